What follows belongs to an exercise in optimizing a design on an open flow for small area; a production flow would make more cautious choices.
RTL that was checked went through simulation tests only; none was proved equivalent to the original.
The runs stand in the order in which they began. Some may have run side by side, so a run need not build on the results above it, and the first need not be the original design.
Some runs may be left out. An edit can pass the tests and still lose a function that they never use.
Only the layout flow was run in runs 3 and 6 to 8; the RTL was not checked for function there.

--- run.sh ---
#!/bin/bash
# synth_recipe.tcl (not shown) runs the flow's synth.tcl, then flattens the netlist and writes it again
# the make line also repeats each setting of config.mk as NAME=value (left out here)
make -C /OpenROAD-flow-scripts/flow DESIGN_CONFIG=/design/flow/config.mk WORK_HOME=/design/flow/orfs CLKGATE_MAP_FILE= SYNTH_SCRIPT=/design/flow/synth_recipe.tcl finish
--- config.mk ---
export PLATFORM = sky130hd
export DESIGN_NAME = butterfly_unit
export DESIGN_NICKNAME = butterfly_unit
export VERILOG_FILES = /design/flow/design.v
export SDC_FILE = /design/flow/constraint.sdc
export NUM_CORES = 4
export LEC_CHECK = 0
export CAP_MARGIN = 20
export CORE_MARGIN = 2
export CORE_UTILIZATION = 40
export PLACE_DENSITY = 0.6
export SLEW_MARGIN = 20
--- constraint.sdc ---
create_clock -name core_clock -period 20.0 [get_ports {clk}]
set_input_delay 4.0000 -clock core_clock [delete_from_list [all_inputs] [get_ports {clk}]]
set_output_delay 4.0000 -clock core_clock [all_outputs]
set_load 0.01 [all_outputs]
--- design.v ---
module butterfly_unit #(
    parameter Q_IN    = 15,
    parameter Q_DATA = 15,
    parameter Q_OUT   = 15
)(
    input  wire clk,
    input  wire reset,
    input  wire valid_in,
    input  wire signed [Q_IN:0]    a_real, a_imag,
    input  wire signed [Q_IN:0]    b_real, b_imag,
    input  wire signed [Q_DATA:0] W_real, W_imag,
    output reg valid_out,
    output reg signed [Q_OUT:0]   y0_real, y0_imag,
    output reg signed [Q_OUT:0]   y1_real, y1_imag
);
    localparam IDLE = 2'b0;
    wire signed [Q_DATA+Q_IN+1:0] mult_real = b_real * W_real - b_imag * W_imag;
    wire signed [Q_DATA+Q_IN+1:0] mult_imag = b_real * W_imag + b_imag * W_real;
    wire signed [Q_OUT:0] bw_real = mult_real >>> (Q_DATA);
    wire signed [Q_OUT:0] bw_imag = mult_imag >>> (Q_DATA);
    always @(posedge clk or posedge reset) begin
        if (reset) begin
            y0_real <= 0;
            y0_imag <= 0;
            y1_real <= 0;
            y1_imag <= 0;
        end else if (valid_in) begin
            y0_real <= a_real + bw_real;
            y0_imag <= a_imag + bw_imag;
            y1_real <= a_real - bw_real;
            y1_imag <= a_imag - bw_imag;
            valid_out <= 1;
        end
        else begin
            valid_out <= 0;
        end
    end
endmodule
==> PnR_summary.wiki, run 1 <==
{| class="wikitable"
! Metric !! Value
|-
| Run status || no timing/DRC/antenna violations
|-
| Net total in the final layout || 6257
|-
| Routed vias/inst || 4.87
|-
| Data required time at the worst endpoint || 20180 ps
|-
| Fraction of layout cells with a size suffix above 1 || 0.0270
|-
| Number of cells upsized or downsized after cts || 0
|-
| Starting utilization of the core area || 0.404
|-
| Maximum net fanout on the critical path || 32
|-
| Synthesized area || 0.0433 mm^2
|-
| Cell types occupying the most area after synthesis || fa_1 52%, inv_1 11%, ha_1 11%, and2_1 7.8%, nand2_1 3.9%
|-
| Critical path class || in2reg
|-
| Maximum frequency from static timing analysis || 0.0719 GHz
|-
| Number of global-route vias before repair || 32209
|-
| Post-synthesis cell type with the largest combined area || fa_1
|-
| Signal arrival time at the worst endpoint || 14090 ps
|-
| Synth-to-Final Area Change || 7.90%
|-
| Routed vias || 29608
|-
| Wire length of the first global-routing pass || 182000 um
|-
| Final count of pins violating max slew || 0
|-
| Capturing element type of the critical path || register
|-
| Number of clock sinks seen by CTS || 63
|-
| Skew-Pair Late Insertion Delay || 330 ps
|-
| I/O pins || 164
|-
| Row cnt || 120
|-
| Total wirelength of the detailed-routed design || 111000 um
|-
| Sequential cell area fraction in the yosys report || 0.0365
|-
| Most Frequent Cell on Critical Path || fa_1
|-
| Slew HR || 0.344
|-
| Final hold violations || 0
|-
| Detailed Routing Iterations Pass 1 || 5
|-
| Wire per inst || 18.3 um
|-
| Overall routing resource usage || 0.210
|-
| Distinct cells, synth || 56
|-
| Final setup violation count || 0
|-
| Critical Path Slowest Stage Cell || xnor2_1
|-
| TritonCTS Buffers || 9
|-
| Number of enable-type register cells in the synthesized netlist || 1
|-
| Average cell area after synthesis || 9.33 um^2
|-
| Clock-pin slew of the registers on the worst-case setup and hold paths || 60 ps
|-
| Initial antenna violation count || 2
|-
| GRT Residual Overflow || 0
|-
| Pin slew with the least headroom to its limit || 983 ps
|-
| Antenna Violating Nets Remaining || 0
|-
| Die span in y || 333 um
|-
| Clock tree from TritonCTS || yes
|-
| Unrepaired setup endpoints after global routing || no
|-
| Worst stage delay on the critical path || 670 ps
|-
| Buffer count from post-CTS setup fixing || 0
|-
| Setup TNS || 0 ps
|-
| Share of flip-flops with an asynchronous set or reset after synthesis || 0.984
|-
| Setup crit start kind || primary input
|-
| Core region area || 0.107 mm^2
|-
| Ys flop type || dfrtp_1
|-
| Violation count after the first detailed-route iteration || 1465
|-
| Number of max-cap violations || 0
|-
| Hold_buf cts || 0
|-
| Clock Tree Buf Depth || 2
|-
| Final min period || 13910 ps
|-
| Yosys top cell area share || 0.519
|-
| Chip Width || 333 um
|-
| Hold WC Path Type || reg2reg
|-
| Weighted congestion at the end of routability-driven global placement || 0.863
|-
| Synthesis Warnings || 1
|-
| Root buffer cell || clkbuf_16
|-
| Pin count of the biggest net entering global routing || 93
|-
| Count of H-tree levels built during CTS || 3
|-
| Quantity of I/O buffers inserted on ports || 163
|-
| Finished Core Util || 0.436
|-
| Gate count of the mapped netlist || 4643
|-
| Inst Count DP || 6063
|-
| Number of synthesized register bits || 63
|-
| Final HPWL DP || 86800 um
|-
| Worst Skew || 0 ps
|-
| Share of the clock period used by the worst path || 0.695
|-
| Residual DRC count || 0
|-
| Area of the die || 0.111 mm^2
|-
| Post-route insts no fill || 6082
|}
==> flip-flops by register name (all words and copies together), names as in the netlist <==
| signal | flops |
|---|---|
| valid_out | 1 |
| y0_real | 15 |
| y1_imag | 16 |
| y1_real | 16 |
| y0_imag | 15 |
==> final cells by class <==
cell class / count / area (um^2)
clock inverters: 3 / 90.1
diodes: 4 / 10.0
multi-input cells: 3066 / 36000
clock buffers: 12 / 256
well taps: 1403 / 1760
fillers: 10484 / 60500
repair buffers: 230 / 2120
flip-flops and latches: 63 / 1580
inverters: 1301 / 4880
==> layer usage <==
layer  up-vias  track usage  part of all wire
met3       104       0.0222             0.046
met2       686        0.361              0.50
met1     15608        0.289              0.43
met4         2       0.0380             0.019
met5         -            0           0.00012
li1      13208            -                 -
==> worst paths after layout <==
path	start	end	slack, ps	cells after the start
max in group asynchronous	reset	y0_imag[3]	15110	3
hold / removal	y0_imag[1]	y0_imag[1]	510	1
hold reg to reg	y0_imag[1]	y0_imag[1]	510	1
setup reg to reg	y0_real[6]	y0_real[6]	19150	2
min in group asynchronous	reset	y1_real[15]	3900	2
setup / recovery	b_real[10]	y0_real[15]	6090	36
==> per-stage QoR <==
step / setup WS, ps / hold slack [ps] / instance area, um^2
2_1_floorplan: 7610 / 551 / 43300
3_3_place_gp: 5840 / 490 / 46400
3_5_place_dp: 5780 / 496 / 46400
4_1_cts: 6110 / 513 / 46700
5_1_grt: 5650 / 524 / 46700
6_report: 6090 / 510 / 46700
==> cells in the mapped netlist, types with 6 or more instances <==
library cell  instances
inv_1              1300
mux2_2               33
or3_1                 7
nor3_1               13
nor2_1              118
and2_1              540
fa_1               1123
dfrtp_1              62
o21a_1                8
o21bai_1             13
a21oi_1              79
clkbuf_1            202
nor2b_1              10
a211oi_1              9
nand3_1               9
buf_1                 6
a31oi_1              11
ha_1                364
a21o_1               20
xor2_1               33
o21ai_0              33
nand2b_1             37
nand2_1             445
xnor2_1             115
==> layout by cell type, fill, tap and decap left out, types with 11 or more instances in the layout <==
cell type | synthesis | layout
a21oi_1 | 79 | 79
nor3_1 | 13 | 13
xor2_1 | 33 | 33
clkdlybuf4s50_1 | 0 | 160
mux2_2 | 33 | 33
o21ai_0 | 33 | 33
o21bai_1 | 13 | 13
nand2_1 | 445 | 445
a31oi_1 | 11 | 11
ha_1 | 364 | 364
buf_4 | 2 | 68
inv_1 | 1300 | 1299
dfrtp_1 | 62 | 62
a21o_1 | 20 | 20
xnor2_1 | 115 | 115
and2_1 | 540 | 540
fa_1 | 1123 | 1123
nand2b_1 | 37 | 37
nor2_1 | 118 | 118
==> critical path: cells and delay by family <==
kind	cells	cell delay [ps]
and+or+nand+nor	4	540
adders and majority gates	10	4710
buffers and inverters	7	1180
xor gates and xnor gates	2	810
AOI/OAI and AO/OA	13	2790
==> cells by family (layout without fill, tap and decap cells) <==
kind of cell | count (synthesis) | count (layout) | synth area share
buffers and inverters | 1514 | 1546 | 0.131
adders and majority gates | 1487 | 1487 | 0.624
and+or+nand+nor | 1190 | 1190 | 0.139
AOI/OAI and AO/OA | 207 | 207 | 0.0298
xor gates and xnor gates | 149 | 149 | 0.0303
DFF | 63 | 63 | 0.0365
muxes | 33 | 33 | 0.00858
other | 0 | 4 | 0
Power of run 1 is not shown: default switching activity piles up to over one toggle a cycle in this logic, so the estimate is an artifact.
## Run 2: large edit since run 1, in outline
design.v: 38 -> 2476 lines; modules unchanged: 0
  butterfly_unit: edited, 38 -> 2472 lines, shown in part
  bu_fa: new, 4 lines
==> module butterfly_unit, changes in run 2, first 43 of 2471 lines <==
@@ -14,9 +14,2444 @@
     output reg signed [Q_OUT:0]   y1_real, y1_imag
 );
-    localparam IDLE = 2'b0;
-    wire signed [Q_DATA+Q_IN+1:0] mult_real = b_real * W_real - b_imag * W_imag;
-    wire signed [Q_DATA+Q_IN+1:0] mult_imag = b_real * W_imag + b_imag * W_real;
-    wire signed [Q_OUT:0] bw_real = mult_real >>> (Q_DATA);
-    wire signed [Q_OUT:0] bw_imag = mult_imag >>> (Q_DATA);
+  wire one1 = W_real[0] ^ 1'b0;
+  wire two2 = (W_real[1] & ~W_real[0] & ~1'b0) | (~W_real[1] & W_real[0] & 1'b0);
+  wire ng3 = W_real[1] & ~(W_real[0] & 1'b0);
+  wire nm4 = ~W_real[1] & (W_real[0] | 1'b0);
+  wire t5 = b_real[0] ^ ng3;
+  wire t6 = b_real[1] ^ ng3;
+  wire t7 = b_real[2] ^ ng3;
+  wire t8 = b_real[3] ^ ng3;
+  wire t9 = b_real[4] ^ ng3;
+  wire t10 = b_real[5] ^ ng3;
+  wire t11 = b_real[6] ^ ng3;
+  wire t12 = b_real[7] ^ ng3;
+  wire t13 = b_real[8] ^ ng3;
+  wire t14 = b_real[9] ^ ng3;
+  wire t15 = b_real[10] ^ ng3;
+  wire t16 = b_real[11] ^ ng3;
+  wire t17 = b_real[12] ^ ng3;
+  wire t18 = b_real[13] ^ ng3;
+  wire t19 = b_real[14] ^ ng3;
+  wire t20 = b_real[15] ^ ng3;
+  wire n21 = ~((one1 & t5) | (two2 & ng3));
+  wire n22 = ~((one1 & t6) | (two2 & t5));
+  wire n23 = ~((one1 & t7) | (two2 & t6));
+  wire n24 = ~((one1 & t8) | (two2 & t7));
+  wire n25 = ~((one1 & t9) | (two2 & t8));
+  wire n26 = ~((one1 & t10) | (two2 & t9));
+  wire n27 = ~((one1 & t11) | (two2 & t10));
+  wire n28 = ~((one1 & t12) | (two2 & t11));
+  wire n29 = ~((one1 & t13) | (two2 & t12));
+  wire n30 = ~((one1 & t14) | (two2 & t13));
+  wire n31 = ~((one1 & t15) | (two2 & t14));
+  wire n32 = ~((one1 & t16) | (two2 & t15));
+  wire n33 = ~((one1 & t17) | (two2 & t16));
+  wire n34 = ~((one1 & t18) | (two2 & t17));
+  wire n35 = ~((one1 & t19) | (two2 & t18));
==> module bu_fa as of run 2 <==
module bu_fa (input wire a, input wire b, input wire ci, output wire s, output wire co);
  assign s = a ^ b ^ ci;
  assign co = (a & b) | (a & ci) | (b & ci);
endmodule
--- a/config.mk
+++ b/config.mk
@@ -11,2 +11,3 @@
 export PLACE_DENSITY = 0.6
 export SLEW_MARGIN = 20
+export SYNTH_HIERARCHICAL = 1
==> PnR_summary.wiki, run 2 <==
{| class="wikitable"
! Metric !! Value
|-
| Maximum net fanout on the critical path || 15
|-
| Signal arrival time at the worst endpoint || 19190 ps
|-
| Initial antenna violation count || 1
|-
| Most common cell after layout, fill and taps aside || fa_1
|-
| Unrepaired setup endpoints after global routing || no
|-
| Number of max-cap violations || 0
|-
| Clock Tree Buf Depth || 2
|-
| Placement-stage worst setup slack || 593 ps
|-
| Final worst slack || 1090 ps
|-
| Number of global-route vias before repair || 21405
|-
| Xor and xnor area share after synthesis || 0.164
|-
| Violation count after the first detailed-route iteration || 2086
|-
| Finished Core Util || 0.453
|-
| Data required time at the worst endpoint || 20280 ps
|-
| Core region area || 0.0619 mm^2
|-
| I/O pins || 164
|-
| Worst stage delay on the critical path || 820 ps
|-
| Number of enable-type register cells in the synthesized netlist || 0
|-
| Antenna Violating Nets Remaining || 0
|-
| Run status || no timing/DRC/antenna violations
|-
| Top post-synthesis cells by count || 576 x fa_1, 420 x a22oi_1, 368 x xnor2_1
|-
| Adder and majority cell fraction of the synthesized area || 0.475
|-
| Number of diodes added for antenna fixing || 0
|-
| Final hold violations || 0
|-
| Area taken by flip-flops and latches || 0.00157 mm^2
|-
| Inst Count DP || 3242
|-
| Ys flop type || dfrtp_1
|-
| Capturing element type of the critical path || register
|-
| Area of the die || 0.0650 mm^2
|-
| Yosys top cell area share || 0.458
|-
| Critical Path Slowest Stage Cell || clkdlybuf4s50_1
|-
| Final min period || 18910 ps
|-
| Row cnt || 91
|-
| Wire length of the first global-routing pass || 133000 um
|-
| Post-synthesis cell type with the largest combined area || fa_1
|-
| Quantity of I/O buffers inserted on ports || 163
|-
| Die span in y || 255 um
|-
| Post-route insts no fill || 3258
|-
| Registers with the most flip-flops || y0_imag: 16 flops, y1_real: 16 flops
|-
| Sequential cell area fraction in the yosys report || 0.0624
|-
| Synthesized area || 0.0252 mm^2
|-
| Routed vias || 19412
|-
| Most frequent cells in the layout || 576 x fa_1, 420 x a22oi_1, 368 x xnor2_1, 158 x clkdlybuf4s50_1, 120 x inv_1
|-
| Fill cell total of the finished layout || 5977
|-
| Most Frequent Cell on Critical Path || fa_1
|-
| Gate count of the mapped netlist || 2370
|-
| Final HPWL DP || 69700 um
|-
| Share of flip-flops with an asynchronous set or reset after synthesis || 0.984
|-
| Critical path class || in2reg
|-
| Hold WC Path Type || reg2reg
|-
| Slew HR || 0.324
|-
| Share of the clock period used by the worst path || 0.946
|-
| Buffer count from post-CTS setup fixing || 0
|-
| Average cell area after synthesis || 10.6 um^2
|-
| Worst Skew || 0 ps
|-
| Chip Width || 255 um
|-
| Clock tree from TritonCTS || yes
|-
| Area fraction in and, or, nand and nor cells after synthesis || 0.0409
|-
| Residual DRC count || 0
|-
| Weighted congestion at the end of routability-driven global placement || 0.974
|-
| Starting utilization of the core area || 0.407
|-
| Skew-Pair Late Insertion Delay || 380 ps
|-
| Detailed Routing Iterations Pass 1 || 6
|-
| Final count of pins violating max slew || 0
|-
| Number of synthesized register bits || 63
|-
| Wire per inst || 26.5 um
|-
| Number of clock sinks seen by CTS || 63
|-
| Synthesis Warnings || 7
|-
| Post-synthesis mux area share || 0.0304
|-
| Synth-to-Final Area Change || 11.4%
|-
| GRT Residual Overflow || 0
|-
| Library cell with the highest instance count after synthesis || fa_1
|-
| Number of cells upsized or downsized after cts || 0
|-
| Distinct cells, synth || 49
|-
| Setup TNS || 0 ps
|-
| Synth Area in Compound Gates || 0.168
|-
| Overall routing resource usage || 0.276
|-
| Fraction of layout cells with a size suffix above 1 || 0.0814
|-
| Pin slew with the least headroom to its limit || 1010 ps
|-
| Dominant combinational cell family by area after synthesis || adder cells
|-
| Clock-pin slew of the registers on the worst-case setup and hold paths || 70 ps
|-
| Area occupied by multi-input gates || 0.0222 mm^2
|-
| Final setup violation count || 0
|-
| Total wirelength of the detailed-routed design || 86400 um
|-
| TritonCTS Buffers || 9
|-
| Hold_buf cts || 0
|-
| Net total in the final layout || 3126
|-
| Count of H-tree levels built during CTS || 3
|-
| Root buffer cell || clkbuf_16
|-
| Cell types occupying the most area after synthesis || fa_1 46%, xnor2_1 13%, a22oi_1 13%, dfrtp_1 6.2%, xor2_1 3.5%
|-
| Maximum frequency from static timing analysis || 0.0529 GHz
|-
| Pin count of the biggest net entering global routing || 73
|-
| Routed vias/inst || 5.96
|-
| Setup crit start kind || primary input
|}
## run 2: through the flow
step	instance area [um^2]	hold WS [ps]
after detailed placement	27700	495
after global placement	27700	493
after CTS	28100	514
after floorplan	25200	547
after global routing	28100	530
final	28100	506
## run 2: cell type report
type                       count  share of cell area
multi-input combinational   1944               0.792
sequential                    63              0.0560
inverter                     130              0.0175
clock inverter                 6             0.00330
tap                          837              0.0373
clock buffer                  10             0.00852
timing repair buffer         268              0.0854
## run 2: metal layers
metal	part of all wire	vias up	track usage
met5	0.00013	-	0
met4	0.051	2	0.128
met3	0.089	227	0.0594
met2	0.46	1064	0.437
met1	0.40	9959	0.365
li1	-	8160	-
## run 2: modules after synthesis (local to each module, per instance)
module,flops+latches,times used,cells
bu_fa,0,576,1
butterfly_unit,63,1,1794
## run 2: cell families after synthesis
family | after synthesis
multiplexers | 71
buffers and inverters | 376
flip-flops | 63
AO/OA/AOI/OAI | 584
other | 1
XOR/XNOR | 469
adder cells (fa/ha/maj) | 611
AND/OR/NAND/NOR | 195
## run 2: worst paths after layout
path,slack [ps],startpoint,depth (start not counted),endpoint
min reg2reg,510,y1_real[1],1,y1_real[1]
min,510,y1_real[1],1,y1_real[1]
max in group asynchronous,15190,reset,3,y0_real[2]
min in group asynchronous,4190,reset,3,y0_imag[15]
max,1090,W_real[5],42,y1_real[15]
max reg2reg,18790,y1_real[0],2,y1_real[0]
## run 2: critical path: cells and delay by family
kind	cells	cell delay (ps)
fa+ha+maj	29	11970
xor+xnor	4	670
compound gates	1	120
mux	1	260
simple gates	4	910
buf+inv	3	1220
Power of run 2 is left out for the same reason.
==> run 3: too many edits to list; what changed since run 2 <==
design.v: 2476 -> 2214 lines; modules unchanged: 1
  butterfly_unit: edited, 2472 -> 2210 lines, shown in part
==> module butterfly_unit as of run 3, first 46 of 2210 lines <==
module butterfly_unit #(
    parameter Q_IN    = 15,
    parameter Q_DATA = 15,
    parameter Q_OUT   = 15
)(
    input  wire clk,
    input  wire reset,
    input  wire valid_in,
    input  wire signed [Q_IN:0]    a_real, a_imag,
    input  wire signed [Q_IN:0]    b_real, b_imag,
    input  wire signed [Q_DATA:0] W_real, W_imag,
    output reg valid_out,
    output reg signed [Q_OUT:0]   y0_real, y0_imag,
    output reg signed [Q_OUT:0]   y1_real, y1_imag
);
  wire p1 = b_real[0] ^ b_imag[0];
  wire p2 = b_real[0] & b_imag[0];
  wire s3, c3;
  bu_fa u3 (.a(b_real[1]), .b(b_imag[1]), .ci(p2), .s(s3), .co(c3));
  wire s4, c4;
  bu_fa u4 (.a(b_real[2]), .b(b_imag[2]), .ci(c3), .s(s4), .co(c4));
  wire s5, c5;
  bu_fa u5 (.a(b_real[3]), .b(b_imag[3]), .ci(c4), .s(s5), .co(c5));
  wire s6, c6;
  bu_fa u6 (.a(b_real[4]), .b(b_imag[4]), .ci(c5), .s(s6), .co(c6));
  wire s7, c7;
  bu_fa u7 (.a(b_real[5]), .b(b_imag[5]), .ci(c6), .s(s7), .co(c7));
  wire s8, c8;
  bu_fa u8 (.a(b_real[6]), .b(b_imag[6]), .ci(c7), .s(s8), .co(c8));
  wire s9, c9;
  bu_fa u9 (.a(b_real[7]), .b(b_imag[7]), .ci(c8), .s(s9), .co(c9));
  wire s10, c10;
  bu_fa u10 (.a(b_real[8]), .b(b_imag[8]), .ci(c9), .s(s10), .co(c10));
  wire s11, c11;
  bu_fa u11 (.a(b_real[9]), .b(b_imag[9]), .ci(c10), .s(s11), .co(c11));
  wire s12, c12;
  bu_fa u12 (.a(b_real[10]), .b(b_imag[10]), .ci(c11), .s(s12), .co(c12));
  wire s13, c13;
  bu_fa u13 (.a(b_real[11]), .b(b_imag[11]), .ci(c12), .s(s13), .co(c13));
  wire s14, c14;
  bu_fa u14 (.a(b_real[12]), .b(b_imag[12]), .ci(c13), .s(s14), .co(c14));
  wire s15, c15;
  bu_fa u15 (.a(b_real[13]), .b(b_imag[13]), .ci(c14), .s(s15), .co(c15));
  wire s16, c16;
  bu_fa u16 (.a(b_real[14]), .b(b_imag[14]), .ci(c15), .s(s16), .co(c16));
  wire s17, c17;
==> PnR_summary.wiki, run 3 <==
{| class="wikitable"
! Metric !! Value
|-
| Residual DRC count || 0
|-
| TritonCTS Buffers || 9
|-
| Most common cell after layout, fill and taps aside || fa_1
|-
| Post-synthesis cell type with the largest combined area || fa_1
|-
| Number of global-route vias before repair || 18474
|-
| Slew HR || 0.261
|-
| Hold_buf cts || 0
|-
| Clock Tree Buf Depth || 2
|-
| I/O pins || 164
|-
| GRT Residual Overflow || 0
|-
| Die span in y || 242 um
|-
| Critical path class || in2reg
|-
| Initial antenna violation count || 1
|-
| Final HPWL DP || 57000 um
|-
| Total wirelength of the detailed-routed design || 64900 um
|-
| Routed vias || 16765
|-
| Antenna Violating Nets Remaining || 0
|-
| Number of cells upsized or downsized after cts || 0
|-
| Placement-stage worst setup slack || 231 ps
|-
| Final worst slack || 691 ps
|-
| Maximum net fanout on the critical path || 2
|-
| Wire per inst || 21.5 um
|-
| Quantity of I/O buffers inserted on ports || 163
|-
| Hold WC Path Type || reg2reg
|-
| Number of synthesized register bits || 63
|-
| Fraction of layout cells with a size suffix above 1 || 0.0842
|-
| Most frequent cells in the layout || 504 x fa_1, 350 x a22oi_1, 232 x xor2_1, 200 x inv_1, 175 x xnor2_1
|-
| Share of flip-flops with an asynchronous set or reset after synthesis || 0.984
|-
| Distinct cells, synth || 52
|-
| Share of the clock period used by the worst path || 0.965
|-
| Buffer count from post-CTS setup fixing || 0
|-
| Number of enable-type register cells in the synthesized netlist || 0
|-
| Pin count of the biggest net entering global routing || 74
|-
| Signal arrival time at the worst endpoint || 19480 ps
|-
| Number of clock sinks seen by CTS || 63
|-
| Starting utilization of the core area || 0.404
|-
| Detailed Routing Iterations Pass 1 || 5
|-
| Number of max-cap violations || 0
|-
| Final min period || 19310 ps
|-
| Top post-synthesis cells by count || 504 x fa_1, 350 x a22oi_1, 232 x xor2_1
|-
| Registers with the most flip-flops || y0_imag: 16 flops, y1_real: 16 flops
|-
| Synthesis Warnings || 7
|-
| Clock-pin slew of the registers on the worst-case setup and hold paths || 60 ps
|-
| Run status || no timing/DRC/antenna violations
|-
| Weighted congestion at the end of routability-driven global placement || 0.906
|-
| Synth-to-Final Area Change || 13.5%
|-
| Final setup violation count || 0
|-
| Unrepaired setup endpoints after global routing || no
|-
| Clock tree from TritonCTS || yes
|-
| Core region area || 0.0563 mm^2
|-
| Setup crit start kind || primary input
|-
| Row cnt || 87
|-
| Library cell with the highest instance count after synthesis || fa_1
|-
| Routed vias/inst || 5.56
|-
| Worst Skew || 0 ps
|-
| Synthesized area || 0.0227 mm^2
|-
| Data required time at the worst endpoint || 20170 ps
|-
| Count of H-tree levels built during CTS || 3
|-
| Most Frequent Cell on Critical Path || fa_1
|-
| Chip Width || 242 um
|-
| Skew-Pair Late Insertion Delay || 320 ps
|-
| Average cell area after synthesis || 10.6 um^2
|-
| Net total in the final layout || 2920
|-
| Gate count of the mapped netlist || 2139
|-
| Pin slew with the least headroom to its limit || 1110 ps
|-
| Cell types occupying the most area after synthesis || fa_1 44%, a22oi_1 12%, xor2_1 8.9%, dfrtp_1 6.8%, xnor2_1 6.7%
|-
| Yosys top cell area share || 0.444
|-
| Worst stage delay on the critical path || 540 ps
|-
| Maximum frequency from static timing analysis || 0.0518 GHz
|-
| Final count of pins violating max slew || 0
|-
| Fill cell total of the finished layout || 5405
|-
| Worst hold margin || 505 ps
|-
| Sequential cell area fraction in the yosys report || 0.0691
|-
| Violation count after the first detailed-route iteration || 1367
|-
| Capturing element type of the critical path || register
|-
| Final hold violations || 0
|-
| Overall routing resource usage || 0.230
|-
| Critical Path Slowest Stage Cell || fa_1
|-
| Wire length of the first global-routing pass || 106000 um
|-
| Root buffer cell || clkbuf_16
|-
| Area of the die || 0.0587 mm^2
|-
| Setup TNS || 0 ps
|-
| Ys flop type || dfrtp_1
|}
[run 3: worst paths after layout]
path                                  from     endpoint  slack, ps  cells after the start
max in group asynchronous            reset   y1_real[2]      15250                      3
worst min register to register  y1_real[3]   y1_real[3]        500                      1
worst min-delay path            y1_real[3]   y1_real[3]        500                      1
worst max-delay path             b_real[0]  y1_real[15]        690                     43
worst max register to register  y0_imag[2]   y0_imag[2]      19190                      1
min in group asynchronous            reset   y1_imag[2]       4240                      3
[run 3: final cells by class]
cell class	instances	area [um^2]	area share
inverter	205	769	0.0298
sequential	63	1570	0.0609
antenna	2	5.00	0.000194
multi-input combinational	1714	19800	0.768
timing repair buffer	259	2350	0.0910
clock inverter	7	128	0.00495
clock buffer	9	225	0.00873
tap	756	946	0.0367
[run 3: kinds of logic after synthesis]
kind of cell / share of synthesized area
adders and majority gates: 0.483
AOI/OAI and AO/OA: 0.155
xor gates and xnor gates: 0.162
buffers and inverters: 0.0647
and+or+nand+nor: 0.0334
muxes: 0.0325
DFF: 0.0691
other: 0.000165
[run 3: stage by stage]
| step | util | instance area, um^2 | std cells |
|---|---|---|---|
| after CTS | 0.458 | 25800 | 3012 |
| after global placement | 0.451 | 25400 | 2996 |
| after floorplan | - | 22800 | 2159 |
| after detailed placement | 0.452 | 25400 | 2996 |
| final | 0.458 | 25800 | 3015 |
| after global routing | 0.458 | 25800 | 3013 |
[run 3: modules after synthesis (local to each module, per instance)]
module,cell area [um^2],times used
butterfly_unit,12600,1
bu_fa,20.0,504
[run 3: layer usage]
| metal | up-vias | share of wire | track usage |
|---|---|---|---|
| met4 | 2 | 0.039 | 0.0746 |
| met2 | 552 | 0.49 | 0.388 |
| met1 | 8707 | 0.41 | 0.302 |
| li1 | 7417 | - | - |
| met5 | - | 0.00015 | 0 |
| met3 | 87 | 0.056 | 0.0338 |
[run 3: critical path: cells and delay by family]
kind                       cells  cell delay, ps
xor gates and xnor gates       3             590
buffers and inverters          3             600
adders and majority gates     35           14040
AOI/OAI and AO/OA              2             240
Power of run 3 is left out for the same reason.
## Run 4: large edit since run 3, in outline
design.v: 2214 -> 2237 lines; modules unchanged: 1
  butterfly_unit: edited, 2210 -> 2233 lines, shown in part
==> module butterfly_unit, changes in run 4, first 42 of 3180 lines <==
@@ -448,1748 +448,1771 @@
   wire n388 = ~((one351 & t371) | (two352 & t370));
   wire n389 = ~(ng353);
-  wire n390 = ~(n110 ^ n92);
-  wire n391 = n110 | n92;
-  wire n392 = ~(n93 ^ n391);
-  wire n393 = n93 | n391;
+  wire s390, c390;
+  bu_fa u390 (.a(n150), .b(n132), .ci(n94), .s(s390), .co(c390));
+  wire s391, c391;
+  bu_fa u391 (.a(n133), .b(c390), .ci(n95), .s(s391), .co(c391));
+  wire s392, c392;
+  bu_fa u392 (.a(n190), .b(n172), .ci(n134), .s(s392), .co(c392));
+  wire s393, c393;
+  bu_fa u393 (.a(s392), .b(n96), .ci(c391), .s(s393), .co(c393));
   wire s394, c394;
-  bu_fa u394 (.a(n150), .b(n132), .ci(n94), .s(s394), .co(c394));
-  wire n395 = ~(n393 ^ s394);
-  wire n396 = n393 | s394;
+  bu_fa u394 (.a(n173), .b(c392), .ci(n135), .s(s394), .co(c394));
+  wire s395, c395;
+  bu_fa u395 (.a(s394), .b(n97), .ci(c393), .s(s395), .co(c395));
+  wire s396, c396;
+  bu_fa u396 (.a(n230), .b(n212), .ci(n174), .s(s396), .co(c396));
   wire s397, c397;
-  bu_fa u397 (.a(n133), .b(c394), .ci(n95), .s(s397), .co(c397));
-  wire n398 = ~(n396 ^ s397);
-  wire n399 = n396 | s397;
+  bu_fa u397 (.a(s396), .b(n136), .ci(c394), .s(s397), .co(c397));
+  wire s398, c398;
+  bu_fa u398 (.a(s397), .b(n98), .ci(c395), .s(s398), .co(c398));
+  wire s399, c399;
+  bu_fa u399 (.a(n213), .b(c396), .ci(n175), .s(s399), .co(c399));
   wire s400, c400;
-  bu_fa u400 (.a(n190), .b(n172), .ci(n134), .s(s400), .co(c400));
+  bu_fa u400 (.a(s399), .b(n137), .ci(c397), .s(s400), .co(c400));
   wire s401, c401;
-  bu_fa u401 (.a(s400), .b(n96), .ci(c397), .s(s401), .co(c401));
-  wire n402 = ~(n399 ^ s401);
-  wire n403 = n399 | s401;
+  bu_fa u401 (.a(s400), .b(n99), .ci(c398), .s(s401), .co(c401));
+  wire s402, c402;
==> PnR_summary.wiki, run 4 <==
{| class="wikitable"
! Metric !! Value
|-
| Run status || no timing/DRC/antenna violations
|-
| Placement-stage worst setup slack || -25.7 ps
|-
| Clock-pin slew of the registers on the worst-case setup and hold paths || 60 ps
|-
| Synthesized area || 0.0226 mm^2
|-
| Overall routing resource usage || 0.234
|-
| Total wirelength of the detailed-routed design || 65700 um
|-
| Maximum frequency from static timing analysis || 0.0515 GHz
|-
| Final HPWL DP || 59300 um
|-
| Final min period || 19420 ps
|-
| Routed vias || 16260
|-
| Starting utilization of the core area || 0.403
|-
| I/O pins || 164
|-
| Number of cells upsized or downsized after cts || 0
|-
| Antenna Violating Nets Remaining || 0
|-
| Wire length of the first global-routing pass || 106000 um
|-
| Hold_buf cts || 0
|-
| Most common cell after layout, fill and taps aside || fa_1
|-
| Number of clock sinks seen by CTS || 63
|-
| Skew-Pair Late Insertion Delay || 340 ps
|-
| Fill cell total of the finished layout || 5298
|-
| Number of max-cap violations || 0
|-
| Signal arrival time at the worst endpoint || 19650 ps
|-
| Critical Path Slowest Stage Cell || fa_2
|-
| Area taken by flip-flops and latches || 0.00157 mm^2
|-
| Post-route insts no fill || 2920
|-
| GRT Residual Overflow || 0
|-
| Final count of pins violating max slew || 0
|-
| Detailed Routing Iterations Pass 1 || 5
|-
| Fraction of layout cells with a size suffix above 1 || 0.0892
|-
| Unrepaired setup endpoints after global routing || no
|-
| Number of enable-type register cells in the synthesized netlist || 0
|-
| Synth-to-Final Area Change || 13.5%
|-
| Average cell area after synthesis || 11.1 um^2
|-
| Top post-synthesis cells by count || 541 x fa_1, 348 x a22oi_1, 240 x xor2_1
|-
| Row cnt || 87
|-
| Residual DRC count || 0
|-
| Data required time at the worst endpoint || 20230 ps
|-
| Violation count after the first detailed-route iteration || 1064
|-
| Final hold violations || 0
|-
| Die span in y || 242 um
|-
| Share of the clock period used by the worst path || 0.971
|-
| Gate count of the mapped netlist || 2037
|-
| Weighted congestion at the end of routability-driven global placement || 0.963
|-
| Net total in the final layout || 2837
|-
| Wire per inst || 22.5 um
|-
| Cell types occupying the most area after synthesis || fa_1 48%, a22oi_1 12%, xor2_1 9.3%, dfrtp_1 6.9%, xnor2_1 6.5%
|-
| Area of the die || 0.0584 mm^2
|-
| Initial antenna violation count || 2
|-
| Inst Count DP || 2904
|-
| Number of synthesized register bits || 63
|-
| Root buffer cell || clkbuf_16
|-
| Setup crit start kind || primary input
|-
| Buffer count from post-CTS setup fixing || 0
|-
| Most Frequent Cell on Critical Path || fa_1
|-
| Hold WC Path Type || reg2reg
|-
| Maximum net fanout on the critical path || 8
|-
| Post-synthesis cell type with the largest combined area || fa_1
|-
| Worst stage delay on the critical path || 630 ps
|-
| Count of buffering cells on the critical path with inverters included || 2
|-
| Slew HR || 0.382
|-
| Quantity of I/O buffers inserted on ports || 163
|-
| Final worst slack || 576 ps
|-
| Clock tree from TritonCTS || yes
|-
| Final setup violation count || 0
|-
| Count of H-tree levels built during CTS || 3
|-
| Pin slew with the least headroom to its limit || 927 ps
|-
| Share of flip-flops with an asynchronous set or reset after synthesis || 0.984
|-
| Ys flop type || dfrtp_1
|-
| Synthesis Warnings || 7
|-
| Core region area || 0.0561 mm^2
|-
| Registers with the most flip-flops || y0_imag: 16 flops, y1_real: 16 flops
|-
| Library cell with the highest instance count after synthesis || fa_1
|-
| TritonCTS Buffers || 9
|-
| Distinct cells, synth || 45
|-
| Yosys top cell area share || 0.480
|-
| Chip Width || 242 um
|-
| Number of global-route vias before repair || 18134
|-
| Sequential cell area fraction in the yosys report || 0.0696
|-
| Clock Tree Buf Depth || 2
|-
| Capturing element type of the critical path || register
|-
| Category of cells accounting for the largest share of critical-path delay || adder cells
|-
| Area occupied by multi-input gates || 0.0199 mm^2
|-
| Routed vias/inst || 5.57
|-
| Pin count of the biggest net entering global routing || 74
|-
| Worst hold margin || 508 ps
|-
| Critical path class || in2reg
|-
| Most frequent cells in the layout || 536 x fa_1, 348 x a22oi_1, 240 x xor2_1, 168 x xnor2_1, 162 x clkdlybuf4s50_1
|-
| Worst Skew || 0 ps
|}
[run 4: cell types whose count changed in the layout (fill, tap and decap cells not counted), moves of 8 or more]
cell | previous run | this run
nor3_1 | 15 | 31
inv_1 | 200 | 134
fa_1 | 504 | 536
xor2_1 | 232 | 240
nor3b_1 | 14 | 2
ha_1 | 65 | 38
buf_4 | 96 | 106
[run 4: worst paths after layout]
check / cells after the start / slack [ps] / endpoint / start
min in group asynchronous: 3 / 4220 / y0_real[14] / reset
min reg2reg: 1 / 510 / y0_imag[8] / y0_imag[8]
min: 1 / 510 / y0_imag[8] / y0_imag[8]
max reg2reg: 1 / 19110 / y1_imag[15] / y1_imag[15]
max in group asynchronous: 3 / 15240 / y1_imag[10] / reset
max: 40 / 580 / y1_imag[15] / b_imag[0]
[run 4: layer usage]
layer	global-route usage	wire [um]
met4	0.105	3370
met3	0.0315	3300
met1	0.304	27400
met2	0.390	31600
met5	0	13
[run 4: modules after synthesis (local to each module, per instance)]
module,cells,copies in the design,area [um^2],flops+latches
bu_fa,1,541,20.0,0
butterfly_unit,1496,1,11800,63
[run 4: kinds of logic (layout without fill, tap and decap cells)]
logic type / after synthesis / after routing / synth area share
other: 1 / 22 / 0.000166
adders and majority gates: 579 / 579 / 0.501
muxes: 68 / 68 / 0.0326
xor gates and xnor gates: 417 / 417 / 0.166
buffers and inverters: 315 / 421 / 0.0542
AOI/OAI and AO/OA: 460 / 460 / 0.146
DFF: 63 / 63 / 0.0696
and+or+nand+nor: 134 / 134 / 0.0304
[run 4: layout make-up]
| type | instances | area share |
|---|---|---|
| Antenna cell | 1 | 0.0000976 |
| Inverter | 137 | 0.0201 |
| Clock buffer | 12 | 0.0104 |
| Tap cell | 756 | 0.0369 |
| Sequential cell | 63 | 0.0613 |
| Multi-Input combinational cell | 1679 | 0.776 |
| Clock inverter | 3 | 0.000683 |
| Timing Repair Buffer | 269 | 0.0945 |
[run 4: metrics by stage]
step / instance area, um^2 / util / setup TNS [ps]
floorplan: 22700 / - / 0
global placement: 25300 / 0.452 / 0
detailed placement: 25300 / 0.452 / -25.7
CTS: 25600 / 0.457 / 0
global route: 25600 / 0.457 / 0
finish: 25600 / 0.457 / 0
Power of run 4 is left out for the same reason.
==> inputs of run 5 (changes only) <==
==> flow/run.sh (new file) <==
#!/bin/bash
set -o pipefail
cp standard.sh standard_sh.txt
export BUFFER_PORTS_ARGS="-buffer_cell sky130_fd_sc_hd__buf_1"
bash standard.sh > standard.log 2>&1
==> standard.sh (new file) <==
#!/bin/bash
# synth_recipe.tcl (not shown) runs the flow's synth.tcl, then flattens the netlist and writes it again
# the make line also repeats each setting of config.mk as NAME=value (left out here)
make -C /OpenROAD-flow-scripts/flow DESIGN_CONFIG=/design/flow/config.mk WORK_HOME=/design/flow/orfs CLKGATE_MAP_FILE= SYNTH_SCRIPT=/design/flow/synth_recipe.tcl "${@:-finish}"
removed: run.sh
==> PnR_summary.wiki, run 5 <==
{| class="wikitable"
! Metric !! Value
|-
| Finished layout cell area || 0.0246 mm^2
|-
| Share of the clock period used by the worst path || 0.957
|-
| Total wirelength of the detailed-routed design || 62800 um
|-
| Final count of pins violating max slew || 0
|-
| Post-synthesis cell type with the largest combined area || fa_1
|-
| Pin slew with the least headroom to its limit || 896 ps
|-
| Post-route insts no fill || 2920
|-
| Final min period || 19140 ps
|-
| Number of cells upsized or downsized after cts || 0
|-
| Clock tree from TritonCTS || yes
|-
| Net total in the final layout || 2836
|-
| Number of max-cap violations || 0
|-
| Fraction of layout cells with a size suffix above 1 || 0.0874
|-
| Number of clock sinks seen by CTS || 63
|-
| GRT Residual Overflow || 0
|-
| Number of enable-type register cells in the synthesized netlist || 0
|-
| Detailed Routing Iterations Pass 1 || 5
|-
| Ys flop type || dfrtp_1
|-
| Gate count of the mapped netlist || 2037
|-
| Cell types occupying the most area after synthesis || fa_1 48%, a22oi_1 12%, xor2_1 9.3%, dfrtp_1 6.9%, xnor2_1 6.5%
|-
| Buffer count from post-CTS setup fixing || 0
|-
| Area of the die || 0.0584 mm^2
|-
| Worst stage delay on the critical path || 640 ps
|-
| Routed vias || 16086
|-
| Hold_buf cts || 0
|-
| I/O pins || 164
|-
| Worst hold margin || 505 ps
|-
| Weighted congestion at the end of routability-driven global placement || 0.882
|-
| Setup crit start kind || primary input
|-
| Starting utilization of the core area || 0.403
|-
| Residual DRC count || 0
|-
| Die span in y || 242 um
|-
| Initial antenna violation count || 2
|-
| Number of global-route vias before repair || 17864
|-
| Placed cell area || 0.0243 mm^2
|-
| Skew-Pair Late Insertion Delay || 340 ps
|-
| Wire length of the first global-routing pass || 101000 um
|-
| Maximum net fanout on the critical path || 8
|-
| Routed vias/inst || 5.51
|-
| Maximum frequency from static timing analysis || 0.0522 GHz
|-
| Most Frequent Cell on Critical Path || fa_1
|-
| Synth-to-Final Area Change || 8.98%
|-
| Violation count after the first detailed-route iteration || 964
|-
| Final HPWL DP || 56800 um
|-
| Chip Width || 242 um
|-
| Top post-synthesis cells by count || 541 x fa_1, 348 x a22oi_1, 240 x xor2_1
|-
| Antenna Violating Nets Remaining || 0
|-
| Count of H-tree levels built during CTS || 3
|-
| Registers with the most flip-flops || y0_imag: 16 flops, y1_real: 16 flops
|-
| Critical path class || in2reg
|-
| Overall routing resource usage || 0.221
|-
| Sequential cell area fraction in the yosys report || 0.0696
|-
| Unrepaired setup endpoints after global routing || no
|-
| Setup TNS || 0 ps
|-
| Clock-pin slew of the registers on the worst-case setup and hold paths || 70 ps
|-
| Hold WC Path Type || reg2reg
|-
| Data required time at the worst endpoint || 20240 ps
|-
| Clock Tree Buf Depth || 2
|-
| Wire per inst || 21.5 um
|-
| TritonCTS Buffers || 9
|-
| Final hold violations || 0
|-
| Synthesized area || 0.0226 mm^2
|-
| Capturing element type of the critical path || register
|-
| Average cell area after synthesis || 11.1 um^2
|-
| Yosys top cell area share || 0.480
|-
| Number of synthesized register bits || 63
|-
| Synthesis Warnings || 7
|-
| Quantity of I/O buffers inserted on ports || 163
|-
| Root buffer cell || clkbuf_16
|-
| Distinct cells, synth || 45
|-
| Slew HR || 0.403
|-
| Run status || no timing/DRC/antenna violations
|-
| Pin count of the biggest net entering global routing || 74
|-
| Most frequent cells in the layout || 541 x fa_1, 348 x a22oi_1, 240 x xor2_1, 168 x xnor2_1, 162 x buf_1
|-
| Share of flip-flops with an asynchronous set or reset after synthesis || 0.984
|-
| Core region area || 0.0561 mm^2
|-
| Critical Path Slowest Stage Cell || fa_1
|-
| Final setup violation count || 0
|-
| Inst Count DP || 2903
|-
| Library cell with the highest instance count after synthesis || fa_1
|-
| Signal arrival time at the worst endpoint || 19380 ps
|-
| Row cnt || 87
|-
| Most common cell after layout, fill and taps aside || fa_1
|-
| Worst Skew || 0 ps
|}
## run 5: cell counts after synthesis
No cell type changed its count.
## run 5: worst paths after layout
path	start	endpoint	slack (ps)	depth (start not counted)
worst max-delay path	b_real[0]	y1_imag[15]	860	41
worst min-delay path	y1_real[14]	y1_real[14]	500	1
worst max register to register	y1_imag[15]	y1_imag[15]	19230	1
worst min register to register	y1_real[14]	y1_real[14]	500	1
max in group asynchronous	reset	y0_imag[3]	15580	3
min in group asynchronous	reset	y1_real[15]	3880	3
## run 5: layout make-up
| cell class | count | area (um^2) |
|---|---|---|
| multi-input combinational | 1679 | 19900 |
| sequential | 63 | 1570 |
| inverter | 137 | 514 |
| tap | 756 | 946 |
| timing repair buffer | 268 | 1400 |
| clock buffer | 10 | 239 |
| fill | 5328 | 31500 |
| antenna | 1 | 2.50 |
| clock inverter | 6 | 43.8 |
## run 5: Yosys stat by module (local to each module, per instance)
module,cells,times used,flops+latches,cell area (um^2)
butterfly_unit,1496,1,63,11800
bu_fa,1,541,0,20.0
## run 5: kinds of logic after synthesis
logic type,after synthesis,synth area share
fa+ha+maj,579,0.501
simple gates,134,0.0304
compound gates,460,0.146
xor+xnor,417,0.166
buf+inv,315,0.0542
other cells,1,0.000166
flops,63,0.0696
mux,68,0.0326
## run 5: metal layers
layer / wire (um) / GRT usage / share of wire / vias to the layer above
met3: 2220 / 0.0181 / 0.035 / 82
met1: 26300 / 0.286 / 0.42 / 8499
met2: 31800 / 0.390 / 0.51 / 393
met4: 2390 / 0.0786 / 0.038 / 2
li1: - / - / - / 7110
met5: 13 / 0 / 0.00021 / -
## run 5: metrics by stage
stage,utilization,setup slack (ps)
floorplan,-,459
global placement,0.434,618
detailed placement,0.434,413
CTS,0.439,800
global route,0.439,316
finish,0.439,856
## run 5: worst max-delay path: cells and delay by family
kind,cells,cell delay (ps)
adder cells (fa/ha/maj),32,13440
XOR/XNOR,3,760
AND/OR/NAND/NOR,2,390
buffers and inverters,2,360
multiplexers,1,260
AO/OA/AOI/OAI,1,140
Power of run 5 is left out for the same reason.
## Run 6: large edit since run 5, in outline
design.v: 2237 -> 2173 lines; modules unchanged: 1
  butterfly_unit: edited, 2233 -> 2169 lines, shown in part
==> module butterfly_unit, changes in run 6, first 49 of 2065 lines <==
@@ -1004,1215 +1004,1151 @@
   wire n826 = ~((one789 & t809) | (two790 & t808));
   wire n827 = ~(nm792);
-  wire n828 = ~(a_real[0]);
-  wire n829 = ~(a_real[1]);
-  wire n830 = ~(a_real[2]);
-  wire n831 = ~(a_real[3]);
-  wire n832 = ~(a_real[4]);
-  wire n833 = ~(a_real[5]);
-  wire n834 = ~(a_real[6]);
-  wire n835 = ~(a_real[7]);
-  wire n836 = ~(a_real[8]);
-  wire n837 = ~(a_real[9]);
-  wire n838 = ~(a_real[10]);
-  wire n839 = ~(a_real[11]);
-  wire n840 = ~(a_real[12]);
-  wire n841 = ~(a_real[13]);
-  wire n842 = ~(a_real[14]);
-  wire n843 = ~(a_real[15]);
+  wire s828, c828;
+  bu_fa u828 (.a(n548), .b(n110), .ci(n530), .s(s828), .co(c828));
+  wire n829 = n92 | s828;
+  wire s830, c830;
+  bu_fa u830 (.a(n531), .b(n93), .ci(c828), .s(s830), .co(c830));
+  wire n831 = n829 | s830;
+  wire s832, c832;
+  bu_fa u832 (.a(n588), .b(n570), .ci(n532), .s(s832), .co(c832));
+  wire s833, c833;
+  bu_fa u833 (.a(c830), .b(s390), .ci(n831), .s(s833), .co(c833));
+  wire n834 = s832 | s833;
+  wire s835, c835;
+  bu_fa u835 (.a(n571), .b(c832), .ci(n533), .s(s835), .co(c835));
+  wire s836, c836;
+  bu_fa u836 (.a(c833), .b(s391), .ci(s835), .s(s836), .co(c836));
+  wire n837 = n834 | s836;
+  wire s838, c838;
+  bu_fa u838 (.a(n628), .b(n610), .ci(n572), .s(s838), .co(c838));
+  wire s839, c839;
+  bu_fa u839 (.a(s838), .b(n534), .ci(c835), .s(s839), .co(c839));
+  wire s840, c840;
+  bu_fa u840 (.a(s393), .b(c836), .ci(s839), .s(s840), .co(c840));
+  wire n841 = s840 | n837;
+  wire s842, c842;
+  bu_fa u842 (.a(n611), .b(c838), .ci(n573), .s(s842), .co(c842));
+  wire s843, c843;
+  bu_fa u843 (.a(s842), .b(n535), .ci(c839), .s(s843), .co(c843));
   wire s844, c844;
-  bu_fa u844 (.a(n548), .b(n110), .ci(n530), .s(s844), .co(c844));
-  wire n845 = n92 | s844;
==> flow/run.sh (replaced) <==
#!/bin/bash
set -o pipefail
export BUFFER_PORTS_ARGS="-buffer_cell sky130_fd_sc_hd__buf_1"
export GPL_KEEP_OVERFLOW=0
bash standard.sh > standard.log 2>&1
--- a/config.mk
+++ b/config.mk
@@ -9,4 +9,5 @@
 export CORE_MARGIN = 2
 export CORE_UTILIZATION = 40
+export CTS_BUF_LIST = sky130_fd_sc_hd__clkbuf_8
 export PLACE_DENSITY = 0.6
 export SLEW_MARGIN = 20
==> PnR_summary.wiki, run 6 <==
{| class="wikitable"
! Metric !! Value
|-
| Residual DRC count || 0
|-
| Wire length of the first global-routing pass || 97500 um
|-
| Clock-pin slew of the registers on the worst-case setup and hold paths || 80 ps
|-
| Count of H-tree levels built during CTS || 3
|-
| Ys flop type || dfrtp_1
|-
| Fill cell total of the finished layout || 5347
|-
| Minimum setup slack among reg-to-reg paths || 19200 ps
|-
| Clock Tree Buf Depth || 2
|-
| Number of enable-type register cells in the synthesized netlist || 0
|-
| Initial antenna violation count || 0
|-
| Routed vias || 15768
|-
| Critical Path Slowest Stage Cell || fa_2
|-
| Number of global-route vias before repair || 16797
|-
| Weighted congestion at the end of routability-driven global placement || 0.872
|-
| Chip Width || 241 um
|-
| Number of clock sinks seen by CTS || 63
|-
| Capturing element type of the critical path || register
|-
| Wire per inst || 21.8 um
|-
| Row cnt || 86
|-
| Total wirelength of the detailed-routed design || 61600 um
|-
| Synthesized area || 0.0225 mm^2
|-
| TritonCTS Buffers || 9
|-
| Worst reg-to-reg path cell count || 1
|-
| Overall routing resource usage || 0.219
|-
| Detailed Routing Iterations Pass 1 || 5
|-
| Placement-stage worst setup slack || -815 ps
|-
| Most common cell after layout, fill and taps aside || fa_1
|-
| Area of the die || 0.0581 mm^2
|-
| Final hold violations || 0
|-
| Pin count of the biggest net entering global routing || 56
|-
| Average cell area after synthesis || 11.2 um^2
|-
| Routed vias/inst || 5.59
|-
| Synth-to-Final Area Change || 7.99%
|-
| Final min period || 19460 ps
|-
| Distinct cells, synth || 48
|-
| Signal arrival time at the worst endpoint || 19690 ps
|-
| Final worst slack || 542 ps
|-
| Registers with the most flip-flops || y0_imag: 16 flops, y1_real: 16 flops
|-
| Sequential cell area fraction in the yosys report || 0.0699
|-
| Unrepaired setup endpoints after global routing || no
|-
| Share of the clock period used by the worst path || 0.973
|-
| Number of max-cap violations || 0
|-
| Cell types occupying the most area after synthesis || fa_1 48%, a22oi_1 12%, xor2_1 9.4%, dfrtp_1 6.9%, xnor2_1 6.6%
|-
| Quantity of I/O buffers inserted on ports || 163
|-
| Library cell with the highest instance count after synthesis || fa_1
|-
| Worst Skew || 0 ps
|-
| Maximum net fanout on the critical path || 35
|-
| Fraction of layout cells with a size suffix above 1 || 0.0959
|-
| GRT Residual Overflow || 0
|-
| Violation count after the first detailed-route iteration || 1083
|-
| Share of flip-flops with an asynchronous set or reset after synthesis || 0.984
|-
| Hold Path Stages || 1
|-
| Die span in y || 241 um
|-
| Final count of pins violating max slew || 0
|-
| Number of diodes added for antenna fixing || 0
|-
| Post-synthesis cell type with the largest combined area || fa_1
|-
| Antenna Violating Nets Remaining || 0
|-
| Synthesis Warnings || 7
|-
| Final setup violation count || 0
|-
| Data required time at the worst endpoint || 20230 ps
|-
| Yosys top cell area share || 0.482
|-
| Gate count of the mapped netlist || 2007
|-
| Hold WC Path Type || reg2reg
|-
| Run status || no timing/DRC/antenna violations
|-
| Clock tree from TritonCTS || yes
|-
| I/O pins || 164
|-
| Worst stage delay on the critical path || 780 ps
|-
| Slew HR || 0.273
|-
| Setup crit start kind || primary input
|-
| Maximum frequency from static timing analysis || 0.0514 GHz
|-
| Setup TNS || 0 ps
|-
| Net total in the final layout || 2748
|-
| Starting utilization of the core area || 0.406
|-
| Critical path class || in2reg
|-
| Number of synthesized register bits || 63
|-
| Pin slew with the least headroom to its limit || 1090 ps
|-
| Root buffer cell || clkbuf_8
|-
| Top post-synthesis cells by count || 541 x fa_1, 348 x a22oi_1, 240 x xor2_1
|-
| Final HPWL DP || 54600 um
|-
| Most frequent cells in the layout || 507 x fa_1, 348 x a22oi_1, 240 x xor2_1, 169 x xnor2_1, 157 x buf_1
|-
| Skew-Pair Late Insertion Delay || 330 ps
|-
| Most Frequent Cell on Critical Path || fa_1
|-
| Core region area || 0.0553 mm^2
|}
==> run 6: changes by cell type in the layout (fill, tap and decap cells not counted), moves of 5 or more <==
| cell | before | now |
|---|---|---|
| o21ai_1 | 17 | 0 |
| o21ai_2 | 1 | 18 |
| inv_1 | 134 | 104 |
| fa_1 | 541 | 507 |
| clkbuf_16 | 9 | 0 |
| clkbuf_8 | 1 | 10 |
| buf_6 | 0 | 10 |
| buf_4 | 105 | 32 |
| buf_1 | 162 | 157 |
| fa_2 | 0 | 34 |
| nand2b_1 | 13 | 8 |
| nand2b_2 | 0 | 5 |
==> run 6: worst paths after layout <==
check / startpoint / endpoint
setup / recovery: b_real[0] / y0_imag[15]
hold / removal: y0_real[10] / y0_real[10]
setup reg to reg: y0_imag[2] / y0_imag[2]
hold reg to reg: y0_real[10] / y0_real[10]
max in group asynchronous: reset / y0_real[1]
min in group asynchronous: reset / y0_imag[3]
==> run 6: what timing repair did <==
action / in CTS / in global routing
pin swaps: 0 / 12
gates cloned: 1 / 0
setup endpoints to repair: 2 / 3
gates resized for setup: 11 / 33
hold buffers: 0 / 0
buffers inserted: 1 / 31
==> run 6: worst max-delay path: cells and delay by family <==
family	cells	cell delay, ps
adders and majority gates	33	13930
xor gates and xnor gates	3	500
muxes	1	270
buffers and inverters	2	290
AOI/OAI and AO/OA	1	220
and+or+nand+nor	2	450
==> run 6: modules after synthesis (local to each module, per instance) <==
module	times used	flops+latches	cells inside
bu_fa	541	0	1
butterfly_unit	1	63	1466
==> run 6: cell families after synthesis <==
kind of cell / after synthesis / share of synthesized area
buffers and inverters: 286 / 0.0499
AO/OA/AOI/OAI: 459 / 0.147
AND/OR/NAND/NOR: 133 / 0.0306
multiplexers: 69 / 0.0333
flip-flops: 63 / 0.0699
adder cells (fa/ha/maj): 579 / 0.503
XOR/XNOR: 417 / 0.167
other: 1 / 0.000167
==> run 6: final cells by class <==
class / count / area (um^2) / share of cell area
timing repair buffer: 209 / 1090 / 0.0449
clock buffer: 10 / 138 / 0.00567
tap: 748 / 936 / 0.0386
inverter: 108 / 412 / 0.0170
clock inverter: 6 / 45.0 / 0.00186
sequential: 63 / 1570 / 0.0647
multi-input combinational: 1678 / 20100 / 0.827
timing repair inverter: 1 / 5.00 / 0.000206
==> run 6: stage by stage <==
step / hold slack (ps) / util / instance area, um^2 / instances
2_1_floorplan: 547 / - / 22600 / 2027
6_report: 508 / 0.439 / 24300 / 2823
3_5_place_dp: 495 / 0.428 / 23700 / 2774
4_1_cts: 512 / 0.432 / 23900 / 2792
3_3_place_gp: 491 / 0.423 / 23400 / 2760
5_1_grt: 529 / 0.439 / 24300 / 2823
==> run 6: per-layer routing <==
metal | GRT usage | routed length [um] | vias to the layer above
met1 | 0.303 | 26800 | 8380
li1 | - | - | 6917
met4 | 0.0599 | 1900 | 0
met5 | 0 | 0 | -
met2 | 0.368 | 30200 | 397
met3 | 0.0215 | 2680 | 74
Power of run 6 is left out for the same reason.
==> inputs of run 7 (changes only) <==
--- a/config.mk
+++ b/config.mk
@@ -6,9 +6,8 @@
 export NUM_CORES = 4
 export LEC_CHECK = 0
-export CAP_MARGIN = 20
+export CAP_MARGIN = 0
 export CORE_MARGIN = 2
 export CORE_UTILIZATION = 40
-export CTS_BUF_LIST = sky130_fd_sc_hd__clkbuf_8
 export PLACE_DENSITY = 0.6
-export SLEW_MARGIN = 20
+export SLEW_MARGIN = 0
 export SYNTH_HIERARCHICAL = 1
==> PnR_summary.wiki, run 7 <==
{| class="wikitable"
! Metric !! Value
|-
| Maximum net fanout on the critical path || 21
|-
| Xor and xnor area share after synthesis || 0.167
|-
| Distinct cells, synth || 48
|-
| Weighted congestion at the end of routability-driven global placement || 0.872
|-
| Adder and majority cell fraction of the synthesized area || 0.503
|-
| Fill cell total of the finished layout || 5331
|-
| Starting utilization of the core area || 0.406
|-
| Antenna Violating Nets Remaining || 0
|-
| Share of the clock period used by the worst path || 0.974
|-
| Area of the die || 0.0581 mm^2
|-
| Slew HR || 0.115
|-
| Synth-to-Final Area Change || 9.87%
|-
| Routing usage on met3 || 0.0196
|-
| Synthesized area || 0.0225 mm^2
|-
| Net total in the final layout || 2776
|-
| Hold_buf cts || 0
|-
| Synthesis Warnings || 7
|-
| Dominant combinational cell family by area after synthesis || adder cells
|-
| Average cell area after synthesis || 11.2 um^2
|-
| Post-synthesis mux area share || 0.0333
|-
| Critical path class || in2reg
|-
| Gate count of the mapped netlist || 2007
|-
| Worst stage delay on the critical path || 660 ps
|-
| Post-synthesis cell type with the largest combined area || fa_1
|-
| Routing usage on met1 || 0.306
|-
| Final min period || 19480 ps
|-
| Residual DRC count || 0
|-
| Sequential cell area fraction in the yosys report || 0.0699
|-
| Root buffer cell || clkbuf_16
|-
| Inst Count DP || 2774
|-
| Library cell with the highest instance count after synthesis || fa_1
|-
| Core region area || 0.0553 mm^2
|-
| Final hold violations || 0
|-
| Fraction of layout cells with a size suffix above 1 || 0.102
|-
| Skew-Pair Late Insertion Delay || 320 ps
|-
| Wire length of the first global-routing pass || 98300 um
|-
| Synth Area in Compound Gates || 0.147
|-
| Most frequent cells in the layout || 502 x fa_1, 348 x a22oi_1, 239 x xor2_1, 169 x xnor2_1, 157 x buf_1
|-
| Die span in y || 241 um
|-
| Timing startpoint of the critical path || b_imag[0]
|-
| Most common cell after layout, fill and taps aside || fa_1
|-
| Quantity of I/O buffers inserted on ports || 163
|-
| Yosys top cell area share || 0.482
|-
| Post-route insts no fill || 2849
|-
| Hold_sp || y0_real[10]
|-
| Routed vias || 15932
|-
| Count of H-tree levels built during CTS || 3
|-
| Critical Path Slowest Stage Cell || fa_2
|-
| Number of diodes added for antenna fixing || 0
|-
| Wire per inst || 21.8 um
|-
| Clock tree from TritonCTS || yes
|-
| Initial antenna violation count || 0
|-
| Number of global-route vias before repair || 16929
|-
| Hold WC Path Type || reg2reg
|-
| Minimum setup slack among reg-to-reg paths || 19190 ps
|-
| Number of max-cap violations || 0
|-
| Top post-synthesis cells by count || 541 x fa_1, 348 x a22oi_1, 240 x xor2_1
|-
| I/O pins || 164
|-
| Overall routing resource usage || 0.220
|-
| Registers with the most flip-flops || y0_imag: 16 flops, y1_real: 16 flops
|-
| Routed vias/inst || 5.59
|-
| Final count of pins violating max slew || 0
|-
| Data required time at the worst endpoint || 20210 ps
|-
| Signal arrival time at the worst endpoint || 19690 ps
|-
| GRT Residual Overflow || 0
|-
| Final HPWL DP || 54600 um
|-
| Clock Tree Buf Depth || 2
|-
| Number of clock sinks seen by CTS || 63
|-
| Row cnt || 86
|-
| Maximum frequency from static timing analysis || 0.0513 GHz
|-
| Run status || no timing/DRC/antenna violations
|-
| Pin count of the biggest net entering global routing || 44
|-
| Number of enable-type register cells in the synthesized netlist || 0
|-
| Most congested layer reported by global routing || met2
|-
| Ys flop type || dfrtp_1
|-
| Violation count after the first detailed-route iteration || 990
|-
| Global-route met2 utilization || 0.377
|-
| Area fraction in and, or, nand and nor cells after synthesis || 0.0306
|-
| Chip Width || 241 um
|-
| Capturing element type of the critical path || register
|-
| Setup crit start kind || primary input
|-
| Final setup violation count || 0
|-
| Unrepaired setup endpoints after global routing || no
|-
| R2R Path Start || y0_imag[2]
|-
| Share of flip-flops with an asynchronous set or reset after synthesis || 0.984
|-
| Number of synthesized register bits || 63
|-
| Detailed Routing Iterations Pass 1 || 5
|-
| Most Frequent Cell on Critical Path || fa_2
|-
| Worst Skew || 0 ps
|-
| TritonCTS Buffers || 9
|-
| Total wirelength of the detailed-routed design || 62100 um
|-
| Clock-pin slew of the registers on the worst-case setup and hold paths || 50 ps
|-
| Pin slew with the least headroom to its limit || 1320 ps
|-
| Cell types occupying the most area after synthesis || fa_1 48%, a22oi_1 12%, xor2_1 9.4%, dfrtp_1 6.9%, xnor2_1 6.6%
|}
==> run 7: cells by family after synthesis <==
logic type | count (synthesis)
muxes | 69
and+or+nand+nor | 133
xor gates and xnor gates | 417
adders and majority gates | 579
buffers and inverters | 286
DFF | 63
AOI/OAI and AO/OA | 459
other | 1
==> run 7: timing repair <==
item                       in CTS  in global routing
pin swaps                       0                 21
gates resized for setup        26                 47
gates cloned                    1                  0
buffers inserted                1                 57
setup endpoints to repair       6                  4
==> run 7: routing by layer <==
layer  part of all wire  routed length (um)
met4              0.025                1580
met1               0.44               27100
met3              0.039                2430
met5                  0                   0
met2               0.50               30900
==> run 7: path summary, 6_finish.rpt <==
path / to / cells after the start
min: y0_real[10] / 1
max in group asynchronous: y0_real[9] / 3
max reg2reg: y0_imag[2] / 1
min reg2reg: y0_real[10] / 1
min in group asynchronous: y1_imag[14] / 2
max: y0_imag[15] / 42
==> run 7: modules after synthesis (local to each module, per instance) <==
module          area, um^2  flops+latches  times used  cells inside
butterfly_unit       11600             63           1          1466
bu_fa                 20.0              0         541             1
==> run 7: cell type report <==
cell class / instances / area, um^2 / share of cell area
Timing Repair Buffer: 237 / 1430 / 0.0579
Sequential cell: 63 / 1570 / 0.0636
Tap cell: 748 / 936 / 0.0379
Clock inverter: 3 / 68.8 / 0.00279
Timing Repair inverter: 1 / 5.00 / 0.000203
Multi-Input combinational cell: 1678 / 20000 / 0.811
Inverter: 108 / 409 / 0.0166
Clock buffer: 11 / 243 / 0.00983
==> run 7: critical path: cells and delay by family <==
family          cells  cell delay, ps
xor+xnor            3             530
mux                 1             270
buf+inv             3             470
compound gates      1             120
fa+ha+maj          34           14250
==> run 7: metrics by stage <==
stage,setup slack [ps],cell area [um^2],TNS [ps],utilization,hold slack (ps)
after global placement,-1350,23400,-4070,0.423,491
after global routing,19.0,24700,0,0.447,523
final,517,24700,0,0.447,503
after floorplan,534,22600,0,-,547
after detailed placement,-1580,23600,-5400,0.428,498
after CTS,11.3,24000,0,0.434,508
Power of run 7 is left out for the same reason.
## Run 8: large edit since run 7, in outline
design.v: 2173 -> 2173 lines; modules unchanged: 1
  butterfly_unit: edited, 2169 -> 2169 lines, shown in part
==> module butterfly_unit, changes in run 8, first 38 of 2821 lines <==
@@ -574,1581 +574,1581 @@
   wire s452, c452;
   bu_fa u452 (.a(s451), .b(n108), .ci(c445), .s(s452), .co(c452));
-  wire s453, c453;
-  bu_fa u453 (.a(1'b0), .b(n375), .ci(n337), .s(s453), .co(c453));
-  wire s454, c454;
-  bu_fa u454 (.a(c446), .b(s453), .ci(n299), .s(s454), .co(c454));
+  wire hs453 = n375 ^ n337;
+  wire hc454 = n375 & n337;
   wire s455, c455;
-  bu_fa u455 (.a(c447), .b(s454), .ci(n261), .s(s455), .co(c455));
+  bu_fa u455 (.a(c446), .b(hs453), .ci(n299), .s(s455), .co(c455));
   wire s456, c456;
-  bu_fa u456 (.a(c448), .b(s455), .ci(n223), .s(s456), .co(c456));
+  bu_fa u456 (.a(c447), .b(s455), .ci(n261), .s(s456), .co(c456));
   wire s457, c457;
-  bu_fa u457 (.a(c449), .b(s456), .ci(n185), .s(s457), .co(c457));
+  bu_fa u457 (.a(c448), .b(s456), .ci(n223), .s(s457), .co(c457));
   wire s458, c458;
-  bu_fa u458 (.a(c450), .b(s457), .ci(n147), .s(s458), .co(c458));
+  bu_fa u458 (.a(c449), .b(s457), .ci(n185), .s(s458), .co(c458));
   wire s459, c459;
-  bu_fa u459 (.a(c451), .b(n109), .ci(s458), .s(s459), .co(c459));
+  bu_fa u459 (.a(c450), .b(s458), .ci(n147), .s(s459), .co(c459));
   wire s460, c460;
-  bu_fa u460 (.a(1'b0), .b(n376), .ci(n338), .s(s460), .co(c460));
-  wire s461, c461;
-  bu_fa u461 (.a(c453), .b(s460), .ci(n300), .s(s461), .co(c461));
-  wire s462, c462;
-  bu_fa u462 (.a(c454), .b(s461), .ci(n262), .s(s462), .co(c462));
+  bu_fa u460 (.a(c451), .b(n109), .ci(s459), .s(s460), .co(c460));
+  wire hs461 = n376 ^ n338;
+  wire hc462 = n376 & n338;
   wire s463, c463;
-  bu_fa u463 (.a(c455), .b(s462), .ci(n224), .s(s463), .co(c463));
+  bu_fa u463 (.a(hc454), .b(hs461), .ci(n300), .s(s463), .co(c463));
   wire s464, c464;
-  bu_fa u464 (.a(c456), .b(s463), .ci(n186), .s(s464), .co(c464));
--- a/config.mk
+++ b/config.mk
@@ -6,8 +6,9 @@
 export NUM_CORES = 4
 export LEC_CHECK = 0
-export CAP_MARGIN = 0
+export CAP_MARGIN = 20
 export CORE_MARGIN = 2
 export CORE_UTILIZATION = 40
+export CTS_BUF_LIST = sky130_fd_sc_hd__clkbuf_8
 export PLACE_DENSITY = 0.6
-export SLEW_MARGIN = 0
+export SLEW_MARGIN = 20
 export SYNTH_HIERARCHICAL = 1
==> PnR_summary.wiki, run 8 <==
{| class="wikitable"
! Metric !! Value
|-
| Run status || no timing/DRC/antenna violations
|-
| Library cell with the highest instance count after synthesis || fa_1
|-
| Average cell area after synthesis || 11.1 um^2
|-
| Most frequent cells in the layout || 493 x fa_1, 350 x a22oi_1, 230 x xor2_1, 179 x xnor2_1, 157 x buf_1
|-
| Hold_buf cts || 0
|-
| Post-synthesis cell type with the largest combined area || fa_1
|-
| Number of synthesized register bits || 63
|-
| Data required time at the worst endpoint || 20250 ps
|-
| Hold WC Path Type || reg2reg
|-
| Fill cell total of the finished layout || 5300
|-
| Pin slew with the least headroom to its limit || 1060 ps
|-
| Starting utilization of the core area || 0.405
|-
| Routed vias || 15967
|-
| Root buffer cell || clkbuf_8
|-
| Cell types occupying the most area after synthesis || fa_1 47%, a22oi_1 12%, xor2_1 9.0%, xnor2_1 7.0%, dfrtp_1 7.0%
|-
| Yosys top cell area share || 0.467
|-
| Clock tree from TritonCTS || yes
|-
| Final min period || 19420 ps
|-
| I/O pins || 164
|-
| Core region area || 0.0551 mm^2
|-
| Capturing element type of the critical path || register
|-
| Most Frequent Cell on Critical Path || fa_1
|-
| Final count of pins violating max slew || 0
|-
| Placement-stage worst setup slack || -825 ps
|-
| Row cnt || 86
|-
| Critical path class || in2reg
|-
| Maximum net fanout on the critical path || 36
|-
| Quantity of I/O buffers inserted on ports || 163
|-
| Count of H-tree levels built during CTS || 3
|-
| Worst Skew || 0 ps
|-
| Antenna Violating Nets Remaining || 0
|-
| Slew HR || 0.294
|-
| Category of cells accounting for the largest share of critical-path delay || adder cells
|-
| Worst stage delay on the critical path || 1010 ps
|-
| Wire per inst || 22.9 um
|-
| Number of max-cap violations || 0
|-
| Signal arrival time at the worst endpoint || 19670 ps
|-
| Detailed Routing Iterations Pass 1 || 5
|-
| Inst Count DP || 2757
|-
| GRT Residual Overflow || 0
|-
| Synthesis Warnings || 7
|-
| Synth-to-Final Area Change || 7.61%
|-
| Final hold violations || 0
|-
| Clock-pin slew of the registers on the worst-case setup and hold paths || 80 ps
|-
| Share of the clock period used by the worst path || 0.971
|-
| Violation count after the first detailed-route iteration || 1042
|-
| Chip Width || 240 um
|-
| Clock Tree Buf Depth || 2
|-
| Initial antenna violation count || 9
|-
| Setup crit start kind || primary input
|-
| TritonCTS Buffers || 9
|-
| Residual DRC count || 0
|-
| Gate count of the mapped netlist || 2006
|-
| Fraction of layout cells with a size suffix above 1 || 0.0898
|-
| Number of clock sinks seen by CTS || 63
|-
| Maximum frequency from static timing analysis || 0.0515 GHz
|-
| Total wirelength of the detailed-routed design || 64100 um
|-
| Post-route insts no fill || 2798
|-
| Distinct cells, synth || 41
|-
| Share of flip-flops with an asynchronous set or reset after synthesis || 0.984
|-
| Weighted congestion at the end of routability-driven global placement || 1.03
|-
| Setup TNS || 0 ps
|-
| Number of global-route vias before repair || 17205
|-
| Net total in the final layout || 2721
|-
| Pin count of the biggest net entering global routing || 41
|-
| Final HPWL DP || 55500 um
|-
| Area of the die || 0.0576 mm^2
|-
| Most common cell after layout, fill and taps aside || fa_1
|-
| Critical Path Slowest Stage Cell || fa_1
|-
| Count of buffering cells on the critical path with inverters included || 2
|-
| Overall routing resource usage || 0.228
|-
| Die span in y || 240 um
|-
| Sequential cell area fraction in the yosys report || 0.0705
|-
| Number of enable-type register cells in the synthesized netlist || 0
|-
| Final worst slack || 580 ps
|-
| Registers with the most flip-flops || y0_imag: 16 flops, y1_real: 16 flops
|-
| Ys flop type || dfrtp_1
|-
| Worst hold margin || 509 ps
|-
| Synthesized area || 0.0223 mm^2
|-
| Top post-synthesis cells by count || 520 x fa_1, 350 x a22oi_1, 230 x xor2_1
|-
| Final setup violation count || 0
|-
| Wire length of the first global-routing pass || 101000 um
|-
| Skew-Pair Late Insertion Delay || 370 ps
|-
| Routed vias/inst || 5.71
|}
run 8: cell types whose count changed after synthesis, sizes merged, moves of 10 or more:
| cell | previous run | this run |
|---|---|---|
| clkbuf | 108 | 97 |
| xnor2 | 171 | 181 |
| buf | 70 | 80 |
| ha | 38 | 59 |
| xor2 | 241 | 231 |
| fa | 541 | 520 |
run 8: cell type report:
class	count	area, um^2	share of cell area
tap	748	936	0.0390
timing repair inverter	1	5.00	0.000209
sequential	63	1570	0.0655
clock inverter	7	103	0.00428
multi-input combinational	1657	19800	0.825
inverter	109	415	0.0173
antenna	2	5.00	0.000209
clock buffer	9	124	0.00516
timing repair buffer	202	1030	0.0428
run 8: repair_timing:
action	in CTS	in global routing
gates cloned	1	0
buffers inserted	1	20
pin swaps	1	12
endpoints found under the setup margin	3	3
endpoints found under the hold margin	0	0
resized for setup	7	30
run 8: logic make-up after synthesis:
group                    count (synthesis)  synth area share
AO/OA/AOI/OAI                          460             0.148
buffers and inverters                  286            0.0501
flip-flops                              63            0.0705
AND/OR/NAND/NOR                        133            0.0304
multiplexers                            68            0.0332
XOR/XNOR                               417             0.168
adder cells (fa/ha/maj)                579             0.500
run 8: worst paths after layout:
check	slack (ps)	cells past startpoint	to	from
setup / recovery	580	42	y0_real[15]	W_real[0]
setup reg to reg	19160	1	y1_imag[2]	y1_imag[2]
min in group asynchronous	3590	2	y0_imag[9]	reset
hold / removal	510	1	y0_real[10]	y0_real[10]
hold reg to reg	510	1	y0_real[10]	y0_real[10]
max in group asynchronous	15860	3	y1_real[8]	reset
run 8: per-module statistics from Yosys (local to each module, per instance):
module,times used,cells,flops+latches,area (um^2)
butterfly_unit,1,1486,63,11900
bu_fa,520,1,0,20.0
run 8: metrics by stage:
step | cell area, um^2 | util
2_1_floorplan | 22300 | -
3_3_place_gp | 23100 | 0.420
3_5_place_dp | 23400 | 0.425
4_1_cts | 23700 | 0.430
5_1_grt | 24000 | 0.435
6_report | 24000 | 0.435
run 8: routing by layer:
metal,global-route usage,vias up,share of wire
met5,0,-,0.0013
met4,0.0843,14,0.043
met3,0.0404,108,0.059
met2,0.383,476,0.49
met1,0.295,8439,0.41
li1,-,6930,-
Power of run 8 is left out for the same reason.
--- run 9: outline of the changes from run 8 ---
design.v: 2173 -> 2193 lines; modules unchanged: 1
  butterfly_unit: edited, 2169 -> 2183 lines, shown in part
  bu_xnor: new, 3 lines
  bu_or: new, 3 lines
==> module butterfly_unit, changes in run 9, first 39 of 1674 lines <==
@@ -1221,934 +1221,948 @@
   wire s952, c952;
   bu_fa u952 (.a(s468), .b(c941), .ci(s951), .s(s952), .co(c952));
-  wire n953 = ~(s952 ^ c942);
-  wire n954 = s952 | c942;
+  wire hx953, ho953;
+  bu_xnor ux953 (.a(s952), .b(c942), .y(hx953));
+  bu_or uo953 (.a(s952), .b(c942), .y(ho953));
+  wire s954, c954;
+  bu_fa u954 (.a(a_real[4]), .b(n822), .ci(hc944), .s(s954), .co(c954));
   wire s955, c955;
-  bu_fa u955 (.a(a_real[4]), .b(n822), .ci(hc944), .s(s955), .co(c955));
+  bu_fa u955 (.a(s954), .b(n784), .ci(c945), .s(s955), .co(c955));
   wire s956, c956;
-  bu_fa u956 (.a(s955), .b(n784), .ci(c945), .s(s956), .co(c956));
+  bu_fa u956 (.a(s955), .b(n746), .ci(c946), .s(s956), .co(c956));
   wire s957, c957;
-  bu_fa u957 (.a(s956), .b(n746), .ci(c946), .s(s957), .co(c957));
+  bu_fa u957 (.a(s956), .b(n708), .ci(c947), .s(s957), .co(c957));
   wire s958, c958;
-  bu_fa u958 (.a(s957), .b(n708), .ci(c947), .s(s958), .co(c958));
+  bu_fa u958 (.a(s957), .b(n670), .ci(c948), .s(s958), .co(c958));
   wire s959, c959;
-  bu_fa u959 (.a(s958), .b(n670), .ci(c948), .s(s959), .co(c959));
+  bu_fa u959 (.a(s958), .b(n632), .ci(c949), .s(s959), .co(c959));
   wire s960, c960;
-  bu_fa u960 (.a(s959), .b(n632), .ci(c949), .s(s960), .co(c960));
+  bu_fa u960 (.a(n594), .b(s959), .ci(c950), .s(s960), .co(c960));
   wire s961, c961;
-  bu_fa u961 (.a(n594), .b(s960), .ci(c950), .s(s961), .co(c961));
+  bu_fa u961 (.a(s474), .b(s960), .ci(c468), .s(s961), .co(c961));
   wire s962, c962;
-  bu_fa u962 (.a(s474), .b(s961), .ci(c468), .s(s962), .co(c962));
-  wire s963, c963;
-  bu_fa u963 (.a(c951), .b(s962), .ci(c952), .s(s963), .co(c963));
-  wire n964 = ~(s963 ^ n954);
-  wire n965 = s963 | n954;
-  wire hs966 = a_real[5] ^ n823;
-  wire hc967 = a_real[5] & n823;
==> module bu_xnor as of run 9 <==
module bu_xnor (input wire a, input wire b, output wire y);
  assign y = ~(a ^ b);
endmodule
==> module bu_or as of run 9 <==
module bu_or (input wire a, input wire b, output wire y);
  assign y = a | b;
endmodule
==> PnR_summary.wiki, run 9 <==
{| class="wikitable"
! Metric !! Value
|-
| Hold_sp || y0_real[11]
|-
| Number of enable-type register cells in the synthesized netlist || 0
|-
| Die span in y || 240 um
|-
| Quantity of I/O buffers inserted on ports || 163
|-
| Most common cell after layout, fill and taps aside || fa_1
|-
| Cell types occupying the most area after synthesis || fa_1 47%, a22oi_1 12%, xor2_1 9.0%, xnor2_1 7.7%, dfrtp_1 7.0%
|-
| Routed vias || 15871
|-
| Most Frequent Cell on Critical Path || fa_1
|-
| Final hold violations || 0
|-
| Area fraction in and, or, nand and nor cells after synthesis || 0.0370
|-
| Final HPWL DP || 55300 um
|-
| Average cell area after synthesis || 11.1 um^2
|-
| Share of flip-flops with an asynchronous set or reset after synthesis || 0.984
|-
| Detailed Routing Iterations Pass 1 || 6
|-
| Setup crit start kind || primary input
|-
| Dominant combinational cell family by area after synthesis || adder cells
|-
| Number of global-route vias before repair || 16866
|-
| I/O pins || 164
|-
| Area of the die || 0.0576 mm^2
|-
| Number of clock sinks seen by CTS || 63
|-
| Minimum setup slack among reg-to-reg paths || 19200 ps
|-
| Pin slew with the least headroom to its limit || 1120 ps
|-
| Core region area || 0.0551 mm^2
|-
| Distinct cells, synth || 39
|-
| Ys flop type || dfrtp_1
|-
| Number of synthesized register bits || 63
|-
| Initial antenna violation count || 3
|-
| Synth Area in Compound Gates || 0.144
|-
| Maximum net fanout on the critical path || 32
|-
| Chip Width || 240 um
|-
| Post-synthesis mux area share || 0.0376
|-
| Number of max-cap violations || 0
|-
| Timing startpoint of the critical path || b_imag[0]
|-
| Setup TNS || 0 ps
|-
| Synth-to-Final Area Change || 9.48%
|-
| Worst hold margin || 508 ps
|-
| Root buffer cell || clkbuf_8
|-
| Wire length of the first global-routing pass || 98900 um
|-
| Clock Tree Buf Depth || 2
|-
| Overall routing resource usage || 0.223
|-
| Adder and majority cell fraction of the synthesized area || 0.493
|-
| Skew-Pair Late Insertion Delay || 350 ps
|-
| Hold WC Path Type || reg2reg
|-
| Synthesis Warnings || 7
|-
| Top post-synthesis cells by count || 520 x fa_1, 350 x a22oi_1, 230 x xor2_1
|-
| Share of the clock period used by the worst path || 0.976
|-
| Clock tree from TritonCTS || yes
|-
| Violation count after the first detailed-route iteration || 1046
|-
| Run status || no timing/DRC/antenna violations
|-
| Registers with the most flip-flops || y0_imag: 16 flops, y1_real: 16 flops
|-
| Xor and xnor area share after synthesis || 0.173
|-
| Hold Path Stages || 1
|-
| Final count of pins violating max slew || 0
|-
| R2R Path Start || y1_imag[1]
|-
| Worst stage delay on the critical path || 730 ps
|-
| Yosys top cell area share || 0.467
|-
| Starting utilization of the core area || 0.404
|-
| Signal arrival time at the worst endpoint || 19800 ps
|-
| Clock-pin slew of the registers on the worst-case setup and hold paths || 80 ps
|-
| Gate count of the mapped netlist || 2011
|-
| Pin count of the biggest net entering global routing || 52
|-
| Worst Skew || 0 ps
|-
| Critical path class || in2reg
|-
| Hold endpoint || y0_real[11]
|-
| Fill cell total of the finished layout || 5220
|-
| Capturing element type of the critical path || register
|-
| Wire per inst || 22.1 um
|-
| Antenna Violating Nets Remaining || 0
|-
| Residual DRC count || 0
|-
| Slew HR || 0.256
|-
| Data required time at the worst endpoint || 20280 ps
|-
| Routed vias/inst || 5.58
|-
| Final min period || 19520 ps
|-
| GRT Residual Overflow || 0
|-
| Total wirelength of the detailed-routed design || 62900 um
|-
| Net total in the final layout || 2754
|-
| Most frequent cells in the layout || 493 x fa_1, 350 x a22oi_1, 230 x xor2_1, 197 x xnor2_1, 156 x buf_1
|-
| Synthesized area || 0.0223 mm^2
|-
| Maximum frequency from static timing analysis || 0.0512 GHz
|-
| Weighted congestion at the end of routability-driven global placement || 0.887
|-
| Post-synthesis cell type with the largest combined area || fa_1
|-
| Count of H-tree levels built during CTS || 3
|-
| Critical Path Slowest Stage Cell || fa_2
|-
| Worst reg-to-reg path cell count || 1
|-
| Row cnt || 86
|-
| Fraction of layout cells with a size suffix above 1 || 0.114
|-
| Endpoint of the most critical register-to-register path || y1_imag[1]
|-
| TritonCTS Buffers || 9
|-
| Sequential cell area fraction in the yosys report || 0.0706
|-
| Library cell with the highest instance count after synthesis || fa_1
|-
| Final setup violation count || 0
|}
run 9: cell count changes after synthesis, sizes merged, moves of 14 or more:
cell   previous run  this run
inv             109        81
nor2             27        43
xnor2           181       197
ha               59        45
mux2             47        61
or2               0        14
run 9: layout make-up:
cell class,count,area [um^2],area share
Antenna cell,1,2.50,0.000103
Clock buffer,10,138,0.00564
Clock inverter,6,108,0.00441
Inverter,81,310,0.0127
Multi-Input combinational cell,1688,19900,0.816
Sequential cell,63,1570,0.0644
Tap cell,748,936,0.0384
Timing Repair Buffer,246,1420,0.0583
Timing Repair inverter,1,5.00,0.000205
run 9: kinds of logic (layout without fill, tap and decap cells):
logic type,Yosys count,after routing
AO/OA/AOI/OAI,452,452
adder cells (fa/ha/maj),565,565
XOR/XNOR,432,432
flip-flops,63,63
AND/OR/NAND/NOR,163,163
other,0,1
buffers and inverters,260,344
multiplexers,76,76
run 9: worst max path at each step:
| stage | to | slack [ps] | depth (start not counted) |
|---|---|---|---|
| after global routing | y0_imag[15] | -20 | 43 |
| after global placement | y0_imag[15] | -1320 | 42 |
| after detailed placement | y0_imag[15] | -720 | 42 |
| final | y0_imag[15] | 480 | 42 |
| after CTS | y0_imag[15] | 10 | 41 |
| after floorplan | y0_imag[15] | 690 | 45 |
run 9: through the flow:
step	instance area (um^2)	utilization	setup WS, ps	instances
floorplan	22300	-	691	2011
global placement	23100	0.420	-1320	2743
detailed placement	23400	0.424	-719	2757
CTS	23700	0.430	14.7	2775
global route	24400	0.443	-19.0	2844
finish	24400	0.443	481	2844
run 9: critical path: cells and delay by family:
kind / cells / cell delay, ps
xor+xnor: 3 / 590
fa+ha+maj: 33 / 14110
simple gates: 2 / 500
buf+inv: 2 / 330
compound gates: 2 / 240
run 9: per-module statistics from Yosys, one instance, submodules excluded:
module,flops+latches,area [um^2]
butterfly_unit,63,11700
bu_fa,0,20.0
bu_xnor,0,8.76
bu_or,0,6.26
run 9: routing by layer:
metal / share of wire / global-route usage / routed length [um] / vias up
met5: 0.00029 / 0 / 18 / -
met4: 0.032 / 0.0687 / 1980 / 4
met3: 0.051 / 0.0264 / 3230 / 76
met2: 0.46 / 0.356 / 29100 / 473
met1: 0.45 / 0.320 / 28500 / 8306
li1: - / - / - / 7012
run 9: timing repair:
action	CTS	global route
gates cloned	1	0
setup endpoints to repair	2	4
pin swaps	0	18
setup buffers	1	68
gates resized for setup	10	29
hold buffers	0	0
Power of run 9 is left out for the same reason.
--- run 10: outline of the changes from run 9 ---
design.v: 2193 -> 2195 lines; modules unchanged: 3
  butterfly_unit: edited, 2183 -> 2185 lines, shown in part
==> module butterfly_unit, changes in run 10, first 41 of 3093 lines <==
@@ -448,1721 +448,1723 @@
   wire n388 = ~((one351 & t371) | (two352 & t370));
   wire n389 = ~(ng353);
-  wire s390, c390;
-  bu_fa u390 (.a(n150), .b(n132), .ci(n94), .s(s390), .co(c390));
-  wire s391, c391;
-  bu_fa u391 (.a(n133), .b(c390), .ci(n95), .s(s391), .co(c391));
+  wire hx390, ho390;
+  bu_xnor ux390 (.a(n110), .b(n92), .y(hx390));
+  bu_or uo390 (.a(n110), .b(n92), .y(ho390));
+  wire hx391, ho391;
+  bu_xnor ux391 (.a(n93), .b(ho390), .y(hx391));
+  bu_or uo391 (.a(n93), .b(ho390), .y(ho391));
   wire s392, c392;
-  bu_fa u392 (.a(n190), .b(n172), .ci(n134), .s(s392), .co(c392));
-  wire s393, c393;
-  bu_fa u393 (.a(s392), .b(n96), .ci(c391), .s(s393), .co(c393));
+  bu_fa u392 (.a(n150), .b(n132), .ci(n94), .s(s392), .co(c392));
+  wire hx393, ho393;
+  bu_xnor ux393 (.a(ho391), .b(s392), .y(hx393));
+  bu_or uo393 (.a(ho391), .b(s392), .y(ho393));
   wire s394, c394;
-  bu_fa u394 (.a(n173), .b(c392), .ci(n135), .s(s394), .co(c394));
-  wire s395, c395;
-  bu_fa u395 (.a(s394), .b(n97), .ci(c393), .s(s395), .co(c395));
+  bu_fa u394 (.a(n133), .b(c392), .ci(n95), .s(s394), .co(c394));
+  wire hx395, ho395;
+  bu_xnor ux395 (.a(ho393), .b(s394), .y(hx395));
+  bu_or uo395 (.a(ho393), .b(s394), .y(ho395));
   wire s396, c396;
-  bu_fa u396 (.a(n230), .b(n212), .ci(n174), .s(s396), .co(c396));
+  bu_fa u396 (.a(n190), .b(n172), .ci(n134), .s(s396), .co(c396));
   wire s397, c397;
-  bu_fa u397 (.a(s396), .b(n136), .ci(c394), .s(s397), .co(c397));
-  wire s398, c398;
-  bu_fa u398 (.a(s397), .b(n98), .ci(c395), .s(s398), .co(c398));
+  bu_fa u397 (.a(s396), .b(n96), .ci(c394), .s(s397), .co(c397));
+  wire hx398, ho398;
+  bu_xnor ux398 (.a(ho395), .b(s397), .y(hx398));
+  bu_or uo398 (.a(ho395), .b(s397), .y(ho398));
   wire s399, c399;
--- a/config.mk
+++ b/config.mk
@@ -10,4 +10,6 @@
 export CORE_UTILIZATION = 40
 export CTS_BUF_LIST = sky130_fd_sc_hd__clkbuf_8
+export CTS_CLUSTER_DIAMETER = 150
+export CTS_CLUSTER_SIZE = 50
 export PLACE_DENSITY = 0.6
 export SLEW_MARGIN = 20
==> PnR_summary.wiki, run 10 <==
{| class="wikitable"
! Metric !! Value
|-
| Number of enable-type register cells in the synthesized netlist || 0
|-
| Wire length of the first global-routing pass || 102000 um
|-
| Root buffer cell || clkbuf_8
|-
| Setup crit start kind || primary input
|-
| Critical Path Slowest Stage Cell || fa_1
|-
| Detailed Routing Iterations Pass 1 || 7
|-
| Hold WC Path Type || reg2reg
|-
| Run status || no timing/DRC/antenna violations
|-
| Routed vias/inst || 5.85
|-
| Final setup violation count || 0
|-
| Unrepaired setup endpoints after global routing || no
|-
| Clock tree from TritonCTS || yes
|-
| Signal arrival time at the worst endpoint || 19690 ps
|-
| Cell types occupying the most area after synthesis || fa_1 44%, a22oi_1 12%, xor2_1 8.9%, xnor2_1 8.9%, dfrtp_1 7.0%
|-
| Count of H-tree levels built during CTS || 3
|-
| Final count of pins violating max slew || 0
|-
| Starting utilization of the core area || 0.404
|-
| Routed vias || 16217
|-
| Most congested layer reported by global routing || met2
|-
| Area of the die || 0.0573 mm^2
|-
| Worst Skew || 0 ps
|-
| Post-synthesis cell type with the largest combined area || fa_1
|-
| Pin count of the biggest net entering global routing || 56
|-
| Library cell with the highest instance count after synthesis || fa_1
|-
| Synthesis Warnings || 7
|-
| Residual DRC count || 0
|-
| Data required time at the worst endpoint || 20240 ps
|-
| Distinct cells, synth || 49
|-
| Share of the clock period used by the worst path || 0.973
|-
| Antenna Violating Nets Remaining || 0
|-
| Row cnt || 86
|-
| Ys flop type || dfrtp_1
|-
| Sequential cell area fraction in the yosys report || 0.0710
|-
| Minimum setup slack among reg-to-reg paths || 19150 ps
|-
| Synth Area in Compound Gates || 0.161
|-
| Final HPWL DP || 56600 um
|-
| Global-route met2 utilization || 0.390
|-
| Number of global-route vias before repair || 17490
|-
| I/O pins || 164
|-
| Worst hold margin || 509 ps
|-
| Category of cells accounting for the largest share of critical-path delay || adder cells
|-
| Average cell area after synthesis || 10.8 um^2
|-
| Area occupied by multi-input gates || 0.0197 mm^2
|-
| Most common cell after layout, fill and taps aside || fa_1
|-
| Wire per inst || 23.3 um
|-
| Number of synthesized register bits || 63
|-
| Hold_buf cts || 0
|-
| Most frequent cells in the layout || 469 x fa_1, 355 x a22oi_1, 225 x xor2_1, 224 x xnor2_1, 157 x buf_1
|-
| Registers with the most flip-flops || y0_imag: 16 flops, y1_real: 16 flops
|-
| Worst stage delay on the critical path || 880 ps
|-
| Overall routing resource usage || 0.232
|-
| Adder and majority cell fraction of the synthesized area || 0.463
|-
| Clock Tree Buf Depth || 2
|-
| TritonCTS Buffers || 9
|-
| Yosys top cell area share || 0.437
|-
| Total wirelength of the detailed-routed design || 64700 um
|-
| Violation count after the first detailed-route iteration || 1159
|-
| Maximum frequency from static timing analysis || 0.0514 GHz
|-
| Die span in y || 239 um
|-
| Number of clock sinks seen by CTS || 63
|-
| Setup TNS || 0 ps
|-
| Finished Core Util || 0.430
|-
| Count of buffering cells on the critical path with inverters included || 2
|-
| Core region area || 0.0549 mm^2
|-
| Maximum net fanout on the critical path || 34
|-
| Net total in the final layout || 2688
|-
| Initial antenna violation count || 4
|-
| Critical path class || in2reg
|-
| Most Frequent Cell on Critical Path || fa_1
|-
| Final hold violations || 0
|-
| Fraction of layout cells with a size suffix above 1 || 0.0774
|-
| Dominant combinational cell family by area after synthesis || adder cells
|-
| Routing usage on met1 || 0.315
|-
| Post-synthesis mux area share || 0.0373
|-
| Chip Width || 239 um
|-
| Quantity of I/O buffers inserted on ports || 163
|-
| Number of max-cap violations || 0
|-
| Final min period || 19450 ps
|-
| Area taken by flip-flops and latches || 0.00157 mm^2
|-
| Synthesized area || 0.0221 mm^2
|-
| Skew-Pair Late Insertion Delay || 380 ps
|-
| Gate count of the mapped netlist || 2047
|-
| Synth-to-Final Area Change || 6.44%
|-
| Area fraction in and, or, nand and nor cells after synthesis || 0.0416
|-
| Slew HR || 0.312
|-
| GRT Residual Overflow || 0
|-
| Xor and xnor area share after synthesis || 0.181
|-
| Top post-synthesis cells by count || 483 x fa_1, 355 x a22oi_1, 225 x xor2_1
|-
| Routing usage on met3 || 0.0365
|-
| Fill cell total of the finished layout || 5196
|-
| Clock-pin slew of the registers on the worst-case setup and hold paths || 90 ps
|-
| Weighted congestion at the end of routability-driven global placement || 0.903
|-
| Share of flip-flops with an asynchronous set or reset after synthesis || 0.984
|-
| Capturing element type of the critical path || register
|-
| Pin slew with the least headroom to its limit || 1030 ps
|}
run 10: area by class of cell:
type | instances | share of cell area
repair buffers | 180 | 0.0359
diodes | 2 | 0.000212
flip-flops and latches | 63 | 0.0667
multi-input cells | 1724 | 0.837
inverters | 83 | 0.0133
clock buffers | 10 | 0.00584
clock inverters | 6 | 0.00382
well taps | 704 | 0.0374
run 10: logic make-up after synthesis:
logic type | after synthesis
flip-flops | 63
AND/OR/NAND/NOR | 166
AO/OA/AOI/OAI | 501
XOR/XNOR | 452
buffers and inverters | 260
multiplexers | 75
adder cells (fa/ha/maj) | 530
run 10: routing by layer:
metal | vias to the layer above | wire length, um
met2 | 498 | 31100
li1 | 7081 | -
met5 | - | 41
met1 | 8540 | 27800
met3 | 92 | 4200
met4 | 6 | 1550
run 10: metrics by stage:
stage / instance area (um^2) / instances / setup slack [ps]
after global placement: 22900 / 2737 / -1190
after global routing: 23600 / 2771 / 6.54
after detailed placement: 23300 / 2754 / -374
after floorplan: 22100 / 2047 / 903
after CTS: 23500 / 2770 / 44.2
final: 23600 / 2772 / 549
run 10: final timing paths:
path,to,cells after the start,from
max in group asynchronous,y1_imag[1],3,reset
min in group asynchronous,y1_real[15],2,reset
setup / recovery,y0_imag[15],42,b_real[0]
hold / removal,y1_imag[11],1,y1_imag[11]
hold reg to reg,y1_imag[11],1,y1_imag[11]
setup reg to reg,y1_imag[4],1,y1_imag[4]
run 10: per-module statistics from Yosys (local to each module, per instance):
module	flip-flops and latches	cells	cell area [um^2]	copies in the design
butterfly_unit	63	1486	11900	1
bu_fa	0	1	20.0	483
bu_xnor	0	1	8.76	39
bu_or	0	1	6.26	39
run 10: repair_timing:
| action | in CTS | in global routing |
|---|---|---|
| endpoints found under the setup margin | 0 | 4 |
| buffers inserted | 0 | 0 |
| gates resized for setup | 0 | 14 |
Power of run 10 is left out for the same reason.
==> inputs of run 11 (changes only) <==
--- a/config.mk
+++ b/config.mk
@@ -10,6 +10,4 @@
 export CORE_UTILIZATION = 40
 export CTS_BUF_LIST = sky130_fd_sc_hd__clkbuf_8
-export CTS_CLUSTER_DIAMETER = 150
-export CTS_CLUSTER_SIZE = 50
 export PLACE_DENSITY = 0.6
 export SLEW_MARGIN = 20
==> PnR_summary.wiki, run 11 <==
{| class="wikitable"
! Metric !! Value
|-
| Run status || no timing/DRC/antenna violations
|-
| Wire per inst || 23.3 um
|-
| Area fraction in and, or, nand and nor cells after synthesis || 0.0416
|-
| Synthesis Warnings || 7
|-
| Clock-pin slew of the registers on the worst-case setup and hold paths || 90 ps
|-
| Hold Path Stages || 1
|-
| Pin slew with the least headroom to its limit || 1030 ps
|-
| Routing usage on met1 || 0.315
|-
| Critical Path Slowest Stage Cell || fa_1
|-
| Library cell with the highest instance count after synthesis || fa_1
|-
| Clock Tree Buf Depth || 2
|-
| Number of synthesized register bits || 63
|-
| Share of the clock period used by the worst path || 0.973
|-
| Adder and majority cell fraction of the synthesized area || 0.463
|-
| Count of H-tree levels built during CTS || 3
|-
| Pin count of the biggest net entering global routing || 56
|-
| Clock tree from TritonCTS || yes
|-
| Maximum frequency from static timing analysis || 0.0514 GHz
|-
| Synthesized area || 0.0221 mm^2
|-
| Residual DRC count || 0
|-
| Dominant combinational cell family by area after synthesis || adder cells
|-
| Data required time at the worst endpoint || 20240 ps
|-
| Number of global-route vias before repair || 17490
|-
| Worst reg-to-reg path cell count || 1
|-
| Hold_sp || y1_imag[11]
|-
| Overall routing resource usage || 0.232
|-
| Category of cells accounting for the largest share of critical-path delay || adder cells
|-
| Ys flop type || dfrtp_1
|-
| Signal arrival time at the worst endpoint || 19690 ps
|-
| Most congested layer reported by global routing || met2
|-
| Number of max-cap violations || 0
|-
| Critical path class || in2reg
|-
| Timing startpoint of the critical path || b_real[0]
|-
| Routed vias || 16217
|-
| Final hold violations || 0
|-
| Most Frequent Cell on Critical Path || fa_1
|-
| Hold WC Path Type || reg2reg
|-
| Sequential cell area fraction in the yosys report || 0.0710
|-
| Worst stage delay on the critical path || 880 ps
|-
| TritonCTS Buffers || 9
|-
| Violation count after the first detailed-route iteration || 1159
|-
| Final HPWL DP || 56600 um
|-
| Capturing element type of the critical path || register
|-
| Number of cells upsized or downsized after cts || 0
|-
| Initial antenna violation count || 4
|-
| Post-synthesis cell type with the largest combined area || fa_1
|-
| Endpoint of the most critical register-to-register path || y1_imag[4]
|-
| Setup crit start kind || primary input
|-
| Number of clock sinks seen by CTS || 63
|-
| Fill cell total of the finished layout || 5196
|-
| Total wirelength of the detailed-routed design || 64700 um
|-
| Final min period || 19450 ps
|-
| Hold endpoint || y1_imag[11]
|-
| Minimum setup slack among reg-to-reg paths || 19150 ps
|-
| Average cell area after synthesis || 10.8 um^2
|-
| Net total in the final layout || 2688
|-
| Chip Width || 239 um
|-
| Row cnt || 86
|-
| Global-route met2 utilization || 0.390
|-
| Wire length of the first global-routing pass || 102000 um
|-
| Weighted congestion at the end of routability-driven global placement || 0.903
|-
| GRT Residual Overflow || 0
|-
| Detailed Routing Iterations Pass 1 || 7
|-
| Die span in y || 239 um
|-
| Buffer count from post-CTS setup fixing || 0
|-
| Gate count of the mapped netlist || 2047
|-
| Xor and xnor area share after synthesis || 0.181
|-
| Most frequent cells in the layout || 469 x fa_1, 355 x a22oi_1, 225 x xor2_1, 224 x xnor2_1, 157 x buf_1
|-
| Core region area || 0.0549 mm^2
|-
| Maximum net fanout on the critical path || 34
|-
| Root buffer cell || clkbuf_8
|-
| Slew HR || 0.312
|-
| Registers with the most flip-flops || y0_imag: 16 flops, y1_real: 16 flops
|-
| Most common cell after layout, fill and taps aside || fa_1
|-
| Worst Skew || 0 ps
|-
| Cell types occupying the most area after synthesis || fa_1 44%, a22oi_1 12%, xor2_1 8.9%, xnor2_1 8.9%, dfrtp_1 7.0%
|-
| Final count of pins violating max slew || 0
|-
| Yosys top cell area share || 0.437
|-
| Top post-synthesis cells by count || 483 x fa_1, 355 x a22oi_1, 225 x xor2_1
|-
| Unrepaired setup endpoints after global routing || no
|-
| Skew-Pair Late Insertion Delay || 380 ps
|-
| Count of buffering cells on the critical path with inverters included || 2
|-
| Fraction of layout cells with a size suffix above 1 || 0.0774
|-
| Synth-to-Final Area Change || 6.44%
|-
| Share of flip-flops with an asynchronous set or reset after synthesis || 0.984
|-
| Setup TNS || 0 ps
|-
| R2R Path Start || y1_imag[4]
|-
| Routed vias/inst || 5.85
|-
| Antenna Violating Nets Remaining || 0
|-
| Area of the die || 0.0573 mm^2
|-
| Starting utilization of the core area || 0.404
|-
| Final setup violation count || 0
|-
| Number of enable-type register cells in the synthesized netlist || 0
|-
| Hold_buf cts || 0
|-
| Synth Area in Compound Gates || 0.161
|-
| I/O pins || 164
|-
| Post-synthesis mux area share || 0.0373
|-
| Routing usage on met3 || 0.0365
|-
| Quantity of I/O buffers inserted on ports || 163
|-
| Distinct cells, synth || 49
|}
==> run 11: area by class of cell <==
class	instances	area, um^2	area share
Inverter	83	314	0.0133
Tap cell	704	881	0.0374
Clock buffer	10	138	0.00584
Antenna cell	2	5.00	0.000212
Sequential cell	63	1570	0.0667
Multi-Input combinational cell	1724	19700	0.837
Clock inverter	6	90.1	0.00382
Timing Repair Buffer	180	847	0.0359
==> run 11: per-module statistics from Yosys, one instance, submodules excluded <==
module | copies in the design | cell area (um^2) | flops+latches
bu_or | 39 | 6.26 | 0
bu_xnor | 39 | 8.76 | 0
butterfly_unit | 1 | 11900 | 63
bu_fa | 483 | 20.0 | 0
==> run 11: worst max path at each step <==
stage                        endpoint  slack, ps  depth (start not counted)
after floorplan           y0_imag[15]        900                         44
after global placement    y0_imag[15]      -1190                         43
after detailed placement  y0_imag[15]       -370                         43
after CTS                 y0_imag[15]         40                         41
after global routing      y0_imag[15]          7                         43
final                     y0_imag[15]        550                         42
==> run 11: metrics by stage <==
stage	instance area, um^2	cells	hold WS [ps]	utilization	worst slack, ps
after detailed placement	23300	2754	495	0.424	-374
final	23600	2772	509	0.430	549
after floorplan	22100	2047	551	-	903
after CTS	23500	2770	513	0.428	44.2
after global placement	22900	2737	491	0.418	-1190
after global routing	23600	2771	534	0.429	6.54
==> run 11: kinds of logic after synthesis <==
kind of cell               count (synthesis)
adders and majority gates                530
xor gates and xnor gates                 452
AOI/OAI and AO/OA                        501
muxes                                     75
buffers and inverters                    260
and+or+nand+nor                          166
DFF                                       63
==> run 11: layer usage <==
layer | up-vias | wire length (um)
li1 | 7081 | -
met1 | 8540 | 27800
met2 | 498 | 31100
met3 | 92 | 4200
met4 | 6 | 1550
met5 | - | 41
Power of run 11 is left out for the same reason.
==> inputs of run 12 (changes only) <==
==> flow/run.sh (replaced) <==
#!/bin/bash
set -o pipefail
export BUFFER_PORTS_ARGS="-buffer_cell sky130_fd_sc_hd__buf_1"
export GPL_KEEP_OVERFLOW=0
export SETUP_MOVE_SEQUENCE="unbuffer,sizeup,swap"
bash standard.sh > standard.log 2>&1
==> PnR_summary.wiki, run 12 <==
{| class="wikitable"
! Metric !! Value
|-
| Skew-Pair Late Insertion Delay || 380 ps
|-
| Total wirelength of the detailed-routed design || 64700 um
|-
| Routed vias || 16217
|-
| Final min period || 19450 ps
|-
| Synth Area in Compound Gates || 0.161
|-
| Chip Width || 239 um
|-
| Routed vias/inst || 5.85
|-
| Slew HR || 0.312
|-
| Row cnt || 86
|-
| Weighted congestion at the end of routability-driven global placement || 0.903
|-
| Hold WC Path Type || reg2reg
|-
| Number of synthesized register bits || 63
|-
| Overall routing resource usage || 0.232
|-
| Most frequent cells in the layout || 469 x fa_1, 355 x a22oi_1, 225 x xor2_1, 224 x xnor2_1, 157 x buf_1
|-
| Initial antenna violation count || 4
|-
| Worst reg-to-reg path cell count || 1
|-
| Clock-pin slew of the registers on the worst-case setup and hold paths || 90 ps
|-
| Violation count after the first detailed-route iteration || 1159
|-
| Wire per inst || 23.3 um
|-
| Critical path class || in2reg
|-
| Minimum setup slack among reg-to-reg paths || 19150 ps
|-
| Share of the clock period used by the worst path || 0.973
|-
| Dominant combinational cell family by area after synthesis || adder cells
|-
| Number of global-route vias before repair || 17490
|-
| Synthesis Warnings || 7
|-
| Pin count of the biggest net entering global routing || 56
|-
| I/O pins || 164
|-
| Clock tree from TritonCTS || yes
|-
| Ys flop type || dfrtp_1
|-
| GRT Residual Overflow || 0
|-
| Quantity of I/O buffers inserted on ports || 163
|-
| Most common cell after layout, fill and taps aside || fa_1
|-
| Run status || no timing/DRC/antenna violations
|-
| Count of H-tree levels built during CTS || 3
|-
| Synth-to-Final Area Change || 6.44%
|-
| Buffer count from post-CTS setup fixing || 0
|-
| TritonCTS Buffers || 9
|-
| Post-synthesis cell type with the largest combined area || fa_1
|-
| Die span in y || 239 um
|-
| Hold_buf cts || 0
|-
| Number of max-cap violations || 0
|-
| Residual DRC count || 0
|-
| Distinct cells, synth || 49
|-
| Final count of pins violating max slew || 0
|-
| Worst Setup EP || y0_imag[15]
|-
| Area of the die || 0.0573 mm^2
|-
| Detailed Routing Iterations Pass 1 || 7
|-
| Final hold violations || 0
|-
| Root buffer cell || clkbuf_8
|-
| Placed cell area || 0.0233 mm^2
|-
| R2R Path Start || y1_imag[4]
|-
| Post-synthesis mux area share || 0.0373
|-
| Average cell area after synthesis || 10.8 um^2
|-
| Pin slew with the least headroom to its limit || 1030 ps
|-
| Final HPWL DP || 56600 um
|-
| Gate count of the mapped netlist || 2047
|-
| Finished layout cell area || 0.0236 mm^2
|-
| Cell types occupying the most area after synthesis || fa_1 44%, a22oi_1 12%, xor2_1 8.9%, xnor2_1 8.9%, dfrtp_1 7.0%
|-
| Area fraction in and, or, nand and nor cells after synthesis || 0.0416
|-
| Yosys top cell area share || 0.437
|-
| Adder and majority cell fraction of the synthesized area || 0.463
|-
| Number of enable-type register cells in the synthesized netlist || 0
|-
| Capturing element type of the critical path || register
|-
| Fraction of layout cells with a size suffix above 1 || 0.0774
|-
| Critical Path Slowest Stage Cell || fa_1
|-
| Final setup violation count || 0
|-
| Worst stage delay on the critical path || 880 ps
|-
| Signal arrival time at the worst endpoint || 19690 ps
|-
| Synthesized area || 0.0221 mm^2
|-
| Post-route insts no fill || 2772
|-
| Top post-synthesis cells by count || 483 x fa_1, 355 x a22oi_1, 225 x xor2_1
|-
| Setup crit start kind || primary input
|-
| Maximum net fanout on the critical path || 34
|-
| Data required time at the worst endpoint || 20240 ps
|-
| Core region area || 0.0549 mm^2
|-
| Number of clock sinks seen by CTS || 63
|-
| Unrepaired setup endpoints after global routing || no
|-
| Maximum frequency from static timing analysis || 0.0514 GHz
|-
| Wire length of the first global-routing pass || 102000 um
|-
| Xor and xnor area share after synthesis || 0.181
|-
| Timing startpoint of the critical path || b_real[0]
|-
| Net total in the final layout || 2688
|-
| Share of flip-flops with an asynchronous set or reset after synthesis || 0.984
|-
| Inst Count DP || 2754
|-
| Library cell with the highest instance count after synthesis || fa_1
|-
| Registers with the most flip-flops || y0_imag: 16 flops, y1_real: 16 flops
|-
| Starting utilization of the core area || 0.404
|-
| Worst Skew || 0 ps
|-
| Clock Tree Buf Depth || 2
|-
| Antenna Violating Nets Remaining || 0
|-
| Most Frequent Cell on Critical Path || fa_1
|-
| Sequential cell area fraction in the yosys report || 0.0710
|-
| Endpoint of the most critical register-to-register path || y1_imag[4]
|}
[run 12: layout make-up]
cell class	count	area, um^2
Sequential cell	63	1570
Tap cell	704	881
Clock buffer	10	138
Inverter	83	314
Multi-Input combinational cell	1724	19700
Clock inverter	6	90.1
Fill cell	5196	31300
Antenna cell	2	5.00
Timing Repair Buffer	180	847
[run 12: worst max-delay path, delay by kind of cell]
| family | cells | cell delay, ps |
|---|---|---|
| fa+ha+maj | 34 | 14210 |
| xor+xnor | 4 | 910 |
| compound gates | 2 | 190 |
| buf+inv | 2 | 350 |
[run 12: cells by family (layout without fill, tap and decap cells)]
kind of cell | Yosys count | in the layout
AOI/OAI and AO/OA | 501 | 501
other | 0 | 2
muxes | 75 | 75
buffers and inverters | 260 | 279
adders and majority gates | 530 | 530
xor gates and xnor gates | 452 | 452
and+or+nand+nor | 166 | 166
DFF | 63 | 63
[run 12: per-module statistics from Yosys (local to each module, per instance)]
module	copies in the design	cells inside	flip-flops and latches	area [um^2]
bu_xnor	39	1	0	8.76
bu_fa	483	1	0	20.0
bu_or	39	1	0	6.26
butterfly_unit	1	1486	63	11900
[run 12: worst min-delay path by stage]
stage,startpoint,to,slack (ps),cells after the start
floorplan,y0_real[12],y0_real[12],550,1
global placement,y1_imag[9],y1_imag[9],490,1
detailed placement,y1_imag[14],y1_imag[14],500,1
CTS,y1_imag[11],y1_imag[11],510,1
global route,y1_real[10],y1_real[10],530,1
finish,y1_imag[11],y1_imag[11],510,1
[run 12: routing by layer]
metal	track usage	share of wire	vias up
li1	-	-	7081
met1	0.315	0.43	8540
met2	0.390	0.48	498
met3	0.0365	0.065	92
met4	0.0538	0.024	6
met5	0	0.00063	-
[run 12: stage by stage]
step | util | hold slack, ps | setup slack, ps | TNS [ps]
floorplan | - | 551 | 903 | 0
global placement | 0.418 | 491 | -1190 | -4300
detailed placement | 0.424 | 495 | -374 | -594
CTS | 0.428 | 513 | 44.2 | 0
global route | 0.429 | 534 | 6.54 | 0
finish | 0.430 | 509 | 549 | 0
[run 12: what timing repair did]
| item | in CTS | in global routing |
|---|---|---|
| gates resized for setup | 0 | 14 |
| hold endpoints to repair | 0 | 0 |
| endpoints found under the setup margin | 0 | 4 |
Power of run 12 is left out for the same reason.
## Run 13: large edit since run 12, in outline
design.v: 2195 -> 2353 lines; modules unchanged: 3
  butterfly_unit: edited, 2185 -> 2339 lines, shown in part
  bu_sel3: new, 4 lines
==> module butterfly_unit as of run 13, first 46 of 2339 lines <==
module butterfly_unit #(
    parameter Q_IN    = 15,
    parameter Q_DATA = 15,
    parameter Q_OUT   = 15
)(
    input  wire clk,
    input  wire reset,
    input  wire valid_in,
    input  wire signed [Q_IN:0]    a_real, a_imag,
    input  wire signed [Q_IN:0]    b_real, b_imag,
    input  wire signed [Q_DATA:0] W_real, W_imag,
    output reg valid_out,
    output reg signed [Q_OUT:0]   y0_real, y0_imag,
    output reg signed [Q_OUT:0]   y1_real, y1_imag
);
  wire p1 = b_real[0] ^ b_imag[0];
  wire p2 = b_real[0] & b_imag[0];
  wire s3, c3;
  bu_fa u3 (.a(b_real[1]), .b(b_imag[1]), .ci(p2), .s(s3), .co(c3));
  wire s4, c4;
  bu_fa u4 (.a(b_real[2]), .b(b_imag[2]), .ci(c3), .s(s4), .co(c4));
  wire s5, c5;
  bu_fa u5 (.a(b_real[3]), .b(b_imag[3]), .ci(c4), .s(s5), .co(c5));
  wire s6, c6;
  bu_fa u6 (.a(b_real[4]), .b(b_imag[4]), .ci(c5), .s(s6), .co(c6));
  wire s7, c7;
  bu_fa u7 (.a(b_real[5]), .b(b_imag[5]), .ci(c6), .s(s7), .co(c7));
  wire s8, c8;
  bu_fa u8 (.a(b_real[6]), .b(b_imag[6]), .ci(c7), .s(s8), .co(c8));
  wire s9, c9;
  bu_fa u9 (.a(b_real[7]), .b(b_imag[7]), .ci(c8), .s(s9), .co(c9));
  wire s10, c10;
  bu_fa u10 (.a(b_real[8]), .b(b_imag[8]), .ci(c9), .s(s10), .co(c10));
  wire s11, c11;
  bu_fa u11 (.a(b_real[9]), .b(b_imag[9]), .ci(c10), .s(s11), .co(c11));
  wire s12, c12;
  bu_fa u12 (.a(b_real[10]), .b(b_imag[10]), .ci(c11), .s(s12), .co(c12));
  wire s13, c13;
  bu_fa u13 (.a(b_real[11]), .b(b_imag[11]), .ci(c12), .s(s13), .co(c13));
  wire s14, c14;
  bu_fa u14 (.a(b_real[12]), .b(b_imag[12]), .ci(c13), .s(s14), .co(c14));
  wire s15, c15;
  bu_fa u15 (.a(b_real[13]), .b(b_imag[13]), .ci(c14), .s(s15), .co(c15));
  wire s16, c16;
  bu_fa u16 (.a(b_real[14]), .b(b_imag[14]), .ci(c15), .s(s16), .co(c16));
  wire s17, c17;
==> module bu_sel3 as of run 13 <==
module bu_sel3 (input wire s1, input wire m1, input wire s2, input wire m2,
                input wire s3, input wire m3, output wire y);
  assign y = ~((s1 & m1) | (s2 & m2) | (s3 & m3));
endmodule
==> flow/run.sh (replaced) <==
#!/bin/bash
set -o pipefail
export BUFFER_PORTS_ARGS="-buffer_cell sky130_fd_sc_hd__buf_1"
export GPL_KEEP_OVERFLOW=0
bash standard.sh > standard.log 2>&1
==> PnR_summary.wiki, run 13 <==
{| class="wikitable"
! Metric !! Value
|-
| Die span in y || 229 um
|-
| Wire per inst || 28.1 um
|-
| Gate count of the mapped netlist || 1556
|-
| Synth-to-Final Area Change || 11.5%
|-
| Final hold violations || 0
|-
| Violation count after the first detailed-route iteration || 4220
|-
| Pin count of the biggest net entering global routing || 58
|-
| Most common cell after layout, fill and taps aside || fa_1
|-
| Number of diodes added for antenna fixing || 0
|-
| Number of max-cap violations || 0
|-
| Top post-synthesis cells by count || 539 x fa_1, 399 x a222oi_1, 95 x inv_1
|-
| Fraction of layout cells with a size suffix above 1 || 0.129
|-
| Worst hold margin || 509 ps
|-
| Synthesized area || 0.0202 mm^2
|-
| Weighted congestion at the end of routability-driven global placement || 0.928
|-
| Maximum net fanout on the critical path || 4
|-
| Starting utilization of the core area || 0.404
|-
| Initial antenna violation count || 2
|-
| Number of synthesized register bits || 63
|-
| Clock tree from TritonCTS || yes
|-
| Number of clock sinks seen by CTS || 63
|-
| Yosys top cell area share || 0.535
|-
| Cell types occupying the most area after synthesis || fa_1 53%, a222oi_1 20%, dfrtp_1 7.7%, mux2_2 3.3%, xnor2_1 2.3%
|-
| Setup crit start kind || primary input
|-
| Quantity of I/O buffers inserted on ports || 163
|-
| Critical Path Slowest Stage Cell || fa_2
|-
| Core region area || 0.0500 mm^2
|-
| Run status || no timing/DRC/antenna violations
|-
| Ys flop type || dfrtp_1
|-
| Slew HR || 0.306
|-
| Count of H-tree levels built during CTS || 3
|-
| Signal arrival time at the worst endpoint || 19800 ps
|-
| Library cell with the highest instance count after synthesis || fa_1
|-
| Sequential cell area fraction in the yosys report || 0.0779
|-
| Residual DRC count || 0
|-
| Net total in the final layout || 2416
|-
| Chip Width || 229 um
|-
| Final setup violation count || 0
|-
| I/O pins || 164
|-
| Hold_buf cts || 0
|-
| Overall routing resource usage || 0.269
|-
| Root buffer cell || clkbuf_8
|-
| GRT Residual Overflow || 0
|-
| Share of the clock period used by the worst path || 0.980
|-
| Wire length of the first global-routing pass || 109000 um
|-
| Synthesis Warnings || 7
|-
| Data required time at the worst endpoint || 20210 ps
|-
| Antenna Violating Nets Remaining || 0
|-
| Detailed Routing Iterations Pass 1 || 16
|-
| Share of flip-flops with an asynchronous set or reset after synthesis || 0.984
|-
| Final HPWL DP || 56000 um
|-
| Final count of pins violating max slew || 0
|-
| Critical path class || in2reg
|-
| Average cell area after synthesis || 13.0 um^2
|-
| Routed vias || 17013
|-
| Most frequent cells in the layout || 489 x fa_1, 399 x a222oi_1, 157 x buf_1, 95 x inv_1, 62 x dfrtp_1
|-
| Pin slew with the least headroom to its limit || 1040 ps
|-
| Post-synthesis cell type with the largest combined area || fa_1
|-
| Worst Skew || 0 ps
|-
| Total wirelength of the detailed-routed design || 68200 um
|-
| Number of enable-type register cells in the synthesized netlist || 0
|-
| Clock-pin slew of the registers on the worst-case setup and hold paths || 70 ps
|-
| Final min period || 19590 ps
|-
| Row cnt || 82
|-
| Distinct cells, synth || 43
|-
| Capturing element type of the critical path || register
|-
| Registers with the most flip-flops || y0_imag: 16 flops, y1_real: 16 flops
|-
| Routed vias/inst || 7.01
|-
| Skew-Pair Late Insertion Delay || 340 ps
|-
| Hold WC Path Type || reg2reg
|-
| Worst stage delay on the critical path || 600 ps
|-
| Setup TNS || 0 ps
|-
| Area of the die || 0.0523 mm^2
|-
| Maximum frequency from static timing analysis || 0.0510 GHz
|-
| Number of global-route vias before repair || 17595
|-
| Unrepaired setup endpoints after global routing || no
|-
| TritonCTS Buffers || 9
|-
| Most Frequent Cell on Critical Path || fa_2
|-
| Clock Tree Buf Depth || 2
|}
## run 13: cell count changes after synthesis, sizes merged, moves of 18 or more
| cell | change |
|---|---|
| buf | -64 |
| fa | +56 |
| xor2 | -192 |
| a222oi | +398 |
| a22oi | -353 |
| o21a | -18 |
| nand2 | -20 |
| nor2b | +36 |
| clkbuf | -82 |
| xnor2 | -169 |
| o21ai | -34 |
## run 13: per-module statistics from Yosys, one instance, submodules excluded
| module | cell area, um^2 | copies in the design | cells inside | flops+latches |
|---|---|---|---|---|
| bu_sel3 | 10.0 | 399 | 1 | 0 |
| bu_xnor | 8.76 | 28 | 1 | 0 |
| butterfly_unit | 4970 | 1 | 562 | 63 |
| bu_fa | 20.0 | 539 | 1 | 0 |
| bu_or | 6.26 | 28 | 1 | 0 |
## run 13: worst paths after layout
kind                       startpoint          end  slack [ps]  cells past startpoint
min in group asynchronous       reset   y1_real[0]        3530                      2
min                        y0_imag[5]   y0_imag[5]         510                      1
max reg2reg                y1_real[2]   y1_real[2]       19200                      1
max in group asynchronous       reset  y0_real[11]       15960                      3
min reg2reg                y0_imag[5]   y0_imag[5]         510                      1
max                         b_real[0]  y0_imag[15]         410                     42
## run 13: layout make-up
| cell class | count | area (um^2) |
|---|---|---|
| clock inverters | 6 | 62.6 |
| well taps | 672 | 841 |
| clock buffers | 10 | 138 |
| multi-input cells | 1386 | 18500 |
| repair buffers | 193 | 980 |
| flip-flops and latches | 63 | 1570 |
| fillers | 4692 | 27500 |
| inverters | 97 | 367 |
## run 13: logic make-up (layout without fill, tap and decap cells)
logic type	after synthesis	after routing	share of synthesized area
other cells	1	21	0.000186
flops	63	63	0.0779
simple gates	158	158	0.0431
buf+inv	128	306	0.0250
compound gates	481	481	0.222
fa+ha+maj	572	572	0.555
xor+xnor	91	92	0.0423
mux	62	62	0.0345
## run 13: worst max-delay path, delay by kind of cell
| family | cells | cell delay, ps |
|---|---|---|
| fa+ha+maj | 36 | 14750 |
| compound gates | 2 | 600 |
| xor+xnor | 2 | 290 |
| buf+inv | 2 | 190 |
## run 13: routing by layer
layer,track usage,wire length (um),share of wire,up-vias
met2,0.409,30900,0.45,1286
met4,0.0842,2750,0.040,4
met1,0.392,26900,0.39,8799
li1,-,-,-,6792
met5,0,24,0.00035,-
met3,0.0453,7680,0.11,132
## run 13: repair_timing
action | CTS | global route
hold endpoints to repair | 0 | 0
endpoints found under the setup margin | 5 | 7
gates resized for setup | 25 | 35
buffers inserted | 18 | 2
pin swaps | 23 | 21
gates cloned | 1 | 0
## run 13: through the flow
stage,worst slack [ps],cells,utilization,cell area (um^2)
2_1_floorplan,68.9,1576,-,20300
3_3_place_gp,-1180,2380,0.432,21600
3_5_place_dp,-963,2390,0.439,21900
4_1_cts,8.20,2425,0.447,22400
5_1_grt,8.01,2427,0.450,22500
6_report,407,2427,0.450,22500
Power of run 13 is left out for the same reason.
==> inputs of run 14 (changes only) <==
--- a/design.v
+++ b/design.v
@@ -203,7 +203,5 @@
   wire sel110;
   bu_sel3 us110 (.s1(s1_90), .m1(p18), .s2(s2_91), .m2(p18), .s3(s3_92), .m3(s88), .y(sel110));
-  wire sel111;
-  bu_sel3 us111 (.s1(s1_90), .m1(p18), .s2(s2_91), .m2(p18), .s3(s3_92), .m3(m389), .y(sel111));
-  wire n112 = ~sel111;
+  wire n112 = (W_real[0] | W_real[1]) & p18;
   wire s1_113 = W_real[2] & ~W_real[3];
   wire s2_114 = ~W_real[2] & W_real[3];
@@ -245,7 +243,5 @@
   wire sel133;
   bu_sel3 us133 (.s1(s1_113), .m1(p18), .s2(s2_114), .m2(p18), .s3(s3_115), .m3(s88), .y(sel133));
-  wire sel134;
-  bu_sel3 us134 (.s1(s1_113), .m1(p18), .s2(s2_114), .m2(p18), .s3(s3_115), .m3(m389), .y(sel134));
-  wire n135 = ~sel134;
+  wire n135 = (W_real[2] | W_real[3]) & p18;
   wire s1_136 = W_real[4] & ~W_real[5];
   wire s2_137 = ~W_real[4] & W_real[5];
@@ -287,7 +283,5 @@
   wire sel156;
   bu_sel3 us156 (.s1(s1_136), .m1(p18), .s2(s2_137), .m2(p18), .s3(s3_138), .m3(s88), .y(sel156));
-  wire sel157;
-  bu_sel3 us157 (.s1(s1_136), .m1(p18), .s2(s2_137), .m2(p18), .s3(s3_138), .m3(m389), .y(sel157));
-  wire n158 = ~sel157;
+  wire n158 = (W_real[4] | W_real[5]) & p18;
   wire s1_159 = W_real[6] & ~W_real[7];
   wire s2_160 = ~W_real[6] & W_real[7];
@@ -329,7 +323,5 @@
   wire sel179;
   bu_sel3 us179 (.s1(s1_159), .m1(p18), .s2(s2_160), .m2(p18), .s3(s3_161), .m3(s88), .y(sel179));
-  wire sel180;
-  bu_sel3 us180 (.s1(s1_159), .m1(p18), .s2(s2_160), .m2(p18), .s3(s3_161), .m3(m389), .y(sel180));
-  wire n181 = ~sel180;
+  wire n181 = (W_real[6] | W_real[7]) & p18;
   wire s1_182 = W_real[8] & ~W_real[9];
   wire s2_183 = ~W_real[8] & W_real[9];
@@ -371,7 +363,5 @@
   wire sel202;
   bu_sel3 us202 (.s1(s1_182), .m1(p18), .s2(s2_183), .m2(p18), .s3(s3_184), .m3(s88), .y(sel202));
-  wire sel203;
-  bu_sel3 us203 (.s1(s1_182), .m1(p18), .s2(s2_183), .m2(p18), .s3(s3_184), .m3(m389), .y(sel203));
-  wire n204 = ~sel203;
+  wire n204 = (W_real[8] | W_real[9]) & p18;
   wire s1_205 = W_real[10] & ~W_real[11];
   wire s2_206 = ~W_real[10] & W_real[11];
@@ -413,7 +403,5 @@
   wire sel225;
   bu_sel3 us225 (.s1(s1_205), .m1(p18), .s2(s2_206), .m2(p18), .s3(s3_207), .m3(s88), .y(sel225));
-  wire sel226;
-  bu_sel3 us226 (.s1(s1_205), .m1(p18), .s2(s2_206), .m2(p18), .s3(s3_207), .m3(m389), .y(sel226));
-  wire n227 = ~sel226;
+  wire n227 = (W_real[10] | W_real[11]) & p18;
   wire s1_228 = W_real[12] & ~W_real[13];
   wire s2_229 = ~W_real[12] & W_real[13];
@@ -455,7 +443,5 @@
   wire sel248;
   bu_sel3 us248 (.s1(s1_228), .m1(p18), .s2(s2_229), .m2(p18), .s3(s3_230), .m3(s88), .y(sel248));
-  wire sel249;
-  bu_sel3 us249 (.s1(s1_228), .m1(p18), .s2(s2_229), .m2(p18), .s3(s3_230), .m3(m389), .y(sel249));
-  wire n250 = ~sel249;
+  wire n250 = (W_real[12] | W_real[13]) & p18;
   wire two251 = W_real[15] & ~W_real[14];
   wire t252 = p1 ^ W_real[15];
@@ -855,7 +841,5 @@
   wire sel471;
   bu_sel3 us471 (.s1(s1_451), .m1(p70), .s2(s2_452), .m2(p70), .s3(s3_453), .m3(s449), .y(sel471));
-  wire sel472;
-  bu_sel3 us472 (.s1(s1_451), .m1(p70), .s2(s2_452), .m2(p70), .s3(s3_453), .m3(m3450), .y(sel472));
-  wire n473 = ~sel472;
+  wire n473 = (b_imag[0] | b_imag[1]) & p70;
   wire s1_474 = b_imag[2] & ~b_imag[3];
   wire s2_475 = ~b_imag[2] & b_imag[3];
@@ -897,7 +881,5 @@
   wire sel494;
   bu_sel3 us494 (.s1(s1_474), .m1(p70), .s2(s2_475), .m2(p70), .s3(s3_476), .m3(s449), .y(sel494));
-  wire sel495;
-  bu_sel3 us495 (.s1(s1_474), .m1(p70), .s2(s2_475), .m2(p70), .s3(s3_476), .m3(m3450), .y(sel495));
-  wire n496 = ~sel495;
+  wire n496 = (b_imag[2] | b_imag[3]) & p70;
   wire s1_497 = b_imag[4] & ~b_imag[5];
   wire s2_498 = ~b_imag[4] & b_imag[5];
@@ -939,7 +921,5 @@
   wire sel517;
   bu_sel3 us517 (.s1(s1_497), .m1(p70), .s2(s2_498), .m2(p70), .s3(s3_499), .m3(s449), .y(sel517));
-  wire sel518;
-  bu_sel3 us518 (.s1(s1_497), .m1(p70), .s2(s2_498), .m2(p70), .s3(s3_499), .m3(m3450), .y(sel518));
-  wire n519 = ~sel518;
+  wire n519 = (b_imag[4] | b_imag[5]) & p70;
   wire s1_520 = b_imag[6] & ~b_imag[7];
   wire s2_521 = ~b_imag[6] & b_imag[7];
@@ -981,7 +961,5 @@
   wire sel540;
   bu_sel3 us540 (.s1(s1_520), .m1(p70), .s2(s2_521), .m2(p70), .s3(s3_522), .m3(s449), .y(sel540));
-  wire sel541;
-  bu_sel3 us541 (.s1(s1_520), .m1(p70), .s2(s2_521), .m2(p70), .s3(s3_522), .m3(m3450), .y(sel541));
-  wire n542 = ~sel541;
+  wire n542 = (b_imag[6] | b_imag[7]) & p70;
   wire s1_543 = b_imag[8] & ~b_imag[9];
   wire s2_544 = ~b_imag[8] & b_imag[9];
@@ -1023,7 +1001,5 @@
   wire sel563;
   bu_sel3 us563 (.s1(s1_543), .m1(p70), .s2(s2_544), .m2(p70), .s3(s3_545), .m3(s449), .y(sel563));
-  wire sel564;
-  bu_sel3 us564 (.s1(s1_543), .m1(p70), .s2(s2_544), .m2(p70), .s3(s3_545), .m3(m3450), .y(sel564));
-  wire n565 = ~sel564;
+  wire n565 = (b_imag[8] | b_imag[9]) & p70;
   wire s1_566 = b_imag[10] & ~b_imag[11];
   wire s2_567 = ~b_imag[10] & b_imag[11];
@@ -1065,7 +1041,5 @@
   wire sel586;
   bu_sel3 us586 (.s1(s1_566), .m1(p70), .s2(s2_567), .m2(p70), .s3(s3_568), .m3(s449), .y(sel586));
-  wire sel587;
-  bu_sel3 us587 (.s1(s1_566), .m1(p70), .s2(s2_567), .m2(p70), .s3(s3_568), .m3(m3450), .y(sel587));
-  wire n588 = ~sel587;
+  wire n588 = (b_imag[10] | b_imag[11]) & p70;
   wire s1_589 = b_imag[12] & ~b_imag[13];
   wire s2_590 = ~b_imag[12] & b_imag[13];
@@ -1107,7 +1081,5 @@
   wire sel609;
   bu_sel3 us609 (.s1(s1_589), .m1(p70), .s2(s2_590), .m2(p70), .s3(s3_591), .m3(s449), .y(sel609));
-  wire sel610;
-  bu_sel3 us610 (.s1(s1_589), .m1(p70), .s2(s2_590), .m2(p70), .s3(s3_591), .m3(m3450), .y(sel610));
-  wire n611 = ~sel610;
+  wire n611 = (b_imag[12] | b_imag[13]) & p70;
   wire two612 = b_imag[15] & ~b_imag[14];
   wire t613 = p53 ^ b_imag[15];
@@ -1609,7 +1581,5 @@
   wire sel911;
   bu_sel3 us911 (.s1(s1_891), .m1(p52), .s2(s2_892), .m2(p52), .s3(s3_893), .m3(s889), .y(sel911));
-  wire sel912;
-  bu_sel3 us912 (.s1(s1_891), .m1(p52), .s2(s2_892), .m2(p52), .s3(s3_893), .m3(m3890), .y(sel912));
-  wire n913 = ~sel912;
+  wire n913 = (b_real[0] | b_real[1]) & p52;
   wire s1_914 = b_real[2] & ~b_real[3];
   wire s2_915 = ~b_real[2] & b_real[3];
@@ -1651,7 +1621,5 @@
   wire sel934;
   bu_sel3 us934 (.s1(s1_914), .m1(p52), .s2(s2_915), .m2(p52), .s3(s3_916), .m3(s889), .y(sel934));
-  wire sel935;
-  bu_sel3 us935 (.s1(s1_914), .m1(p52), .s2(s2_915), .m2(p52), .s3(s3_916), .m3(m3890), .y(sel935));
-  wire n936 = ~sel935;
+  wire n936 = (b_real[2] | b_real[3]) & p52;
   wire s1_937 = b_real[4] & ~b_real[5];
   wire s2_938 = ~b_real[4] & b_real[5];
@@ -1693,7 +1661,5 @@
   wire sel957;
   bu_sel3 us957 (.s1(s1_937), .m1(p52), .s2(s2_938), .m2(p52), .s3(s3_939), .m3(s889), .y(sel957));
-  wire sel958;
-  bu_sel3 us958 (.s1(s1_937), .m1(p52), .s2(s2_938), .m2(p52), .s3(s3_939), .m3(m3890), .y(sel958));
-  wire n959 = ~sel958;
+  wire n959 = (b_real[4] | b_real[5]) & p52;
   wire s1_960 = b_real[6] & ~b_real[7];
   wire s2_961 = ~b_real[6] & b_real[7];
@@ -1735,7 +1701,5 @@
   wire sel980;
   bu_sel3 us980 (.s1(s1_960), .m1(p52), .s2(s2_961), .m2(p52), .s3(s3_962), .m3(s889), .y(sel980));
-  wire sel981;
-  bu_sel3 us981 (.s1(s1_960), .m1(p52), .s2(s2_961), .m2(p52), .s3(s3_962), .m3(m3890), .y(sel981));
-  wire n982 = ~sel981;
+  wire n982 = (b_real[6] | b_real[7]) & p52;
   wire s1_983 = b_real[8] & ~b_real[9];
   wire s2_984 = ~b_real[8] & b_real[9];
@@ -1777,7 +1741,5 @@
   wire sel1003;
   bu_sel3 us1003 (.s1(s1_983), .m1(p52), .s2(s2_984), .m2(p52), .s3(s3_985), .m3(s889), .y(sel1003));
-  wire sel1004;
-  bu_sel3 us1004 (.s1(s1_983), .m1(p52), .s2(s2_984), .m2(p52), .s3(s3_985), .m3(m3890), .y(sel1004));
-  wire n1005 = ~sel1004;
+  wire n1005 = (b_real[8] | b_real[9]) & p52;
   wire s1_1006 = b_real[10] & ~b_real[11];
   wire s2_1007 = ~b_real[10] & b_real[11];
@@ -1819,7 +1781,5 @@
   wire sel1026;
   bu_sel3 us1026 (.s1(s1_1006), .m1(p52), .s2(s2_1007), .m2(p52), .s3(s3_1008), .m3(s889), .y(sel1026));
-  wire sel1027;
-  bu_sel3 us1027 (.s1(s1_1006), .m1(p52), .s2(s2_1007), .m2(p52), .s3(s3_1008), .m3(m3890), .y(sel1027));
-  wire n1028 = ~sel1027;
+  wire n1028 = (b_real[10] | b_real[11]) & p52;
   wire s1_1029 = b_real[12] & ~b_real[13];
   wire s2_1030 = ~b_real[12] & b_real[13];
@@ -1861,7 +1821,5 @@
   wire sel1049;
   bu_sel3 us1049 (.s1(s1_1029), .m1(p52), .s2(s2_1030), .m2(p52), .s3(s3_1031), .m3(s889), .y(sel1049));
-  wire sel1050;
-  bu_sel3 us1050 (.s1(s1_1029), .m1(p52), .s2(s2_1030), .m2(p52), .s3(s3_1031), .m3(m3890), .y(sel1050));
-  wire n1051 = ~sel1050;
+  wire n1051 = (b_real[12] | b_real[13]) & p52;
   wire two1052 = b_real[15] & ~b_real[14];
   wire t1053 = p35 ^ b_real[15];
==> PnR_summary.wiki, run 14 <==
{| class="wikitable"
! Metric !! Value
|-
| Fraction of layout cells with a size suffix above 1 || 0.149
|-
| Number of max-cap violations || 0
|-
| Critical Path Slowest Stage Cell || xnor2_1
|-
| Most common cell after layout, fill and taps aside || fa_1
|-
| Initial antenna violation count || 5
|-
| Maximum net fanout on the critical path || 6
|-
| Synthesis Warnings || 7
|-
| Ys flop type || dfrtp_1
|-
| Pin count of the biggest net entering global routing || 45
|-
| Starting utilization of the core area || 0.403
|-
| Setup crit start kind || primary input
|-
| Number of clock sinks seen by CTS || 63
|-
| Distinct cells, synth || 45
|-
| Weighted congestion at the end of routability-driven global placement || 0.942
|-
| Routing usage on met1 || 0.369
|-
| Post-synthesis cell type with the largest combined area || fa_1
|-
| Skew-Pair Late Insertion Delay || 360 ps
|-
| Wire length of the first global-routing pass || 110000 um
|-
| Cell types occupying the most area after synthesis || fa_1 54%, a222oi_1 19%, dfrtp_1 7.7%, mux2_2 3.4%, xnor2_1 2.2%
|-
| Hold WC Path Type || reg2reg
|-
| Clock-pin slew of the registers on the worst-case setup and hold paths || 70 ps
|-
| Number of enable-type register cells in the synthesized netlist || 0
|-
| Routed vias/inst || 6.99
|-
| Chip Width || 228 um
|-
| Quantity of I/O buffers inserted on ports || 163
|-
| Registers with the most flip-flops || y0_imag: 16 flops, y1_real: 16 flops
|-
| Critical path class || in2reg
|-
| Final hold violations || 0
|-
| Share of the clock period used by the worst path || 0.979
|-
| Root buffer cell || clkbuf_8
|-
| Share of flip-flops with an asynchronous set or reset after synthesis || 0.984
|-
| Die span in y || 228 um
|-
| Gate count of the mapped netlist || 1555
|-
| Clock tree from TritonCTS || yes
|-
| Number of global-route vias before repair || 17738
|-
| Most Frequent Cell on Critical Path || fa_2
|-
| Library cell with the highest instance count after synthesis || fa_1
|-
| Overall routing resource usage || 0.270
|-
| Net total in the final layout || 2440
|-
| Routed vias || 17128
|-
| Row cnt || 82
|-
| Core region area || 0.0499 mm^2
|-
| Fill cell total of the finished layout || 4607
|-
| Most frequent cells in the layout || 472 x fa_1, 378 x a222oi_1, 159 x buf_1, 74 x inv_1, 67 x fa_2
|-
| I/O pins || 164
|-
| Most congested layer reported by global routing || met2
|-
| Maximum frequency from static timing analysis || 0.0511 GHz
|-
| Run status || no timing/DRC/antenna violations
|-
| Area of the die || 0.0521 mm^2
|-
| Data required time at the worst endpoint || 20250 ps
|-
| Synthesized area || 0.0201 mm^2
|-
| Violation count after the first detailed-route iteration || 4279
|-
| Signal arrival time at the worst endpoint || 19840 ps
|-
| Area occupied by multi-input gates || 0.0185 mm^2
|-
| Final setup violation count || 0
|-
| Yosys top cell area share || 0.537
|-
| Slew HR || 0.243
|-
| Average cell area after synthesis || 12.9 um^2
|-
| Worst hold margin || 508 ps
|-
| Final count of pins violating max slew || 0
|-
| Worst Skew || 0 ps
|-
| Pin slew with the least headroom to its limit || 1140 ps
|-
| Number of diodes added for antenna fixing || 0
|-
| Count of H-tree levels built during CTS || 3
|-
| Clock Tree Buf Depth || 2
|-
| Number of synthesized register bits || 63
|-
| Final HPWL DP || 56500 um
|-
| TritonCTS Buffers || 9
|-
| Final min period || 19580 ps
|-
| Residual DRC count || 0
|-
| Wire per inst || 28.5 um
|-
| Sequential cell area fraction in the yosys report || 0.0782
|-
| Area taken by flip-flops and latches || 0.00157 mm^2
|-
| Worst stage delay on the critical path || 600 ps
|-
| Top post-synthesis cells by count || 539 x fa_1, 378 x a222oi_1, 78 x inv_1
|-
| GRT Residual Overflow || 0
|-
| Antenna Violating Nets Remaining || 0
|-
| Total wirelength of the detailed-routed design || 69700 um
|-
| Synth-to-Final Area Change || 11.9%
|-
| Detailed Routing Iterations Pass 1 || 14
|-
| Capturing element type of the critical path || register
|-
| Global-route met2 utilization || 0.423
|-
| Routing usage on met3 || 0.0720
|}
[run 14: cell count changes after synthesis, moves of 12 or more]
cell,delta
a21oi_1,+18
nor2b_1,-16
xor2_1,-29
a31oi_1,-12
and2_1,+42
nor3_1,-32
nor2_1,+21
a222oi_1,-21
inv_1,-17
a211oi_1,+31
[run 14: cell type report]
type / instances / area share
inverter: 82 / 0.0143
timing repair buffer: 214 / 0.0484
timing repair inverter: 2 / 0.000390
tap: 672 / 0.0374
clock buffer: 10 / 0.00612
multi-input combinational: 1402 / 0.822
sequential: 63 / 0.0699
clock inverter: 6 / 0.00161
[run 14: path summary, 6_finish.rpt]
check,startpoint,endpoint,slack [ps],cells after the start
max in group asynchronous,reset,y1_real[3],15860,3
worst max-delay path,b_imag[0],y1_real[15],420,43
min in group asynchronous,reset,y1_imag[15],3630,2
worst min-delay path,y1_imag[6],y1_imag[6],510,1
worst min register to register,y1_imag[6],y1_imag[6],510,1
worst max register to register,y1_real[0],y1_real[0],19210,1
[run 14: timing repair]
item,in CTS,in global routing
gates cloned,2,0
resized for setup,44,35
hold buffers,0,0
setup buffers,21,23
endpoints found under the setup margin,6,4
pin swaps,24,32
[run 14: metrics by stage]
step                      setup TNS [ps]   util  setup slack, ps  cell area (um^2)  std cells
after global placement            -10320  0.431            -2160             21500       2382
after floorplan                        0      -             45.5             20200       1575
after global routing               -9.85  0.451            -9.85             22500       2451
after CTS                              0  0.444             14.7             22200       2427
final                                  0  0.451              416             22500       2451
after detailed placement           -5700  0.435            -1200             21700       2388
[run 14: worst max-delay path, delay by kind of cell]
family / cells / cell delay [ps]
buffers and inverters: 4 / 530
AO/OA/AOI/OAI: 1 / 450
adder cells (fa/ha/maj): 33 / 13320
AND/OR/NAND/NOR: 1 / 270
XOR/XNOR: 3 / 990
multiplexers: 1 / 270
[run 14: logic make-up after synthesis]
family                     synth area share
AOI/OAI and AO/OA                     0.231
xor gates and xnor gates             0.0292
adders and majority gates             0.556
buffers and inverters                0.0224
DFF                                  0.0782
muxes                                0.0342
other                              0.000187
and+or+nand+nor                      0.0494
[run 14: metal layers]
metal  part of all wire  wire length (um)
met5            0.00080                56
met4              0.034              2340
met3               0.13              8950
met2               0.45             31600
met1               0.38             26800
[run 14: per-module statistics from Yosys, one instance, submodules excluded]
module | area (um^2) | cells | times used
butterfly_unit | 5110 | 582 | 1
bu_xnor | 8.76 | 1 | 28
bu_fa | 20.0 | 1 | 539
bu_sel3 | 10.0 | 1 | 378
bu_or | 6.26 | 1 | 28
Power of run 14 is left out for the same reason.
==> inputs of run 15 (changes only) <==
==> flow/run.sh (replaced) <==
#!/bin/bash
set -o pipefail
export BUFFER_PORTS_ARGS="-buffer_cell sky130_fd_sc_hd__buf_1"
export GPL_KEEP_OVERFLOW=0
export SETUP_MOVE_SEQUENCE="unbuffer,sizeup,swap"
bash standard.sh > standard.log 2>&1
==> PnR_summary.wiki, run 15 <==
{| class="wikitable"
! Metric !! Value
|-
| Synth Area in Compound Gates || 0.231
|-
| Clock-pin slew of the registers on the worst-case setup and hold paths || 70 ps
|-
| Root buffer cell || clkbuf_8
|-
| Final count of pins violating max slew || 0
|-
| Area taken by flip-flops and latches || 0.00157 mm^2
|-
| Count of buffering cells on the critical path with inverters included || 3
|-
| Setup TNS || 0 ps
|-
| Hold WC Path Type || reg2reg
|-
| Fill cell total of the finished layout || 4612
|-
| Total wirelength of the detailed-routed design || 69100 um
|-
| Number of max-cap violations || 0
|-
| Clock Tree Buf Depth || 2
|-
| Synth-to-Final Area Change || 10.0%
|-
| Number of global-route vias before repair || 17608
|-
| Antenna Violating Nets Remaining || 0
|-
| Distinct cells, synth || 45
|-
| Final setup violation count || 0
|-
| Library cell with the highest instance count after synthesis || fa_1
|-
| Top post-synthesis cells by count || 539 x fa_1, 378 x a222oi_1, 78 x inv_1
|-
| Run status || no timing/DRC/antenna violations
|-
| Category of cells accounting for the largest share of critical-path delay || adder cells
|-
| Area occupied by multi-input gates || 0.0185 mm^2
|-
| GRT Residual Overflow || 0
|-
| Chip Width || 228 um
|-
| Net total in the final layout || 2394
|-
| Share of flip-flops with an asynchronous set or reset after synthesis || 0.984
|-
| Share of the clock period used by the worst path || 0.977
|-
| Count of H-tree levels built during CTS || 3
|-
| Pin slew with the least headroom to its limit || 1150 ps
|-
| Setup crit start kind || primary input
|-
| Residual DRC count || 0
|-
| Maximum net fanout on the critical path || 18
|-
| Xor and xnor area share after synthesis || 0.0292
|-
| Cell types occupying the most area after synthesis || fa_1 54%, a222oi_1 19%, dfrtp_1 7.7%, mux2_2 3.4%, xnor2_1 2.2%
|-
| Violation count after the first detailed-route iteration || 4461
|-
| Post-route insts no fill || 2405
|-
| Detailed Routing Iterations Pass 1 || 15
|-
| Skew-Pair Late Insertion Delay || 360 ps
|-
| Starting utilization of the core area || 0.403
|-
| Most frequent cells in the layout || 463 x fa_1, 378 x a222oi_1, 160 x buf_1, 76 x fa_2, 74 x inv_1
|-
| Clock tree from TritonCTS || yes
|-
| Post-synthesis cell type with the largest combined area || fa_1
|-
| Die span in y || 228 um
|-
| Registers with the most flip-flops || y0_imag: 16 flops, y1_real: 16 flops
|-
| Area of the die || 0.0521 mm^2
|-
| Ys flop type || dfrtp_1
|-
| Dominant combinational cell family by area after synthesis || adder cells
|-
| Row cnt || 82
|-
| Average cell area after synthesis || 12.9 um^2
|-
| Initial antenna violation count || 5
|-
| Worst stage delay on the critical path || 610 ps
|-
| Capturing element type of the critical path || register
|-
| Buffer count from post-CTS setup fixing || 0
|-
| Most common cell after layout, fill and taps aside || fa_1
|-
| Quantity of I/O buffers inserted on ports || 163
|-
| Yosys top cell area share || 0.537
|-
| Adder and majority cell fraction of the synthesized area || 0.556
|-
| Critical Path Slowest Stage Cell || fa_2
|-
| Synthesis Warnings || 7
|-
| Inst Count DP || 2388
|-
| Final min period || 19530 ps
|-
| Wire length of the first global-routing pass || 109000 um
|-
| Critical path class || in2reg
|-
| Worst Skew || 0 ps
|-
| Synthesized area || 0.0201 mm^2
|-
| Number of enable-type register cells in the synthesized netlist || 0
|-
| Number of synthesized register bits || 63
|-
| Fraction of layout cells with a size suffix above 1 || 0.131
|-
| Signal arrival time at the worst endpoint || 19780 ps
|-
| Weighted congestion at the end of routability-driven global placement || 0.942
|-
| Final hold violations || 0
|-
| Slew HR || 0.237
|-
| Sequential cell area fraction in the yosys report || 0.0782
|-
| Maximum frequency from static timing analysis || 0.0512 GHz
|-
| Pin count of the biggest net entering global routing || 45
|-
| Routed vias/inst || 7.00
|-
| I/O pins || 164
|-
| Post-synthesis mux area share || 0.0342
|-
| Placement-stage worst setup slack || -1200 ps
|-
| Data required time at the worst endpoint || 20250 ps
|-
| TritonCTS Buffers || 9
|-
| Most Frequent Cell on Critical Path || fa_2
|-
| Wire per inst || 28.7 um
|-
| Number of clock sinks seen by CTS || 63
|-
| Final worst slack || 467 ps
|-
| Number of diodes added for antenna fixing || 0
|-
| Area fraction in and, or, nand and nor cells after synthesis || 0.0494
|-
| Routed vias || 16845
|-
| Overall routing resource usage || 0.268
|-
| Final HPWL DP || 56500 um
|-
| Core region area || 0.0499 mm^2
|-
| Hold_buf cts || 0
|-
| Gate count of the mapped netlist || 1555
|}
run 15: cell counts after synthesis:
Identical to the previous run, type by type.
run 15: cell type report:
cell class,instances,share of cell area
repair buffers,170,0.0320
clock inverters,6,0.00164
multi-input cells,1402,0.837
well taps,672,0.0380
inverters,82,0.0144
clock buffers,10,0.00622
flip-flops and latches,63,0.0711
run 15: metal layers:
metal,global-route usage,vias to the layer above,part of all wire
li1,-,6731,-
met1,0.369,8771,0.39
met2,0.422,1210,0.46
met3,0.0669,123,0.12
met4,0.0778,10,0.030
met5,0,-,0.00081
run 15: Yosys stat by module, one instance, submodules excluded:
module / cell area [um^2] / copies in the design
bu_fa: 20.0 / 539
bu_or: 6.26 / 28
bu_sel3: 10.0 / 378
bu_xnor: 8.76 / 28
butterfly_unit: 5110 / 1
run 15: timing repair:
action,in CTS,in global routing
endpoints found under the setup margin,6,4
resized for setup,48,39
hold endpoints to repair,0,0
pin swaps,20,22
run 15: logic make-up (layout without fill, tap and decap cells):
group,after synthesis,in the layout
adder cells (fa/ha/maj),570,570
XOR/XNOR,60,60
AO/OA/AOI/OAI,512,512
AND/OR/NAND/NOR,178,178
buffers and inverters,110,268
flip-flops,63,63
other,1,21
multiplexers,61,61
run 15: worst paths after layout:
kind | from | endpoint | slack, ps | cells past startpoint
worst max-delay path | b_imag[0] | y1_real[15] | 470 | 43
worst min-delay path | y1_imag[6] | y1_imag[6] | 510 | 1
worst max register to register | y1_real[0] | y1_real[0] | 19210 | 1
worst min register to register | y1_imag[6] | y1_imag[6] | 510 | 1
max in group asynchronous | reset | y1_real[3] | 15860 | 3
min in group asynchronous | reset | y1_imag[15] | 3630 | 2
run 15: through the flow:
stage | hold WS, ps | instance area, um^2 | utilization
after floorplan | 551 | 20200 | -
after global placement | 491 | 21500 | 0.431
after detailed placement | 495 | 21700 | 0.435
after CTS | 511 | 22000 | 0.441
after global routing | 525 | 22100 | 0.444
final | 508 | 22100 | 0.444
Power of run 15 is left out for the same reason.
==> inputs of run 16 (changes only) <==
--- a/design.v
+++ b/design.v
@@ -2223,59 +2223,127 @@
   wire s1282, c1282;
   bu_fa u1282 (.a(a_real[2]), .b(~hx781), .ci(c1281), .s(s1282), .co(c1282));
-  wire s1283, c1283;
-  bu_fa u1283 (.a(a_real[3]), .b(~hx792), .ci(c1282), .s(s1283), .co(c1283));
-  wire s1284, c1284;
-  bu_fa u1284 (.a(a_real[4]), .b(~s801), .ci(c1283), .s(s1284), .co(c1284));
-  wire s1285, c1285;
-  bu_fa u1285 (.a(a_real[5]), .b(~hx811), .ci(c1284), .s(s1285), .co(c1285));
-  wire s1286, c1286;
-  bu_fa u1286 (.a(a_real[6]), .b(~s819), .ci(c1285), .s(s1286), .co(c1286));
-  wire s1287, c1287;
-  bu_fa u1287 (.a(a_real[7]), .b(~hx828), .ci(c1286), .s(s1287), .co(c1287));
-  wire s1288, c1288;
-  bu_fa u1288 (.a(a_real[8]), .b(~s835), .ci(c1287), .s(s1288), .co(c1288));
-  wire s1289, c1289;
-  bu_fa u1289 (.a(a_real[9]), .b(~hx843), .ci(c1288), .s(s1289), .co(c1289));
-  wire s1290, c1290;
-  bu_fa u1290 (.a(a_real[10]), .b(~s849), .ci(c1289), .s(s1290), .co(c1290));
-  wire s1291, c1291;
-  bu_fa u1291 (.a(a_real[11]), .b(~hx856), .ci(c1290), .s(s1291), .co(c1291));
-  wire s1292, c1292;
-  bu_fa u1292 (.a(a_real[12]), .b(~s861), .ci(c1291), .s(s1292), .co(c1292));
-  wire s1293, c1293;
-  bu_fa u1293 (.a(a_real[13]), .b(~hx867), .ci(c1292), .s(s1293), .co(c1293));
-  wire zr1294 = a_real[14] ^ ~n871 ^ c1293;
-  wire s1295, c1295;
-  bu_fa u1295 (.a(a_imag[0]), .b(~s1169), .ci(~hx1160), .s(s1295), .co(c1295));
-  wire s1296, c1296;
-  bu_fa u1296 (.a(a_imag[1]), .b(~s1178), .ci(c1295), .s(s1296), .co(c1296));
-  wire s1297, c1297;
-  bu_fa u1297 (.a(a_imag[2]), .b(~hx1189), .ci(c1296), .s(s1297), .co(c1297));
-  wire s1298, c1298;
-  bu_fa u1298 (.a(a_imag[3]), .b(~hx1200), .ci(c1297), .s(s1298), .co(c1298));
-  wire s1299, c1299;
-  bu_fa u1299 (.a(a_imag[4]), .b(~s1209), .ci(c1298), .s(s1299), .co(c1299));
-  wire s1300, c1300;
-  bu_fa u1300 (.a(a_imag[5]), .b(~hx1219), .ci(c1299), .s(s1300), .co(c1300));
-  wire s1301, c1301;
-  bu_fa u1301 (.a(a_imag[6]), .b(~s1227), .ci(c1300), .s(s1301), .co(c1301));
-  wire s1302, c1302;
-  bu_fa u1302 (.a(a_imag[7]), .b(~hx1236), .ci(c1301), .s(s1302), .co(c1302));
-  wire s1303, c1303;
-  bu_fa u1303 (.a(a_imag[8]), .b(~s1243), .ci(c1302), .s(s1303), .co(c1303));
-  wire s1304, c1304;
-  bu_fa u1304 (.a(a_imag[9]), .b(~hx1251), .ci(c1303), .s(s1304), .co(c1304));
-  wire s1305, c1305;
-  bu_fa u1305 (.a(a_imag[10]), .b(~s1257), .ci(c1304), .s(s1305), .co(c1305));
-  wire s1306, c1306;
-  bu_fa u1306 (.a(a_imag[11]), .b(~hx1264), .ci(c1305), .s(s1306), .co(c1306));
-  wire s1307, c1307;
-  bu_fa u1307 (.a(a_imag[12]), .b(~s1269), .ci(c1306), .s(s1307), .co(c1307));
-  wire s1308, c1308;
-  bu_fa u1308 (.a(a_imag[13]), .b(~hx1275), .ci(c1307), .s(s1308), .co(c1308));
-  wire zi1309 = a_imag[14] ^ ~n1279 ^ c1308;
+  wire zrp1283 = ~(a_real[3] ^ hx792);
+  wire zr1284 = zrp1283 ^ c1282;
+  wire zrg1285 = a_real[3] & ~hx792;
+  wire cc1286;
+  bu_ao21 ua1286 (.g(zrg1285), .p(zrp1283), .c(c1282), .y(cc1286));
+  wire zrp1287 = ~(a_real[4] ^ s801);
+  wire zr1288 = zrp1287 ^ cc1286;
+  wire zrg1289 = a_real[4] & ~s801;
+  wire cc1290;
+  bu_ao21 ua1290 (.g(zrg1289), .p(zrp1287), .c(cc1286), .y(cc1290));
+  wire zrp1291 = ~(a_real[5] ^ hx811);
+  wire zr1292 = zrp1291 ^ cc1290;
+  wire zrg1293 = a_real[5] & ~hx811;
+  wire cc1294;
+  bu_ao21 ua1294 (.g(zrg1293), .p(zrp1291), .c(cc1290), .y(cc1294));
+  wire zrp1295 = ~(a_real[6] ^ s819);
+  wire zr1296 = zrp1295 ^ cc1294;
+  wire zrg1297 = a_real[6] & ~s819;
+  wire cc1298;
+  bu_ao21 ua1298 (.g(zrg1297), .p(zrp1295), .c(cc1294), .y(cc1298));
+  wire zrp1299 = ~(a_real[7] ^ hx828);
+  wire zr1300 = zrp1299 ^ cc1298;
+  wire zrg1301 = a_real[7] & ~hx828;
+  wire cc1302;
+  bu_ao21 ua1302 (.g(zrg1301), .p(zrp1299), .c(cc1298), .y(cc1302));
+  wire zrp1303 = ~(a_real[8] ^ s835);
+  wire zr1304 = zrp1303 ^ cc1302;
+  wire zrg1305 = a_real[8] & ~s835;
+  wire cc1306;
+  bu_ao21 ua1306 (.g(zrg1305), .p(zrp1303), .c(cc1302), .y(cc1306));
+  wire zrp1307 = ~(a_real[9] ^ hx843);
+  wire zr1308 = zrp1307 ^ cc1306;
+  wire zrg1309 = a_real[9] & ~hx843;
+  wire cc1310;
+  bu_ao21 ua1310 (.g(zrg1309), .p(zrp1307), .c(cc1306), .y(cc1310));
+  wire zrp1311 = ~(a_real[10] ^ s849);
+  wire zr1312 = zrp1311 ^ cc1310;
+  wire zrg1313 = a_real[10] & ~s849;
+  wire cc1314;
+  bu_ao21 ua1314 (.g(zrg1313), .p(zrp1311), .c(cc1310), .y(cc1314));
+  wire zrp1315 = ~(a_real[11] ^ hx856);
+  wire zr1316 = zrp1315 ^ cc1314;
+  wire zrg1317 = a_real[11] & ~hx856;
+  wire cc1318;
+  bu_ao21 ua1318 (.g(zrg1317), .p(zrp1315), .c(cc1314), .y(cc1318));
+  wire zrp1319 = ~(a_real[12] ^ s861);
+  wire zr1320 = zrp1319 ^ cc1318;
+  wire zrg1321 = a_real[12] & ~s861;
+  wire cc1322;
+  bu_ao21 ua1322 (.g(zrg1321), .p(zrp1319), .c(cc1318), .y(cc1322));
+  wire zrp1323 = ~(a_real[13] ^ hx867);
+  wire zr1324 = zrp1323 ^ cc1322;
+  wire zrg1325 = a_real[13] & ~hx867;
+  wire cc1326;
+  bu_ao21 ua1326 (.g(zrg1325), .p(zrp1323), .c(cc1322), .y(cc1326));
+  wire zrp1327 = ~(a_real[14] ^ n871);
+  wire zr1328 = zrp1327 ^ cc1326;
+  wire s1329, c1329;
+  bu_fa u1329 (.a(a_imag[0]), .b(~s1169), .ci(~hx1160), .s(s1329), .co(c1329));
+  wire s1330, c1330;
+  bu_fa u1330 (.a(a_imag[1]), .b(~s1178), .ci(c1329), .s(s1330), .co(c1330));
+  wire s1331, c1331;
+  bu_fa u1331 (.a(a_imag[2]), .b(~hx1189), .ci(c1330), .s(s1331), .co(c1331));
+  wire zip1332 = ~(a_imag[3] ^ hx1200);
+  wire zi1333 = zip1332 ^ c1331;
+  wire zig1334 = a_imag[3] & ~hx1200;
+  wire cc1335;
+  bu_ao21 ua1335 (.g(zig1334), .p(zip1332), .c(c1331), .y(cc1335));
+  wire zip1336 = ~(a_imag[4] ^ s1209);
+  wire zi1337 = zip1336 ^ cc1335;
+  wire zig1338 = a_imag[4] & ~s1209;
+  wire cc1339;
+  bu_ao21 ua1339 (.g(zig1338), .p(zip1336), .c(cc1335), .y(cc1339));
+  wire zip1340 = ~(a_imag[5] ^ hx1219);
+  wire zi1341 = zip1340 ^ cc1339;
+  wire zig1342 = a_imag[5] & ~hx1219;
+  wire cc1343;
+  bu_ao21 ua1343 (.g(zig1342), .p(zip1340), .c(cc1339), .y(cc1343));
+  wire zip1344 = ~(a_imag[6] ^ s1227);
+  wire zi1345 = zip1344 ^ cc1343;
+  wire zig1346 = a_imag[6] & ~s1227;
+  wire cc1347;
+  bu_ao21 ua1347 (.g(zig1346), .p(zip1344), .c(cc1343), .y(cc1347));
+  wire zip1348 = ~(a_imag[7] ^ hx1236);
+  wire zi1349 = zip1348 ^ cc1347;
+  wire zig1350 = a_imag[7] & ~hx1236;
+  wire cc1351;
+  bu_ao21 ua1351 (.g(zig1350), .p(zip1348), .c(cc1347), .y(cc1351));
+  wire zip1352 = ~(a_imag[8] ^ s1243);
+  wire zi1353 = zip1352 ^ cc1351;
+  wire zig1354 = a_imag[8] & ~s1243;
+  wire cc1355;
+  bu_ao21 ua1355 (.g(zig1354), .p(zip1352), .c(cc1351), .y(cc1355));
+  wire zip1356 = ~(a_imag[9] ^ hx1251);
+  wire zi1357 = zip1356 ^ cc1355;
+  wire zig1358 = a_imag[9] & ~hx1251;
+  wire cc1359;
+  bu_ao21 ua1359 (.g(zig1358), .p(zip1356), .c(cc1355), .y(cc1359));
+  wire zip1360 = ~(a_imag[10] ^ s1257);
+  wire zi1361 = zip1360 ^ cc1359;
+  wire zig1362 = a_imag[10] & ~s1257;
+  wire cc1363;
+  bu_ao21 ua1363 (.g(zig1362), .p(zip1360), .c(cc1359), .y(cc1363));
+  wire zip1364 = ~(a_imag[11] ^ hx1264);
+  wire zi1365 = zip1364 ^ cc1363;
+  wire zig1366 = a_imag[11] & ~hx1264;
+  wire cc1367;
+  bu_ao21 ua1367 (.g(zig1366), .p(zip1364), .c(cc1363), .y(cc1367));
+  wire zip1368 = ~(a_imag[12] ^ s1269);
+  wire zi1369 = zip1368 ^ cc1367;
+  wire zig1370 = a_imag[12] & ~s1269;
+  wire cc1371;
+  bu_ao21 ua1371 (.g(zig1370), .p(zip1368), .c(cc1367), .y(cc1371));
+  wire zip1372 = ~(a_imag[13] ^ hx1275);
+  wire zi1373 = zip1372 ^ cc1371;
+  wire zig1374 = a_imag[13] & ~hx1275;
+  wire cc1375;
+  bu_ao21 ua1375 (.g(zig1374), .p(zip1372), .c(cc1371), .y(cc1375));
+  wire zip1376 = ~(a_imag[14] ^ n1279);
+  wire zi1377 = zip1376 ^ cc1375;
   wire [15:0] y0r_n = {n871, hx867, s861, hx856, s849, hx843, s835, hx828, s819, hx811, s801, hx792, hx781, s770, s761, s752};
-  wire [15:0] y0i_n = {zi1309, s1308, s1307, s1306, s1305, s1304, s1303, s1302, s1301, s1300, s1299, s1298, s1297, s1296, s1295, hx1160};
-  wire [15:0] y1r_n = {zr1294, s1293, s1292, s1291, s1290, s1289, s1288, s1287, s1286, s1285, s1284, s1283, s1282, s1281, s1280, s752};
+  wire [15:0] y0i_n = {zi1377, zi1373, zi1369, zi1365, zi1361, zi1357, zi1353, zi1349, zi1345, zi1341, zi1337, zi1333, s1331, s1330, s1329, hx1160};
+  wire [15:0] y1r_n = {zr1328, zr1324, zr1320, zr1316, zr1312, zr1308, zr1304, zr1300, zr1296, zr1292, zr1288, zr1284, s1282, s1281, s1280, s752};
   wire [15:0] y1i_n = {n1279, hx1275, s1269, hx1264, s1257, hx1251, s1243, hx1236, s1227, hx1219, s1209, hx1200, hx1189, s1178, s1169, hx1160};
     always @(posedge clk or posedge reset) begin
@@ -2304,4 +2372,7 @@
   assign y = ~((s1 & m1) | (s2 & m2) | (s3 & m3));
 endmodule
+module bu_ao21 (input wire g, input wire p, input wire c, output wire y);
+  assign y = g | (p & c);
+endmodule
 module bu_xnor (input wire a, input wire b, output wire y);
   assign y = ~(a ^ b);
==> PnR_summary.wiki, run 16 <==
{| class="wikitable"
! Metric !! Value
|-
| Most frequent cells in the layout || 504 x fa_1, 378 x a222oi_1, 161 x buf_1, 80 x a21oi_1, 74 x inv_1
|-
| Data required time at the worst endpoint || 20300 ps
|-
| Number of global-route vias before repair || 17891
|-
| Met3 layer wire length in the routed design || 8200 um
|-
| Post-synthesis cell type with the largest combined area || fa_1
|-
| TritonCTS Buffers || 9
|-
| Top post-synthesis cells by count || 517 x fa_1, 378 x a222oi_1, 80 x a21oi_1
|-
| Number of clock sinks seen by CTS || 63
|-
| Starting utilization of the core area || 0.404
|-
| Pin slew with the least headroom to its limit || 1090 ps
|-
| Placement-stage worst setup slack || -222 ps
|-
| Violation count after the first detailed-route iteration || 4495
|-
| Net total in the final layout || 2464
|-
| Unrepaired setup endpoints after global routing || no
|-
| Area of the die || 0.0524 mm^2
|-
| Share of flip-flops with an asynchronous set or reset after synthesis || 0.984
|-
| Average cell area after synthesis || 12.5 um^2
|-
| Hold_buf cts || 0
|-
| Quantity of I/O buffers inserted on ports || 163
|-
| Clock Tree Buf Depth || 2
|-
| Fraction of layout cells with a size suffix above 1 || 0.0804
|-
| Critical Path Slowest Stage Cell || fa_1
|-
| Registers with the most flip-flops || y0_imag: 16 flops, y1_real: 16 flops
|-
| Routed vias || 17579
|-
| Final hold violations || 0
|-
| Inst Count DP || 2458
|-
| Weighted congestion at the end of routability-driven global placement || 0.991
|-
| Run status || no timing/DRC/antenna violations
|-
| GRT Residual Overflow || 0
|-
| Row cnt || 82
|-
| Synthesized area || 0.0202 mm^2
|-
| Setup crit start kind || primary input
|-
| Critical path class || in2reg
|-
| Slew HR || 0.269
|-
| Detailed Routing Iterations Pass 1 || 17
|-
| Chip Width || 229 um
|-
| Synth-to-Final Area Change || 9.71%
|-
| Clock-pin slew of the registers on the worst-case setup and hold paths || 100 ps
|-
| Routed vias/inst || 7.10
|-
| I/O pins || 164
|-
| Synthesis Warnings || 7
|-
| Number of diodes added for antenna fixing || 0
|-
| Number of synthesized register bits || 63
|-
| Worst stage delay on the critical path || 820 ps
|-
| Placed cell area || 0.0219 mm^2
|-
| Finished Core Util || 0.443
|-
| Wire length of the first global-routing pass || 113000 um
|-
| Initial antenna violation count || 1
|-
| Number of enable-type register cells in the synthesized netlist || 0
|-
| Maximum frequency from static timing analysis || 0.0513 GHz
|-
| Final worst slack || 519 ps
|-
| Post-route insts no fill || 2475
|-
| Sequential cell area fraction in the yosys report || 0.0777
|-
| Final setup violation count || 0
|-
| Ys flop type || dfrtp_1
|-
| Metal2 WL || 32300 um
|-
| Share of the clock period used by the worst path || 0.974
|-
| Hold WC Path Type || reg2reg
|-
| Final HPWL DP || 57600 um
|-
| Most common cell after layout, fill and taps aside || fa_1
|-
| Antenna Violating Nets Remaining || 0
|-
| Finished layout cell area || 0.0222 mm^2
|-
| Library cell with the highest instance count after synthesis || fa_1
|-
| Overall routing resource usage || 0.281
|-
| Core region area || 0.0501 mm^2
|-
| Capturing element type of the critical path || register
|-
| Distinct cells, synth || 45
|-
| Die span in y || 229 um
|-
| Pin count of the biggest net entering global routing || 45
|-
| Yosys top cell area share || 0.511
|-
| Final count of pins violating max slew || 0
|-
| Cell types occupying the most area after synthesis || fa_1 51%, a222oi_1 19%, dfrtp_1 7.7%, xnor2_1 3.2%, ha_1 3.1%
|-
| Gate count of the mapped netlist || 1623
|-
| Most Frequent Cell on Critical Path || fa_1
|-
| Detailed-route wire length on metal 1 || 28200 um
|-
| Worst Skew || 0 ps
|-
| Number of max-cap violations || 0
|-
| Total wirelength of the detailed-routed design || 71700 um
|-
| Skew-Pair Late Insertion Delay || 390 ps
|-
| Clock tree from TritonCTS || yes
|-
| Root buffer cell || clkbuf_8
|-
| Highest routed metal layer || met5
|-
| Final min period || 19480 ps
|-
| Residual DRC count || 0
|-
| Count of H-tree levels built during CTS || 3
|-
| Signal arrival time at the worst endpoint || 19780 ps
|-
| Maximum net fanout on the critical path || 18
|-
| Wire per inst || 29.0 um
|}
## run 16: per-module statistics from Yosys (local to each module, per instance)
module	times used	flip-flops and latches	cells inside	cell area, um^2
bu_ao21	22	0	1	7.51
bu_fa	517	0	1	20.0
bu_or	28	0	1	6.26
bu_sel3	378	0	1	10.0
bu_xnor	28	0	1	8.76
butterfly_unit	1	63	650	5520
## run 16: per-layer routing
metal | track usage | vias to the layer above
li1 | - | 6987
met1 | 0.396 | 9056
met2 | 0.430 | 1393
met3 | 0.0580 | 141
met4 | 0.101 | 2
met5 | 0 | -
## run 16: final cells by class
class | count | area [um^2]
clock buffers | 10 | 138
clock inverters | 6 | 67.6
fillers | 4734 | 27900
inverters | 82 | 314
multi-input cells | 1468 | 18500
flip-flops and latches | 63 | 1570
well taps | 672 | 841
repair buffers | 174 | 787
## run 16: final timing paths
check | from | to | slack [ps] | depth (start not counted)
worst min register to register | y0_real[10] | y0_real[10] | 510 | 1
max in group asynchronous | reset | y1_imag[2] | 15900 | 3
worst max-delay path | W_real[0] | y0_imag[15] | 520 | 42
worst min-delay path | y0_real[10] | y0_real[10] | 510 | 1
min in group asynchronous | reset | y0_imag[15] | 3540 | 2
worst max register to register | y0_real[13] | y0_real[13] | 19200 | 1
## run 16: what timing repair did
action,4_1_cts,5_1_grt
setup endpoints to repair,0,4
buffers inserted,0,0
resized for setup,0,17
## run 16: stage by stage
stage,hold WS [ps],setup TNS (ps)
floorplan,551,0
global placement,490,-3150
detailed placement,495,-292
CTS,515,0
global route,529,0
finish,512,0
## run 16: kinds of logic (layout without fill, tap and decap cells)
| logic type | count (synthesis) | in the layout | synth area share |
|---|---|---|---|
| other | 1 | 21 | 0.000185 |
| adders and majority gates | 570 | 570 | 0.544 |
| buffers and inverters | 112 | 272 | 0.0221 |
| xor gates and xnor gates | 82 | 82 | 0.0385 |
| AOI/OAI and AO/OA | 556 | 556 | 0.243 |
| DFF | 63 | 63 | 0.0777 |
| and+or+nand+nor | 200 | 200 | 0.0532 |
| muxes | 39 | 39 | 0.0217 |
## run 16: worst max-delay path, delay by kind of cell
kind / cells / cell delay (ps)
buffers and inverters: 2 / 290
multiplexers: 1 / 260
XOR/XNOR: 4 / 980
adder cells (fa/ha/maj): 28 / 12280
AND/OR/NAND/NOR: 6 / 1510
AO/OA/AOI/OAI: 1 / 440
Power of run 16 is left out for the same reason.
==> inputs of run 17 (changes only) <==
==> design.v: back to that of run 14 <==
--- a/config.mk
+++ b/config.mk
@@ -8,7 +8,7 @@
 export CAP_MARGIN = 20
 export CORE_MARGIN = 2
-export CORE_UTILIZATION = 40
+export CORE_UTILIZATION = 55
 export CTS_BUF_LIST = sky130_fd_sc_hd__clkbuf_8
-export PLACE_DENSITY = 0.6
+export PLACE_DENSITY = 0.7
 export SLEW_MARGIN = 20
 export SYNTH_HIERARCHICAL = 1
==> PnR_summary.wiki, run 17 <==
{| class="wikitable"
! Metric !! Value
|-
| Run status || no timing/DRC/antenna violations
|-
| Antenna Violating Nets Remaining || 0
|-
| Area of the die || 0.0381 mm^2
|-
| Clock-pin slew of the registers on the worst-case setup and hold paths || 90 ps
|-
| Weighted congestion at the end of routability-driven global placement || 1.01
|-
| TritonCTS Buffers || 9
|-
| Ys flop type || dfrtp_1
|-
| Most Frequent Cell on Critical Path || fa_2
|-
| Number of max-cap violations || 0
|-
| Sequential cell area fraction in the yosys report || 0.0782
|-
| Endpoint of the most critical register-to-register path || y0_imag[15]
|-
| Critical path class || in2reg
|-
| Inst Count DP || 2185
|-
| Wire length of the first global-routing pass || 106000 um
|-
| Core region area || 0.0363 mm^2
|-
| Number of enable-type register cells in the synthesized netlist || 0
|-
| Final min period || 19630 ps
|-
| Total wirelength of the detailed-routed design || 67100 um
|-
| Synthesized area || 0.0201 mm^2
|-
| Clock tree from TritonCTS || yes
|-
| Registers with the most flip-flops || y0_imag: 16 flops, y1_real: 16 flops
|-
| Maximum frequency from static timing analysis || 0.0509 GHz
|-
| Worst Skew || 0 ps
|-
| Clock Tree Buf Depth || 2
|-
| Data required time at the worst endpoint || 20290 ps
|-
| Quantity of I/O buffers inserted on ports || 163
|-
| Buffer count from post-CTS setup fixing || 0
|-
| Timing startpoint of the critical path || b_real[0]
|-
| GRT Residual Overflow || 0
|-
| Row cnt || 70
|-
| Most common cell after layout, fill and taps aside || fa_1
|-
| Number of synthesized register bits || 63
|-
| Net total in the final layout || 2394
|-
| Library cell with the highest instance count after synthesis || fa_1
|-
| Routed vias/inst || 7.77
|-
| Final HPWL DP || 53700 um
|-
| Setup crit start kind || primary input
|-
| Worst stage delay on the critical path || 830 ps
|-
| R2R Path Start || y0_imag[15]
|-
| Root buffer cell || clkbuf_8
|-
| Share of the clock period used by the worst path || 0.981
|-
| Gate count of the mapped netlist || 1555
|-
| Fill cell total of the finished layout || 2975
|-
| Number of clock sinks seen by CTS || 63
|-
| Maximum net fanout on the critical path || 18
|-
| Slew HR || 0.177
|-
| Overall routing resource usage || 0.364
|-
| Minimum setup slack among reg-to-reg paths || 19060 ps
|-
| Hold WC Path Type || reg2reg
|-
| Capturing element type of the critical path || register
|-
| Top post-synthesis cells by count || 539 x fa_1, 378 x a222oi_1, 78 x inv_1
|-
| Post-synthesis cell type with the largest combined area || fa_1
|-
| Chip Width || 195 um
|-
| Skew-Pair Late Insertion Delay || 390 ps
|-
| Starting utilization of the core area || 0.554
|-
| Distinct cells, synth || 45
|-
| Post-route insts no fill || 2201
|-
| Number of global-route vias before repair || 18061
|-
| Violation count after the first detailed-route iteration || 4395
|-
| Most frequent cells in the layout || 462 x fa_1, 378 x a222oi_1, 159 x buf_1, 77 x fa_2, 73 x inv_1
|-
| Worst reg-to-reg path cell count || 1
|-
| Fraction of layout cells with a size suffix above 1 || 0.132
|-
| Detailed Routing Iterations Pass 1 || 17
|-
| Final setup violation count || 0
|-
| Cell types occupying the most area after synthesis || fa_1 54%, a222oi_1 19%, dfrtp_1 7.7%, mux2_2 3.4%, xnor2_1 2.2%
|-
| Worst Setup EP || y1_real[15]
|-
| Setup TNS || 0 ps
|-
| Average cell area after synthesis || 12.9 um^2
|-
| Die span in y || 195 um
|-
| Synth-to-Final Area Change || 9.01%
|-
| Signal arrival time at the worst endpoint || 19920 ps
|-
| Count of H-tree levels built during CTS || 3
|-
| Routed vias || 17097
|-
| Pin count of the biggest net entering global routing || 45
|-
| Residual DRC count || 0
|-
| Wire per inst || 30.5 um
|-
| Final count of pins violating max slew || 0
|-
| Final hold violations || 0
|-
| Critical Path Slowest Stage Cell || fa_2
|-
| Initial antenna violation count || 0
|-
| Yosys top cell area share || 0.537
|-
| Pin slew with the least headroom to its limit || 1230 ps
|-
| I/O pins || 164
|-
| Number of diodes added for antenna fixing || 0
|-
| Share of flip-flops with an asynchronous set or reset after synthesis || 0.984
|-
| Synthesis Warnings || 7
|}
==> run 17: changes by cell type after synthesis, sizes merged, moves of 22 or more <==
cell / previous run / this run
a21o: 26 / 4
a21oi: 81 / 59
fa: 517 / 539
ha: 50 / 28
mux2: 39 / 61
nor2: 68 / 46
xnor2: 75 / 53
==> run 17: stage by stage <==
| stage | instance area (um^2) | worst slack (ps) | utilization | hold WS [ps] |
|---|---|---|---|---|
| after floorplan | 20200 | 45.5 | - | 551 |
| after global placement | 21200 | -1970 | 0.586 | 488 |
| after detailed placement | 21500 | -1130 | 0.592 | 494 |
| after CTS | 21800 | 3.66 | 0.601 | 511 |
| after global routing | 21900 | -8.98 | 0.604 | 527 |
| final | 21900 | 372 | 0.604 | 507 |
==> run 17: per-module statistics from Yosys (local to each module, per instance) <==
module	flops+latches	copies in the design
bu_sel3	0	378
bu_fa	0	539
bu_or	0	28
bu_xnor	0	28
butterfly_unit	63	1
==> run 17: kinds of logic (layout without fill, tap and decap cells) <==
kind of cell / after synthesis / after routing / synth area share
compound gates: 512 / 512 / 0.231
fa+ha+maj: 570 / 570 / 0.556
flops: 63 / 63 / 0.0782
buf+inv: 110 / 268 / 0.0224
mux: 61 / 61 / 0.0342
other cells: 1 / 21 / 0.000187
xor+xnor: 60 / 60 / 0.0292
simple gates: 178 / 178 / 0.0494
==> run 17: worst max-delay path: cells and delay by family <==
kind	cells	cell delay (ps)
muxes	1	260
adders and majority gates	36	14520
xor gates and xnor gates	2	370
AOI/OAI and AO/OA	1	470
buffers and inverters	3	250
==> run 17: final cells by class <==
class / instances / area (um^2) / area share
Clock buffer: 9 / 124 / 0.00565
Clock inverter: 7 / 96.3 / 0.00440
Inverter: 82 / 319 / 0.0146
Multi-Input combinational cell: 1402 / 18500 / 0.844
Sequential cell: 63 / 1570 / 0.0717
Tap cell: 468 / 586 / 0.0267
Timing Repair Buffer: 170 / 713 / 0.0325
==> run 17: worst min-delay path by stage <==
stage | startpoint | end | slack (ps) | cells after the start
after floorplan | y0_imag[15] | y0_imag[15] | 550 | 1
after global placement | y1_real[8] | y1_real[8] | 490 | 1
after detailed placement | y0_real[10] | y0_real[10] | 490 | 1
after CTS | y0_real[6] | y0_real[6] | 510 | 1
after global routing | y1_imag[9] | y1_imag[9] | 530 | 1
final | y1_real[6] | y1_real[6] | 510 | 1
==> run 17: layer usage <==
layer	track usage	wire, um	vias to the layer above
li1	-	-	6731
met5	0	0	-
met4	0.153	3400	0
met3	0.107	8590	262
met2	0.583	31600	1398
met1	0.466	23500	8706
==> run 17: timing repair <==
action | 4_1_cts | 5_1_grt
hold buffers | 0 | 0
setup endpoints to repair | 4 | 5
resized for setup | 34 | 54
gates cloned | 0 | 0
pin swaps | 6 | 43
Power of run 17 is left out for the same reason.

what the ideal ports hide:
The flow's constraints put no driver on any port. The routed layouts listed below were extracted and timed again, unchanged, in two steps. Step 1 assumes that a clkbuf_16 drives the clock port and a buf_2 every other input. Step 2 times the ports against the registers' clock, not the clock port: input delays grow and output delays shrink by t, the midpoint of the rising clock arrivals with the driver on. Slacks: ideal ports / drivers / drivers and shift; pairs: ideal ports / drivers.
run	shift t [ns]	setup slack, ns	latest minus earliest clock arrival (ns)	worst register clock-pin slew, ns	cell pins on the clock port's net
run 1	0.382	6.090 / 6.111 / 5.729	0.015 / 0.015	0.06 / 0.06	1
run 2	0.429	1.086 / 1.116 / 0.686	0.017 / 0.017	0.07 / 0.07	1
run 3	0.365	0.691 / 0.707 / 0.342	0.012 / 0.012	0.06 / 0.06	1
run 4	0.378	0.576 / 0.587 / 0.209	0.007 / 0.007	0.06 / 0.06	1
run 5	0.376	0.856 / 0.871 / 0.495	0.018 / 0.018	0.07 / 0.07	1
run 6	0.367	0.542 / 0.525 / 0.158	0.008 / 0.008	0.08 / 0.08	1
run 7	0.359	0.517 / 0.515 / 0.156	0.008 / 0.008	0.05 / 0.05	1
run 8	0.394	0.580 / 0.583 / 0.190	0.024 / 0.023	0.09 / 0.09	1
run 9	0.390	0.481 / 0.487 / 0.098	0.009 / 0.009	0.08 / 0.08	1
run 10	0.420	0.549 / 0.545 / 0.125	0.020 / 0.020	0.09 / 0.09	1
run 11	0.420	0.549 / 0.545 / 0.125	0.020 / 0.020	0.09 / 0.09	1
run 12	0.420	0.549 / 0.545 / 0.125	0.020 / 0.020	0.09 / 0.09	1
run 13	0.369	0.407 / 0.421 / 0.052	0.012 / 0.012	0.08 / 0.08	1
run 14	0.394	0.416 / 0.434 / 0.040	0.013 / 0.013	0.08 / 0.08	1
run 15	0.397	0.467 / 0.487 / 0.090	0.014 / 0.014	0.08 / 0.08	1
run 16	0.433	0.519 / 0.529 / 0.095	0.027 / 0.027	0.10 / 0.10	1
run 17	0.440	0.372 / 0.396 / -0.043	0.012 / 0.011	0.09 / 0.09	1
Met with ideal ports but missed after step 2: setup timing in run 17.
